This design comes from an exercise in tuning for small area on the open sky130 flow, not from production work.
At most, simulation tests tie the RTL to the original design; equivalence was not proved.
Runs are listed by start time; runs that overlapped did not see each other's results, and the first one shown may already differ from the original design.
The series may have gaps, and a smaller design here may also do less where the tests do not look.
Function not checked in runs 4 to 6 and 11: the RTL went through the layout flow alone.
Power is estimated from default activity; no workload was simulated.

<file path="design.v">
module Hq2x #(parameter LENGTH = 16, parameter HALF_DEPTH = 1, parameter DWIDTH = HALF_DEPTH ? 11 : 23)
(
	input             clk,
	input             ce_in,
	input  [DWIDTH:0] inputpixel,
	input             mono,
	input             disable_hq2x,
	input             reset_frame,
	input             reset_line,
	input             ce_out,
	input       [1:0] read_y,
	input             hblank,
	output [DWIDTH:0] outpixel
);
localparam AWIDTH = $clog2(LENGTH)-1;
localparam DWIDTH1 = DWIDTH+1;
function [5:0] hq_table;
	input [7:0] idx;
begin
	case (idx)
		8'd0: hq_table = 6'd19;
		8'd1: hq_table = 6'd19;
		8'd2: hq_table = 6'd26;
		8'd3: hq_table = 6'd11;
		8'd4: hq_table = 6'd19;
		8'd5: hq_table = 6'd19;
		8'd6: hq_table = 6'd26;
		8'd7: hq_table = 6'd11;
		8'd8: hq_table = 6'd23;
		8'd9: hq_table = 6'd15;
		8'd10: hq_table = 6'd47;
		8'd11: hq_table = 6'd35;
		8'd12: hq_table = 6'd23;
		8'd13: hq_table = 6'd15;
		8'd14: hq_table = 6'd55;
		8'd15: hq_table = 6'd39;
		8'd16: hq_table = 6'd19;
		8'd17: hq_table = 6'd19;
		8'd18: hq_table = 6'd26;
		8'd19: hq_table = 6'd58;
		8'd20: hq_table = 6'd19;
		8'd21: hq_table = 6'd19;
		8'd22: hq_table = 6'd26;
		8'd23: hq_table = 6'd58;
		8'd24: hq_table = 6'd23;
		8'd25: hq_table = 6'd15;
		8'd26: hq_table = 6'd35;
		8'd27: hq_table = 6'd35;
		8'd28: hq_table = 6'd23;
		8'd29: hq_table = 6'd15;
		8'd30: hq_table = 6'd7;
		8'd31: hq_table = 6'd35;
		8'd32: hq_table = 6'd19;
		8'd33: hq_table = 6'd19;
		8'd34: hq_table = 6'd26;
		8'd35: hq_table = 6'd11;
		8'd36: hq_table = 6'd19;
		8'd37: hq_table = 6'd19;
		8'd38: hq_table = 6'd26;
		8'd39: hq_table = 6'd11;
		8'd40: hq_table = 6'd23;
		8'd41: hq_table = 6'd15;
		8'd42: hq_table = 6'd55;
		8'd43: hq_table = 6'd39;
		8'd44: hq_table = 6'd23;
		8'd45: hq_table = 6'd15;
		8'd46: hq_table = 6'd51;
		8'd47: hq_table = 6'd43;
		8'd48: hq_table = 6'd19;
		8'd49: hq_table = 6'd19;
		8'd50: hq_table = 6'd26;
		8'd51: hq_table = 6'd58;
		8'd52: hq_table = 6'd19;
		8'd53: hq_table = 6'd19;
		8'd54: hq_table = 6'd26;
		8'd55: hq_table = 6'd58;
		8'd56: hq_table = 6'd23;
		8'd57: hq_table = 6'd15;
		8'd58: hq_table = 6'd51;
		8'd59: hq_table = 6'd35;
		8'd60: hq_table = 6'd23;
		8'd61: hq_table = 6'd15;
		8'd62: hq_table = 6'd7;
		8'd63: hq_table = 6'd43;
		8'd64: hq_table = 6'd19;
		8'd65: hq_table = 6'd19;
		8'd66: hq_table = 6'd26;
		8'd67: hq_table = 6'd11;
		8'd68: hq_table = 6'd19;
		8'd69: hq_table = 6'd19;
		8'd70: hq_table = 6'd26;
		8'd71: hq_table = 6'd11;
		8'd72: hq_table = 6'd23;
		8'd73: hq_table = 6'd61;
		8'd74: hq_table = 6'd35;
		8'd75: hq_table = 6'd35;
		8'd76: hq_table = 6'd23;
		8'd77: hq_table = 6'd61;
		8'd78: hq_table = 6'd51;
		8'd79: hq_table = 6'd35;
		8'd80: hq_table = 6'd19;
		8'd81: hq_table = 6'd19;
		8'd82: hq_table = 6'd26;
		8'd83: hq_table = 6'd11;
		8'd84: hq_table = 6'd19;
		8'd85: hq_table = 6'd19;
		8'd86: hq_table = 6'd26;
		8'd87: hq_table = 6'd11;
		8'd88: hq_table = 6'd23;
		8'd89: hq_table = 6'd15;
		8'd90: hq_table = 6'd51;
		8'd91: hq_table = 6'd35;
		8'd92: hq_table = 6'd23;
		8'd93: hq_table = 6'd15;
		8'd94: hq_table = 6'd51;
		8'd95: hq_table = 6'd35;
		8'd96: hq_table = 6'd19;
		8'd97: hq_table = 6'd19;
		8'd98: hq_table = 6'd26;
		8'd99: hq_table = 6'd11;
		8'd100: hq_table = 6'd19;
		8'd101: hq_table = 6'd19;
		8'd102: hq_table = 6'd26;
		8'd103: hq_table = 6'd11;
		8'd104: hq_table = 6'd23;
		8'd105: hq_table = 6'd61;
		8'd106: hq_table = 6'd7;
		8'd107: hq_table = 6'd35;
		8'd108: hq_table = 6'd23;
		8'd109: hq_table = 6'd61;
		8'd110: hq_table = 6'd7;
		8'd111: hq_table = 6'd43;
		8'd112: hq_table = 6'd19;
		8'd113: hq_table = 6'd19;
		8'd114: hq_table = 6'd26;
		8'd115: hq_table = 6'd11;
		8'd116: hq_table = 6'd19;
		8'd117: hq_table = 6'd19;
		8'd118: hq_table = 6'd26;
		8'd119: hq_table = 6'd58;
		8'd120: hq_table = 6'd23;
		8'd121: hq_table = 6'd15;
		8'd122: hq_table = 6'd51;
		8'd123: hq_table = 6'd35;
		8'd124: hq_table = 6'd23;
		8'd125: hq_table = 6'd61;
		8'd126: hq_table = 6'd7;
		8'd127: hq_table = 6'd43;
		8'd128: hq_table = 6'd19;
		8'd129: hq_table = 6'd19;
		8'd130: hq_table = 6'd26;
		8'd131: hq_table = 6'd11;
		8'd132: hq_table = 6'd19;
		8'd133: hq_table = 6'd19;
		8'd134: hq_table = 6'd26;
		8'd135: hq_table = 6'd11;
		8'd136: hq_table = 6'd23;
		8'd137: hq_table = 6'd15;
		8'd138: hq_table = 6'd47;
		8'd139: hq_table = 6'd35;
		8'd140: hq_table = 6'd23;
		8'd141: hq_table = 6'd15;
		8'd142: hq_table = 6'd55;
		8'd143: hq_table = 6'd39;
		8'd144: hq_table = 6'd19;
		8'd145: hq_table = 6'd19;
		8'd146: hq_table = 6'd26;
		8'd147: hq_table = 6'd11;
		8'd148: hq_table = 6'd19;
		8'd149: hq_table = 6'd19;
		8'd150: hq_table = 6'd26;
		8'd151: hq_table = 6'd11;
		8'd152: hq_table = 6'd23;
		8'd153: hq_table = 6'd15;
		8'd154: hq_table = 6'd51;
		8'd155: hq_table = 6'd35;
		8'd156: hq_table = 6'd23;
		8'd157: hq_table = 6'd15;
		8'd158: hq_table = 6'd51;
		8'd159: hq_table = 6'd35;
		8'd160: hq_table = 6'd19;
		8'd161: hq_table = 6'd19;
		8'd162: hq_table = 6'd26;
		8'd163: hq_table = 6'd11;
		8'd164: hq_table = 6'd19;
		8'd165: hq_table = 6'd19;
		8'd166: hq_table = 6'd26;
		8'd167: hq_table = 6'd11;
		8'd168: hq_table = 6'd23;
		8'd169: hq_table = 6'd15;
		8'd170: hq_table = 6'd55;
		8'd171: hq_table = 6'd39;
		8'd172: hq_table = 6'd23;
		8'd173: hq_table = 6'd15;
		8'd174: hq_table = 6'd51;
		8'd175: hq_table = 6'd43;
		8'd176: hq_table = 6'd19;
		8'd177: hq_table = 6'd19;
		8'd178: hq_table = 6'd26;
		8'd179: hq_table = 6'd11;
		8'd180: hq_table = 6'd19;
		8'd181: hq_table = 6'd19;
		8'd182: hq_table = 6'd26;
		8'd183: hq_table = 6'd11;
		8'd184: hq_table = 6'd23;
		8'd185: hq_table = 6'd15;
		8'd186: hq_table = 6'd51;
		8'd187: hq_table = 6'd39;
		8'd188: hq_table = 6'd23;
		8'd189: hq_table = 6'd15;
		8'd190: hq_table = 6'd7;
		8'd191: hq_table = 6'd43;
		8'd192: hq_table = 6'd19;
		8'd193: hq_table = 6'd19;
		8'd194: hq_table = 6'd26;
		8'd195: hq_table = 6'd11;
		8'd196: hq_table = 6'd19;
		8'd197: hq_table = 6'd19;
		8'd198: hq_table = 6'd26;
		8'd199: hq_table = 6'd11;
		8'd200: hq_table = 6'd23;
		8'd201: hq_table = 6'd15;
		8'd202: hq_table = 6'd51;
		8'd203: hq_table = 6'd35;
		8'd204: hq_table = 6'd23;
		8'd205: hq_table = 6'd15;
		8'd206: hq_table = 6'd51;
		8'd207: hq_table = 6'd39;
		8'd208: hq_table = 6'd19;
		8'd209: hq_table = 6'd19;
		8'd210: hq_table = 6'd26;
		8'd211: hq_table = 6'd11;
		8'd212: hq_table = 6'd19;
		8'd213: hq_table = 6'd19;
		8'd214: hq_table = 6'd26;
		8'd215: hq_table = 6'd11;
		8'd216: hq_table = 6'd23;
		8'd217: hq_table = 6'd15;
		8'd218: hq_table = 6'd51;
		8'd219: hq_table = 6'd35;
		8'd220: hq_table = 6'd23;
		8'd221: hq_table = 6'd15;
		8'd222: hq_table = 6'd7;
		8'd223: hq_table = 6'd35;
		8'd224: hq_table = 6'd19;
		8'd225: hq_table = 6'd19;
		8'd226: hq_table = 6'd26;
		8'd227: hq_table = 6'd11;
		8'd228: hq_table = 6'd19;
		8'd229: hq_table = 6'd19;
		8'd230: hq_table = 6'd26;
		8'd231: hq_table = 6'd11;
		8'd232: hq_table = 6'd23;
		8'd233: hq_table = 6'd15;
		8'd234: hq_table = 6'd51;
		8'd235: hq_table = 6'd35;
		8'd236: hq_table = 6'd23;
		8'd237: hq_table = 6'd15;
		8'd238: hq_table = 6'd7;
		8'd239: hq_table = 6'd43;
		8'd240: hq_table = 6'd19;
		8'd241: hq_table = 6'd19;
		8'd242: hq_table = 6'd26;
		8'd243: hq_table = 6'd11;
		8'd244: hq_table = 6'd19;
		8'd245: hq_table = 6'd19;
		8'd246: hq_table = 6'd26;
		8'd247: hq_table = 6'd11;
		8'd248: hq_table = 6'd23;
		8'd249: hq_table = 6'd15;
		8'd250: hq_table = 6'd7;
		8'd251: hq_table = 6'd35;
		8'd252: hq_table = 6'd23;
		8'd253: hq_table = 6'd15;
		8'd254: hq_table = 6'd7;
		8'd255: hq_table = 6'd43;
		default: hq_table = 6'd0;
	endcase
end
endfunction
wire [5:0] hqrule = hq_table(nextpatt);
reg [23:0] Prev0, Prev1, Prev2, Curr0, Curr1, Curr2, Next0, Next1, Next2;
reg [23:0] A, B, D, F, G, H;
reg  [7:0] pattern, nextpatt;
reg  [1:0] cyc;
reg  curbuf;
reg  prevbuf;
wire iobuf = !curbuf;
wire diff0, diff1;
DiffCheck diffcheck0(Curr1, (cyc == 0) ? Prev0 : (cyc == 1) ? Curr0 : (cyc == 2) ? Prev2 : Next1, diff0);
DiffCheck diffcheck1(Curr1, (cyc == 0) ? Prev1 : (cyc == 1) ? Next0 : (cyc == 2) ? Curr2 : Next2, diff1);
wire [7:0] new_pattern = {diff1, diff0, pattern[7:2]};
wire [23:0] X = (cyc == 0) ? A : (cyc == 1) ? Prev1 : (cyc == 2) ? Next1 : G;
wire [23:0] blend_result_pre;
Blend blender(clk, ce_in, disable_hq2x ? 6'd0 : hqrule, Curr0, X, B, D, F, H, blend_result_pre);
wire [DWIDTH:0] Curr20tmp;
wire     [23:0] Curr20 = HALF_DEPTH ? h2rgb(Curr20tmp) : Curr20tmp;
wire [DWIDTH:0] Curr21tmp;
wire     [23:0] Curr21 = HALF_DEPTH ? h2rgb(Curr21tmp) : Curr21tmp;
reg  [AWIDTH:0] wrin_addr2;
reg  [DWIDTH:0] wrpix;
reg             wrin_en;
function [23:0] h2rgb;
	input [11:0] v;
begin
	h2rgb = mono ? {v[7:0], v[7:0], v[7:0]} : {v[11:8],v[11:8],v[7:4],v[7:4],v[3:0],v[3:0]};
end
endfunction
function [11:0] rgb2h;
	input [23:0] v;
begin
	rgb2h = mono ? {4'b0000, v[23:20], v[19:16]} : {v[23:20], v[15:12], v[7:4]};
end
endfunction
hq2x_in #(.LENGTH(LENGTH), .DWIDTH(DWIDTH)) hq2x_in
(
	.clk(clk),
	.rdaddr(offs),
	.rdbuf0(prevbuf),
	.rdbuf1(curbuf),
	.q0(Curr20tmp),
	.q1(Curr21tmp),
	.wraddr(wrin_addr2),
	.wrbuf(iobuf),
	.data(wrpix),
	.wren(wrin_en)
);
reg     [AWIDTH+1:0] read_x;
reg     [AWIDTH+1:0] wrout_addr; 
reg                  wrout_en;
reg  [DWIDTH1*4-1:0] wrdata, wrdata_pre;
wire [DWIDTH1*4-1:0] outpixel_x4;
reg  [DWIDTH1*2-1:0] outpixel_x2;
assign outpixel = read_x[0] ? outpixel_x2[DWIDTH1*2-1:DWIDTH1] : outpixel_x2[DWIDTH:0];
hq2x_buf #(.NUMWORDS(LENGTH*2), .AWIDTH(AWIDTH+1), .DWIDTH(DWIDTH1*4-1)) hq2x_out
(
	.clock(clk),
	.rdaddress({read_x[AWIDTH+1:1],read_y[1]}),
	.q(outpixel_x4),
	.data(wrdata),
	.wraddress(wrout_addr),
	.wren(wrout_en)
);
always @(posedge clk) begin
	if(ce_out) begin
		if(read_x[0]) outpixel_x2 <= read_y[0] ? outpixel_x4[DWIDTH1*4-1:DWIDTH1*2] : outpixel_x4[DWIDTH1*2-1:0];
		if(~hblank & ~&read_x) read_x <= read_x + 1'd1;
		if(hblank) read_x <= 0;
	end
end
wire [DWIDTH:0] blend_result = HALF_DEPTH ? rgb2h(blend_result_pre) : blend_result_pre[DWIDTH:0];
reg [AWIDTH:0] offs;
reg old_reset_line;
reg old_reset_frame;
reg [3:0] wrdata_finished;
reg [AWIDTH+1:0] waddr;
always @(posedge clk) begin
	wrout_en <= 0;
	wrin_en  <= 0;
	if(ce_in) begin
		case(cyc)
			0: wrdata[DWIDTH:0]                   <= blend_result;
			1: wrdata[DWIDTH1+DWIDTH:DWIDTH1]     <= blend_result;
			2: wrdata[DWIDTH1*3+DWIDTH:DWIDTH1*3] <= blend_result;
			3: wrdata[DWIDTH1*2+DWIDTH:DWIDTH1*2] <= blend_result;
		endcase
		wrdata_finished <= wrdata_finished << 1;
		if(wrdata_finished[3]) begin
			wrout_en <= 1;
			wrout_addr <= waddr;
		end
		if(~&offs) begin
			if (cyc == 1) begin
				Prev2 <= Curr20;
				Curr2 <= Curr21;
				Next2 <= HALF_DEPTH ? h2rgb(inputpixel) : inputpixel;
				wrpix <= inputpixel;
				wrin_addr2 <= offs;
				wrin_en <= 1;
			end
			if(cyc==3) begin
				offs <= offs + 1'd1;
				waddr <= {offs, curbuf};
				wrdata_finished[0] <= 1;
			end
		end
		pattern <= new_pattern;
		if(cyc==3) begin
			nextpatt <= {new_pattern[7:6], new_pattern[3], new_pattern[5], new_pattern[2], new_pattern[4], new_pattern[1:0]};
			{A, G} <= {Prev0, Next0};
			{B, F, H, D} <= {Prev1, Curr2, Next1, Curr0};
			{Prev0, Prev1} <= {Prev1, Prev2};
			{Curr0, Curr1} <= {Curr1, Curr2};
			{Next0, Next1} <= {Next1, Next2};
		end else begin
			nextpatt <= {nextpatt[5], nextpatt[3], nextpatt[0], nextpatt[6], nextpatt[1], nextpatt[7], nextpatt[4], nextpatt[2]};
			{B, F, H, D} <= {F, H, D, B};
		end
		cyc <= cyc + 1'b1;
		if(old_reset_line && ~reset_line) begin
			old_reset_frame <= reset_frame;
			offs <= 0;
			cyc <= 0;
			curbuf <= ~curbuf;
			prevbuf <= curbuf;
			{Prev0, Prev1, Prev2, Curr0, Curr1, Curr2, Next0, Next1, Next2} <= '0;
			if(old_reset_frame & ~reset_frame) begin
				curbuf <= 0;
				prevbuf <= 0;
			end
		end
		old_reset_line  <= reset_line;
	end
end
endmodule
module hq2x_in #(parameter LENGTH = 16, parameter DWIDTH = 11, parameter AWIDTH = $clog2(LENGTH)-1)
(
	input            clk,
	input [AWIDTH:0] rdaddr,
	input            rdbuf0, rdbuf1,
	output[DWIDTH:0] q0,q1,
	input [AWIDTH:0] wraddr,
	input            wrbuf,
	input [DWIDTH:0] data,
	input            wren
);
wire  [DWIDTH:0] out0, out1;
assign q0 = rdbuf0 ? out1 : out0;
assign q1 = rdbuf1 ? out1 : out0;
hq2x_buf #(.NUMWORDS(LENGTH), .AWIDTH(AWIDTH), .DWIDTH(DWIDTH)) buf0(clk,data,rdaddr,wraddr,wren && (wrbuf == 0),out0);
hq2x_buf #(.NUMWORDS(LENGTH), .AWIDTH(AWIDTH), .DWIDTH(DWIDTH)) buf1(clk,data,rdaddr,wraddr,wren && (wrbuf == 1),out1);
endmodule
module hq2x_buf #(parameter NUMWORDS = 16, parameter AWIDTH = 3, parameter DWIDTH = 11)
(
	input                 clock,
	input      [DWIDTH:0] data,
	input      [AWIDTH:0] rdaddress,
	input      [AWIDTH:0] wraddress,
	input                 wren,
	output reg [DWIDTH:0] q
);
reg [DWIDTH:0] ram[0:NUMWORDS-1];
always_ff@(posedge clock) begin
	if(wren) ram[wraddress] <= data;
	q <= ram[rdaddress];
end
endmodule
module DiffCheck
(
	input [23:0] rgb1,
	input [23:0] rgb2,
	output       result
);
	wire [7:0] r = rgb1[7:1]   - rgb2[7:1];
	wire [7:0] g = rgb1[15:9]  - rgb2[15:9];
	wire [7:0] b = rgb1[23:17] - rgb2[23:17];
	wire [8:0] t = $signed(r) + $signed(b);
	wire [9:0] y = $signed(t) + $signed({g[7], g});
	wire [8:0] u = $signed(r) - $signed(b);
	wire [9:0] v = $signed({g, 1'b0}) - $signed(t);
	wire y_inside = (y < 10'h60 || y >= 10'h3a0);
	wire u_inside = (!u[8:4] || &u[8:4]);  
	wire v_inside = (v < 10'h18 || v >= 10'h3e8);
	assign result = !(y_inside && u_inside && v_inside);
endmodule
module Blend
(
	input         clk,
	input         clk_en,
	input   [5:0] rule,
	input  [23:0] E,
	input  [23:0] A,
	input  [23:0] B,
	input  [23:0] D,
	input  [23:0] F,
	input  [23:0] H,
	output reg [23:0] Result
);
	localparam BLEND1 = 7'b110_10_00;  
	localparam BLEND2 = 7'b100_10_10;  
	localparam BLEND3 = 7'b101_10_01;  
	localparam BLEND4 = 7'b110_01_01;  
	localparam BLEND5 = 7'b010_11_11;  
	localparam BLEND6 = 7'b111_00_00;  
	reg [23:0] a,b,d,e,h,f;
	reg  [3:0] bl_rule;
	reg  [1:0] df_rule;
	always @(posedge clk) if (clk_en) begin
		{bl_rule,df_rule} <= rule;
		a <= A; b <= B; d <= D; e <= E; f <= F; h <= H;
	end
	wire is_diff;
	DiffCheck diff_checker(df_rule[1] ? b : h, df_rule[0] ? d : f, is_diff);
	reg [23:0] i10,i20,i30;
	reg  [6:0] op0;
	always @(posedge clk) if (clk_en) begin
		i10 <= e;
		case({!is_diff, bl_rule})
		1,11,12,13,17: {op0, i20, i30} <= {BLEND1, a, 24'd0};
		      2,14,18: {op0, i20, i30} <= {BLEND1, d, 24'd0};
		      3,15,19: {op0, i20, i30} <= {BLEND1, b, 24'd0};
			4,20,24,27: {op0, i20, i30} <= {BLEND2, d, b};
			      5,21: {op0, i20, i30} <= {BLEND2, a, b};
			      6,22: {op0, i20, i30} <= {BLEND2, a, d};
		        25,29: {op0, i20, i30} <= {BLEND5, d, b};
			        26: {op0, i20, i30} <= {BLEND6, d, b};
			        28: {op0, i20, i30} <= {BLEND4, d, b};
			        30: {op0, i20, i30} <= {BLEND3, b, d};
			        31: {op0, i20, i30} <= {BLEND3, d, b};
		      default: {op0, i20, i30} <= {BLEND1, e, 24'd0}; 
		endcase
	end
	reg [23:0] i1,i2,i3;
	reg  [6:0] op;
	always @(posedge clk) if (clk_en) begin
		op <= op0; i1 <= i10; i2 <= i20; i3 <= i30;
	end
	function  [34:0] mul24x3;
		input  [23:0] op1;
		input   [2:0] op2;
	begin
		mul24x3 = 0;
		if(op2[0]) mul24x3 = mul24x3 + {op1[23:16], 4'b0000, op1[15:8], 4'b0000, op1[7:0]};
		if(op2[1]) mul24x3 = mul24x3 + {op1[23:16], 4'b0000, op1[15:8], 4'b0000, op1[7:0], 1'b0};
		if(op2[2]) mul24x3 = mul24x3 + {op1[23:16], 4'b0000, op1[15:8], 4'b0000, op1[7:0], 2'b00};
	end
	endfunction
	wire [35:0] res = {mul24x3(i1, op[6:4]), 1'b0} + mul24x3(i2, {op[3:2], !op[3:2]}) + mul24x3(i3, {op[1:0], !op[3:2]});
	always @(posedge clk) if (clk_en) Result <= {res[35:28],res[23:16],res[11:4]};
endmodule
</file>
<file path="constraint.sdc">
create_clock -name core_clock -period 8.0 [get_ports {clk}]
set_input_delay 1.6000 -clock core_clock [delete_from_list [all_inputs] [get_ports {clk}]]
set_output_delay 1.6000 -clock core_clock [all_outputs]
set_load 0.01 [all_outputs]
</file>
<file path="config.mk">
export PLATFORM = sky130hd
export DESIGN_NAME = Hq2x
export DESIGN_NICKNAME = Hq2x
export VERILOG_FILES = /design/flow/design.v
export SDC_FILE = /design/flow/constraint.sdc
export NUM_CORES = 4
export LEC_CHECK = 0
export CAP_MARGIN = 20
export CORE_MARGIN = 2
export CORE_UTILIZATION = 45
export PLACE_DENSITY = 0.6
export SLEW_MARGIN = 20
</file>
<file path="run.sh">
#!/bin/bash
# synth_recipe.tcl (not shown) runs the flow's synth.tcl, then flattens the netlist and writes it again
# the make line also repeats each setting of config.mk as NAME=value (left out here)
make -C /OpenROAD-flow-scripts/flow DESIGN_CONFIG=/design/flow/config.mk WORK_HOME=/design/flow/orfs CLKGATE_MAP_FILE= SYNTH_SCRIPT=/design/flow/synth_recipe.tcl finish
</file>
==> results of run 1 <==
## Yosys cell counts (11+ instances only)
cell	instances	area [sq um]
o2111ai_1	26	227.7
o21ai_0	227	1136
nand3_1	23	115.1
clkbuf_1	261	979.7
nand2_1	168	630.6
nand2b_1	49	306.5
inv_1	276	1036
a21o_1	92	690.7
buf_1	54	202.7
o21a_1	17	127.6
a211oi_1	13	97.59
xnor2_1	136	1191
a22oi_1	27	202.7
nor3_1	37	185.2
and3_1	28	175.2
dfxtp_1	74	1481
or3_1	11	68.82
and2_1	237	1483
a41oi_1	25	219.0
mux2i_1	146	1461
a21oi_1	316	1582
o21bai_1	73	548.0
mux2_2	270	3040
nor2b_1	58	362.9
o31ai_1	16	120.1
xor2_1	67	586.8
mux4_2	600	13510
a22o_1	29	254.0
fa_1	64	1281
ha_1	343	4292
nor2_1	315	1182
edfxtp_1	2729	81950
## metal layers
layer	vias to the layer above	GRT usage (%)	share of wire [%]
met5	-	0	0
met4	0	4.408	2.0
met2	2095	32.88	46
met3	389	2.752	6.2
li1	27750	-	-
met1	33140	32.18	45
## cells by family (layout without fill, tap and decap cells)
group / Yosys count / after routing / share of synthesized area (%)
AOI/OAI and AO/OA: 950 / 950 / 4.901
xor gates and xnor gates: 203 / 203 / 1.459
adders and majority gates: 407 / 407 / 4.572
buffers and inverters: 600 / 995 / 1.861
DFF: 2803 / 2803 / 68.44
muxes: 1016 / 1016 / 14.78
other: 0 / 2 / 0
and+or+nand+nor: 972 / 972 / 3.985
## flip-flops by register name, indices dropped and copies added, names as in the netlist, 48 cells and up
register,count
wrdata,48
hq2x_in.buf1.ram,192
hq2x_out.q,48
hq2x_out.ram,1536
hq2x_in.buf0.ram,192
## layout make-up
cell class / instances / share of cell area, %
clock inverters: 154 / 1.060
repair buffers: 183 / 1.312
diodes: 2 / 0.003662
multi-input cells: 3548 / 26.75
clock buffers: 382 / 5.799
well taps: 3570 / 3.269
inverters: 276 / 0.7581
flip-flops and latches: 2803 / 61.05
## path summary, 6_finish.rpt
path                 startpoint               to  depth (start not counted)
max reg2reg  blender.df_rule[0]  blender.i20[19]                         21
max          blender.df_rule[0]  blender.i20[19]                         21
min             blender.i30[14]   blender.i3[14]                          0
min reg2reg     blender.i30[14]   blender.i3[14]                          0
## layout by cell type (no fill, tap or decap), drive strengths merged, types with 11 or more instances in the layout
cell type      instances
and2                 237
and3                  28
o21ai                232
a21o                  92
edfxtp              2729
clkdlybuf4s50         29
nand2                169
ha                   343
mux4                 600
a41oi                 25
nand2b                49
o31ai                 16
clkbuf               382
mux2i                146
mux2                 270
buf                  154
nor2b                 58
a211oi                13
a22oi                 27
dfxtp                 74
o21a                  17
fa                    64
nand3                 23
xnor2                136
or3                   11
o21bai                73
a22o                  29
nor3                  37
o2111ai               26
xor2                  67
clkinv               115
bufinv                15
a21oi                318
inv                  290
nor2                 315
## report_power, final
| group | total (mW) | leakage (nW) | switching [mW] | internal [mW] |
|---|---|---|---|---|
| clock network | 13.3 | 4.55 | 5.73 | 7.55 |
| registers | 17.4 | 25.7 | 0.535 | 16.9 |
| logic | 8.31 | 16.3 | 4.80 | 3.50 |
| total | 39.0 | 46.6 | 11.1 | 27.9 |
## stage by stage
step                setup WS, ns  util (%)  cell area [sq um]
floorplan                 0.8366         -             121900
global placement          0.9926     47.00             126900
detailed placement        0.9216     47.04             127000
CTS                       0.9566     50.51             136400
global route              0.4423     50.61             136700
finish                    0.9575     50.61             136700
==> results.yml, run 1 <==
drt:
  routed_wl_microns: 294700
  drt-initial-drc-count: 6694
  vias_per_cell: 5.805
  drc: 0
  routedWlPerCell_microns: 26.99
  drt_first_pass_iters: 5
  final_antenna_net_count: 0
  vias: 63380
clocking:
  clockBufferDepth: 4
  cts_hold_buffers: 0
  clockRootBuffer: "clkbuf_16"
  post_cts_resized: 0
  cts_setup_buffers: 0
  clk_latency_ns: 0.91
  clock_sinks: 2803
  htree_levels: 5
  cts_buffers: 298
  clkTransAtPathRegs_ns: 0.06
  cts_tree: "yes"
die:
  fp.dieW_microns: 524.5
  die-area_sq_um: 275100
  rows: 191
  start_util_pct: 45.14
  ioPinCount: 34
  core-area_sq_um: 270000
  die_y_microns: 524.5
global_route:
  grt_use_total_pct: 21.19
  first_global_vias: 63280
  grt-ovfl-total: 0
  grt_antenna_before_repair: 8
  grt_max_degree: 156
  grt_pass1_wl_microns: 433400
timing:
  setup-tns-final_ns: 0
  period_share_pct: 88.03
  worst_clock_skew_ns: 0.07688
  rsz0062_at_grt: "false"
  relSlewSlack_pct: 24.23
  timing.fmax_mhz: 142.0
  finalSetupViolCount: 0
  fin_crit_ns: 7.042
  hold_viol: 0
  tightest_slew_ns: 1.137
  holdWs_ns: 0.4033
  finalMaxSlewViolations: 0
synthesis:
  yosysSeqAreaShare_pct: 68.44
  synth_cell_types: 78
  syn_nets: 7380
  synthArstFlopShare_pct: 0
  synth_ff_type: "edfxtp_1"
  syn_inst: 6951
  avgSynthCellArea_sq_um: 17.54
  yosysWarnings: 4
  netlist_area_sq_um: 121900
  ys_ff_latch: 2803
  synth_edf_count: 2729
placed_design:
  portBuffers: 33
  dp_cells: 10370
  place.gp.congestion: 0.8287
  dpl.hpwl_microns: 175500
critical_path:
  path_buf_inv: 2
  cp-start-kind: "flip-flop"
  cpMaxStageDelayCell: "and3_1"
  critical_path_required_ns: 8.68
  critical-path-top-delay-family: "compound AO/OA/AOI/OAI gates"
  path_max_fanout: 24
  crit_path_cell_trace: "buf_4 -> mux2i_1 -> fa_1 -> ha_1 -> a21o_1 -> a21oi_1 -> o21bai_1 -> a21oi_1 -> o21bai_1 -> a21oi_1 -> xor2_1 -> inv_1 -> ha_1 -> a2111oi_0 -> a21oi_1 -> o21ai_0 -> or4b_4 -> a221oi_4 -> and3_1 -> o21ai_0 -> o2111ai_1"
  r2r_slack_ns: 0.96
  crit_top_cell: "a21oi_1"
  critPathKind: "flip-flop to flip-flop"
  worst_path_largest_cell_delay_ns: 0.86
  arrival_ns: 7.72
  endpoint_kind: "flip-flop"
status:
  status: "finished clean"
power_and_ir_drop:
  p_leak_nw: 46.56
  powerDensity_nw_per_um2: 285.3
  total_power_mw: 38.99
  peakVddDrop_v: 0.0002851
job:
  drv_cap: 0
worst_hold_path:
  hp-class: "flip-flop to flip-flop"
final_layout:
  area_growth_pct: 12.11
  fillers: 21670
  regArea_sq_um: 83430
  multi_input_area_sq_um: 36560
  nets: 7539
  drive_gt1_share_pct: 20.49
  final_cells: 10920
==> run 2, diff against run 1 <==
--- a/design.v
+++ b/design.v
@@ -12,8 +12,6 @@
 	input             hblank,
 	output [DWIDTH:0] outpixel
 );
-localparam AWIDTH = $clog2(LENGTH)-1;
-localparam DWIDTH1 = DWIDTH+1;
 function [5:0] hq_table;
 	input [7:0] idx;
 begin
@@ -278,91 +276,154 @@
 	endcase
 end
 endfunction
-wire [5:0] hqrule = hq_table(nextpatt);
-reg [23:0] Prev0, Prev1, Prev2, Curr0, Curr1, Curr2, Next0, Next1, Next2;
-reg [23:0] A, B, D, F, G, H;
+function diff12;
+	input [11:0] p1;
+	input [11:0] p2;
+	reg [6:0] a1, a2, b1, b2, c1, c2;
+	reg [7:0] r, g, b, dm;
+	reg [8:0] t, u;
+	reg [9:0] y, v;
+	reg y_inside, u_inside, v_inside;
+begin
+	a1 = {p1[3:0],  p1[3:1]};  a2 = {p2[3:0],  p2[3:1]};
+	b1 = {p1[11:8], p1[11:9]}; b2 = {p2[11:8], p2[11:9]};
+	c1 = {p1[7:4],  p1[7:5]};  c2 = {p2[7:4],  p2[7:5]};
+	r = a1 - a2;
+	g = c1 - c2;
+	b = b1 - b2;
+	t = $signed(r) + $signed(b);
+	y = $signed(t) + $signed({g[7], g});
+	u = $signed(r) - $signed(b);
+	v = $signed({g, 1'b0}) - $signed(t);
+	y_inside = (y < 10'h60 || y >= 10'h3a0);
+	u_inside = (!u[8:4] || &u[8:4]);
+	v_inside = (v < 10'h18 || v >= 10'h3e8);
+	dm = {1'b0, p1[7:1]} - {1'b0, p2[7:1]};
+	if (mono)
+		diff12 = !(dm[7:5] == 3'b000 || dm[7:5] == 3'b111);
+	else
+		diff12 = !(y_inside && u_inside && v_inside);
+end
+endfunction
+function [7:0] wsum;
+	input [2:0] typ;
+	input [3:0] n1;
+	input [3:0] n2;
+	input [3:0] n3;
+	reg [2:0] m1, m2, m3;
+begin
+	case (typ)
+		3'd0: begin m1 = 3'd6; m2 = 3'd4; m3 = 3'd0; end
+		3'd1: begin m1 = 3'd4; m2 = 3'd4; m3 = 3'd4; end
+		3'd2: begin m1 = 3'd5; m2 = 3'd4; m3 = 3'd2; end
+		3'd3: begin m1 = 3'd6; m2 = 3'd2; m3 = 3'd2; end
+		3'd4: begin m1 = 3'd2; m2 = 3'd6; m3 = 3'd6; end
+		default: begin m1 = 3'd7; m2 = 3'd1; m3 = 3'd1; end
+	endcase
+	wsum = 8'd2 * n1 * m1 + n2 * m2 + n3 * m3;
+end
+endfunction
+function [3:0] topn;
+	input [7:0] s;
+begin
+	topn = s[7:4] + ({1'b0, s[7:4]} + {1'b0, s[3:0]} >= 5'd16);
+end
+endfunction
+reg [11:0] Prev0, Prev1, Prev2, Curr0, Curr1, Curr2, Next0, Next1, Next2;
+reg [11:0] A, B, D, F, G, H;
 reg  [7:0] pattern, nextpatt;
 reg  [1:0] cyc;
 reg  curbuf;
 reg  prevbuf;
-wire iobuf = !curbuf;
-wire diff0, diff1;
-DiffCheck diffcheck0(Curr1, (cyc == 0) ? Prev0 : (cyc == 1) ? Curr0 : (cyc == 2) ? Prev2 : Next1, diff0);
-DiffCheck diffcheck1(Curr1, (cyc == 0) ? Prev1 : (cyc == 1) ? Next0 : (cyc == 2) ? Curr2 : Next2, diff1);
+wire diff0 = diff12(Curr1, (cyc == 0) ? Prev0 : (cyc == 1) ? Curr0 : (cyc == 2) ? Prev2 : Next1);
+wire diff1 = diff12(Curr1, (cyc == 0) ? Prev1 : (cyc == 1) ? Next0 : (cyc == 2) ? Curr2 : Next2);
 wire [7:0] new_pattern = {diff1, diff0, pattern[7:2]};
-wire [23:0] X = (cyc == 0) ? A : (cyc == 1) ? Prev1 : (cyc == 2) ? Next1 : G;
-wire [23:0] blend_result_pre;
-Blend blender(clk, ce_in, disable_hq2x ? 6'd0 : hqrule, Curr0, X, B, D, F, H, blend_result_pre);
-wire [DWIDTH:0] Curr20tmp;
-wire     [23:0] Curr20 = HALF_DEPTH ? h2rgb(Curr20tmp) : Curr20tmp;
-wire [DWIDTH:0] Curr21tmp;
-wire     [23:0] Curr21 = HALF_DEPTH ? h2rgb(Curr21tmp) : Curr21tmp;
-reg  [AWIDTH:0] wrin_addr2;
-reg  [DWIDTH:0] wrpix;
-reg             wrin_en;
-function [23:0] h2rgb;
-	input [11:0] v;
-begin
-	h2rgb = mono ? {v[7:0], v[7:0], v[7:0]} : {v[11:8],v[11:8],v[7:4],v[7:4],v[3:0],v[3:0]};
+wire [11:0] X = (cyc == 0) ? A : (cyc == 1) ? Prev1 : (cyc == 2) ? Next1 : G;
+wire [7:0] nextpatt_nx = (cyc == 3) ?
+	{new_pattern[7:6], new_pattern[3], new_pattern[5], new_pattern[2], new_pattern[4], new_pattern[1:0]} :
+	{nextpatt[5], nextpatt[3], nextpatt[0], nextpatt[6], nextpatt[1], nextpatt[7], nextpatt[4], nextpatt[2]};
+reg [5:0] hqrule;    
+wire [3:0] bl_rule = hqrule[5:2];
+wire [1:0] df_rule = hqrule[1:0];
+wire is_diff = diff12(df_rule[1] ? B : H, df_rule[0] ? D : F);
+reg  [2:0] btyp0;
+reg [11:0] bi20, bi30;
+always @(*) begin
+	case({!is_diff, bl_rule})
+		1,11,12,13,17: begin btyp0 = 3'd0; bi20 = X; bi30 = D; end
+		      2,14,18: begin btyp0 = 3'd0; bi20 = D; bi30 = D; end
+		      3,15,19: begin btyp0 = 3'd0; bi20 = B; bi30 = D; end
+		   4,20,24,27: begin btyp0 = 3'd1; bi20 = D; bi30 = B; end
+		         5,21: begin btyp0 = 3'd1; bi20 = X; bi30 = B; end
+		         6,22: begin btyp0 = 3'd1; bi20 = X; bi30 = D; end
+		        25,29: begin btyp0 = 3'd4; bi20 = D; bi30 = B; end
+		           26: begin btyp0 = 3'd5; bi20 = D; bi30 = B; end
+		           28: begin btyp0 = 3'd3; bi20 = D; bi30 = B; end
+		           30: begin btyp0 = 3'd2; bi20 = B; bi30 = D; end
+		           31: begin btyp0 = 3'd2; bi20 = D; bi30 = B; end
+		      default: begin btyp0 = 3'd0; bi20 = Curr0; bi30 = D; end
+	endcase
 end
-endfunction
-function [11:0] rgb2h;
-	input [23:0] v;
+reg  [2:0] btyp;
+reg [11:0] bi1, bi2, bi3;
+wire [7:0] s_hi  = wsum(btyp, bi1[11:8], bi2[11:8], bi3[11:8]);
+wire [7:0] s_mid = wsum(btyp, bi1[7:4],  bi2[7:4],  bi3[7:4]);
+wire [7:0] s_lo  = wsum(btyp, bi1[3:0],  bi2[3:0],  bi3[3:0]);
+wire [11:0] blend_now = mono ? {4'b0000, s_mid + {4'b0000, s_lo[7:4]}}
+                             : {topn(s_hi), topn(s_mid), topn(s_lo)};
+reg [11:0] bl2, bl3, blend_result;
+reg [11:0] ibuf0 [0:LENGTH-2];
+reg [11:0] ibuf1 [0:LENGTH-2];
+function [11:0] rd_in;
+	input sel;
+	input [3:0] a;
+	reg [11:0] v0, v1;
 begin
-	rgb2h = mono ? {4'b0000, v[23:20], v[19:16]} : {v[23:20], v[15:12], v[7:4]};
+	v0 = ibuf0[(a == 4'd15) ? 4'd14 : a];
+	v1 = ibuf1[(a == 4'd15) ? 4'd14 : a];
+	rd_in = sel ? v1 : v0;
 end
 endfunction
-hq2x_in #(.LENGTH(LENGTH), .DWIDTH(DWIDTH)) hq2x_in
-(
-	.clk(clk),
-	.rdaddr(offs),
-	.rdbuf0(prevbuf),
-	.rdbuf1(curbuf),
-	.q0(Curr20tmp),
-	.q1(Curr21tmp),
-	.wraddr(wrin_addr2),
-	.wrbuf(iobuf),
-	.data(wrpix),
-	.wren(wrin_en)
-);
-reg     [AWIDTH+1:0] read_x;
-reg     [AWIDTH+1:0] wrout_addr; 
-reg                  wrout_en;
-reg  [DWIDTH1*4-1:0] wrdata, wrdata_pre;
-wire [DWIDTH1*4-1:0] outpixel_x4;
-reg  [DWIDTH1*2-1:0] outpixel_x2;
-assign outpixel = read_x[0] ? outpixel_x2[DWIDTH1*2-1:DWIDTH1] : outpixel_x2[DWIDTH:0];
-hq2x_buf #(.NUMWORDS(LENGTH*2), .AWIDTH(AWIDTH+1), .DWIDTH(DWIDTH1*4-1)) hq2x_out
-(
-	.clock(clk),
-	.rdaddress({read_x[AWIDTH+1:1],read_y[1]}),
-	.q(outpixel_x4),
-	.data(wrdata),
-	.wraddress(wrout_addr),
-	.wren(wrout_en)
-);
+reg [47:0] obuf [0:2*LENGTH-3];
+reg  [4:0] read_x;
+reg  [4:0] wrout_addr;
+reg        wrout_en;
+reg [47:0] wrdata;
+reg [47:0] q;
+reg [23:0] outpixel_x2;
+assign outpixel = read_x[0] ? outpixel_x2[23:12] : outpixel_x2[11:0];
+wire [3:0] rpos = read_x[4:1];
+wire [4:0] raddr = {rpos[3:1], rpos[0] & ~&rpos[3:1], read_y[1]};
 always @(posedge clk) begin
+	q <= obuf[raddr];
+	if (wrout_en && wrout_addr < 5'd30) obuf[wrout_addr] <= wrdata;
 	if(ce_out) begin
-		if(read_x[0]) outpixel_x2 <= read_y[0] ? outpixel_x4[DWIDTH1*4-1:DWIDTH1*2] : outpixel_x4[DWIDTH1*2-1:0];
+		if(read_x[0]) outpixel_x2 <= read_y[0] ? q[47:24] : q[23:0];
 		if(~hblank & ~&read_x) read_x <= read_x + 1'd1;
 		if(hblank) read_x <= 0;
 	end
 end
-wire [DWIDTH:0] blend_result = HALF_DEPTH ? rgb2h(blend_result_pre) : blend_result_pre[DWIDTH:0];
-reg [AWIDTH:0] offs;
+reg [3:0] offs;
 reg old_reset_line;
 reg old_reset_frame;
 reg [3:0] wrdata_finished;
-reg [AWIDTH+1:0] waddr;
+reg [4:0] waddr;
+wire line_start  = old_reset_line && ~reset_line;
+wire frame_start = line_start && old_reset_frame && ~reset_frame;
+wire curbuf_next = frame_start ? 1'b0 : line_start ? ~curbuf : curbuf;
 always @(posedge clk) begin
 	wrout_en <= 0;
-	wrin_en  <= 0;
 	if(ce_in) begin
+		hqrule <= disable_hq2x ? 6'd0 : hq_table(nextpatt_nx);
+		btyp <= btyp0; bi1 <= Curr0; bi2 <= bi20; bi3 <= bi30;
+		bl2 <= blend_now;
+		bl3 <= bl2;
+		blend_result <= bl3;
 		case(cyc)
-			0: wrdata[DWIDTH:0]                   <= blend_result;
-			1: wrdata[DWIDTH1+DWIDTH:DWIDTH1]     <= blend_result;
-			2: wrdata[DWIDTH1*3+DWIDTH:DWIDTH1*3] <= blend_result;
-			3: wrdata[DWIDTH1*2+DWIDTH:DWIDTH1*2] <= blend_result;
+			0: wrdata[11:0]  <= blend_result;
+			1: wrdata[23:12] <= blend_result;
+			2: wrdata[47:36] <= blend_result;
+			3: wrdata[35:24] <= blend_result;
 		endcase
 		wrdata_finished <= wrdata_finished << 1;
 		if(wrdata_finished[3]) begin
@@ -371,12 +432,11 @@
 		end
 		if(~&offs) begin
 			if (cyc == 1) begin
-				Prev2 <= Curr20;
-				Curr2 <= Curr21;
-				Next2 <= HALF_DEPTH ? h2rgb(inputpixel) : inputpixel;
-				wrpix <= inputpixel;
-				wrin_addr2 <= offs;
-				wrin_en <= 1;
+				Prev2 <= rd_in(prevbuf, offs);
+				Curr2 <= rd_in(curbuf, offs);
+				Next2 <= inputpixel;
+				if (curbuf_next) ibuf0[offs] <= inputpixel;
+				else             ibuf1[offs] <= inputpixel;
 			end
 			if(cyc==3) begin
 				offs <= offs + 1'd1;
@@ -397,7 +457,7 @@
 			{B, F, H, D} <= {F, H, D, B};
 		end
 		cyc <= cyc + 1'b1;
-		if(old_reset_line && ~reset_line) begin
+		if(line_start) begin
 			old_reset_frame <= reset_frame;
 			offs <= 0;
 			cyc <= 0;
@@ -413,118 +473,3 @@
 	end
 end
 endmodule
-module hq2x_in #(parameter LENGTH = 16, parameter DWIDTH = 11, parameter AWIDTH = $clog2(LENGTH)-1)
-(
-	input            clk,
-	input [AWIDTH:0] rdaddr,
-	input            rdbuf0, rdbuf1,
-	output[DWIDTH:0] q0,q1,
-	input [AWIDTH:0] wraddr,
-	input            wrbuf,
-	input [DWIDTH:0] data,
-	input            wren
-);
-wire  [DWIDTH:0] out0, out1;
-assign q0 = rdbuf0 ? out1 : out0;
-assign q1 = rdbuf1 ? out1 : out0;
-hq2x_buf #(.NUMWORDS(LENGTH), .AWIDTH(AWIDTH), .DWIDTH(DWIDTH)) buf0(clk,data,rdaddr,wraddr,wren && (wrbuf == 0),out0);
-hq2x_buf #(.NUMWORDS(LENGTH), .AWIDTH(AWIDTH), .DWIDTH(DWIDTH)) buf1(clk,data,rdaddr,wraddr,wren && (wrbuf == 1),out1);
-endmodule
-module hq2x_buf #(parameter NUMWORDS = 16, parameter AWIDTH = 3, parameter DWIDTH = 11)
-(
-	input                 clock,
-	input      [DWIDTH:0] data,
-	input      [AWIDTH:0] rdaddress,
-	input      [AWIDTH:0] wraddress,
-	input                 wren,
-	output reg [DWIDTH:0] q
-);
-reg [DWIDTH:0] ram[0:NUMWORDS-1];
-always_ff@(posedge clock) begin
-	if(wren) ram[wraddress] <= data;
-	q <= ram[rdaddress];
-end
-endmodule
-module DiffCheck
-(
-	input [23:0] rgb1,
-	input [23:0] rgb2,
-	output       result
-);
-	wire [7:0] r = rgb1[7:1]   - rgb2[7:1];
-	wire [7:0] g = rgb1[15:9]  - rgb2[15:9];
-	wire [7:0] b = rgb1[23:17] - rgb2[23:17];
-	wire [8:0] t = $signed(r) + $signed(b);
-	wire [9:0] y = $signed(t) + $signed({g[7], g});
-	wire [8:0] u = $signed(r) - $signed(b);
-	wire [9:0] v = $signed({g, 1'b0}) - $signed(t);
-	wire y_inside = (y < 10'h60 || y >= 10'h3a0);
-	wire u_inside = (!u[8:4] || &u[8:4]);  
-	wire v_inside = (v < 10'h18 || v >= 10'h3e8);
-	assign result = !(y_inside && u_inside && v_inside);
-endmodule
-module Blend
-(
-	input         clk,
-	input         clk_en,
-	input   [5:0] rule,
-	input  [23:0] E,
-	input  [23:0] A,
-	input  [23:0] B,
-	input  [23:0] D,
-	input  [23:0] F,
-	input  [23:0] H,
-	output reg [23:0] Result
-);
-	localparam BLEND1 = 7'b110_10_00;  
-	localparam BLEND2 = 7'b100_10_10;  
-	localparam BLEND3 = 7'b101_10_01;  
-	localparam BLEND4 = 7'b110_01_01;  
-	localparam BLEND5 = 7'b010_11_11;  
-	localparam BLEND6 = 7'b111_00_00;  
-	reg [23:0] a,b,d,e,h,f;
-	reg  [3:0] bl_rule;
-	reg  [1:0] df_rule;
-	always @(posedge clk) if (clk_en) begin
-		{bl_rule,df_rule} <= rule;
-		a <= A; b <= B; d <= D; e <= E; f <= F; h <= H;
-	end
-	wire is_diff;
-	DiffCheck diff_checker(df_rule[1] ? b : h, df_rule[0] ? d : f, is_diff);
-	reg [23:0] i10,i20,i30;
-	reg  [6:0] op0;
-	always @(posedge clk) if (clk_en) begin
-		i10 <= e;
-		case({!is_diff, bl_rule})
-		1,11,12,13,17: {op0, i20, i30} <= {BLEND1, a, 24'd0};
-		      2,14,18: {op0, i20, i30} <= {BLEND1, d, 24'd0};
-		      3,15,19: {op0, i20, i30} <= {BLEND1, b, 24'd0};
-			4,20,24,27: {op0, i20, i30} <= {BLEND2, d, b};
-			      5,21: {op0, i20, i30} <= {BLEND2, a, b};
-			      6,22: {op0, i20, i30} <= {BLEND2, a, d};
-		        25,29: {op0, i20, i30} <= {BLEND5, d, b};
-			        26: {op0, i20, i30} <= {BLEND6, d, b};
-			        28: {op0, i20, i30} <= {BLEND4, d, b};
-			        30: {op0, i20, i30} <= {BLEND3, b, d};
-			        31: {op0, i20, i30} <= {BLEND3, d, b};
-		      default: {op0, i20, i30} <= {BLEND1, e, 24'd0}; 
-		endcase
-	end
-	reg [23:0] i1,i2,i3;
-	reg  [6:0] op;
-	always @(posedge clk) if (clk_en) begin
-		op <= op0; i1 <= i10; i2 <= i20; i3 <= i30;
-	end
-	function  [34:0] mul24x3;
-		input  [23:0] op1;
-		input   [2:0] op2;
-	begin
-		mul24x3 = 0;
-		if(op2[0]) mul24x3 = mul24x3 + {op1[23:16], 4'b0000, op1[15:8], 4'b0000, op1[7:0]};
-		if(op2[1]) mul24x3 = mul24x3 + {op1[23:16], 4'b0000, op1[15:8], 4'b0000, op1[7:0], 1'b0};
-		if(op2[2]) mul24x3 = mul24x3 + {op1[23:16], 4'b0000, op1[15:8], 4'b0000, op1[7:0], 2'b00};
-	end
-	endfunction
-	wire [35:0] res = {mul24x3(i1, op[6:4]), 1'b0} + mul24x3(i2, {op[3:2], !op[3:2]}) + mul24x3(i3, {op[1:0], !op[3:2]});
-	always @(posedge clk) if (clk_en) Result <= {res[35:28],res[23:16],res[11:4]};
-endmodule
==> results.yml, run 2 <==
clocking:
  clockRootBuffer: "clkbuf_16"
  clockBufferDepth: 3
  cts_setup_buffers: 0
  clock_sinks: 2225
  cts_hold_buffers: 0
  cts_buffers: 217
  clkTransAtPathRegs_ns: 0.06
  clk_latency_ns: 0.87
  cts_tree: "yes"
  htree_levels: 4
final_layout:
  area_growth_pct: 11.30
  fin_util_pct: 50.26
  largest_reg_flops: 1440
  drive_gt1_share_pct: 12.77
  regMostFlops: "obuf"
  stdcell_area_sq_um: 107600
  final_cell_mix: "2176 x edfxtp_1, 319 x nor2_1, 291 x a21oi_1"
  fillers: 17860
  final_common_cell: "edfxtp_1"
  nets: 6608
  top_regs: "obuf x1440, ibuf0 x180, ibuf1 x180"
  final_cells: 9292
drt:
  vias: 55810
  drt-initial-drc-count: 6458
  drt_first_pass_iters: 6
  vias_per_cell: 6.007
  final_antenna_net_count: 0
  routedWlPerCell_microns: 26.99
  drc: 0
  routed_wl_microns: 250800
global_route:
  grtUsageMet3_pct: 3.146
  grt_pass1_wl_microns: 368200
  grt-ovfl-total: 0
  grt_antenna_before_repair: 5
  busiest_layer: "met2"
  use_met2_pct: 36.96
  grt_max_degree: 172
  first_global_vias: 55420
  groute.layer.met1.usage_pct: 32.25
  grt_use_total_pct: 22.74
job:
  drv_cap: 0
placed_design:
  dp_cells: 8890
  place_ws_ns: 0.7598
  portBuffers: 33
  place_area_sq_um: 100500
  place.gp.congestion: 0.8543
  dpl.hpwl_microns: 138500
critical_path:
  arrival_ns: 7.91
  crit_top_cell: "a21oi_1"
  worst_path_largest_cell_delay_ns: 0.54
  critical_path_required_ns: 8.66
  cp-start-kind: "flip-flop"
  critPathKind: "flip-flop to flip-flop"
  cpMaxStageDelayCell: "or4_1"
  endpoint_kind: "flip-flop"
  path_max_fanout: 16
timing:
  relSlewSlack_pct: 24.43
  period_share_pct: 90.65
  rsz0062_at_grt: "false"
  layout_setup_ws_ns: 0.7479
  setup-tns-final_ns: 0
  holdWs_ns: 0.3788
  finalMaxSlewViolations: 0
  finalSetupViolCount: 0
  hold_viol: 0
  tightest_slew_ns: 1.131
  worst_clock_skew_ns: 0.07207
  timing.fmax_mhz: 137.9
  fin_crit_ns: 7.252
die:
  start_util_pct: 45.16
  rows: 170
  fp.dieW_microns: 467.4
  die_y_microns: 467.4
  ioPinCount: 34
  core-area_sq_um: 214000
  die-area_sq_um: 218500
synthesis:
  synth_top_area_share_pct: 67.62
  avgSynthCellArea_sq_um: 15.45
  synth_ff_type: "edfxtp_1"
  syn_inst: 6256
  synth_top_area_cell: "edfxtp_1"
  yosysSeqAreaShare_pct: 68.63
  synth_cell_types: 90
  synth_edf_count: 2176
  yosysWarnings: 1
  synthArstFlopShare_pct: 0
  synth_area_leaders: "edfxtp_1 68%, mux4_2 4.8%, ha_1 3.0%, o221ai_1 2.6%, mux2i_1 2.4%"
  syn_nets: 6593
  ys_ff_latch: 2225
  netlist_area_sq_um: 96640
  yosys-top-cells-count: "2176 x edfxtp_1, 353 x nor2_1, 294 x clkbuf_1, 292 x a21oi_1, 290 x o221ai_1"
  yosysMostFrequentCell: "edfxtp_1"
worst_hold_path:
  hp-class: "flip-flop to flip-flop"
power_and_ir_drop:
  p_leak_nw: 36.19
  peakVddDrop_v: 0.0005367
  powerDensity_nw_per_um2: 310.9
  total_power_mw: 33.44
status:
  status: "finished clean"
-- run 2: cell types whose count changed after synthesis, moves of 68 or more --
cell,previous run,this run
edfxtp_1,2729,2176
and2_1,237,159
nand3_1,23,134
mux2i_1,146,229
o22ai_1,4,148
ha_1,343,233
mux4_2,600,204
xnor2_1,136,68
mux2_2,270,102
o221ai_1,4,290
-- run 2: final cells by class --
type	count	area (sq um)	area share, %
Sequential cell	2225	66320	61.66
Multi-Input combinational cell	3403	28240	26.26
Clock inverter	111	1191	1.107
Clock buffer	288	5892	5.478
Timing Repair Buffer	162	1354	1.259
Tap cell	2838	3551	3.301
Antenna cell	3	7.507	0.006980
Inverter	262	998.5	0.9283
-- run 2: power by group --
group / switching, mW / total, mW / internal (mW) / leakage (nW)
Sequential: 0.302 / 13.5 / 13.2 / 20.2
Clock: 4.41 / 10.2 / 5.76 / 3.43
Combinational: 5.65 / 9.72 / 4.08 / 12.6
-- run 2: path summary, 6_finish.rpt --
path              cells past startpoint  slack (ns)   start              end
setup / recovery                     30        0.75  cyc[0]        hqrule[2]
hold reg to reg                       0        0.38  bl3[2]  blend_result[2]
setup reg to reg                     30        0.75  cyc[0]        hqrule[2]
hold / removal                        0        0.38  bl3[2]  blend_result[2]
-- run 2: routing by layer --
layer	routed length (microns)	part of all wire, %
met3	17270	6.9
met2	121100	48
met1	106600	42
met4	5892	2.3
met5	0	0
-- run 2: cells by family (layout without fill, tap and decap cells) --
group	after synthesis	after routing	synth area share, %
DFF	2225	2225	68.63
muxes	536	536	8.326
and+or+nand+nor	1098	1098	5.428
AOI/OAI and AO/OA	1332	1332	9.308
xor gates and xnor gates	122	122	1.113
adders and majority gates	315	315	4.715
other	0	3	0
buffers and inverters	628	823	2.478
-- run 2: worst max-delay path: cells and delay by family (launching register included) --
family	cells	cell delay [ns]
mux	2	0.54
simple gates	4	0.80
flops	1	0.44
compound gates	14	2.76
fa+ha+maj	4	1.36
xor+xnor	2	0.46
buf+inv	4	0.71
-- run 2: repair_timing --
| action | 4_1_cts | 5_1_grt |
|---|---|---|
| gates resized for setup | 0 | 3 |
| setup endpoints to repair | 0 | 3 |
| hold endpoints to repair | 0 | 0 |
==> run 3, diff against run 2 <==
--- a/design.v
+++ b/design.v
@@ -279,30 +279,30 @@
 function diff12;
 	input [11:0] p1;
 	input [11:0] p2;
-	reg [6:0] a1, a2, b1, b2, c1, c2;
-	reg [7:0] r, g, b, dm;
-	reg [8:0] t, u;
-	reg [9:0] y, v;
-	reg y_inside, u_inside, v_inside;
+	reg signed [6:0] dl, dm, dh;
+	reg signed [7:0] S, U, V;
+	reg [7:0] dmono;
+	reg [2:0] rp, rn;
+	reg y_in, u_in, v_in;
 begin
-	a1 = {p1[3:0],  p1[3:1]};  a2 = {p2[3:0],  p2[3:1]};
-	b1 = {p1[11:8], p1[11:9]}; b2 = {p2[11:8], p2[11:9]};
-	c1 = {p1[7:4],  p1[7:5]};  c2 = {p2[7:4],  p2[7:5]};
-	r = a1 - a2;
-	g = c1 - c2;
-	b = b1 - b2;
-	t = $signed(r) + $signed(b);
-	y = $signed(t) + $signed({g[7], g});
-	u = $signed(r) - $signed(b);
-	v = $signed({g, 1'b0}) - $signed(t);
-	y_inside = (y < 10'h60 || y >= 10'h3a0);
-	u_inside = (!u[8:4] || &u[8:4]);
-	v_inside = (v < 10'h18 || v >= 10'h3e8);
-	dm = {1'b0, p1[7:1]} - {1'b0, p2[7:1]};
+	dl = $signed({3'b000, p1[3:0]})  - $signed({3'b000, p2[3:0]});
+	dm = $signed({3'b000, p1[7:4]})  - $signed({3'b000, p2[7:4]});
+	dh = $signed({3'b000, p1[11:8]}) - $signed({3'b000, p2[11:8]});
+	S = dl + dm + dh;
+	U = dl - dh;
+	V = 2 * dm - dl - dh;
+	y_in = (S <= 8'sd11) && (S >= -8'sd11);
+	u_in = ((U <= 8'sd1) && (U >= -8'sd1)) ||
+	       (U == -8'sd2 && p2[0] && !p2[8] && !p1[0] && p1[8]);
+	rp = {p2[4], 1'b0} + p1[0] + p1[8];
+	rn = {p1[4], 1'b0} + p2[0] + p2[8];
+	v_in = ((V <= 8'sd2) && (V >= -8'sd2)) ||
+	       (V == -8'sd3 && rp >= rn + 3'd3);
+	dmono = {1'b0, p1[7:1]} - {1'b0, p2[7:1]};
 	if (mono)
-		diff12 = !(dm[7:5] == 3'b000 || dm[7:5] == 3'b111);
+		diff12 = !(dmono[7:5] == 3'b000 || dmono[7:5] == 3'b111);
 	else
-		diff12 = !(y_inside && u_inside && v_inside);
+		diff12 = !(y_in && u_in && v_in);
 end
 endfunction
 function [7:0] wsum;
@@ -310,17 +310,19 @@
 	input [3:0] n1;
 	input [3:0] n2;
 	input [3:0] n3;
-	reg [2:0] m1, m2, m3;
+	reg [4:0] m;
+	reg t1, t2, t3, t4, t5;
 begin
-	case (typ)
-		3'd0: begin m1 = 3'd6; m2 = 3'd4; m3 = 3'd0; end
-		3'd1: begin m1 = 3'd4; m2 = 3'd4; m3 = 3'd4; end
-		3'd2: begin m1 = 3'd5; m2 = 3'd4; m3 = 3'd2; end
-		3'd3: begin m1 = 3'd6; m2 = 3'd2; m3 = 3'd2; end
-		3'd4: begin m1 = 3'd2; m2 = 3'd6; m3 = 3'd6; end
-		default: begin m1 = 3'd7; m2 = 3'd1; m3 = 3'd1; end
-	endcase
-	wsum = 8'd2 * n1 * m1 + n2 * m2 + n3 * m3;
+	m = n2 + n3;
+	t1 = typ == 3'd1; t2 = typ == 3'd2; t4 = typ == 3'd4; t5 = typ == 3'd5;
+	t3 = !(t1 | t2 | t4 | t5);
+	wsum = ({1'b0, n1, 3'b000} & {8{!t4}})
+	     + ({2'b00, n1, 2'b00} & {8{t3 | t4 | t5}})
+	     + ({3'b000, n1, 1'b0} & {8{t2 | t5}})
+	     + ({1'b0, m, 2'b00}   & {8{t1 | t4}})
+	     + ({2'b00, m, 1'b0}   & {8{t2 | t3 | t4}})
+	     + ({3'b000, m}        & {8{t5}})
+	     + ({3'b000, n2, 1'b0} & {8{t2}});
 end
 endfunction
 function [3:0] topn;
@@ -350,9 +352,9 @@
 reg [11:0] bi20, bi30;
 always @(*) begin
 	case({!is_diff, bl_rule})
-		1,11,12,13,17: begin btyp0 = 3'd0; bi20 = X; bi30 = D; end
-		      2,14,18: begin btyp0 = 3'd0; bi20 = D; bi30 = D; end
-		      3,15,19: begin btyp0 = 3'd0; bi20 = B; bi30 = D; end
+		1,11,12,13,17: begin btyp0 = 3'd3; bi20 = X; bi30 = X; end
+		      2,14,18: begin btyp0 = 3'd3; bi20 = D; bi30 = D; end
+		      3,15,19: begin btyp0 = 3'd3; bi20 = B; bi30 = B; end
 		   4,20,24,27: begin btyp0 = 3'd1; bi20 = D; bi30 = B; end
 		         5,21: begin btyp0 = 3'd1; bi20 = X; bi30 = B; end
 		         6,22: begin btyp0 = 3'd1; bi20 = X; bi30 = D; end
@@ -361,7 +363,7 @@
 		           28: begin btyp0 = 3'd3; bi20 = D; bi30 = B; end
 		           30: begin btyp0 = 3'd2; bi20 = B; bi30 = D; end
 		           31: begin btyp0 = 3'd2; bi20 = D; bi30 = B; end
-		      default: begin btyp0 = 3'd0; bi20 = Curr0; bi30 = D; end
+		      default: begin btyp0 = 3'd3; bi20 = Curr0; bi30 = Curr0; end
 	endcase
 end
 reg  [2:0] btyp;
@@ -393,9 +395,15 @@
 reg [23:0] outpixel_x2;
 assign outpixel = read_x[0] ? outpixel_x2[23:12] : outpixel_x2[11:0];
 wire [3:0] rpos = read_x[4:1];
-wire [4:0] raddr = {rpos[3:1], rpos[0] & ~&rpos[3:1], read_y[1]};
+reg [47:0] q_nx;
+integer qi;
+always @(*) begin
+	q_nx = 48'd0;
+	for (qi = 0; qi < 2*LENGTH-2; qi = qi + 1)
+		if (rpos == qi[4:1] && read_y[1] == qi[0]) q_nx = q_nx | obuf[qi];
+end
 always @(posedge clk) begin
-	q <= obuf[raddr];
+	q <= q_nx;
 	if (wrout_en && wrout_addr < 5'd30) obuf[wrout_addr] <= wrdata;
 	if(ce_out) begin
 		if(read_x[0]) outpixel_x2 <= read_y[0] ? q[47:24] : q[23:0];
==> results.yml, run 3 <==
timing:
  setup-tns-final_ns: 0
  fin_crit_ns: 7.049
  finalMaxSlewViolations: 0
  tightest_slew_ns: 1.162
  hold_viol: 0
  worst_clock_skew_ns: 0.07560
  period_share_pct: 88.11
  finalSetupViolCount: 0
  relSlewSlack_pct: 22.55
  timing.fmax_mhz: 141.9
  rsz0062_at_grt: "false"
power_and_ir_drop:
  seqPwrFrac_pct: 45.0
  p_sw_share_pct: 28.01
  powerDensity_nw_per_um2: 293.2
  combPwrFrac_pct: 21.2
  p_leak_nw: 34.57
  share_clk_of_total_power_pct: 33.7
  p_sw_mw: 8.439
  power.internal_mw: 21.69
  peakVddDrop_v: 0.0003480
global_route:
  grt-ovfl-total: 0
  grt_pass1_wl_microns: 365300
  groute.layer.met1.usage_pct: 31.95
  grt_max_degree: 85
  grt_antenna_before_repair: 5
  use_met2_pct: 42.15
  grt_use_total_pct: 24.36
  grtUsageMet3_pct: 3.172
  first_global_vias: 52260
  busiest_layer: "met2"
critical_path:
  cpMaxStageDelayCell: "o211ai_4"
  critical-path-top-delay-family: "compound AO/OA/AOI/OAI gates"
  worst_path_largest_cell_delay_ns: 0.82
  cp-start-kind: "flip-flop"
  endpoint_kind: "flip-flop"
  critical_path_required_ns: 8.56
  critPathKind: "flip-flop to flip-flop"
  path_buf_inv: 4
  path_max_fanout: 24
  arrival_ns: 7.61
  crit_top_cell: "inv_1"
  crit_path_cell_trace: "mux2i_1 -> ha_1 -> inv_1 -> fa_1 -> a21o_1 -> a21oi_1 -> inv_1 -> fa_1 -> inv_1 -> ha_1 -> inv_1 -> a221o_1 -> a211oi_1 -> nand4_1 -> o2bb2a_2 -> a2111oi_4 -> o21ai_2 -> a21boi_1 -> o211ai_4 -> o2111ai_1"
final_layout:
  top_regs: "obuf x1440, ibuf0 x180, ibuf1 x180"
  final_common_cell: "edfxtp_1"
  drive_gt1_share_pct: 11.81
  largest_reg_flops: 1440
  final_cell_mix: "2176 x edfxtp_1, 525 x a22oi_1, 256 x nand2_1"
  fin_util_pct: 50.85
  fillers: 16430
  area_growth_pct: 12.30
  nets: 6173
  regMostFlops: "obuf"
drt:
  vias_per_cell: 6.035
  routed_wl_microns: 254500
  drt_first_pass_iters: 7
  drt-initial-drc-count: 6210
  final_antenna_net_count: 0
  routedWlPerCell_microns: 29.18
  vias: 52630
  drc: 0
die:
  fp.dieW_microns: 455.0
  die-area_sq_um: 207000
  start_util_pct: 45.28
  ioPinCount: 34
  rows: 165
  core-area_sq_um: 202100
  die_y_microns: 455.0
clocking:
  clkTransAtPathRegs_ns: 0.06
  cts_tree: "yes"
  cts_setup_buffers: 0
  cts_hold_buffers: 0
  cts_buffers: 214
  clk_latency_ns: 0.88
  clockBufferDepth: 3
  clock_sinks: 2225
  post_cts_resized: 0
  clockRootBuffer: "clkbuf_16"
  htree_levels: 4
synthesis:
  ys_ff_latch: 2225
  yosysSeqAreaShare_pct: 72.47
  synth_area_leaders: "edfxtp_1 71%, a22oi_1 4.3%, ha_1 2.6%, fa_1 2.3%, mux2i_1 1.8%"
  yosys-top-cells-count: "2176 x edfxtp_1, 525 x a22oi_1, 260 x nor2_1, 256 x nand2_1, 253 x clkbuf_1"
  synth_edf_count: 2176
  syn_inst: 5764
  synth_top_area_cell: "edfxtp_1"
  synth_top_area_share_pct: 71.40
  yosysWarnings: 1
  avgSynthCellArea_sq_um: 15.88
  syn_nets: 6080
  yosysMostFrequentCell: "edfxtp_1"
  synth_cell_types: 88
  synthArstFlopShare_pct: 0
  synth_ff_type: "edfxtp_1"
  netlist_area_sq_um: 91520
status:
  status: "finished clean"
placed_design:
  portBuffers: 33
  dpl.hpwl_microns: 144800
  place.gp.congestion: 0.8510
job:
  drv_cap: 0
worst_hold_path:
  hp-class: "flip-flop to flip-flop"
run 3: final cells by class:
| type | instances | area, sq um | area share [%] |
|---|---|---|---|
| repair buffers | 177 | 1469 | 1.429 |
| well taps | 2672 | 3343 | 3.253 |
| clock inverters | 127 | 1301 | 1.266 |
| diodes | 3 | 7.507 | 0.007304 |
| inverters | 223 | 837.1 | 0.8144 |
| multi-input cells | 3016 | 23730 | 23.09 |
| flip-flops and latches | 2225 | 66320 | 64.53 |
| clock buffers | 278 | 5767 | 5.611 |
run 3: cells by family after synthesis:
family	share of synthesized area, %
DFF	72.47
xor gates and xnor gates	0.7082
muxes	3.648
adders and majority gates	4.900
and+or+nand+nor	5.772
AOI/OAI and AO/OA	10.34
buffers and inverters	2.164
run 3: per-layer routing:
layer | part of all wire [%] | wire length [microns]
met3 | 6.6 | 16860
met1 | 40 | 101600
met4 | 3.0 | 7646
met2 | 50 | 128400
met5 | 0 | 0
run 3: final timing paths:
| path | startpoint | to | slack [ns] | cells past startpoint |
|---|---|---|---|---|
| setup / recovery | hqrule[1] | bi2[1] | 0.95 | 20 |
| hold / removal | bl3[3] | blend_result[3] | 0.39 | 0 |
| setup reg to reg | hqrule[1] | bi2[1] | 0.95 | 20 |
| hold reg to reg | bl3[3] | blend_result[3] | 0.39 | 0 |
run 3: worst register-to-register path: stages, from the launching register on:
cell and delay (ns):
edfxtp_1 0.75, mux2i_1 0.37, ha_1 0.19, inv_1 0.06, fa_1 0.46, a21o_1 0.20, a21oi_1 0.45, inv_1 0.12
fa_1 0.51, inv_1 0.09, ha_1 0.40, inv_1 0.09, a221o_1 0.35, a211oi_1 0.26, nand4_1 0.13, o2bb2a_2 0.31
a2111oi_4 0.53, o21ai_2 0.15, a21boi_1 0.31, o211ai_4 0.82, o2111ai_1 0.21
run 3: power groups by stage:
stage / logic, mW / clock network, mW / registers (mW)
6_report: 6.40 / 10.2 / 13.6
3_5_place_dp: 6.39 / 0 / 13.8
3_3_place_gp: 6.26 / 0 / 13.8
4_1_cts: 6.43 / 10.3 / 13.6
5_1_grt: 7.20 / 10.7 / 13.6
2_1_floorplan: 4.85 / 0 / 13.6
run 3: per-stage QoR:
stage	instances	power [mW]	hold slack, ns	setup WS (ns)	cell area, sq um
after floorplan	5764	18.46	0.4003	1.292	91520
after global placement	8308	20.07	0.4023	1.237	95610
after detailed placement	8313	20.20	0.4045	1.030	95690
after CTS	8718	30.26	0.3948	0.9817	102800
after global routing	8719	31.48	0.4038	0.4088	102800
final	8721	30.13	0.3926	0.9514	102800
==> run 4, diff against run 3 <==
--- a/design.v
+++ b/design.v
@@ -279,30 +279,28 @@
 function diff12;
 	input [11:0] p1;
 	input [11:0] p2;
-	reg signed [6:0] dl, dm, dh;
-	reg signed [7:0] S, U, V;
-	reg [7:0] dmono;
+	reg [4:0] Lp, Hp, Mp;
+	reg [5:0] T;
+	reg [6:0] S, U, V;
 	reg [2:0] rp, rn;
-	reg y_in, u_in, v_in;
+	reg y_in, u_in, v_in, m_in;
 begin
-	dl = $signed({3'b000, p1[3:0]})  - $signed({3'b000, p2[3:0]});
-	dm = $signed({3'b000, p1[7:4]})  - $signed({3'b000, p2[7:4]});
-	dh = $signed({3'b000, p1[11:8]}) - $signed({3'b000, p2[11:8]});
-	S = dl + dm + dh;
-	U = dl - dh;
-	V = 2 * dm - dl - dh;
-	y_in = (S <= 8'sd11) && (S >= -8'sd11);
-	u_in = ((U <= 8'sd1) && (U >= -8'sd1)) ||
-	       (U == -8'sd2 && p2[0] && !p2[8] && !p1[0] && p1[8]);
+	Lp = {1'b0, p1[3:0]}  + {1'b0, ~p2[3:0]};      
+	Mp = {1'b0, p1[7:4]}  + {1'b0, ~p2[7:4]};      
+	Hp = {1'b0, p1[11:8]} + {1'b0, ~p2[11:8]};     
+	T = {1'b0, Lp} + {1'b0, Hp};                   
+	S = {1'b0, T} + {2'b00, Mp};                   
+	U = {2'b00, Lp} + {2'b00, ~Hp};                
+	V = {1'b0, Mp, 1'b0} + {1'b0, ~T};             
+	y_in = (S >= 7'd34) && (S <= 7'd56);
+	u_in = ((U >= 7'd30) && (U <= 7'd32)) || (U == 7'd29 && p2[0] && !p2[8] && !p1[0] && p1[8]);
 	rp = {p2[4], 1'b0} + p1[0] + p1[8];
 	rn = {p1[4], 1'b0} + p2[0] + p2[8];
-	v_in = ((V <= 8'sd2) && (V >= -8'sd2)) ||
-	       (V == -8'sd3 && rp >= rn + 3'd3);
-	dmono = {1'b0, p1[7:1]} - {1'b0, p2[7:1]};
-	if (mono)
-		diff12 = !(dmono[7:5] == 3'b000 || dmono[7:5] == 3'b111);
-	else
-		diff12 = !(y_in && u_in && v_in);
+	v_in = ((V >= 7'd61) && (V <= 7'd65)) || (V == 7'd60 && rp >= rn + 3'd3);
+	m_in = ((Mp >= 5'd12) && (Mp <= 5'd18)) ||
+	       (Mp == 5'd11 && p1[3:1] >= p2[3:1]) ||
+	       (Mp == 5'd19 && p1[3:1] <  p2[3:1]);
+	diff12 = mono ? !m_in : !(y_in && u_in && v_in);
 end
 endfunction
 function [7:0] wsum;
--- a/config.mk
+++ b/config.mk
@@ -8,5 +8,8 @@
 export CAP_MARGIN = 20
 export CORE_MARGIN = 2
 export CORE_UTILIZATION = 45
+export CTS_BUF_LIST = sky130_fd_sc_hd__clkbuf_16
+export CTS_CLUSTER_DIAMETER = 100
+export CTS_CLUSTER_SIZE = 30
 export PLACE_DENSITY = 0.6
 export SLEW_MARGIN = 20
==> results.yml, run 4 <==
critical_path:
  reg2reg_from: "hqrule[0]"
  critPathKind: "flip-flop to flip-flop"
  r2r-end: "bi3[6]"
  endpoint_kind: "flip-flop"
  arrival_ns: 7.33
  cp-start-kind: "flip-flop"
  r2r_slack_ns: 1.27
  reg2reg_depth: 21
  critical_path_required_ns: 8.61
  path_max_fanout: 12
worst_hold_path:
  hold_depth: 0
  hp-class: "flip-flop to flip-flop"
  hold_end: "blend_result[3]"
  worstHoldStart: "bl3[3]"
power_and_ir_drop:
  powerDensity_nw_per_um2: 262.3
  total_power_mw: 25.68
  peakVddDrop_v: 0.0003709
  p_leak_nw: 32.11
final_layout:
  largest_reg_flops: 1440
  stdcell_area_sq_um: 97910
  top_regs: "obuf x1440, ibuf0 x180, ibuf1 x180"
  drive_gt1_share_pct: 8.863
  nets: 5979
  area_growth_pct: 7.576
  final_common_cell: "edfxtp_1"
  antennaDiodeCount: 0
  regMostFlops: "obuf"
  final_cell_mix: "2176 x edfxtp_1, 340 x a22oi_1, 264 x nor2_1"
placed_design:
  place_area_sq_um: 95280
  dpl.hpwl_microns: 145000
  place.gp.congestion: 0.8619
  portBuffers: 33
timing:
  holdWs_ns: 0.4278
  finalSetupViolCount: 0
  hold_viol: 0
  timing.fmax_mhz: 148.7
  setup-tns-final_ns: 0
  rsz0062_at_grt: "false"
  tightest_slew_ns: 1.175
  fin_crit_ns: 6.726
  finalMaxSlewViolations: 0
  relSlewSlack_pct: 21.64
  period_share_pct: 84.08
  worst_clock_skew_ns: 0.03589
synthesis:
  synthSimpleGateAreaFrac_pct: 5.278
  muxShareOfSynthArea_pct: 3.616
  yosysSeqAreaShare_pct: 72.87
  synth_compound_area_share_pct: 10.96
  synthArstFlopShare_pct: 0
  synth_top_area_share_pct: 71.80
  syn_nets: 6007
  yosysWarnings: 1
  avgSynthCellArea_sq_um: 15.93
  synth_ff_type: "edfxtp_1"
  synth_xor_area_share_pct: 0.7795
  syn_inst: 5713
  synth_fa_ha_area_share_pct: 4.416
  yosys-top-cells-count: "2176 x edfxtp_1, 340 x a22oi_1, 334 x nor2_1, 231 x clkbuf_1, 212 x nand2_1"
  synth_edf_count: 2176
  synth_top_area_cell: "edfxtp_1"
  synth_area_leaders: "edfxtp_1 72%, a22oi_1 2.8%, ha_1 2.6%, mux2i_1 2.1%, fa_1 1.8%"
  ys_ff_latch: 2225
  synth_cell_types: 86
  yosysMostFrequentCell: "edfxtp_1"
  synth_top_family_by_area: "compound AO/OA/AOI/OAI gates"
  netlist_area_sq_um: 91010
global_route:
  grt_antenna_before_repair: 2
  grt_max_degree: 85
  grt_pass1_wl_microns: 369500
  grt-ovfl-total: 0
  grt_use_total_pct: 24.94
  first_global_vias: 50710
drt:
  vias: 52560
  drt_first_pass_iters: 7
  drc: 0
  final_antenna_net_count: 0
  routed_wl_microns: 260500
  routedWlPerCell_microns: 30.96
  drt-initial-drc-count: 7862
  vias_per_cell: 6.246
clocking:
  cts_setup_buffers: 0
  post_cts_resized: 0
  clk_latency_ns: 0.79
  cts_tree: "yes"
  clockRootBuffer: "clkbuf_16"
  clkTransAtPathRegs_ns: 0.11
  clock_sinks: 2225
  clockBufferDepth: 3
  htree_levels: 3
  cts_hold_buffers: 0
  cts_buffers: 87
die:
  rows: 165
  ioPinCount: 34
  fp.dieW_microns: 453.7
  start_util_pct: 45.12
  die_y_microns: 453.7
  die-area_sq_um: 205900
  core-area_sq_um: 201700
job:
  drv_cap: 0
status:
  status: "finished clean"
run 4: cell types whose count changed after synthesis, sizes merged, moves of 35 or more:
cell,change
a21oi,+57
a221o,+35
a221oi,+72
a22o,+65
a22oi,-185
inv,-44
nand2,-44
nand3,-46
nor2,+74
o22ai,+39
or4,-40
run 4: cell families (layout without fill, tap and decap cells):
family	count (synthesis)	in the layout
compound gates	1326	1326
xor+xnor	81	81
fa+ha+maj	272	272
buf+inv	487	517
flops	2225	2225
mux	313	313
simple gates	1009	1009
run 4: power by group:
group	switching, mW	internal [mW]	total, mW
logic	3.70	2.79	6.49
registers	0.344	13.2	13.6
clock network	3.55	2.06	5.61
run 4: critical path, cell delays in order (launching register included):
cell,delay (ns)
edfxtp_1,0.82
mux2i_1,0.42
ha_1,0.24
inv_1,0.08
fa_1,0.47
xnor2_1,0.18
ha_1,0.45
inv_2,0.10
nor2_1,0.11
nor2_1,0.06
xnor2_1,0.20
inv_1,0.07
ha_1,0.34
a21oi_1,0.23
a21oi_1,0.11
or4b_2,0.66
mux2i_1,0.20
and3_1,0.25
a21oi_2,0.13
a21oi_1,0.92
a222oi_1,0.31
a21oi_1,0.22
run 4: worst max path at each step:
stage | endpoint | cells after the start | startpoint | slack (ns)
2_1_floorplan | hqrule[4] | 24 | cyc[0] | 2.14
3_3_place_gp | hqrule[0] | 26 | cyc[0] | 1.52
3_5_place_dp | hqrule[5] | 25 | cyc[0] | 1.39
4_1_cts | hqrule[5] | 25 | cyc[0] | 1.28
5_1_grt | hqrule[5] | 26 | cyc[0] | 0.61
6_report | bi3[6] | 21 | hqrule[0] | 1.27
run 4: layer usage:
layer	up-vias	routed length [microns]	part of all wire, %	track usage [%]
li1	22420	-	-	-
met3	283	22620	8.7	3.272
met4	0	4973	1.9	4.625
met5	-	0	0	0
met2	2506	127300	49	41.86
met1	27350	105700	41	35.14
run 4: area by class of cell:
| type | instances | area [sq um] |
|---|---|---|
| clock buffer | 87 | 2177 |
| clock inverter | 60 | 392.9 |
| fill | 17040 | 103800 |
| inverter | 179 | 671.9 |
| multi-input combinational | 3001 | 23340 |
| sequential | 2225 | 66320 |
| tap | 2672 | 3343 |
| timing repair buffer | 191 | 1654 |
run 4: through the flow:
| stage | utilization (%) | setup WS, ns | std cells |
|---|---|---|---|
| 6_report | 48.54 | 1.274 | 8415 |
| 5_1_grt | 48.54 | 0.6062 | 8415 |
| 4_1_cts | 48.51 | 1.279 | 8413 |
| 3_5_place_dp | 47.24 | 1.390 | 8266 |
| 3_3_place_gp | 47.18 | 1.517 | 8262 |
| 2_1_floorplan | - | 2.136 | 5713 |
==> run 5, diff against run 4 <==
--- a/config.mk
+++ b/config.mk
@@ -7,9 +7,9 @@
 export LEC_CHECK = 0
 export CAP_MARGIN = 20
 export CORE_MARGIN = 2
-export CORE_UTILIZATION = 45
+export CORE_UTILIZATION = 65
 export CTS_BUF_LIST = sky130_fd_sc_hd__clkbuf_16
 export CTS_CLUSTER_DIAMETER = 100
 export CTS_CLUSTER_SIZE = 30
-export PLACE_DENSITY = 0.6
+export PLACE_DENSITY = 0.75
 export SLEW_MARGIN = 20
==> results.yml, run 5 <==
status:
  status: "finished clean"
die:
  core-area_sq_um: 139200
  die_y_microns: 378.2
  die-area_sq_um: 143000
  rows: 137
  fp.dieW_microns: 378.2
  ioPinCount: 34
  start_util_pct: 65.39
global_route:
  grt_antenna_before_repair: 1
  grt-ovfl-total: 0
  grt_max_degree: 85
  grt_use_total_pct: 33.59
  grt_pass1_wl_microns: 344700
  first_global_vias: 51400
final_layout:
  final_common_cell: "edfxtp_1"
  top_regs: "obuf x1440, ibuf0 x180, ibuf1 x180"
  nets: 5955
  fin_util_pct: 69.43
  stdcell_area_sq_um: 96640
  area_growth_pct: 6.185
  final_cells: 7591
  final_cell_mix: "2176 x edfxtp_1, 340 x a22oi_1, 259 x nor2_1"
  drive_gt1_share_pct: 8.507
  largest_reg_flops: 1440
  regMostFlops: "obuf"
power_and_ir_drop:
  combPwrFrac_pct: 25.5
  share_clk_of_total_power_pct: 21.3
  seqPwrFrac_pct: 53.2
  power.internal_mw: 18.07
  peakVddDrop_v: 0.0004347
  p_sw_share_pct: 29.12
  p_leak_nw: 31.95
  p_sw_mw: 7.426
  powerDensity_nw_per_um2: 263.9
  total_power_mw: 25.50
critical_path:
  critical_path_required_ns: 8.58
  reg2reg_depth: 21
  cp-start-kind: "flip-flop"
  r2r_slack_ns: 1.20
  arrival_ns: 7.38
  critPathKind: "flip-flop to flip-flop"
  reg2reg_from: "hqrule[0]"
  path_max_fanout: 12
  r2r-end: "bi2[8]"
  endpoint_kind: "flip-flop"
timing:
  rsz0062_at_grt: "false"
  timing.fmax_mhz: 147.1
  period_share_pct: 84.99
  relSlewSlack_pct: 20.33
  layout_setup_ws_ns: 1.201
  worst_clock_skew_ns: 0.04070
  setup-tns-final_ns: 0
  holdWs_ns: 0.4222
  finalMaxSlewViolations: 0
  fin_crit_ns: 6.799
  finalSetupViolCount: 0
  tightest_slew_ns: 1.162
  hold_viol: 0
drt:
  top_layer: "met4"
  drt_first_pass_iters: 8
  vias: 53220
  met3_length_microns: 27080
  routedWlPerCell_microns: 31.69
  wl_met2_microns: 117000
  drt-initial-drc-count: 8147
  routed_wl_microns: 240500
  vias_per_cell: 7.011
  final_antenna_net_count: 0
  drc: 0
  met1Wirelength_microns: 86380
synthesis:
  synth_area_leaders: "edfxtp_1 72%, a22oi_1 2.8%, ha_1 2.6%, mux2i_1 2.1%, fa_1 1.8%"
  syn_nets: 6007
  yosysSeqAreaShare_pct: 72.87
  netlist_area_sq_um: 91010
  synth_top_area_cell: "edfxtp_1"
  avgSynthCellArea_sq_um: 15.93
  syn_inst: 5713
  synth_cell_types: 86
  yosys-top-cells-count: "2176 x edfxtp_1, 340 x a22oi_1, 334 x nor2_1, 231 x clkbuf_1, 212 x nand2_1"
  yosysMostFrequentCell: "edfxtp_1"
  synth_top_area_share_pct: 71.80
  synth_ff_type: "edfxtp_1"
  synthArstFlopShare_pct: 0
  ys_ff_latch: 2225
  synth_edf_count: 2176
  yosysWarnings: 1
clocking:
  cts_buffers: 85
  clk_latency_ns: 0.76
  clockRootBuffer: "clkbuf_16"
  cts_hold_buffers: 0
  post_cts_resized: 0
  htree_levels: 3
  clkTransAtPathRegs_ns: 0.12
  cts_setup_buffers: 0
  clock_sinks: 2225
  clockBufferDepth: 3
  cts_tree: "yes"
worst_hold_path:
  hp-class: "flip-flop to flip-flop"
  worstHoldStart: "bl2[11]"
  hold_depth: 0
  hold_end: "bl3[11]"
placed_design:
  place_ws_ns: 1.430
  place.gp.congestion: 0.8696
  place_area_sq_um: 94130
  portBuffers: 33
  dpl.hpwl_microns: 137500
  dp_cells: 7450
job:
  drv_cap: 0
run 5: metal layers:
layer | vias up | track usage [%]
met2 | 3682 | 55.28
met1 | 26590 | 45.83
li1 | 22380 | -
met5 | - | 0
met3 | 560 | 5.368
met4 | 0 | 12.43
run 5: final cells by class:
class / instances / area [sq um]
Antenna cell: 2 / 5.005
Clock buffer: 86 / 2152
Clock inverter: 53 / 341.6
Fill cell: 9006 / 42550
Inverter: 179 / 671.9
Multi-Input combinational cell: 3001 / 23350
Sequential cell: 2225 / 66320
Tap cell: 1876 / 2347
Timing Repair Buffer: 169 / 1446
run 5: how the worst max path moves through the flow:
stage / start / end / slack, ns / depth (start not counted)
after detailed placement: cyc[0] / hqrule[4] / 1.43 / 23
after CTS: hqrule[0] / bi2[8] / 1.38 / 21
after global placement: hqrule[0] / bi2[5] / 1.62 / 19
after global routing: hqrule[0] / bi2[6] / 0.84 / 21
final: hqrule[0] / bi2[8] / 1.20 / 21
after floorplan: cyc[0] / hqrule[4] / 2.14 / 24
run 5: kinds of logic after synthesis:
kind of cell	after synthesis	synth area share (%)
compound gates	1326	10.96
xor+xnor	81	0.7795
fa+ha+maj	272	4.416
buf+inv	487	2.076
flops	2225	72.87
mux	313	3.616
simple gates	1009	5.278
run 5: critical path, cell delays in order (launching register included):
cell	delay [ns]
edfxtp_1	0.84
mux2i_1	0.40
ha_1	0.23
inv_1	0.06
fa_1	0.46
xnor2_1	0.17
ha_1	0.45
inv_2	0.10
nor2_1	0.12
nor2_1	0.06
xnor2_1	0.22
inv_1	0.07
ha_1	0.34
a21oi_1	0.25
a21oi_1	0.12
or4b_2	0.67
mux2i_1	0.19
nand3_1	0.18
o21ai_4	0.26
mux2i_1	0.98
nand3_1	0.23
a41oi_2	0.24
run 5: power by group through the flow:
stage | registers, mW | logic [mW] | clock network (mW)
floorplan | 13.6 | 4.96 | 0
global placement | 13.8 | 6.23 | 0
detailed placement | 13.8 | 6.44 | 0
CTS | 13.6 | 6.49 | 5.44
global route | 13.6 | 7.27 | 5.81
finish | 13.6 | 6.50 | 5.43
==> run 6, diff against run 5 <==
--- a/config.mk
+++ b/config.mk
@@ -9,7 +9,7 @@
 export CORE_MARGIN = 2
 export CORE_UTILIZATION = 65
 export CTS_BUF_LIST = sky130_fd_sc_hd__clkbuf_16
-export CTS_CLUSTER_DIAMETER = 100
-export CTS_CLUSTER_SIZE = 30
+export CTS_CLUSTER_DIAMETER = 70
+export CTS_CLUSTER_SIZE = 24
 export PLACE_DENSITY = 0.75
 export SLEW_MARGIN = 20
==> results.yml, run 6 <==
status:
  status: "finished clean"
drt:
  drt_first_pass_iters: 9
  drt-initial-drc-count: 8229
  met3_length_microns: 27040
  routedWlPerCell_microns: 31.55
  vias: 53500
  wl_met2_microns: 117300
  vias_per_cell: 6.987
  top_layer: "met5"
  routed_wl_microns: 241600
  final_antenna_net_count: 0
  drc: 0
  met1Wirelength_microns: 86990
power_and_ir_drop:
  peakVddDrop_v: 0.0004349
  powerDensity_nw_per_um2: 271.9
  p_leak_nw: 32.47
  total_power_mw: 26.57
synthesis:
  avgSynthCellArea_sq_um: 15.93
  syn_nets: 6007
  ys_ff_latch: 2225
  netlist_area_sq_um: 91010
  yosysSeqAreaShare_pct: 72.87
  synth_cell_types: 86
  yosysMostFrequentCell: "edfxtp_1"
  synth_area_leaders: "edfxtp_1 72%, a22oi_1 2.8%, ha_1 2.6%, mux2i_1 2.1%, fa_1 1.8%"
  synthArstFlopShare_pct: 0
  yosys-top-cells-count: "2176 x edfxtp_1, 340 x a22oi_1, 334 x nor2_1, 231 x clkbuf_1, 212 x nand2_1"
  syn_inst: 5713
  synth_ff_type: "edfxtp_1"
  synth_top_area_cell: "edfxtp_1"
  synth_edf_count: 2176
  yosysWarnings: 1
  synth_top_area_share_pct: 71.80
placed_design:
  dp_cells: 7450
  place.gp.congestion: 0.8696
  dpl.hpwl_microns: 137500
  portBuffers: 33
global_route:
  grt_antenna_before_repair: 4
  grt_use_total_pct: 33.76
  grt_max_degree: 85
  grt-ovfl-total: 0
  grt_pass1_wl_microns: 346600
  first_global_vias: 51770
clocking:
  clkTransAtPathRegs_ns: 0.09
  clk_latency_ns: 0.78
  clockBufferDepth: 3
  cts_buffers: 114
  htree_levels: 3
  cts_setup_buffers: 0
  clockRootBuffer: "clkbuf_16"
  clock_sinks: 2225
  cts_hold_buffers: 0
  post_cts_resized: 0
  cts_tree: "yes"
final_layout:
  nets: 5984
  final_common_cell: "edfxtp_1"
  final_cell_mix: "2176 x edfxtp_1, 340 x a22oi_1, 260 x nor2_1"
  final_cells: 7656
  top_regs: "obuf x1440, ibuf0 x180, ibuf1 x180"
  drive_gt1_share_pct: 9.311
  area_growth_pct: 7.352
  regMostFlops: "obuf"
  fin_util_pct: 70.19
  largest_reg_flops: 1440
job:
  drv_cap: 0
die:
  start_util_pct: 65.39
  die_y_microns: 378.2
  fp.dieW_microns: 378.2
  die-area_sq_um: 143000
  core-area_sq_um: 139200
  rows: 137
  ioPinCount: 34
timing:
  finalSetupViolCount: 0
  finalMaxSlewViolations: 0
  period_share_pct: 85.17
  setup-tns-final_ns: 0
  worst_clock_skew_ns: 0.02634
  tightest_slew_ns: 1.242
  fin_crit_ns: 6.814
  holdWs_ns: 0.4023
  timing.fmax_mhz: 146.8
  relSlewSlack_pct: 14.85
  hold_viol: 0
  rsz0062_at_grt: "false"
critical_path:
  reg2reg_from: "hqrule[0]"
  path_max_fanout: 12
  critPathKind: "flip-flop to flip-flop"
  cp-start-kind: "flip-flop"
  r2r_slack_ns: 1.19
  reg2reg_depth: 21
  arrival_ns: 7.42
  r2r-end: "bi2[8]"
  critical_path_required_ns: 8.61
  endpoint_kind: "flip-flop"
worst_hold_path:
  worstHoldStart: "bl3[1]"
  hold_depth: 0
  hp-class: "flip-flop to flip-flop"
  hold_end: "blend_result[1]"
==> run 6: cell counts after synthesis <==
Identical to the previous run, type by type.
==> run 6: kinds of logic (layout without fill, tap and decap cells) <==
group	count (synthesis)	in the layout	share of synthesized area [%]
other	0	2	0
and+or+nand+nor	1009	1009	5.278
adders and majority gates	272	272	4.416
xor gates and xnor gates	81	81	0.7795
muxes	313	313	3.616
AOI/OAI and AO/OA	1326	1326	10.96
buffers and inverters	487	552	2.076
DFF	2225	2225	72.87
==> run 6: power by group <==
part | internal, mW | switching (mW) | total (mW)
Clock | 2.80 | 3.69 | 6.48
Sequential | 13.2 | 0.328 | 13.6
Combinational | 2.79 | 3.73 | 6.52
==> run 6: layer usage <==
layer | track usage, % | up-vias
met5 | 0 | -
met4 | 12.91 | 2
met3 | 5.414 | 577
met2 | 55.56 | 3599
li1 | - | 22480
met1 | 45.87 | 26840
==> run 6: cell type report <==
cell class | instances | area, sq um
clock inverter | 89 | 680.7
timing repair buffer | 169 | 1446
fill | 8906 | 41490
tap | 1876 | 2347
inverter | 179 | 671.9
antenna | 2 | 5.005
sequential | 2225 | 66320
clock buffer | 115 | 2878
multi-input combinational | 3001 | 23350
==> run 6: worst max-delay path, stage by stage, from the launching register on <==
cell and delay (ns):
edfxtp_1 0.83, mux2i_1 0.40, ha_1 0.23, inv_1 0.06, fa_1 0.46, xnor2_1 0.17
ha_1 0.45, inv_2 0.10, nor2_1 0.12, nor2_1 0.06, xnor2_1 0.22, inv_1 0.07
ha_1 0.34, a21oi_1 0.23, a21oi_1 0.12, or4b_2 0.67, mux2i_1 0.19, nand3_1 0.18
o21ai_4 0.26, mux2i_1 1.03, nand3_1 0.23, a41oi_2 0.24
==> run 6: metrics by stage <==
stage	area, sq um	setup WS, ns
3_5_place_dp	94130	1.430
6_report	97700	1.186
2_1_floorplan	91010	2.136
3_3_place_gp	93990	1.621
4_1_cts	97690	1.409
5_1_grt	97700	0.8482
==> run 6: worst max-delay path by stage <==
stage,from,endpoint,depth (start not counted)
after floorplan,cyc[0],hqrule[4],24
after global placement,hqrule[0],bi2[5],19
after detailed placement,cyc[0],hqrule[4],23
after CTS,hqrule[0],bi2[8],21
after global routing,hqrule[0],bi2[6],21
final,hqrule[0],bi2[8],21
==> run 7, diff against run 6 <==
--- a/design.v
+++ b/design.v
@@ -310,17 +310,16 @@
 	input [3:0] n3;
 	reg [4:0] m;
 	reg t1, t2, t3, t4, t5;
+	reg [7:0] r1, r2, r3, r4;
 begin
 	m = n2 + n3;
 	t1 = typ == 3'd1; t2 = typ == 3'd2; t4 = typ == 3'd4; t5 = typ == 3'd5;
 	t3 = !(t1 | t2 | t4 | t5);
-	wsum = ({1'b0, n1, 3'b000} & {8{!t4}})
-	     + ({2'b00, n1, 2'b00} & {8{t3 | t4 | t5}})
-	     + ({3'b000, n1, 1'b0} & {8{t2 | t5}})
-	     + ({1'b0, m, 2'b00}   & {8{t1 | t4}})
-	     + ({2'b00, m, 1'b0}   & {8{t2 | t3 | t4}})
-	     + ({3'b000, m}        & {8{t5}})
-	     + ({3'b000, n2, 1'b0} & {8{t2}});
+	r1 = t4 ? {2'b00, n1, 2'b00} : {1'b0, n1, 3'b000};
+	r2 = (t1 | t4) ? {1'b0, m, 2'b00} : (t2 | t3) ? {2'b00, m, 1'b0} : {3'b000, n1, 1'b0};
+	r3 = t2 ? {3'b000, n1, 1'b0} : (t3 | t5) ? {2'b00, n1, 2'b00} : t4 ? {2'b00, m, 1'b0} : 8'd0;
+	r4 = t2 ? {3'b000, n2, 1'b0} : t5 ? {3'b000, m} : 8'd0;
+	wsum = r1 + r2 + r3 + r4;
 end
 endfunction
 function [3:0] topn;
@@ -342,10 +341,8 @@
 wire [7:0] nextpatt_nx = (cyc == 3) ?
 	{new_pattern[7:6], new_pattern[3], new_pattern[5], new_pattern[2], new_pattern[4], new_pattern[1:0]} :
 	{nextpatt[5], nextpatt[3], nextpatt[0], nextpatt[6], nextpatt[1], nextpatt[7], nextpatt[4], nextpatt[2]};
-reg [5:0] hqrule;    
-wire [3:0] bl_rule = hqrule[5:2];
-wire [1:0] df_rule = hqrule[1:0];
-wire is_diff = diff12(df_rule[1] ? B : H, df_rule[0] ? D : F);
+reg [3:0] bl_rule;    
+wire is_diff = diff12((bl_rule == 4'd15) ? H : B, (bl_rule == 4'd14) ? F : D);
 reg  [2:0] btyp0;
 reg [11:0] bi20, bi30;
 always @(*) begin
@@ -420,7 +417,7 @@
 always @(posedge clk) begin
 	wrout_en <= 0;
 	if(ce_in) begin
-		hqrule <= disable_hq2x ? 6'd0 : hq_table(nextpatt_nx);
+		bl_rule <= disable_hq2x ? 4'd0 : hq_table(nextpatt_nx) >> 2;
 		btyp <= btyp0; bi1 <= Curr0; bi2 <= bi20; bi3 <= bi30;
 		bl2 <= blend_now;
 		bl3 <= bl2;
--- a/config.mk
+++ b/config.mk
@@ -9,7 +9,7 @@
 export CORE_MARGIN = 2
 export CORE_UTILIZATION = 65
 export CTS_BUF_LIST = sky130_fd_sc_hd__clkbuf_16
-export CTS_CLUSTER_DIAMETER = 70
-export CTS_CLUSTER_SIZE = 24
+export CTS_CLUSTER_DIAMETER = 100
+export CTS_CLUSTER_SIZE = 30
 export PLACE_DENSITY = 0.75
 export SLEW_MARGIN = 20
==> results.yml, run 7 <==
status:
  status: "finished clean"
timing:
  worst_clock_skew_ns: 0.04180
  finalSetupViolCount: 0
  finalMaxSlewViolations: 0
  relSlewSlack_pct: 20.79
  hold_viol: 0
  tightest_slew_ns: 1.185
  fin_crit_ns: 6.762
  period_share_pct: 84.53
  timing.fmax_mhz: 147.9
  setup-tns-final_ns: 0
  rsz0062_at_grt: "false"
drt:
  final_antenna_net_count: 0
  vias_per_cell: 7.188
  drt_first_pass_iters: 14
  wl_met2_microns: 119000
  vias: 53690
  routed_wl_microns: 251300
  met1Wirelength_microns: 88560
  met3_length_microns: 31250
  routedWlPerCell_microns: 33.64
  drc: 0
  drt-initial-drc-count: 8817
  top_layer: "met5"
power_and_ir_drop:
  p_leak_nw: 31.80
  powerDensity_nw_per_um2: 251.5
  peakVddDrop_v: 0.0003616
  total_power_mw: 24.11
final_layout:
  area_growth_pct: 6.331
  final_cells: 7470
  regMostFlops: "obuf"
  nets: 5872
  final_common_cell: "edfxtp_1"
  final_cell_mix: "2174 x edfxtp_1, 428 x a22oi_1, 229 x nor2_1"
  largest_reg_flops: 1440
  fillers: 8831
  top_regs: "obuf x1440, ibuf0 x180, ibuf1 x180"
  drive_gt1_share_pct: 8.533
synthesis:
  yosys-top-cells-count: "2174 x edfxtp_1, 428 x a22oi_1, 302 x nor2_1, 248 x clkbuf_1, 206 x nand2_1"
  syn_inst: 5654
  synth_cell_types: 81
  avgSynthCellArea_sq_um: 15.95
  synth_ff_type: "edfxtp_1"
  yosysMostFrequentCell: "edfxtp_1"
  synth_top_area_cell: "edfxtp_1"
  yosysSeqAreaShare_pct: 73.50
  netlist_area_sq_um: 90160
  yosysWarnings: 1
  synth_area_leaders: "edfxtp_1 72%, a22oi_1 3.6%, ha_1 2.5%, mux2i_1 1.9%, mux2_2 1.5%"
  synth_top_area_share_pct: 72.41
  ys_ff_latch: 2223
  synthArstFlopShare_pct: 0
  syn_nets: 5912
  synth_edf_count: 2174
worst_hold_path:
  hold_depth: 0
  hp-class: "flip-flop to flip-flop"
die:
  die_y_microns: 376.4
  start_util_pct: 65.57
  die-area_sq_um: 141700
  ioPinCount: 34
  core-area_sq_um: 137500
  rows: 136
  fp.dieW_microns: 376.4
global_route:
  grt-ovfl-total: 0
  grt_max_degree: 78
  grt_pass1_wl_microns: 357400
  grt_antenna_before_repair: 6
  grt_use_total_pct: 35.31
  first_global_vias: 51280
placed_design:
  place.gp.congestion: 0.8719
  portBuffers: 33
  dp_cells: 7316
  dpl.hpwl_microns: 138700
critical_path:
  arrival_ns: 7.26
  critical_path_required_ns: 8.50
  cp-start-kind: "flip-flop"
  cpMaxStageDelayCell: "o31ai_4"
  path_max_fanout: 40
  reg2reg_depth: 25
  crit_top_cell: "inv_1"
  worst_path_largest_cell_delay_ns: 0.61
  endpoint_kind: "flip-flop"
  critPathKind: "flip-flop to flip-flop"
clocking:
  htree_levels: 3
  cts_buffers: 86
  clockBufferDepth: 3
  cts_setup_buffers: 0
  cts_hold_buffers: 0
  clkTransAtPathRegs_ns: 0.12
  clockRootBuffer: "clkbuf_16"
  cts_tree: "yes"
  clock_sinks: 2223
  clk_latency_ns: 0.76
  post_cts_resized: 0
job:
  drv_cap: 0
run 7: changes by cell type in the layout (fill, tap and decap cells not counted), sizes merged, moves of 16 or more:
cell,previous run,this run
nor2b,37,88
a221oi,175,146
nor3,31,15
o21ai,95,126
and2,117,100
inv,237,187
a22oi,340,428
a21oi,208,170
clkinv,26,7
mux2i,193,170
clkbuf,115,87
fa,82,55
a22o,170,151
nor2,334,303
run 7: power by group:
| part | total, mW | switching [mW] | internal [mW] |
|---|---|---|---|
| Combinational | 5.12 | 2.99 | 2.13 |
| Clock | 5.50 | 3.42 | 2.07 |
| Sequential | 13.5 | 0.315 | 13.2 |
| Total | 24.1 | 6.73 | 17.4 |
run 7: area by class of cell:
type	instances	area, sq um	share of cell area, %
Multi-Input combinational cell	2986	22740	23.72
Clock buffer	87	2177	2.271
Tap cell	1794	2245	2.341
Timing Repair Buffer	181	1567	1.634
Inverter	136	510.5	0.5325
Antenna cell	4	10.01	0.01044
Sequential cell	2223	66260	69.12
Clock inverter	59	357.8	0.3733
run 7: layer usage:
layer  GRT usage (%)  vias up
met3           6.800      725
met4           13.92        8
li1                -    22290
met5          0.4803        -
met1           47.76    26670
met2           57.26     4007
run 7: cell families (layout without fill, tap and decap cells):
group / after synthesis / after routing / synth area share (%)
and+or+nand+nor: 1014 / 1014 / 5.557
AOI/OAI and AO/OA: 1366 / 1366 / 11.15
DFF: 2223 / 2223 / 73.50
buffers and inverters: 445 / 463 / 1.868
xor gates and xnor gates: 76 / 76 / 0.7383
other: 0 / 4 / 0
muxes: 294 / 294 / 3.453
adders and majority gates: 236 / 236 / 3.733
run 7: path summary, 6_finish.rpt:
check | to | slack, ns | start
worst min register to register | bl3[10] | 0.43 | bl2[10]
worst max register to register | bl_rule[2] | 1.24 | cyc[0]
worst max-delay path | bl_rule[2] | 1.24 | cyc[0]
worst min-delay path | bl3[10] | 0.43 | bl2[10]
run 7: metrics by stage:
step	area (sq um)	worst slack, ns	util, %	hold slack (ns)
detailed placement	93260	1.293	67.83	0.4045
global placement	93200	1.320	67.79	0.4025
global route	95860	0.7297	69.72	0.4383
finish	95870	1.238	69.72	0.4254
floorplan	90160	1.425	-	0.4003
CTS	95800	1.254	69.67	0.4287
run 7: critical path: cells and delay by family (launching register included):
family	cells	cell delay [ns]
AOI/OAI and AO/OA	11	2.44
adders and majority gates	4	1.63
and+or+nand+nor	4	0.94
buffers and inverters	5	0.87
DFF	1	0.46
xor gates and xnor gates	1	0.18
==> run 8, diff against run 7 <==
--- a/config.mk
+++ b/config.mk
@@ -5,11 +5,11 @@
 export SDC_FILE = /design/flow/constraint.sdc
 export NUM_CORES = 4
 export LEC_CHECK = 0
-export CAP_MARGIN = 20
+export CAP_MARGIN = 0
 export CORE_MARGIN = 2
 export CORE_UTILIZATION = 65
 export CTS_BUF_LIST = sky130_fd_sc_hd__clkbuf_16
 export CTS_CLUSTER_DIAMETER = 100
 export CTS_CLUSTER_SIZE = 30
 export PLACE_DENSITY = 0.75
-export SLEW_MARGIN = 20
+export SLEW_MARGIN = 0
==> results.yml, run 8 <==
status:
  status: "finished clean"
die:
  fp.dieW_microns: 376.4
  rows: 136
  core-area_sq_um: 137500
  die-area_sq_um: 141700
  start_util_pct: 65.57
  die_y_microns: 376.4
  ioPinCount: 34
final_layout:
  area_growth_pct: 6.178
  nets: 5866
  regMostFlops: "obuf"
  largest_reg_flops: 1440
  final_common_cell: "edfxtp_1"
  stdcell_area_sq_um: 95730
  final_cell_mix: "2174 x edfxtp_1, 428 x a22oi_1, 242 x nor2_1"
  drive_gt1_share_pct: 8.102
  final_cells: 7462
  top_regs: "obuf x1440, ibuf0 x180, ibuf1 x180"
worst_hold_path:
  hp-class: "flip-flop to flip-flop"
  worstHoldStart: "waddr[2]"
critical_path:
  cpMaxStageDelayCell: "o31ai_4"
  r2r_slack_ns: 1.20
  critical_path_required_ns: 8.49
  endpoint_kind: "flip-flop"
  critPathKind: "flip-flop to flip-flop"
  path_buf_inv: 5
  reg2reg_from: "cyc[0]"
  critical-path-top-delay-family: "compound AO/OA/AOI/OAI gates"
  cp-start-kind: "flip-flop"
  arrival_ns: 7.29
  crit_top_cell: "inv_1"
  worst_path_largest_cell_delay_ns: 0.61
  path_max_fanout: 40
  startpoint: "cyc[0]"
power_and_ir_drop:
  peakVddDrop_v: 0.0003643
  powerDensity_nw_per_um2: 251.7
  p_sw_mw: 6.706
  power.internal_mw: 17.39
  p_sw_share_pct: 27.83
  share_clk_of_total_power_pct: 22.7
  seqPwrFrac_pct: 56.0
  combPwrFrac_pct: 21.3
  p_leak_nw: 31.74
timing:
  timing.fmax_mhz: 147.0
  finalSetupViolCount: 0
  relSlewSlack_pct: 13.55
  setup-tns-final_ns: 0
  tightest_slew_ns: 1.294
  period_share_pct: 85.01
  worst_clock_skew_ns: 0.03589
  fin_crit_ns: 6.801
  finalMaxSlewViolations: 0
  layout_setup_ws_ns: 1.199
  rsz0062_at_grt: "false"
  hold_viol: 0
drt:
  vias: 53700
  drt_first_pass_iters: 8
  routed_wl_microns: 251300
  vias_per_cell: 7.197
  drt-initial-drc-count: 9096
  routedWlPerCell_microns: 33.67
  drc: 0
  final_antenna_net_count: 0
placed_design:
  portBuffers: 33
  dp_cells: 7314
  place_ws_ns: 1.285
  place_area_sq_um: 93200
  dpl.hpwl_microns: 138300
  place.gp.congestion: 0.8719
synthesis:
  yosys-top-cells-count: "2174 x edfxtp_1, 428 x a22oi_1, 302 x nor2_1, 248 x clkbuf_1, 206 x nand2_1"
  syn_inst: 5654
  synth_ff_type: "edfxtp_1"
  syn_nets: 5912
  yosysSeqAreaShare_pct: 73.50
  synthArstFlopShare_pct: 0
  ys_ff_latch: 2223
  synth_edf_count: 2174
  synth_area_leaders: "edfxtp_1 72%, a22oi_1 3.6%, ha_1 2.5%, mux2i_1 1.9%, mux2_2 1.5%"
  yosysWarnings: 1
  yosysMostFrequentCell: "edfxtp_1"
  netlist_area_sq_um: 90160
  synth_cell_types: 81
  synth_top_area_share_pct: 72.41
  synth_top_area_cell: "edfxtp_1"
  avgSynthCellArea_sq_um: 15.95
global_route:
  first_global_vias: 51210
  grt_max_degree: 78
  grt_use_total_pct: 35.23
  grt_antenna_before_repair: 5
  grt_pass1_wl_microns: 356600
  grt-ovfl-total: 0
clocking:
  cts_setup_buffers: 0
  cts_buffers: 85
  clockBufferDepth: 3
  clockRootBuffer: "clkbuf_16"
  clk_latency_ns: 0.75
  clkTransAtPathRegs_ns: 0.12
  cts_hold_buffers: 0
  cts_tree: "yes"
  htree_levels: 3
  post_cts_resized: 0
  clock_sinks: 2223
job:
  drv_cap: 0
run 8: cell count changes in the layout (fill, tap and decap cells not counted), sizes merged:
| cell | before | now |
|---|---|---|
| diode | 4 | 3 |
| clkbuf | 87 | 86 |
| buf | 157 | 145 |
| inv | 187 | 186 |
| clkinv | 7 | 6 |
| clkdlybuf4s50 | 24 | 31 |
| bufinv | 1 | 2 |
run 8: worst paths after layout:
kind              depth (start not counted)       endpoint
hold reg to reg                           0  wrout_addr[2]
hold / removal                            0  wrout_addr[2]
setup / recovery                         25     bl_rule[2]
setup reg to reg                         25     bl_rule[2]
run 8: cells by family (layout without fill, tap and decap cells):
group | Yosys count | count (layout) | synth area share (%)
flip-flops | 2223 | 2223 | 73.50
AO/OA/AOI/OAI | 1366 | 1366 | 11.15
AND/OR/NAND/NOR | 1014 | 1014 | 5.557
buffers and inverters | 445 | 456 | 1.868
multiplexers | 294 | 294 | 3.453
adder cells (fa/ha/maj) | 236 | 236 | 3.733
XOR/XNOR | 76 | 76 | 0.7383
other | 0 | 3 | 0
run 8: area by class of cell:
type | count | area, sq um
Fill cell | 8852 | 41760
Clock buffer | 86 | 2152
Tap cell | 1794 | 2245
Antenna cell | 3 | 7.507
Inverter | 136 | 510.5
Clock inverter | 58 | 355.3
Multi-Input combinational cell | 2986 | 22700
Timing Repair Buffer | 176 | 1491
Sequential cell | 2223 | 66260
run 8: power by group through the flow:
stage	Clock (mW)	Combinational [mW]	Sequential, mW
5_1_grt	5.81	5.69	13.5
2_1_floorplan	0	3.75	13.6
4_1_cts	5.45	5.10	13.5
3_3_place_gp	0	4.94	13.7
3_5_place_dp	0	5.06	13.7
6_report	5.46	5.13	13.5
run 8: metal layers:
metal	vias up	global-route usage (%)	part of all wire (%)
li1	22270	-	-
met1	26840	47.82	35
met2	3933	57.54	48
met3	652	6.494	12
met4	4	13.22	4.3
met5	-	0	0.011
run 8: through the flow:
stage | hold WS (ns) | util, % | power (mW)
2_1_floorplan | 0.4003 | - | 17.33
3_3_place_gp | 0.4025 | 67.79 | 18.68
3_5_place_dp | 0.4045 | 67.79 | 18.81
4_1_cts | 0.4303 | 69.61 | 24.03
5_1_grt | 0.4360 | 69.62 | 25.03
6_report | 0.4294 | 69.62 | 24.09
==> run 9, diff against run 8 <==
==> config.mk (replaced) <==
export PLATFORM = sky130hd
export DESIGN_NAME = Hq2x
export DESIGN_NICKNAME = Hq2x
export VERILOG_FILES = /design/flow/design.v
export SDC_FILE = /design/flow/constraint.sdc
export NUM_CORES = 4
export LEC_CHECK = 0
export CAP_MARGIN = 20
export CORE_MARGIN = 2
export CORE_UTILIZATION = 75
export CTS_BUF_LIST = sky130_fd_sc_hd__clkbuf_16
export CTS_CLUSTER_DIAMETER = 100
export CTS_CLUSTER_SIZE = 30
export PLACE_DENSITY = 0.85
export SLEW_MARGIN = 20
==> results.yml, run 9 <==
critical_path:
  cpMaxStageDelayCell: "o31ai_4"
  crit_top_cell: "inv_1"
  arrival_ns: 7.59
  cp-start-kind: "flip-flop"
  critical_path_required_ns: 8.50
  critical-path-top-delay-family: "compound AO/OA/AOI/OAI gates"
  endpoint_kind: "flip-flop"
  path_max_fanout: 31
  critPathKind: "flip-flop to flip-flop"
  path_buf_inv: 5
  worst_path_largest_cell_delay_ns: 0.66
final_layout:
  drive_gt1_share_pct: 8.445
  regMostFlops: "obuf"
  top_regs: "obuf x1440, ibuf0 x180, ibuf1 x180"
  nets: 5869
  final_cells: 7286
  largest_reg_flops: 1440
  fillers: 6136
  area_growth_pct: 5.954
  final_cell_mix: "2174 x edfxtp_1, 428 x a22oi_1, 229 x nor2_1"
  final_common_cell: "edfxtp_1"
global_route:
  grt_pass1_wl_microns: 359900
  grt_use_total_pct: 41.26
  first_global_vias: 53680
  use_met2_pct: 65.60
  grt-ovfl-total: 0
  groute.layer.met1.usage_pct: 53.25
  busiest_layer: "met2"
  grt_max_degree: 85
  grtUsageMet3_pct: 8.894
  grt_antenna_before_repair: 3
drt:
  drt_first_pass_iters: 9
  vias_per_cell: 7.600
  final_antenna_net_count: 0
  drc: 0
  drt-initial-drc-count: 10730
  routedWlPerCell_microns: 34.86
  vias: 55370
  routed_wl_microns: 254000
synthesis:
  yosysSeqAreaShare_pct: 73.50
  syn_inst: 5654
  synth_edf_count: 2174
  yosysMostFrequentCell: "edfxtp_1"
  synth_top_area_share_pct: 72.41
  synth_top_family_by_area: "compound AO/OA/AOI/OAI gates"
  netlist_area_sq_um: 90160
  synth_xor_area_share_pct: 0.7383
  avgSynthCellArea_sq_um: 15.95
  yosysWarnings: 1
  synth_top_area_cell: "edfxtp_1"
  yosys-top-cells-count: "2174 x edfxtp_1, 428 x a22oi_1, 302 x nor2_1, 248 x clkbuf_1, 206 x nand2_1"
  synth_area_leaders: "edfxtp_1 72%, a22oi_1 3.6%, ha_1 2.5%, mux2i_1 1.9%, mux2_2 1.5%"
  synthSimpleGateAreaFrac_pct: 5.557
  synth_ff_type: "edfxtp_1"
  syn_nets: 5912
  muxShareOfSynthArea_pct: 3.453
  synth_compound_area_share_pct: 11.15
  synth_cell_types: 81
  synth_fa_ha_area_share_pct: 3.733
  synthArstFlopShare_pct: 0
  ys_ff_latch: 2223
job:
  drv_cap: 0
placed_design:
  dpl.hpwl_microns: 140100
  place.gp.congestion: 0.9203
  portBuffers: 33
  dp_cells: 7133
timing:
  fin_crit_ns: 7.092
  relSlewSlack_pct: 14.20
  tightest_slew_ns: 1.284
  timing.fmax_mhz: 141.0
  finalMaxSlewViolations: 0
  holdWs_ns: 0.4230
  rsz0062_at_grt: "false"
  setup-tns-final_ns: 0
  worst_clock_skew_ns: 0.03442
  finalSetupViolCount: 0
  period_share_pct: 88.65
  hold_viol: 0
die:
  rows: 127
  die-area_sq_um: 123000
  die_y_microns: 350.7
  ioPinCount: 34
  core-area_sq_um: 119700
  fp.dieW_microns: 350.7
  start_util_pct: 75.35
clocking:
  clock_sinks: 2223
  clockBufferDepth: 3
  cts_setup_buffers: 0
  htree_levels: 3
  cts_buffers: 84
  clkTransAtPathRegs_ns: 0.12
  cts_hold_buffers: 0
  post_cts_resized: 0
  cts_tree: "yes"
  clockRootBuffer: "clkbuf_16"
  clk_latency_ns: 0.75
power_and_ir_drop:
  powerDensity_nw_per_um2: 250.8
  p_leak_nw: 31.76
  peakVddDrop_v: 0.0004377
worst_hold_path:
  hp-class: "flip-flop to flip-flop"
status:
  status: "finished clean"
run 9: changes by cell type in the layout (fill, tap and decap cells not counted), sizes merged:
cell           before  now
inv               186  194
clkdlybuf4s50      31   25
clkbuf             86   84
clkinv              6    5
diode               3    2
bufinv              2    0
buf               145  155
run 9: worst paths after layout:
path	endpoint	slack, ns	from	cells after the start
max reg2reg	bl_rule[2]	0.91	cyc[0]	25
min	wrout_addr[4]	0.42	waddr[4]	0
max	bl_rule[2]	0.91	cyc[0]	25
min reg2reg	wrout_addr[4]	0.42	waddr[4]	0
run 9: power by group:
| group | internal [mW] | switching (mW) | leakage [nW] |
|---|---|---|---|
| clock | 1.97 | 3.36 | 1.38 |
| combinational | 2.13 | 2.99 | 10.2 |
| sequential | 13.2 | 0.323 | 20.2 |
run 9: kinds of logic after synthesis:
group | count (synthesis)
XOR/XNOR | 76
buffers and inverters | 445
adder cells (fa/ha/maj) | 236
AND/OR/NAND/NOR | 1014
AO/OA/AOI/OAI | 1366
flip-flops | 2223
multiplexers | 294
run 9: area by class of cell:
type / instances / area [sq um] / area share (%)
multi-input combinational: 2986 / 22740 / 23.81
antenna: 2 / 5.005 / 0.005239
inverter: 136 / 510.5 / 0.5344
clock buffer: 84 / 2102 / 2.200
sequential: 2223 / 66260 / 69.37
timing repair buffer: 180 / 1551 / 1.624
clock inverter: 63 / 334.1 / 0.3497
tap: 1612 / 2017 / 2.111
run 9: routing by layer:
layer  up-vias  part of all wire, %
met5         -               0.0067
met4         4                  7.0
met3      1118                   15
met2      5316                   47
met1     26670                   31
li1      22260                    -
run 9: through the flow:
step	setup slack, ns	cell area (sq um)	power [mW]	utilization [%]
after floorplan	1.425	90160	17.33	-
after global placement	1.194	92950	18.57	77.69
after detailed placement	1.044	92970	18.76	77.70
after CTS	1.010	95410	23.82	79.74
after global routing	0.4816	95520	24.79	79.83
final	0.9083	95530	23.96	79.84
==> run 10, diff against run 9 <==
--- a/design.v
+++ b/design.v
@@ -384,22 +384,36 @@
 reg [47:0] obuf [0:2*LENGTH-3];
 reg  [4:0] read_x;
 reg  [4:0] wrout_addr;
-reg        wrout_en;
-reg [47:0] wrdata;
-reg [47:0] q;
+reg        wrout_en, wrout_en_d;
+reg [47:0] wrdata;           
+reg [11:0] blend_result_d;
+reg  [1:0] cyc_d;
+reg        ce_in_d;
+reg  [4:0] raddr;
 reg [23:0] outpixel_x2;
 assign outpixel = read_x[0] ? outpixel_x2[23:12] : outpixel_x2[11:0];
-wire [3:0] rpos = read_x[4:1];
-reg [47:0] q_nx;
+reg [47:0] q;
 integer qi;
 always @(*) begin
-	q_nx = 48'd0;
+	q = 48'd0;
 	for (qi = 0; qi < 2*LENGTH-2; qi = qi + 1)
-		if (rpos == qi[4:1] && read_y[1] == qi[0]) q_nx = q_nx | obuf[qi];
+		if (raddr == qi) q = q | obuf[qi];
 end
 always @(posedge clk) begin
-	q <= q_nx;
-	if (wrout_en && wrout_addr < 5'd30) obuf[wrout_addr] <= wrdata;
+	raddr <= {read_x[4:1], read_y[1]};
+	wrout_en_d <= wrout_en;
+	blend_result_d <= blend_result;
+	cyc_d <= cyc;
+	ce_in_d <= ce_in;
+	if (ce_in_d) begin
+		case(cyc_d)
+			0: wrdata[11:0]  <= blend_result_d;
+			1: wrdata[23:12] <= blend_result_d;
+			2: wrdata[47:36] <= blend_result_d;
+			3: wrdata[35:24] <= blend_result_d;
+		endcase
+	end
+	if (wrout_en_d && wrout_addr < 5'd30) obuf[wrout_addr] <= wrdata;
 	if(ce_out) begin
 		if(read_x[0]) outpixel_x2 <= read_y[0] ? q[47:24] : q[23:0];
 		if(~hblank & ~&read_x) read_x <= read_x + 1'd1;
@@ -422,12 +436,6 @@
 		bl2 <= blend_now;
 		bl3 <= bl2;
 		blend_result <= bl3;
-		case(cyc)
-			0: wrdata[11:0]  <= blend_result;
-			1: wrdata[23:12] <= blend_result;
-			2: wrdata[47:36] <= blend_result;
-			3: wrdata[35:24] <= blend_result;
-		endcase
 		wrdata_finished <= wrdata_finished << 1;
 		if(wrdata_finished[3]) begin
 			wrout_en <= 1;
--- a/config.mk
+++ b/config.mk
@@ -7,9 +7,9 @@
 export LEC_CHECK = 0
 export CAP_MARGIN = 20
 export CORE_MARGIN = 2
-export CORE_UTILIZATION = 75
+export CORE_UTILIZATION = 65
 export CTS_BUF_LIST = sky130_fd_sc_hd__clkbuf_16
 export CTS_CLUSTER_DIAMETER = 100
 export CTS_CLUSTER_SIZE = 30
-export PLACE_DENSITY = 0.85
+export PLACE_DENSITY = 0.75
 export SLEW_MARGIN = 20
==> results.yml, run 10 <==
clocking:
  cts_hold_buffers: 0
  cts_tree: "yes"
  htree_levels: 3
  cts_buffers: 85
  clkTransAtPathRegs_ns: 0.11
  post_cts_resized: 0
  cts_setup_buffers: 0
  clockBufferDepth: 3
  clk_latency_ns: 0.78
  clock_sinks: 2196
  clockRootBuffer: "clkbuf_16"
global_route:
  groute.layer.met1.usage_pct: 46.93
  grt-ovfl-total: 0
  grt_use_total_pct: 34.46
  grt_pass1_wl_microns: 349600
  grt_antenna_before_repair: 3
  first_global_vias: 50860
  grt_max_degree: 134
  grtUsageMet3_pct: 6.354
  use_met2_pct: 56.29
  busiest_layer: "met2"
drt:
  routedWlPerCell_microns: 32.70
  drc: 0
  vias_per_cell: 7.135
  final_antenna_net_count: 0
  drt-initial-drc-count: 8943
  routed_wl_microns: 244400
  drt_first_pass_iters: 8
  vias: 53330
placed_design:
  place.gp.congestion: 0.8816
  portBuffers: 33
  place_area_sq_um: 92560
  place_ws_ns: 1.019
  dpl.hpwl_microns: 134500
die:
  rows: 136
  start_util_pct: 65.31
  die-area_sq_um: 140800
  ioPinCount: 34
  core-area_sq_um: 137200
  die_y_microns: 375.2
  fp.dieW_microns: 375.2
final_layout:
  antennaDiodeCount: 0
  drive_gt1_share_pct: 7.658
  regMostFlops: "obuf"
  area_growth_pct: 6.241
  largest_reg_flops: 1440
  stdcell_area_sq_um: 95160
  top_regs: "obuf x1440, ibuf0 x180, ibuf1 x180"
  nets: 5878
  fillers: 8841
  final_cell_mix: "2174 x edfxtp_1, 266 x nor2_1, 235 x a21oi_1"
  final_common_cell: "edfxtp_1"
synthesis:
  synth_cell_types: 79
  synth_area_leaders: "edfxtp_1 73%, ha_1 2.5%, a221oi_1 2.1%, a22o_1 2.1%, mux2i_1 2.1%"
  ys_ff_latch: 2196
  synth_edf_count: 2174
  yosysWarnings: 1
  avgSynthCellArea_sq_um: 15.80
  synth_top_area_cell: "edfxtp_1"
  synth_top_area_share_pct: 72.88
  syn_nets: 5926
  yosysMostFrequentCell: "edfxtp_1"
  syn_inst: 5668
  synthArstFlopShare_pct: 0
  synth_ff_type: "edfxtp_1"
  netlist_area_sq_um: 89570
  yosysSeqAreaShare_pct: 73.38
  yosys-top-cells-count: "2174 x edfxtp_1, 334 x nor2_1, 264 x clkbuf_1, 237 x a21oi_1, 233 x nand2_1"
worst_hold_path:
  hold_end: "wrout_en_d"
  hp-class: "flip-flop to flip-flop"
  hold_depth: 0
  worstHoldStart: "wrout_en"
timing:
  tightest_slew_ns: 1.231
  relSlewSlack_pct: 17.91
  finalMaxSlewViolations: 0
  setup-tns-final_ns: 0
  rsz0062_at_grt: "false"
  period_share_pct: 87.87
  timing.fmax_mhz: 142.3
  finalSetupViolCount: 0
  layout_setup_ws_ns: 0.9704
  worst_clock_skew_ns: 0.07715
  hold_viol: 0
  fin_crit_ns: 7.030
critical_path:
  r2r-end: "bi3[0]"
  path_max_fanout: 24
  reg2reg_from: "bl_rule[1]"
  arrival_ns: 7.61
  endpoint_kind: "flip-flop"
  r2r_slack_ns: 0.97
  cp-start-kind: "flip-flop"
  reg2reg_depth: 19
  critical_path_required_ns: 8.58
  critPathKind: "flip-flop to flip-flop"
job:
  drv_cap: 0
power_and_ir_drop:
  total_power_mw: 24.15
  powerDensity_nw_per_um2: 253.8
  peakVddDrop_v: 0.0004011
  p_leak_nw: 31.36
status:
  status: "finished clean"
==> run 10: per-layer routing <==
layer  vias to the layer above  part of all wire, %
met1                     26490                   36
met3                       625                   12
met2                      3827                   48
met5                         -                    0
met4                         0                  4.2
li1                      22380                    -
==> run 10: stage by stage <==
| stage | utilization, % | hold WS [ns] | std cells |
|---|---|---|---|
| after floorplan | - | 0.3096 | 5668 |
| after global placement | 67.46 | 0.3102 | 7324 |
| after detailed placement | 67.49 | 0.3207 | 7325 |
| after CTS | 69.35 | 0.3457 | 7472 |
| after global routing | 69.38 | 0.3506 | 7474 |
| final | 69.38 | 0.3439 | 7474 |
==> run 10: cells by family (layout without fill, tap and decap cells) <==
family,count (synthesis),count (layout),synth area share [%]
adders and majority gates,236,236,3.758
muxes,270,270,3.130
DFF,2196,2196,73.38
AOI/OAI and AO/OA,1379,1379,11.42
buffers and inverters,461,473,1.954
and+or+nand+nor,1047,1047,5.593
xor gates and xnor gates,79,79,0.7725
==> run 10: worst max path at each step <==
| stage | cells after the start | slack (ns) | endpoint | start |
|---|---|---|---|---|
| 2_1_floorplan | 24 | 1.69 | bi2[10] | bl_rule[2] |
| 3_3_place_gp | 19 | 1.10 | bi3[0] | bl_rule[2] |
| 3_5_place_dp | 19 | 1.02 | bi3[0] | bl_rule[2] |
| 4_1_cts | 19 | 0.99 | bi3[0] | bl_rule[2] |
| 5_1_grt | 19 | 0.54 | bi3[0] | bl_rule[1] |
| 6_report | 19 | 0.97 | bi3[0] | bl_rule[1] |
==> run 10: worst max-delay path, cell delays in order, from the launching register on <==
cell and delay [ns]:
edfxtp_1 0.58, nand4_2 0.50, mux2_2 0.41, ha_1 0.17, inv_1 0.07, fa_1 0.61
inv_1 0.12, fa_1 0.43, xor2_1 0.40, inv_1 0.10, ha_1 0.30, a211oi_1 0.31
nor2_1 0.10, xor2_1 0.16, or4_1 0.58, a221oi_4 0.40, a211oi_1 0.16, nor3_2 0.74
and4_4 0.53, a221o_1 0.21
==> run 10: area by class of cell <==
cell class	count	area (sq um)	share of cell area [%]
Clock buffer	85	2127	2.235
Clock inverter	62	419.2	0.4405
Inverter	148	555.5	0.5838
Multi-Input combinational cell	3011	22620	23.77
Sequential cell	2196	65720	69.07
Tap cell	1794	2245	2.359
Timing Repair Buffer	178	1473	1.548
==> run 10: power by group <==
group	total, mW	switching (mW)	internal (mW)
clock	5.41	3.40	2.02
combinational	5.42	3.18	2.24
sequential	13.3	0.302	13.0
==> run 11, diff against run 10 <==
--- a/design.v
+++ b/design.v
@@ -276,14 +276,14 @@
 	endcase
 end
 endfunction
-function diff12;
+function [1:0] diff2;
 	input [11:0] p1;
 	input [11:0] p2;
 	reg [4:0] Lp, Hp, Mp;
 	reg [5:0] T;
 	reg [6:0] S, U, V;
 	reg [2:0] rp, rn;
-	reg y_in, u_in, v_in, m_in;
+	reg y_in, u_in, v_in, m_in, u_in_r, v_in_r, m_in_r;
 begin
 	Lp = {1'b0, p1[3:0]}  + {1'b0, ~p2[3:0]};      
 	Mp = {1'b0, p1[7:4]}  + {1'b0, ~p2[7:4]};      
@@ -293,14 +293,28 @@
 	U = {2'b00, Lp} + {2'b00, ~Hp};                
 	V = {1'b0, Mp, 1'b0} + {1'b0, ~T};             
 	y_in = (S >= 7'd34) && (S <= 7'd56);
-	u_in = ((U >= 7'd30) && (U <= 7'd32)) || (U == 7'd29 && p2[0] && !p2[8] && !p1[0] && p1[8]);
+	u_in   = ((U >= 7'd30) && (U <= 7'd32)) || (U == 7'd29 && p2[0] && !p2[8] && !p1[0] && p1[8]);
+	u_in_r = ((U >= 7'd30) && (U <= 7'd32)) || (U == 7'd33 && p1[0] && !p1[8] && !p2[0] && p2[8]);
 	rp = {p2[4], 1'b0} + p1[0] + p1[8];
 	rn = {p1[4], 1'b0} + p2[0] + p2[8];
-	v_in = ((V >= 7'd61) && (V <= 7'd65)) || (V == 7'd60 && rp >= rn + 3'd3);
-	m_in = ((Mp >= 5'd12) && (Mp <= 5'd18)) ||
-	       (Mp == 5'd11 && p1[3:1] >= p2[3:1]) ||
-	       (Mp == 5'd19 && p1[3:1] <  p2[3:1]);
-	diff12 = mono ? !m_in : !(y_in && u_in && v_in);
+	v_in   = ((V >= 7'd61) && (V <= 7'd65)) || (V == 7'd60 && rp >= rn + 3'd3);
+	v_in_r = ((V >= 7'd61) && (V <= 7'd65)) || (V == 7'd66 && rn >= rp + 3'd3);
+	m_in   = ((Mp >= 5'd12) && (Mp <= 5'd18)) ||
+	         (Mp == 5'd11 && p1[3:1] >= p2[3:1]) ||
+	         (Mp == 5'd19 && p1[3:1] <  p2[3:1]);
+	m_in_r = ((Mp >= 5'd12) && (Mp <= 5'd18)) ||
+	         (Mp == 5'd11 && p1[3:1] >  p2[3:1]) ||
+	         (Mp == 5'd19 && p1[3:1] <= p2[3:1]);
+	diff2 = mono ? {!m_in, !m_in_r} : {!(y_in && u_in && v_in), !(y_in && u_in_r && v_in_r)};
+end
+endfunction
+function diff12;
+	input [11:0] p1;
+	input [11:0] p2;
+	reg [1:0] d;
+begin
+	d = diff2(p1, p2);
+	diff12 = d[1];
 end
 endfunction
 function [7:0] wsum;
@@ -342,7 +356,10 @@
 	{new_pattern[7:6], new_pattern[3], new_pattern[5], new_pattern[2], new_pattern[4], new_pattern[1:0]} :
 	{nextpatt[5], nextpatt[3], nextpatt[0], nextpatt[6], nextpatt[1], nextpatt[7], nextpatt[4], nextpatt[2]};
 reg [3:0] bl_rule;    
-wire is_diff = diff12((bl_rule == 4'd15) ? H : B, (bl_rule == 4'd14) ? F : D);
+reg x_bd, x_db, x_bf, x_fb, x_hd, x_dh, x_fh, x_hf;
+reg t_db, t_bd, t_dh, t_hd, t_fb, t_bf;
+wire [1:0] rd = diff2((cyc[1] ? Curr2 : Curr0), (cyc[0] ? Next1 : Prev1));
+wire is_diff = (bl_rule == 4'd15) ? x_hd : (bl_rule == 4'd14) ? x_bf : x_bd;
 reg  [2:0] btyp0;
 reg [11:0] bi20, bi30;
 always @(*) begin
@@ -361,14 +378,12 @@
 		      default: begin btyp0 = 3'd3; bi20 = Curr0; bi30 = Curr0; end
 	endcase
 end
-reg  [2:0] btyp;
-reg [11:0] bi1, bi2, bi3;
-wire [7:0] s_hi  = wsum(btyp, bi1[11:8], bi2[11:8], bi3[11:8]);
-wire [7:0] s_mid = wsum(btyp, bi1[7:4],  bi2[7:4],  bi3[7:4]);
-wire [7:0] s_lo  = wsum(btyp, bi1[3:0],  bi2[3:0],  bi3[3:0]);
+wire [7:0] s_hi  = wsum(btyp0, Curr0[11:8], bi20[11:8], bi30[11:8]);
+wire [7:0] s_mid = wsum(btyp0, Curr0[7:4],  bi20[7:4],  bi30[7:4]);
+wire [7:0] s_lo  = wsum(btyp0, Curr0[3:0],  bi20[3:0],  bi30[3:0]);
 wire [11:0] blend_now = mono ? {4'b0000, s_mid + {4'b0000, s_lo[7:4]}}
                              : {topn(s_hi), topn(s_mid), topn(s_lo)};
-reg [11:0] bl2, bl3, blend_result;
+reg [11:0] bl1, bl2, bl3, blend_result;
 reg [11:0] ibuf0 [0:LENGTH-2];
 reg [11:0] ibuf1 [0:LENGTH-2];
 function [11:0] rd_in;
@@ -432,8 +447,8 @@
 	wrout_en <= 0;
 	if(ce_in) begin
 		bl_rule <= disable_hq2x ? 4'd0 : hq_table(nextpatt_nx) >> 2;
-		btyp <= btyp0; bi1 <= Curr0; bi2 <= bi20; bi3 <= bi30;
-		bl2 <= blend_now;
+		bl1 <= blend_now;
+		bl2 <= bl1;
 		bl3 <= bl2;
 		blend_result <= bl3;
 		wrdata_finished <= wrdata_finished << 1;
@@ -456,16 +471,24 @@
 			end
 		end
 		pattern <= new_pattern;
+		case (cyc)
+			0: {t_db, t_bd} <= rd;
+			1: {t_dh, t_hd} <= rd;
+			2: {t_fb, t_bf} <= rd;
+			default: ;
+		endcase
 		if(cyc==3) begin
 			nextpatt <= {new_pattern[7:6], new_pattern[3], new_pattern[5], new_pattern[2], new_pattern[4], new_pattern[1:0]};
 			{A, G} <= {Prev0, Next0};
 			{B, F, H, D} <= {Prev1, Curr2, Next1, Curr0};
+			{x_db, x_bd, x_dh, x_hd, x_fb, x_bf, x_fh, x_hf} <= {t_db, t_bd, t_dh, t_hd, t_fb, t_bf, rd};
 			{Prev0, Prev1} <= {Prev1, Prev2};
 			{Curr0, Curr1} <= {Curr1, Curr2};
 			{Next0, Next1} <= {Next1, Next2};
 		end else begin
 			nextpatt <= {nextpatt[5], nextpatt[3], nextpatt[0], nextpatt[6], nextpatt[1], nextpatt[7], nextpatt[4], nextpatt[2]};
 			{B, F, H, D} <= {F, H, D, B};
+			{x_bd, x_db, x_bf, x_fb, x_hd, x_dh, x_fh, x_hf} <= {x_fb, x_bf, x_fh, x_hf, x_db, x_bd, x_hd, x_dh};
 		end
 		cyc <= cyc + 1'b1;
 		if(line_start) begin
==> results.yml, run 11 <==
timing:
  rsz0062_at_grt: "false"
  finalMaxSlewViolations: 0
  hold_viol: 0
  worst_clock_skew_ns: 0.05136
  tightest_slew_ns: 1.263
  period_share_pct: 94.99
  setup-tns-final_ns: 0
  relSlewSlack_pct: 15.79
  timing.fmax_mhz: 131.6
  fin_crit_ns: 7.599
  finalSetupViolCount: 0
final_layout:
  final_common_cell: "edfxtp_1"
  multi_input_area_sq_um: 22530
  fillers: 8805
  largest_reg_flops: 1440
  final_cell_mix: "2161 x edfxtp_1, 261 x nor2_1, 224 x a21oi_1"
  regArea_sq_um: 65330
  area_growth_pct: 6.012
  nets: 5814
  regMostFlops: "obuf"
  drive_gt1_share_pct: 8.305
  top_regs: "obuf x1440, ibuf0 x180, ibuf1 x180"
placed_design:
  dpl.hpwl_microns: 132100
  portBuffers: 33
  place.gp.congestion: 0.9255
worst_hold_path:
  hold_end: "wrout_en_d"
  worstHoldStart: "wrout_en"
  hold_depth: 0
  hp-class: "flip-flop to flip-flop"
power_and_ir_drop:
  powerDensity_nw_per_um2: 260.6
  peakVddDrop_v: 0.0004288
  p_leak_nw: 31.10
  total_power_mw: 24.64
critical_path:
  critical_path_required_ns: 8.45
  endpoint_kind: "flip-flop"
  path_max_fanout: 13
  r2r-end: "bl1[2]"
  reg2reg_depth: 27
  arrival_ns: 8.05
  r2r_slack_ns: 0.40
  critPathKind: "flip-flop to flip-flop"
  reg2reg_from: "bl_rule[2]"
  cp-start-kind: "flip-flop"
synthesis:
  syn_inst: 5604
  yosysMostFrequentCell: "edfxtp_1"
  avgSynthCellArea_sq_um: 15.91
  synth_top_area_cell: "edfxtp_1"
  synth_area_leaders: "edfxtp_1 73%, ha_1 2.6%, a22o_1 2.2%, a221oi_1 2.2%, mux2i_1 2.0%"
  yosys-top-cells-count: "2161 x edfxtp_1, 332 x nor2_1, 252 x clkbuf_1, 226 x a21oi_1, 221 x a22o_1"
  yosysSeqAreaShare_pct: 73.27
  syn_nets: 5868
  synthArstFlopShare_pct: 0
  ys_ff_latch: 2183
  synth_cell_types: 92
  netlist_area_sq_um: 89160
  synth_ff_type: "edfxtp_1"
  synth_top_area_share_pct: 72.78
  yosysWarnings: 1
  synth_edf_count: 2161
drt:
  vias: 52590
  vias_per_cell: 7.125
  drc: 0
  routedWlPerCell_microns: 32.43
  final_antenna_net_count: 0
  drt-initial-drc-count: 8973
  drt_first_pass_iters: 7
  routed_wl_microns: 239400
die:
  die_y_microns: 374.4
  core-area_sq_um: 135800
  fp.dieW_microns: 374.4
  ioPinCount: 34
  start_util_pct: 65.66
  rows: 135
  die-area_sq_um: 140200
status:
  status: "finished clean"
clocking:
  clkTransAtPathRegs_ns: 0.12
  clockBufferDepth: 3
  clockRootBuffer: "clkbuf_16"
  clk_latency_ns: 0.75
  cts_tree: "yes"
  clock_sinks: 2183
  htree_levels: 3
  cts_buffers: 84
global_route:
  grt_pass1_wl_microns: 342700
  grt_max_degree: 83
  grt_use_total_pct: 33.78
  first_global_vias: 50750
  grt_antenna_before_repair: 2
  grt-ovfl-total: 0
job:
  drv_cap: 0
run 11: cell type report:
| class | count | area share [%] |
|---|---|---|
| Timing Repair Buffer | 180 | 1.513 |
| Clock inverter | 50 | 0.3044 |
| Multi-Input combinational cell | 2946 | 23.84 |
| Clock buffer | 85 | 2.250 |
| Inverter | 155 | 0.6155 |
| Tap cell | 1781 | 2.357 |
| Sequential cell | 2183 | 69.12 |
| Antenna cell | 1 | 0.002647 |
run 11: cells by family (layout without fill, tap and decap cells):
kind of cell	count (synthesis)	in the layout	synth area share (%)
simple gates	1001	1001	5.414
buf+inv	475	470	2.081
fa+ha+maj	242	242	3.859
compound gates	1330	1330	11.13
other cells	0	1	0
xor+xnor	86	86	0.8448
mux	287	287	3.397
flops	2183	2183	73.27
run 11: report_power, final:
| part | internal [mW] | switching (mW) | total, mW |
|---|---|---|---|
| Clock | 1.99 | 3.31 | 5.30 |
| Sequential | 12.9 | 0.268 | 13.2 |
| Combinational | 2.66 | 3.50 | 6.16 |
run 11: worst max-delay path by stage:
stage / end / from / slack, ns
finish: bl1[2] / bl_rule[2] / 0.40
global route: bl1[2] / bl_rule[2] / 0.007
CTS: bl1[2] / bl_rule[2] / 0.51
detailed placement: bl1[2] / bl_rule[2] / 0.54
global placement: bl1[5] / cyc[0] / 0.69
floorplan: bl1[2] / cyc[0] / 0.49
run 11: what timing repair did:
| action | in CTS | in global routing |
|---|---|---|
| hold buffers | 0 | 0 |
| buffers inserted | 0 | 0 |
| endpoints found under the hold margin | 0 | 0 |
| setup endpoints to repair | 0 | 2 |
| gates resized for setup | 0 | 1 |
run 11: through the flow:
stage	std cells	hold slack [ns]	setup slack, ns	util [%]	area (sq um)
after floorplan	5604	0.3096	0.4903	-	89160
after global placement	7245	0.3130	0.6919	67.82	92100
after detailed placement	7245	0.3227	0.5367	67.82	92110
after CTS	7380	0.3476	0.5075	69.60	94520
after global routing	7380	0.3565	0.006991	69.60	94520
final	7381	0.3384	0.4009	69.60	94520
run 11: worst max-delay path, cell delays in order, from the launching register on:
cell,delay (ns)
edfxtp_1,0.58
nand2b_1,0.22
nor2_1,0.08
a31oi_1,0.16
nand2_1,0.32
nor3b_2,0.62
buf_4,0.30
a21oi_1,0.11
ha_1,0.23
fa_1,0.47
xor2_1,0.20
a221oi_1,0.26
nor2_1,0.11
fa_1,0.55
inv_1,0.05
fa_1,0.47
inv_1,0.04
ha_1,0.20
fa_1,0.46
xor2_1,0.36
ha_1,0.31
a41o_1,0.22
a21o_1,0.17
a21o_1,0.17
ha_1,0.20
ha_1,0.21
xnor2_1,0.15
o21ai_0,0.09
run 11: layer usage:
| layer | routed length (microns) | vias up | track usage [%] |
|---|---|---|---|
| li1 | - | 22070 | - |
| met1 | 84800 | 26220 | 45.50 |
| met2 | 115500 | 3678 | 55.46 |
| met3 | 28120 | 619 | 6.013 |
| met4 | 10970 | 2 | 13.11 |
| met5 | 18 | - | 0 |
==> run 12, diff against run 11 <==
--- a/design.v
+++ b/design.v
@@ -344,21 +344,25 @@
 endfunction
 reg [11:0] Prev0, Prev1, Prev2, Curr0, Curr1, Curr2, Next0, Next1, Next2;
 reg [11:0] A, B, D, F, G, H;
-reg  [7:0] pattern, nextpatt;
+reg  [7:0] nextpatt;
 reg  [1:0] cyc;
 reg  curbuf;
 reg  prevbuf;
-wire diff0 = diff12(Curr1, (cyc == 0) ? Prev0 : (cyc == 1) ? Curr0 : (cyc == 2) ? Prev2 : Next1);
-wire diff1 = diff12(Curr1, (cyc == 0) ? Prev1 : (cyc == 1) ? Next0 : (cyc == 2) ? Curr2 : Next2);
-wire [7:0] new_pattern = {diff1, diff0, pattern[7:2]};
+wire [11:0] in1 = (~&offs) ? inputpixel : Next2;   
+wire [1:0] du = diff2((cyc == 1) ? Curr0 : (cyc == 3) ? Curr2 : Curr1, (cyc == 2) ? Prev2 : Prev1);
+wire [1:0] dv = diff2((cyc == 3) ? Curr2 : Curr1, (cyc == 1) ? in1 : (cyc == 2) ? Curr2 : Next1);
+reg pB, pH, pIf, pIr, pDBf, pDBr, pC, pFf, pFr;    
+reg rA, rG, rD, rIf, rIr;                           
+reg zflag;                                          
+wire pA = !zflag && rA;
+wire pG = !zflag && rG;
+wire pD = !zflag && rD;
+wire [7:0] newpatt = {pIf, pH, pG, pFf, pD, pC, pB, pA};
 wire [11:0] X = (cyc == 0) ? A : (cyc == 1) ? Prev1 : (cyc == 2) ? Next1 : G;
-wire [7:0] nextpatt_nx = (cyc == 3) ?
-	{new_pattern[7:6], new_pattern[3], new_pattern[5], new_pattern[2], new_pattern[4], new_pattern[1:0]} :
+wire [7:0] nextpatt_nx = (cyc == 3) ? newpatt :
 	{nextpatt[5], nextpatt[3], nextpatt[0], nextpatt[6], nextpatt[1], nextpatt[7], nextpatt[4], nextpatt[2]};
 reg [3:0] bl_rule;    
 reg x_bd, x_db, x_bf, x_fb, x_hd, x_dh, x_fh, x_hf;
-reg t_db, t_bd, t_dh, t_hd, t_fb, t_bf;
-wire [1:0] rd = diff2((cyc[1] ? Curr2 : Curr0), (cyc[0] ? Next1 : Prev1));
 wire is_diff = (bl_rule == 4'd15) ? x_hd : (bl_rule == 4'd14) ? x_bf : x_bd;
 reg  [2:0] btyp0;
 reg [11:0] bi20, bi30;
@@ -470,18 +474,21 @@
 				wrdata_finished[0] <= 1;
 			end
 		end
-		pattern <= new_pattern;
 		case (cyc)
-			0: {t_db, t_bd} <= rd;
-			1: {t_dh, t_hd} <= rd;
-			2: {t_fb, t_bf} <= rd;
-			default: ;
+			0: begin pB <= du[1]; pH <= dv[1]; end
+			1: begin {pDBf, pDBr} <= du; {pIf, pIr} <= dv; end
+			2: begin pC <= du[1]; {pFf, pFr} <= dv; end
+			default: begin
+				rA <= du[1]; rG <= dv[1]; rD <= pFr; {rIf, rIr} <= {pIf, pIr};
+			end
 		endcase
+		if (line_start) zflag <= 1'b1;
+		else if (cyc == 3) zflag <= 1'b0;
 		if(cyc==3) begin
-			nextpatt <= {new_pattern[7:6], new_pattern[3], new_pattern[5], new_pattern[2], new_pattern[4], new_pattern[1:0]};
+			nextpatt <= newpatt;
 			{A, G} <= {Prev0, Next0};
 			{B, F, H, D} <= {Prev1, Curr2, Next1, Curr0};
-			{x_db, x_bd, x_dh, x_hd, x_fb, x_bf, x_fh, x_hf} <= {t_db, t_bd, t_dh, t_hd, t_fb, t_bf, rd};
+			{x_db, x_bd, x_dh, x_hd, x_fb, x_bf, x_fh, x_hf} <= {pDBf, pDBr, !zflag && rIf, !zflag && rIr, du, dv};
 			{Prev0, Prev1} <= {Prev1, Prev2};
 			{Curr0, Curr1} <= {Curr1, Curr2};
 			{Next0, Next1} <= {Next1, Next2};
==> results.yml, run 12 <==
die:
  ioPinCount: 34
  start_util_pct: 65.69
  fp.dieW_microns: 371.7
  die_y_microns: 371.7
  rows: 134
  core-area_sq_um: 133800
  die-area_sq_um: 138200
synthesis:
  syn_nets: 5689
  synth_ff_type: "edfxtp_1"
  yosysSeqAreaShare_pct: 74.44
  synth_top_area_share_pct: 73.94
  yosysWarnings: 1
  yosys-top-cells-count: "2164 x edfxtp_1, 631 x a22oi_1, 403 x nand2_1, 210 x nor2_1, 177 x a21oi_1"
  synth_cell_types: 83
  ys_ff_latch: 2186
  avgSynthCellArea_sq_um: 16.07
  synth_compound_area_share_pct: 10.18
  muxShareOfSynthArea_pct: 3.746
  netlist_area_sq_um: 87890
  synthArstFlopShare_pct: 0
  synth_top_area_cell: "edfxtp_1"
  synth_xor_area_share_pct: 0.6677
  yosysMostFrequentCell: "edfxtp_1"
  syn_inst: 5468
  synth_edf_count: 2164
  synth_area_leaders: "edfxtp_1 74%, a22oi_1 5.4%, ha_1 2.1%, nand2_1 1.7%, mux4_2 1.5%"
  synth_fa_ha_area_share_pct: 3.243
  synth_top_family_by_area: "compound AO/OA/AOI/OAI gates"
  synthSimpleGateAreaFrac_pct: 5.657
clocking:
  cts_buffers: 83
  htree_levels: 3
  cts_hold_buffers: 0
  clkTransAtPathRegs_ns: 0.12
  clock_sinks: 2186
  clockBufferDepth: 3
  clk_latency_ns: 0.74
  cts_tree: "yes"
  clockRootBuffer: "clkbuf_16"
timing:
  fin_crit_ns: 7.687
  finalMaxSlewViolations: 0
  relSlewSlack_pct: 18.43
  worst_clock_skew_ns: 0.04625
  period_share_pct: 96.09
  holdWs_ns: 0.3456
  layout_setup_ws_ns: 0.3128
  timing.fmax_mhz: 130.1
  hold_viol: 0
  tightest_slew_ns: 1.224
  finalSetupViolCount: 0
placed_design:
  portBuffers: 33
  place_ws_ns: 0.2351
  dpl.hpwl_microns: 128700
  place.gp.congestion: 0.8931
critical_path:
  critPathKind: "flip-flop to flip-flop"
  arrival_ns: 8.16
  startpoint: "bl_rule[0]"
  reg2reg_depth: 26
  reg2reg_from: "bl_rule[0]"
  endpoint_kind: "flip-flop"
  path_max_fanout: 9
  cp-start-kind: "flip-flop"
  critical_path_required_ns: 8.47
global_route:
  grt_use_total_pct: 33.75
  grt-ovfl-total: 0
  grt_antenna_before_repair: 2
  grt_pass1_wl_microns: 333100
  first_global_vias: 48930
  grt_max_degree: 80
final_layout:
  antennaDiodeCount: 0
  final_common_cell: "edfxtp_1"
  nets: 5670
  regMostFlops: "obuf"
  area_growth_pct: 6.164
  fillers: 8526
  largest_reg_flops: 1440
  final_cell_mix: "2164 x edfxtp_1, 631 x a22oi_1, 401 x nand2_1"
  top_regs: "obuf x1440, ibuf0 x180, ibuf1 x180"
  drive_gt1_share_pct: 8.975
worst_hold_path:
  hp-class: "flip-flop to flip-flop"
  hold_depth: 0
  worstHoldStart: "wrout_en"
power_and_ir_drop:
  p_sw_share_pct: 27.38
  powerDensity_nw_per_um2: 250.9
  p_leak_nw: 30.91
  seqPwrFrac_pct: 56.1
  share_clk_of_total_power_pct: 22.3
  power.internal_mw: 17.00
  combPwrFrac_pct: 21.5
  peakVddDrop_v: 0.0004508
  p_sw_mw: 6.409
drt:
  vias: 51210
  routedWlPerCell_microns: 32.17
  drt_first_pass_iters: 9
  drt-initial-drc-count: 8624
  drc: 0
  final_antenna_net_count: 0
  routed_wl_microns: 233600
  vias_per_cell: 7.052
job:
  drv_cap: 0
status:
  status: "finished clean"
[run 12: cell types whose count changed after synthesis, moves of 73 or more]
cell      before  now
a221oi_1     220   12
a22o_1       221   29
a22oi_1      208  631
buf_2         18   91
clkbuf_1     252  163
mux2i_1      182  108
nand2_1      206  403
nor2_1       332  210
[run 12: what timing repair did]
| action | CTS | global route |
|---|---|---|
| buffers inserted | 0 | 3 |
| setup endpoints to repair | 0 | 6 |
| gates resized for setup | 0 | 3 |
[run 12: layer usage]
layer  global-route usage, %  part of all wire, %  vias to the layer above
met5                       0                0.015                        -
met4                   13.17                  4.8                        4
met3                   5.149                   12                      640
met2                   55.64                   48                     3691
met1                   45.93                   35                    25430
li1                        -                    -                    21440
[run 12: kinds of logic (layout without fill, tap and decap cells)]
family / Yosys count / after routing
flops: 2186 / 2186
mux: 245 / 245
fa+ha+maj: 199 / 199
simple gates: 1059 / 1059
compound gates: 1264 / 1264
buf+inv: 448 / 473
xor+xnor: 67 / 67
[run 12: critical path, cell delays in order (launching register included)]
cell and delay [ns]:
edfxtp_1 0.54, nor2b_1 0.23, o2111ai_2 0.40, nand2_1 0.14
a31oi_1 0.25, and4_1 0.40, buf_4 0.22, mux2_2 0.34
ha_1 0.22, fa_1 0.46, xor2_1 0.21, mux2i_1 0.14
o21ai_0 0.14, fa_1 0.55, inv_1 0.05, fa_1 0.48
inv_1 0.04, ha_1 0.21, fa_1 0.49, xor2_2 0.30
ha_1 0.29, a31o_2 0.23, a21o_1 0.17, a21o_1 0.17
ha_1 0.21, ha_1 0.30, mux2_2 0.25
[run 12: through the flow]
step                      area (sq um)  power [mW]  cells   TNS (ns)  utilization (%)
after floorplan                  87890       17.09   5468          0                -
after global placement           90770       18.20   7123          0            67.84
after detailed placement         90860       18.37   7127          0            67.91
after CTS                        93210       23.36   7256          0            69.67
after global routing             93310       24.38   7261  -0.007478            69.74
final                            93310       23.41   7261          0            69.74
[run 12: power by group through the flow]
stage / Combinational [mW] / Sequential (mW) / Clock [mW]
4_1_cts: 5.00 / 13.1 / 5.23
3_5_place_dp: 4.97 / 13.4 / 0
5_1_grt: 5.64 / 13.2 / 5.57
2_1_floorplan: 3.83 / 13.3 / 0
6_report: 5.04 / 13.1 / 5.22
3_3_place_gp: 4.82 / 13.4 / 0
[run 12: path summary, 6_finish.rpt]
kind	endpoint	slack [ns]
min reg2reg	wrout_en_d	0.35
max	bl1[5]	0.31
max reg2reg	bl1[5]	0.31
min	wrout_en_d	0.35
[run 12: layout make-up]
type	count	area [sq um]	area share [%]
flip-flops and latches	2186	65420	70.12
multi-input cells	2834	21170	22.69
well taps	1768	2212	2.371
clock buffers	84	2102	2.253
repair buffers	189	1565	1.678
inverters	155	581.8	0.6235
clock inverters	45	251.5	0.2695
==> run 13, diff against run 12 <==
--- a/design.v
+++ b/design.v
@@ -342,7 +342,8 @@
 	topn = s[7:4] + ({1'b0, s[7:4]} + {1'b0, s[3:0]} >= 5'd16);
 end
 endfunction
-reg [11:0] Prev0, Prev1, Prev2, Curr0, Curr1, Curr2, Next0, Next1, Next2;
+reg [11:0] Prev0, Prev1, Prev2, Curr0, Curr1, Next0, Next1;
+wire [11:0] Curr2, Next2;
 reg [11:0] A, B, D, F, G, H;
 reg  [7:0] nextpatt;
 reg  [1:0] cyc;
@@ -400,6 +401,8 @@
 	rd_in = sel ? v1 : v0;
 end
 endfunction
+assign Curr2 = rd_in(curbuf, offs);
+assign Next2 = rd_in(!curbuf, offs);
 reg [47:0] obuf [0:2*LENGTH-3];
 reg  [4:0] read_x;
 reg  [4:0] wrout_addr;
@@ -463,8 +466,6 @@
 		if(~&offs) begin
 			if (cyc == 1) begin
 				Prev2 <= rd_in(prevbuf, offs);
-				Curr2 <= rd_in(curbuf, offs);
-				Next2 <= inputpixel;
 				if (curbuf_next) ibuf0[offs] <= inputpixel;
 				else             ibuf1[offs] <= inputpixel;
 			end
@@ -504,7 +505,7 @@
 			cyc <= 0;
 			curbuf <= ~curbuf;
 			prevbuf <= curbuf;
-			{Prev0, Prev1, Prev2, Curr0, Curr1, Curr2, Next0, Next1, Next2} <= '0;
+			{Prev0, Prev1, Prev2, Curr0, Curr1, Next0, Next1} <= '0;
 			if(old_reset_frame & ~reset_frame) begin
 				curbuf <= 0;
 				prevbuf <= 0;
--- a/config.mk
+++ b/config.mk
@@ -9,7 +9,7 @@
 export CORE_MARGIN = 2
 export CORE_UTILIZATION = 65
 export CTS_BUF_LIST = sky130_fd_sc_hd__clkbuf_16
-export CTS_CLUSTER_DIAMETER = 100
-export CTS_CLUSTER_SIZE = 30
+export CTS_CLUSTER_DIAMETER = 90
+export CTS_CLUSTER_SIZE = 27
 export PLACE_DENSITY = 0.75
 export SLEW_MARGIN = 20
==> results.yml, run 13 <==
status:
  status: "finished clean"
placed_design:
  dpl.hpwl_microns: 133000
  portBuffers: 33
  dp_cells: 6971
  place.gp.congestion: 0.8889
  place_area_sq_um: 90170
  place_ws_ns: 0.4462
synthesis:
  yosysSeqAreaShare_pct: 74.30
  synth_edf_count: 2140
  netlist_area_sq_um: 87090
  ys_ff_latch: 2162
  yosys-top-cells-count: "2140 x edfxtp_1, 274 x nor2_1, 242 x a22oi_1, 229 x clkbuf_1, 213 x a221oi_1"
  synth_top_area_cell: "edfxtp_1"
  syn_inst: 5311
  synth_top_area_share_pct: 73.79
  yosysMostFrequentCell: "edfxtp_1"
  yosysWarnings: 1
  synthArstFlopShare_pct: 0
  synth_ff_type: "edfxtp_1"
  synth_area_leaders: "edfxtp_1 74%, ha_1 2.2%, a221oi_1 2.1%, a22o_1 2.1%, a22oi_1 2.1%"
  synth_cell_types: 86
  syn_nets: 5532
  avgSynthCellArea_sq_um: 16.40
drt:
  vias: 51360
  routed_wl_microns: 242200
  drc: 0
  vias_per_cell: 7.198
  routedWlPerCell_microns: 33.95
  drt-initial-drc-count: 9144
  final_antenna_net_count: 0
  drt_first_pass_iters: 7
critical_path:
  r2r-end: "bl1[9]"
  reg2reg_depth: 25
  reg2reg_from: "bl_rule[3]"
  arrival_ns: 7.94
  cp-start-kind: "flip-flop"
  cpMaxStageDelayCell: "edfxtp_1"
  endpoint: "bl1[9]"
  worst_path_largest_cell_delay_ns: 0.64
  endpoint_kind: "flip-flop"
  critical-path-top-delay-family: "adder cells"
  crit_top_cell: "ha_1"
  path_buf_inv: 4
  critPathKind: "flip-flop to flip-flop"
  crit_cells: 25
  critical_path_required_ns: 8.47
  r2r_slack_ns: 0.52
  startpoint: "bl_rule[3]"
  path_max_fanout: 15
clocking:
  clock_sinks: 2162
  clockBufferDepth: 3
  cts_hold_buffers: 0
  clockRootBuffer: "clkbuf_16"
  cts_setup_buffers: 0
  clkTransAtPathRegs_ns: 0.10
  htree_levels: 3
  cts_buffers: 92
  clk_latency_ns: 0.79
  cts_tree: "yes"
power_and_ir_drop:
  powerDensity_nw_per_um2: 258.6
  seqPwrFrac_pct: 54.1
  power.internal_mw: 17.25
  p_leak_nw: 30.41
  combPwrFrac_pct: 22.8
  peakVddDrop_v: 0.0005311
  share_clk_of_total_power_pct: 23.1
  p_sw_mw: 6.800
  total_power_mw: 24.05
  p_sw_share_pct: 28.28
die:
  core-area_sq_um: 133300
  fp.dieW_microns: 370.0
  ioPinCount: 34
  die_y_microns: 370.0
  start_util_pct: 65.34
  die-area_sq_um: 136900
  rows: 134
timing:
  worst_clock_skew_ns: 0.07649
  relSlewSlack_pct: 17.18
  setup-tns-final_ns: 0
  finalMaxSlewViolations: 0
  finalSetupViolCount: 0
  tightest_slew_ns: 1.242
  layout_setup_ws_ns: 0.5225
  rsz0062_at_grt: "false"
  period_share_pct: 93.47
  fin_crit_ns: 7.477
  timing.fmax_mhz: 133.7
  holdWs_ns: 0.3482
  hold_viol: 0
global_route:
  grt_use_total_pct: 35.25
  grt_antenna_before_repair: 2
  grt_pass1_wl_microns: 343700
  grt_max_degree: 66
  first_global_vias: 49030
  grt-ovfl-total: 0
final_layout:
  top_regs: "obuf x1440, ibuf0 x180, ibuf1 x180"
  final_cells: 7135
  regMostFlops: "obuf"
  final_common_cell: "edfxtp_1"
  largest_reg_flops: 1440
  area_growth_pct: 6.753
  drive_gt1_share_pct: 9.860
  nets: 5521
  stdcell_area_sq_um: 92970
  fin_util_pct: 69.75
  final_cell_mix: "2140 x edfxtp_1, 242 x a22oi_1, 213 x a221oi_1"
worst_hold_path:
  hp-class: "flip-flop to flip-flop"
  worstHoldStart: "blend_result[3]"
job:
  drv_cap: 0
[run 13: cell types whose count changed in the layout (fill, tap and decap cells not counted), sizes merged, moves of 22 or more]
cell    delta
mux2      +49
nor2      +64
a22oi    -389
a221oi   +201
mux4      -24
edfxtp    -24
o22ai     -24
nand2    -204
nand2b    +22
a22o     +183
nand4     +34
[run 13: worst min path at each step]
| stage | end | slack [ns] | cells after the start |
|---|---|---|---|
| global route | wrout_en_d | 0.36 | 0 |
| CTS | blend_result_d[3] | 0.36 | 0 |
| global placement | blend_result_d[1] | 0.33 | 0 |
| floorplan | wrout_en_d | 0.31 | 0 |
| finish | blend_result_d[3] | 0.35 | 0 |
| detailed placement | blend_result_d[3] | 0.33 | 0 |
[run 13: what timing repair did]
item                                    CTS  global route
hold endpoints to repair                  0             0
endpoints found under the setup margin    0             5
resized for setup                         0             2
[run 13: worst register-to-register path, cell delays in order, from the launching register on]
cell and delay [ns]:
edfxtp_1 0.64, inv_1 0.23, a22o_1 0.26, a21oi_1 0.21
nor3b_4 0.40, buf_4 0.25, mux2_2 0.36, ha_1 0.23
fa_1 0.46, xor2_1 0.21, a221oi_1 0.27, nor2_1 0.10
fa_1 0.54, inv_1 0.05, fa_1 0.47, inv_1 0.04
ha_1 0.20, fa_1 0.46, xor2_1 0.32, ha_1 0.30
a41o_1 0.23, a21o_1 0.17, a21o_1 0.18, ha_1 0.20
ha_1 0.29, nor2b_1 0.13
[run 13: logic make-up after synthesis]
group | count (synthesis) | synth area share, %
AO/OA/AOI/OAI | 1226 | 10.68
adder cells (fa/ha/maj) | 200 | 3.284
XOR/XNOR | 72 | 0.7241
multiplexers | 270 | 3.769
flip-flops | 2162 | 74.30
AND/OR/NAND/NOR | 944 | 5.254
buffers and inverters | 437 | 1.988
[run 13: area by class of cell]
type                       instances  area (sq um)
antenna                            2         5.005
clock buffer                      92          2302
clock inverter                    67         429.2
fill                            8422         40320
inverter                         133         499.2
multi-input combinational       2712         21170
sequential                      2162         64700
tap                             1768          2212
timing repair buffer             199          1643
[run 13: per-layer routing]
metal / part of all wire, % / up-vias / track usage [%]
li1: - / 21190 / -
met3: 12 / 668 / 6.750
met4: 5.4 / 0 / 15.79
met1: 34 / 25600 / 47.17
met2: 48 / 3905 / 56.98
met5: 0 / - / 0
[run 13: power by group through the flow]
stage	clock, mW	sequential [mW]	combinational, mW
floorplan	0	13.1	4.13
detailed placement	0	13.3	5.39
finish	5.55	13.0	5.49
global placement	0	13.2	5.22
global route	5.89	13.0	6.17
CTS	5.55	13.0	5.44
==> run 14, diff against run 13 <==
--- a/config.mk
+++ b/config.mk
@@ -7,9 +7,9 @@
 export LEC_CHECK = 0
 export CAP_MARGIN = 20
 export CORE_MARGIN = 2
-export CORE_UTILIZATION = 65
+export CORE_UTILIZATION = 70
 export CTS_BUF_LIST = sky130_fd_sc_hd__clkbuf_16
 export CTS_CLUSTER_DIAMETER = 90
-export CTS_CLUSTER_SIZE = 27
-export PLACE_DENSITY = 0.75
+export CTS_CLUSTER_SIZE = 28
+export PLACE_DENSITY = 0.8
 export SLEW_MARGIN = 20
==> results.yml, run 14 <==
drt:
  drt_first_pass_iters: 9
  drc: 0
  routedWlPerCell_microns: 34.57
  wl_met2_microns: 112900
  met1Wirelength_microns: 80470
  vias: 52180
  drt-initial-drc-count: 10080
  final_antenna_net_count: 0
  top_layer: "met5"
  met3_length_microns: 35270
  routed_wl_microns: 241900
  vias_per_cell: 7.457
final_layout:
  top_regs: "obuf x1440, ibuf0 x180, ibuf1 x180"
  largest_reg_flops: 1440
  final_cell_mix: "2140 x edfxtp_1, 242 x a22oi_1, 213 x a221oi_1"
  regMostFlops: "obuf"
  drive_gt1_share_pct: 10.02
  final_common_cell: "edfxtp_1"
  nets: 5531
  fillers: 7051
  area_growth_pct: 6.517
power_and_ir_drop:
  p_leak_nw: 30.37
  seqPwrFrac_pct: 54.4
  share_clk_of_total_power_pct: 22.5
  combPwrFrac_pct: 23.1
  peakVddDrop_v: 0.0005320
  p_sw_mw: 6.713
  power.internal_mw: 17.18
  total_power_mw: 23.90
  p_sw_share_pct: 28.09
  powerDensity_nw_per_um2: 257.6
synthesis:
  yosysWarnings: 1
  syn_inst: 5311
  muxShareOfSynthArea_pct: 3.769
  synth_xor_area_share_pct: 0.7241
  synth_cell_types: 86
  yosysSeqAreaShare_pct: 74.30
  syn_nets: 5532
  ys_ff_latch: 2162
  synthArstFlopShare_pct: 0
  synth_edf_count: 2140
  synth_ff_type: "edfxtp_1"
  synth_compound_area_share_pct: 10.68
  synth_top_family_by_area: "compound AO/OA/AOI/OAI gates"
  synth_area_leaders: "edfxtp_1 74%, ha_1 2.2%, a221oi_1 2.1%, a22o_1 2.1%, a22oi_1 2.1%"
  synthSimpleGateAreaFrac_pct: 5.254
  yosys-top-cells-count: "2140 x edfxtp_1, 274 x nor2_1, 242 x a22oi_1, 229 x clkbuf_1, 213 x a221oi_1"
  synth_top_area_share_pct: 73.79
  netlist_area_sq_um: 87090
  synth_fa_ha_area_share_pct: 3.284
  avgSynthCellArea_sq_um: 16.40
  synth_top_area_cell: "edfxtp_1"
  yosysMostFrequentCell: "edfxtp_1"
timing:
  hold_viol: 0
  timing.fmax_mhz: 132.4
  tightest_slew_ns: 1.253
  finalMaxSlewViolations: 0
  worst_clock_skew_ns: 0.05114
  setup-tns-final_ns: 0
  period_share_pct: 94.39
  fin_crit_ns: 7.551
  rsz0062_at_grt: "false"
  relSlewSlack_pct: 16.50
  finalSetupViolCount: 0
status:
  status: "finished clean"
die:
  die_y_microns: 356.7
  start_util_pct: 70.44
  ioPinCount: 34
  fp.dieW_microns: 356.7
  rows: 129
  core-area_sq_um: 123600
  die-area_sq_um: 127200
job:
  drv_cap: 0
global_route:
  first_global_vias: 50230
  grt_pass1_wl_microns: 344600
  grt-ovfl-total: 0
  grt_antenna_before_repair: 1
  grt_use_total_pct: 38.10
  grt_max_degree: 70
critical_path:
  arrival_ns: 8.04
  cp-start-kind: "flip-flop"
  critPathKind: "flip-flop to flip-flop"
  endpoint_kind: "flip-flop"
  path_max_fanout: 15
  critical_path_required_ns: 8.48
clocking:
  clkTransAtPathRegs_ns: 0.11
  post_cts_resized: 0
  htree_levels: 3
  clockBufferDepth: 3
  cts_hold_buffers: 0
  clockRootBuffer: "clkbuf_16"
  clock_sinks: 2162
  cts_setup_buffers: 0
  cts_tree: "yes"
  clk_latency_ns: 0.76
  cts_buffers: 88
placed_design:
  dpl.hpwl_microns: 132100
  portBuffers: 33
  place.gp.congestion: 0.8693
worst_hold_path:
  hp-class: "flip-flop to flip-flop"
## run 14: cell count changes in the layout (fill, tap and decap cells not counted), moves of 2 or more
cell / change
clkinv_16: -2
inv_1: -14
buf_4: +13
clkinv_8: +2
inv_6: -4
clkbuf_16: -3
inv_12: +2
## run 14: power groups by stage
| stage | clock [mW] | sequential, mW | combinational (mW) |
|---|---|---|---|
| 3_3_place_gp | 0 | 13.2 | 5.23 |
| 6_report | 5.37 | 13.0 | 5.52 |
| 2_1_floorplan | 0 | 13.1 | 4.13 |
| 5_1_grt | 5.69 | 13.0 | 6.18 |
| 3_5_place_dp | 0 | 13.3 | 5.44 |
| 4_1_cts | 5.34 | 13.0 | 5.48 |
## run 14: cell type report
| class | instances | area [sq um] | area share [%] |
|---|---|---|---|
| inverter | 133 | 499.2 | 0.5382 |
| clock inverter | 50 | 335.3 | 0.3615 |
| timing repair buffer | 213 | 1773 | 1.911 |
| antenna | 1 | 2.502 | 0.002698 |
| tap | 1637 | 2048 | 2.208 |
| sequential | 2162 | 64700 | 69.75 |
| clock buffer | 89 | 2227 | 2.401 |
| multi-input combinational | 2712 | 21170 | 22.83 |
## run 14: kinds of logic (layout without fill, tap and decap cells)
kind of cell    count (synthesis)  after routing
other cells                     0              1
simple gates                  944            944
mux                           270            270
xor+xnor                       72             72
fa+ha+maj                     200            200
flops                        2162           2162
buf+inv                       437            485
compound gates               1226           1226
## run 14: critical path: stages (launching register included)
cell and delay, ns:
edfxtp_1 0.66, inv_1 0.24, a22o_1 0.26, a21oi_1 0.19, nor3b_2 0.38, buf_4 0.27, mux2_2 0.37, ha_1 0.24
fa_1 0.47, xor2_1 0.21, a221oi_1 0.26, nor2_1 0.11, fa_1 0.55, inv_1 0.05, fa_1 0.47, inv_1 0.04
ha_1 0.20, fa_1 0.47, xor2_1 0.33, ha_1 0.30, a41o_1 0.24, a21o_1 0.19, a21o_1 0.18, ha_1 0.20
ha_1 0.30, nor2b_1 0.13
## run 14: metrics by stage
step	utilization [%]	area, sq um	std cells	worst slack, ns	hold slack [ns]
after floorplan	-	87090	5311	0.7583	0.3096
after global placement	72.90	90130	6855	0.7651	0.3116
after detailed placement	72.90	90140	6855	0.6104	0.3136
after CTS	74.98	92700	6994	0.5074	0.3188
after global routing	75.03	92760	6996	0.1108	0.3346
final	75.03	92760	6997	0.4487	0.3212
## run 14: per-layer routing
| metal | GRT usage (%) | vias to the layer above |
|---|---|---|
| met1 | 51.50 | 25450 |
| li1 | - | 21190 |
| met5 | 0 | - |
| met3 | 8.875 | 851 |
| met4 | 16.79 | 2 |
| met2 | 60.23 | 4677 |
## run 14: path summary, 6_finish.rpt
check | start | end | slack (ns) | depth (start not counted)
max | bl_rule[3] | bl1[9] | 0.45 | 25
max reg2reg | bl_rule[3] | bl1[9] | 0.45 | 25
min reg2reg | wrout_en | wrout_en_d | 0.32 | 0
min | wrout_en | wrout_en_d | 0.32 | 0
==> run 15, diff against run 14 <==
--- a/design.v
+++ b/design.v
@@ -343,28 +343,45 @@
 end
 endfunction
 reg [11:0] Prev0, Prev1, Prev2, Curr0, Curr1, Next0, Next1;
+reg z0, z1;
+wire [11:0] P0 = z0 ? 12'd0 : Prev0;
+wire [11:0] C0 = z0 ? 12'd0 : Curr0;
+wire [11:0] N0 = z0 ? 12'd0 : Next0;
+wire [11:0] P1 = z1 ? 12'd0 : Prev1;
+wire [11:0] C1 = z1 ? 12'd0 : Curr1;
+wire [11:0] N1 = z1 ? 12'd0 : Next1;
 wire [11:0] Curr2, Next2;
-reg [11:0] A, B, D, F, G, H;
+reg [11:0] A, G;
+reg [11:0] SD;
+reg sz;
+reg  [1:0] rot;
+wire [11:0] SB = sz ? 12'd0 : Prev0;
+wire [11:0] SF = Curr1;
+wire [11:0] SH = sz ? 12'd0 : Next0;
+wire [11:0] B = (rot == 0) ? SB : (rot == 1) ? SF : (rot == 2) ? SH : SD;
+wire [11:0] D = (rot == 0) ? SD : (rot == 1) ? SB : (rot == 2) ? SF : SH;
 reg  [7:0] nextpatt;
 reg  [1:0] cyc;
 reg  curbuf;
 reg  prevbuf;
 wire [11:0] in1 = (~&offs) ? inputpixel : Next2;   
-wire [1:0] du = diff2((cyc == 1) ? Curr0 : (cyc == 3) ? Curr2 : Curr1, (cyc == 2) ? Prev2 : Prev1);
-wire [1:0] dv = diff2((cyc == 3) ? Curr2 : Curr1, (cyc == 1) ? in1 : (cyc == 2) ? Curr2 : Next1);
+wire [1:0] du = diff2((cyc == 1) ? C0 : (cyc == 3) ? Curr2 : C1, (cyc == 2) ? Prev2 : P1);
+wire [1:0] dv = diff2((cyc == 3) ? Curr2 : C1, (cyc == 1) ? in1 : (cyc == 2) ? Curr2 : N1);
 reg pB, pH, pIf, pIr, pDBf, pDBr, pC, pFf, pFr;    
 reg rA, rG, rD, rIf, rIr;                           
-reg zflag;                                          
-wire pA = !zflag && rA;
-wire pG = !zflag && rG;
-wire pD = !zflag && rD;
+wire pA = !z1 && rA;
+wire pG = !z1 && rG;
+wire pD = !z1 && rD;
 wire [7:0] newpatt = {pIf, pH, pG, pFf, pD, pC, pB, pA};
-wire [11:0] X = (cyc == 0) ? A : (cyc == 1) ? Prev1 : (cyc == 2) ? Next1 : G;
+wire [11:0] X = (cyc == 0) ? A : (cyc == 1) ? P1 : (cyc == 2) ? N1 : G;
 wire [7:0] nextpatt_nx = (cyc == 3) ? newpatt :
 	{nextpatt[5], nextpatt[3], nextpatt[0], nextpatt[6], nextpatt[1], nextpatt[7], nextpatt[4], nextpatt[2]};
 reg [3:0] bl_rule;    
-reg x_bd, x_db, x_bf, x_fb, x_hd, x_dh, x_fh, x_hf;
-wire is_diff = (bl_rule == 4'd15) ? x_hd : (bl_rule == 4'd14) ? x_bf : x_bd;
+reg x_bd, x_db, x_bf, x_fb, x_hd, x_dh, x_fh, x_hf;    
+wire r_bd = (rot == 0) ? x_bd : (rot == 1) ? x_fb : (rot == 2) ? x_hf : x_dh;
+wire r_bf = (rot == 0) ? x_bf : (rot == 1) ? x_fh : (rot == 2) ? x_hd : x_db;
+wire r_hd = (rot == 0) ? x_hd : (rot == 1) ? x_db : (rot == 2) ? x_bf : x_fh;
+wire is_diff = (bl_rule == 4'd15) ? r_hd : (bl_rule == 4'd14) ? r_bf : r_bd;
 reg  [2:0] btyp0;
 reg [11:0] bi20, bi30;
 always @(*) begin
@@ -380,12 +397,12 @@
 		           28: begin btyp0 = 3'd3; bi20 = D; bi30 = B; end
 		           30: begin btyp0 = 3'd2; bi20 = B; bi30 = D; end
 		           31: begin btyp0 = 3'd2; bi20 = D; bi30 = B; end
-		      default: begin btyp0 = 3'd3; bi20 = Curr0; bi30 = Curr0; end
+		      default: begin btyp0 = 3'd3; bi20 = C0; bi30 = C0; end
 	endcase
 end
-wire [7:0] s_hi  = wsum(btyp0, Curr0[11:8], bi20[11:8], bi30[11:8]);
-wire [7:0] s_mid = wsum(btyp0, Curr0[7:4],  bi20[7:4],  bi30[7:4]);
-wire [7:0] s_lo  = wsum(btyp0, Curr0[3:0],  bi20[3:0],  bi30[3:0]);
+wire [7:0] s_hi  = wsum(btyp0, C0[11:8], bi20[11:8], bi30[11:8]);
+wire [7:0] s_mid = wsum(btyp0, C0[7:4],  bi20[7:4],  bi30[7:4]);
+wire [7:0] s_lo  = wsum(btyp0, C0[3:0],  bi20[3:0],  bi30[3:0]);
 wire [11:0] blend_now = mono ? {4'b0000, s_mid + {4'b0000, s_lo[7:4]}}
                              : {topn(s_hi), topn(s_mid), topn(s_lo)};
 reg [11:0] bl1, bl2, bl3, blend_result;
@@ -483,20 +500,20 @@
 				rA <= du[1]; rG <= dv[1]; rD <= pFr; {rIf, rIr} <= {pIf, pIr};
 			end
 		endcase
-		if (line_start) zflag <= 1'b1;
-		else if (cyc == 3) zflag <= 1'b0;
 		if(cyc==3) begin
 			nextpatt <= newpatt;
-			{A, G} <= {Prev0, Next0};
-			{B, F, H, D} <= {Prev1, Curr2, Next1, Curr0};
-			{x_db, x_bd, x_dh, x_hd, x_fb, x_bf, x_fh, x_hf} <= {pDBf, pDBr, !zflag && rIf, !zflag && rIr, du, dv};
+			{A, G} <= {P0, N0};
+			SD <= C0;
+			sz <= z1;
+			rot <= 2'd0;
+			{x_db, x_bd, x_dh, x_hd, x_fb, x_bf, x_fh, x_hf} <= {pDBf, pDBr, !z1 && rIf, !z1 && rIr, du, dv};
+			{z0, z1} <= {z1, 1'b0};
 			{Prev0, Prev1} <= {Prev1, Prev2};
 			{Curr0, Curr1} <= {Curr1, Curr2};
 			{Next0, Next1} <= {Next1, Next2};
 		end else begin
 			nextpatt <= {nextpatt[5], nextpatt[3], nextpatt[0], nextpatt[6], nextpatt[1], nextpatt[7], nextpatt[4], nextpatt[2]};
-			{B, F, H, D} <= {F, H, D, B};
-			{x_bd, x_db, x_bf, x_fb, x_hd, x_dh, x_fh, x_hf} <= {x_fb, x_bf, x_fh, x_hf, x_db, x_bd, x_hd, x_dh};
+			rot <= rot + 2'd1;
 		end
 		cyc <= cyc + 1'b1;
 		if(line_start) begin
@@ -505,7 +522,7 @@
 			cyc <= 0;
 			curbuf <= ~curbuf;
 			prevbuf <= curbuf;
-			{Prev0, Prev1, Prev2, Curr0, Curr1, Next0, Next1} <= '0;
+			{z0, z1} <= 2'b11;
 			if(old_reset_frame & ~reset_frame) begin
 				curbuf <= 0;
 				prevbuf <= 0;
--- a/config.mk
+++ b/config.mk
@@ -7,9 +7,9 @@
 export LEC_CHECK = 0
 export CAP_MARGIN = 20
 export CORE_MARGIN = 2
-export CORE_UTILIZATION = 70
+export CORE_UTILIZATION = 65
 export CTS_BUF_LIST = sky130_fd_sc_hd__clkbuf_16
 export CTS_CLUSTER_DIAMETER = 90
-export CTS_CLUSTER_SIZE = 28
-export PLACE_DENSITY = 0.8
+export CTS_CLUSTER_SIZE = 27
+export PLACE_DENSITY = 0.75
 export SLEW_MARGIN = 20
==> results.yml, run 15 <==
worst_hold_path:
  hold_depth: 0
  worstHoldStart: "blend_result[11]"
  hp-class: "flip-flop to flip-flop"
critical_path:
  reg2reg_depth: 31
  critPathKind: "flip-flop to flip-flop"
  path_max_fanout: 7
  critical_path_required_ns: 8.51
  cp-start-kind: "flip-flop"
  worst_path_largest_cell_delay_ns: 0.54
  reg2reg_from: "rot[0]"
  arrival_ns: 8.09
  r2r_slack_ns: 0.42
  endpoint: "bl1[7]"
  cpMaxStageDelayCell: "fa_1"
  r2r-end: "bl1[7]"
  startpoint: "rot[0]"
  endpoint_kind: "flip-flop"
  crit_top_cell: "fa_1"
drt:
  vias: 52220
  routed_wl_microns: 238400
  drc: 0
  drt-initial-drc-count: 8588
  drt_first_pass_iters: 7
  final_antenna_net_count: 0
  routedWlPerCell_microns: 32.73
  vias_per_cell: 7.168
job:
  drv_cap: 0
placed_design:
  place.gp.congestion: 0.8803
  portBuffers: 33
  place_area_sq_um: 89960
  dpl.hpwl_microns: 131300
clocking:
  cts_tree: "yes"
  htree_levels: 3
  clock_sinks: 2130
  clk_latency_ns: 0.78
  cts_hold_buffers: 0
  clkTransAtPathRegs_ns: 0.11
  clockBufferDepth: 3
  clockRootBuffer: "clkbuf_16"
  cts_buffers: 90
timing:
  finalSetupViolCount: 0
  relSlewSlack_pct: 18.30
  worst_clock_skew_ns: 0.06699
  period_share_pct: 94.74
  tightest_slew_ns: 1.226
  fin_crit_ns: 7.579
  hold_viol: 0
  timing.fmax_mhz: 131.9
  finalMaxSlewViolations: 0
  holdWs_ns: 0.3302
  setup-tns-final_ns: 0
synthesis:
  yosys-top-cells-count: "2108 x edfxtp_1, 242 x a22oi_1, 226 x a221oi_1, 219 x a22o_1, 219 x nor2_1"
  avgSynthCellArea_sq_um: 15.96
  synth_ff_type: "edfxtp_1"
  netlist_area_sq_um: 86710
  synthArstFlopShare_pct: 0
  yosysWarnings: 1
  synth_edf_count: 2108
  synth_top_area_cell: "edfxtp_1"
  syn_nets: 5661
  synth_area_leaders: "edfxtp_1 73%, a221oi_1 2.3%, ha_1 2.3%, a22o_1 2.2%, a22oi_1 2.1%"
  syn_inst: 5433
  ys_ff_latch: 2130
  synth_top_area_share_pct: 73.00
  yosysMostFrequentCell: "edfxtp_1"
  synth_cell_types: 95
  yosysSeqAreaShare_pct: 73.51
power_and_ir_drop:
  seqPwrFrac_pct: 55.4
  total_power_mw: 22.86
  p_sw_share_pct: 27.59
  peakVddDrop_v: 0.0005274
  p_leak_nw: 30.41
  power.internal_mw: 16.56
  combPwrFrac_pct: 20.7
  powerDensity_nw_per_um2: 246.5
  share_clk_of_total_power_pct: 23.9
  p_sw_mw: 6.307
final_layout:
  area_growth_pct: 6.965
  fin_util_pct: 69.76
  final_cell_mix: "2108 x edfxtp_1, 242 x a22oi_1, 224 x a221oi_1"
  top_regs: "obuf x1440, ibuf0 x180, ibuf1 x180"
  final_common_cell: "edfxtp_1"
  regMostFlops: "obuf"
  nets: 5674
  largest_reg_flops: 1440
  stdcell_area_sq_um: 92750
  drive_gt1_share_pct: 8.539
  antennaDiodeCount: 0
die:
  fp.dieW_microns: 369.2
  start_util_pct: 65.22
  die-area_sq_um: 136300
  rows: 134
  die_y_microns: 369.2
  core-area_sq_um: 133000
  ioPinCount: 34
global_route:
  grt-ovfl-total: 0
  groute.layer.met1.usage_pct: 45.44
  use_met2_pct: 57.84
  first_global_vias: 50350
  busiest_layer: "met2"
  grt_use_total_pct: 34.72
  grtUsageMet3_pct: 6.142
  grt_antenna_before_repair: 1
  grt_max_degree: 78
  grt_pass1_wl_microns: 341700
status:
  status: "finished clean"
==> run 15: changes by cell type after synthesis, sizes merged, moves of 40 or more <==
cell,change
nor2b,+40
nor2,-55
and2,-57
mux2,-95
o21ai,+65
nand3,+40
==> run 15: final cells by class <==
type | instances | area [sq um]
Clock inverter | 71 | 404.1
Sequential cell | 2130 | 63740
Inverter | 143 | 539.3
Tap cell | 1768 | 2212
Timing Repair Buffer | 241 | 1939
Multi-Input combinational cell | 2840 | 21630
Fill cell | 8478 | 40210
Clock buffer | 91 | 2277
==> run 15: metal layers <==
metal	up-vias	routed length (microns)	part of all wire, %
met5	-	0	0
met4	0	11890	5.0
met3	668	27630	12
met2	3731	116600	49
met1	25990	82290	35
li1	21830	-	-
==> run 15: worst min-delay path by stage <==
stage	end	slack (ns)
after floorplan	wrout_en_d	0.31
after global placement	wrout_en_d	0.32
after detailed placement	wrout_en_d	0.32
after CTS	blend_result_d[11]	0.34
after global routing	wrout_en_d	0.36
final	blend_result_d[11]	0.33
==> run 15: logic make-up after synthesis <==
kind of cell               share of synthesized area, %
xor gates and xnor gates                         0.6970
AOI/OAI and AO/OA                                 12.43
and+or+nand+nor                                   5.492
muxes                                             2.310
DFF                                               73.51
buffers and inverters                             2.157
adders and majority gates                         3.400
==> run 15: worst max-delay path: cells and delay by family (launching register included) <==
family | cells | cell delay, ns
flops | 1 | 0.43
compound gates | 9 | 1.95
mux | 3 | 0.72
buf+inv | 6 | 0.66
xor+xnor | 3 | 0.39
fa+ha+maj | 8 | 2.97
simple gates | 2 | 0.25
==> run 15: what timing repair did <==
action,in CTS,in global routing
setup buffers,0,7
gates resized for setup,0,9
setup endpoints to repair,0,11
==> run 15: power by group through the flow <==
| stage | Combinational [mW] | Clock [mW] | Sequential, mW |
|---|---|---|---|
| 6_report | 4.73 | 5.46 | 12.7 |
| 4_1_cts | 4.66 | 5.46 | 12.7 |
| 2_1_floorplan | 3.45 | 0 | 12.8 |
| 3_3_place_gp | 4.47 | 0 | 12.9 |
| 5_1_grt | 5.27 | 5.82 | 12.7 |
| 3_5_place_dp | 4.62 | 0 | 12.9 |
==> run 15: through the flow <==
stage | cells | worst slack (ns)
3_3_place_gp | 7113 | 0.2999
3_5_place_dp | 7114 | 0.1547
4_1_cts | 7276 | 0.1392
6_report | 7284 | 0.4208
5_1_grt | 7284 | -0.002774
2_1_floorplan | 5433 | 0.4965
==> run 16, diff against run 15 <==
--- a/design.v
+++ b/design.v
@@ -308,15 +308,6 @@
 	diff2 = mono ? {!m_in, !m_in_r} : {!(y_in && u_in && v_in), !(y_in && u_in_r && v_in_r)};
 end
 endfunction
-function diff12;
-	input [11:0] p1;
-	input [11:0] p2;
-	reg [1:0] d;
-begin
-	d = diff2(p1, p2);
-	diff12 = d[1];
-end
-endfunction
 function [7:0] wsum;
 	input [2:0] typ;
 	input [3:0] n1;
@@ -342,6 +333,15 @@
 	topn = s[7:4] + ({1'b0, s[7:4]} + {1'b0, s[3:0]} >= 5'd16);
 end
 endfunction
+reg  [7:0] nextpatt;
+reg  [1:0] cyc;
+reg  [3:0] offs;
+reg        curbuf;
+reg        prevbuf;
+reg        old_reset_line;
+reg        old_reset_frame;
+reg  [3:0] wrdata_finished;
+reg  [4:0] waddr;
 reg [11:0] Prev0, Prev1, Prev2, Curr0, Curr1, Next0, Next1;
 reg z0, z1;
 wire [11:0] P0 = z0 ? 12'd0 : Prev0;
@@ -360,10 +360,6 @@
 wire [11:0] SH = sz ? 12'd0 : Next0;
 wire [11:0] B = (rot == 0) ? SB : (rot == 1) ? SF : (rot == 2) ? SH : SD;
 wire [11:0] D = (rot == 0) ? SD : (rot == 1) ? SB : (rot == 2) ? SF : SH;
-reg  [7:0] nextpatt;
-reg  [1:0] cyc;
-reg  curbuf;
-reg  prevbuf;
 wire [11:0] in1 = (~&offs) ? inputpixel : Next2;   
 wire [1:0] du = diff2((cyc == 1) ? C0 : (cyc == 3) ? Curr2 : C1, (cyc == 2) ? Prev2 : P1);
 wire [1:0] dv = diff2((cyc == 3) ? Curr2 : C1, (cyc == 1) ? in1 : (cyc == 2) ? Curr2 : N1);
@@ -459,11 +455,6 @@
 		if(hblank) read_x <= 0;
 	end
 end
-reg [3:0] offs;
-reg old_reset_line;
-reg old_reset_frame;
-reg [3:0] wrdata_finished;
-reg [4:0] waddr;
 wire line_start  = old_reset_line && ~reset_line;
 wire frame_start = line_start && old_reset_frame && ~reset_frame;
 wire curbuf_next = frame_start ? 1'b0 : line_start ? ~curbuf : curbuf;
==> results.yml, run 16 <==
status:
  status: "finished clean"
die:
  ioPinCount: 34
  die_y_microns: 367.5
  rows: 133
  start_util_pct: 65.40
  die-area_sq_um: 135000
  core-area_sq_um: 131300
  fp.dieW_microns: 367.5
timing:
  timing.fmax_mhz: 130.5
  layout_setup_ws_ns: 0.3345
  relSlewSlack_pct: 19.21
  hold_viol: 0
  fin_crit_ns: 7.665
  tightest_slew_ns: 1.212
  finalSetupViolCount: 0
  worst_clock_skew_ns: 0.04820
  period_share_pct: 95.82
  finalMaxSlewViolations: 0
synthesis:
  synth_area_leaders: "edfxtp_1 74%, a22oi_1 2.6%, ha_1 2.3%, a221oi_1 2.0%, a22o_1 1.9%"
  netlist_area_sq_um: 85870
  synth_edf_count: 2108
  yosysSeqAreaShare_pct: 74.23
  syn_nets: 5492
  yosysMostFrequentCell: "edfxtp_1"
  yosys-top-cells-count: "2108 x edfxtp_1, 299 x a22oi_1, 237 x clkbuf_1, 208 x nor2_1, 199 x a221oi_1"
  yosysWarnings: 1
  avgSynthCellArea_sq_um: 16.31
  synthArstFlopShare_pct: 0
  synth_top_area_cell: "edfxtp_1"
  ys_ff_latch: 2130
  synth_ff_type: "edfxtp_1"
  synth_cell_types: 83
  syn_inst: 5264
  synth_top_area_share_pct: 73.72
placed_design:
  dpl.hpwl_microns: 133400
  place_ws_ns: 0.1268
  dp_cells: 6950
  place.gp.congestion: 0.8608
  portBuffers: 33
  place_area_sq_um: 89340
worst_hold_path:
  worstHoldStart: "wrout_en"
  hp-class: "flip-flop to flip-flop"
critical_path:
  reg2reg_from: "rot[0]"
  worst_path_largest_cell_delay_ns: 0.58
  r2r-end: "bl1[6]"
  crit_top_cell: "ha_1"
  cpMaxStageDelayCell: "mux4_2"
  cp-start-kind: "flip-flop"
  endpoint_kind: "flip-flop"
  r2r_slack_ns: 0.33
  arrival_ns: 8.14
  endpoint: "bl1[6]"
  critPathKind: "flip-flop to flip-flop"
  critical_path_required_ns: 8.47
  reg2reg_depth: 33
  startpoint: "rot[0]"
  path_max_fanout: 11
final_layout:
  stdcell_area_sq_um: 92140
  nets: 5524
  final_common_cell: "edfxtp_1"
  antennaDiodeCount: 0
  final_cell_mix: "2108 x edfxtp_1, 299 x a22oi_1, 198 x a221oi_1"
  final_cells: 7100
  multi_input_area_sq_um: 20970
  top_regs: "obuf x1440, ibuf0 x180, ibuf1 x180"
  fin_util_pct: 70.18
  drive_gt1_share_pct: 9.542
  fillers: 8261
  largest_reg_flops: 1440
  regArea_sq_um: 63740
  area_growth_pct: 7.306
  regMostFlops: "obuf"
clocking:
  clkTransAtPathRegs_ns: 0.10
  cts_buffers: 90
  cts_tree: "yes"
  clock_sinks: 2130
  htree_levels: 3
  clockBufferDepth: 3
  clockRootBuffer: "clkbuf_16"
  clk_latency_ns: 0.76
  cts_hold_buffers: 0
power_and_ir_drop:
  share_clk_of_total_power_pct: 23.4
  p_sw_mw: 6.382
  power.internal_mw: 16.77
  combPwrFrac_pct: 21.8
  seqPwrFrac_pct: 54.8
  peakVddDrop_v: 0.0004331
  powerDensity_nw_per_um2: 251.2
  p_leak_nw: 29.92
  p_sw_share_pct: 27.57
drt:
  routedWlPerCell_microns: 33.57
  drt-initial-drc-count: 9070
  final_antenna_net_count: 0
  vias: 51290
  vias_per_cell: 7.224
  drc: 0
  routed_wl_microns: 238400
  drt_first_pass_iters: 8
global_route:
  grt_antenna_before_repair: 2
  grt_use_total_pct: 34.93
  grt_pass1_wl_microns: 338900
  first_global_vias: 49380
  grt-ovfl-total: 0
  grt_max_degree: 72
job:
  drv_cap: 0
==> run 16: cells by family after synthesis <==
kind of cell	synth area share (%)
DFF	74.23
AOI/OAI and AO/OA	11.71
and+or+nand+nor	5.161
buffers and inverters	2.052
adders and majority gates	3.433
muxes	2.725
xor gates and xnor gates	0.6936
==> run 16: power groups by stage <==
stage | combinational, mW | sequential (mW) | clock [mW]
after floorplan | 3.66 | 12.8 | 0
after global placement | 4.72 | 12.9 | 0
after detailed placement | 4.85 | 12.9 | 0
after CTS | 4.88 | 12.7 | 5.41
after global routing | 5.66 | 12.7 | 5.76
final | 5.04 | 12.7 | 5.42
==> run 16: what timing repair did <==
action,CTS,global route
gates resized for setup,0,29
endpoints found under the setup margin,0,19
buffers inserted,0,9
==> run 16: area by class of cell <==
type	instances	share of cell area (%)
Timing Repair Buffer	242	2.288
Clock inverter	49	0.3069
Clock buffer	92	2.499
Inverter	143	0.5852
Tap cell	1755	2.383
Sequential cell	2130	69.18
Multi-Input combinational cell	2689	22.76
==> run 16: worst max-delay path, delay by kind of cell, from the launching register on <==
kind	cells	cell delay [ns]
buf+inv	5	0.43
fa+ha+maj	10	3.29
xor+xnor	3	0.62
simple gates	3	0.37
compound gates	10	1.45
flops	1	0.44
mux	2	0.80
==> run 16: worst min-delay path by stage <==
stage                      end  cells past startpoint
floorplan           wrout_en_d                      0
global placement    wrout_en_d                      0
detailed placement  wrout_en_d                      0
CTS                 wrout_en_d                      0
global route        wrout_en_d                      0
finish              wrout_en_d                      0
==> run 16: routing by layer <==
metal	vias to the layer above	share of wire, %	wire [microns]	global-route usage (%)
met5	-	0.0055	13	0
met4	2	4.6	10930	13.37
met3	625	13	31460	7.205
met2	3899	47	112900	55.82
met1	25530	35	83060	47.92
li1	21240	-	-	-
==> run 16: through the flow <==
step           total power [mW]  hold WS [ns]  setup TNS (ns)
6_report                  23.15        0.3051               0
5_1_grt                   24.13        0.3176         -0.2843
4_1_cts                   22.97        0.3081               0
3_5_place_dp              17.79        0.3138               0
3_3_place_gp              17.65        0.3110               0
2_1_floorplan             16.50        0.3096               0

==> what the ideal ports hide <==
The flow's constraints put no driver on any port. The routed layouts listed below were extracted and timed again, unchanged, in two steps. Step 1: set_driving_cell puts a clkbuf_16 on clk and a buf_2 on each other input, an assumption about the parent block. Step 2 adds t to the input delays and takes it off the output delays; t is the mean of the earliest and latest rising clock arrival at the registers after step 1. Input paths then give back, and output paths get back, about the clock's delay inside the block. Three values: ideal, step 1, step 2; two values: the first two.
| run | shift t [ns] | setup WS [ns] | worst hold slack (ns) | slew at the worst register clock pin (ns) |
|---|---|---|---|---|
| run 1 | 0.964 | 0.958 / 0.958 / 0.958 | 0.403 / 0.403 / 0.403 | 0.07 / 0.07 |
| run 2 | 0.926 | 0.748 / 0.748 / 0.748 | 0.379 / 0.379 / 0.379 | 0.07 / 0.07 |
| run 3 | 0.925 | 0.951 / 0.951 / 0.951 | 0.393 / 0.393 / 0.393 | 0.07 / 0.07 |
| run 4 | 0.845 | 1.274 / 1.274 / 1.274 | 0.428 / 0.428 / 0.428 | 0.12 / 0.12 |
| run 5 | 0.824 | 1.201 / 1.201 / 1.201 | 0.422 / 0.422 / 0.422 | 0.12 / 0.12 |
| run 6 | 0.845 | 1.186 / 1.186 / 1.186 | 0.402 / 0.402 / 0.402 | 0.10 / 0.10 |
| run 7 | 0.806 | 1.238 / 1.238 / 1.238 | 0.425 / 0.425 / 0.425 | 0.12 / 0.12 |
| run 8 | 0.808 | 1.199 / 1.199 / 1.199 | 0.429 / 0.429 / 0.429 | 0.12 / 0.12 |
| run 9 | 0.804 | 0.908 / 0.908 / 0.908 | 0.423 / 0.423 / 0.423 | 0.12 / 0.12 |
| run 10 | 0.820 | 0.970 / 0.970 / 0.970 | 0.344 / 0.344 / 0.344 | 0.12 / 0.12 |
| run 11 | 0.805 | 0.401 / 0.401 / 0.401 | 0.338 / 0.338 / 0.338 | 0.12 / 0.12 |
| run 12 | 0.794 | 0.313 / 0.313 / 0.313 | 0.346 / 0.346 / 0.346 | 0.12 / 0.12 |
| run 13 | 0.822 | 0.523 / 0.523 / 0.523 | 0.348 / 0.348 / 0.348 | 0.12 / 0.12 |
| run 14 | 0.809 | 0.449 / 0.449 / 0.449 | 0.321 / 0.321 / 0.321 | 0.11 / 0.11 |
| run 15 | 0.817 | 0.421 / 0.421 / 0.322 | 0.330 / 0.330 / 0.330 | 0.11 / 0.11 |
| run 16 | 0.815 | 0.335 / 0.335 / 0.335 | 0.305 / 0.305 / 0.305 | 0.12 / 0.12 |
After both steps setup and hold are still met in every run listed. The setup slack of run 15, which loses most, moves by 0.000 ns with the drivers and by -0.099 ns with both steps.
